Background: an optimization exercise with open tools, aiming at small area. Do not read the settings as production practice.
At most, simulation tests tie the RTL to the original design; equivalence was not proved.
Order is by start time. A run may have started before the one above it ended, and the first run may already hold edits.
The series may have gaps, and a smaller design here may also do less where the tests do not look.
Function not checked in run 6: the RTL went through the layout flow alone.
Power is estimated from default activity; no workload was simulated.

<file path="constraint.sdc">
create_clock -name core_clock -period 10.0 [get_ports {clk}]
set_input_delay 2.0000 -clock core_clock [delete_from_list [all_inputs] [get_ports {clk}]]
set_output_delay 2.0000 -clock core_clock [all_outputs]
set_load 0.01 [all_outputs]
</file>
<file path="config.mk">
export PLATFORM = sky130hd
export DESIGN_NAME = updi_top
export DESIGN_NICKNAME = updi_top
export VERILOG_FILES = /design/flow/design.v
export SDC_FILE = /design/flow/constraint.sdc
export NUM_CORES = 4
export LEC_CHECK = 0
export CAP_MARGIN = 20
export CORE_MARGIN = 2
export CORE_UTILIZATION = 40
export SLEW_MARGIN = 20
</file>
<file path="design.v">
typedef enum {
	UPDI_LDS,
	UPDI_LD,
	UPDI_STS,
	UPDI_ST,
	UPDI_LDCS,
	UPDI_REPEAT,
	UPDI_STCS,
	UPDI_KEY
} updi_instruction;
typedef enum {
	UPDI_BRIDGE_MODE_IDLE,  
	UPDI_BRIDGE_MODE_TX,  
	UPDI_BRIDGE_MODE_RX,  
	UPDI_BRIDGE_MODE_BREAK  
} updi_bridge_mode;
typedef enum {
	UART_IDLE,
	UART_START,
	UART_DATA,
	UART_PARITY,
	UART_STOP
} uart_state;
module uart #(
	parameter DATA_BITS = 8,  
	parameter PARITY_BIT = "none",  
	parameter STOP_BITS = 1,  
	parameter UART_CLK_DIV = 10
) (
	input clk,
	input rst,
	input [DATA_BITS-1 : 0] tx_data,
	input transmit_start,
	output transmit_ready,
	output tx,
	output [DATA_BITS-1 : 0] rx_data,
	output rx_data_valid,
	output rx_error,
	input rx
);
	uart_tx #(DATA_BITS, PARITY_BIT, STOP_BITS, UART_CLK_DIV) tx_module (clk, rst, tx_data, transmit_start, transmit_ready, tx);
	uart_rx #(DATA_BITS, PARITY_BIT, UART_CLK_DIV) rx_module (clk, rst, rx_data, rx_data_valid, rx_error, rx);
endmodule
/*verilator lint_off WIDTHEXPAND*/
module uart_tx #(
	parameter DATA_BITS = 8,  
	parameter PARITY_BIT = "none",  
	parameter STOP_BITS = 1,  
	parameter UART_CLK_DIV = 10
) (
	input clk,  
	input rst,
	input [DATA_BITS-1 : 0] tx_data,
	input start,
	output logic ready,
	output logic tx
);
	uart_state state;
	logic [DATA_BITS-1 : 0] data;
	logic [$clog2(DATA_BITS)-1 : 0] counter;  
	logic parity;
	parity #(.BITS(DATA_BITS), .PARITY(PARITY_BIT)) parity_inst (data, parity);
	logic uart_clk, uart_clk_div_rst;
	clock_divider #(.DIV(UART_CLK_DIV)) clk_div_inst (
		.clk_in(clk),
		.rst(rst || uart_clk_div_rst),
		.clk_out(uart_clk)
	);
	always_ff @(posedge clk) begin
		if (rst) begin
			state <= UART_IDLE;
			ready <= 'b0;
		end
		else begin
			case (state)
				UART_IDLE: begin
					if (start) begin
						uart_clk_div_rst <= 'b1;
						state <= UART_START;
						ready <= 'b0;
						data <= tx_data;
						counter <= 'b0;
					end
					else begin
						ready <= 'b1;
					end
				end
				UART_START: begin
					uart_clk_div_rst <= 'b0;
					if (uart_clk == 'b1) begin
						state <= UART_DATA;
					end
				end
				UART_DATA: begin
					if (uart_clk == 'b1) begin
						if (counter == DATA_BITS-1) begin
							if (PARITY_BIT == "none") begin
								state <= UART_STOP;
							end
							else begin
								state <= UART_PARITY;
							end
						end
						else begin
							counter <= counter + 'b1;
							state <= UART_DATA;
						end
					end
				end
				UART_PARITY: begin
					if (uart_clk == 'b1) begin
						if (STOP_BITS > 1) begin
							counter <= STOP_BITS;
							state <= UART_STOP;
						end
						else begin
							state <= UART_IDLE;
						end
					end
				end
				UART_STOP: begin
					if (uart_clk == 'b1) begin
						if (counter != 'b1) begin
							counter <= counter - 'b1;
							state <= UART_STOP;
						end
						else begin
							state <= UART_IDLE;
							ready <= 'b1;
						end
					end
				end
			endcase
		end
	end
	always_comb begin
		tx = 'b1;
		case (state)
			UART_IDLE: tx = 'b1;
			UART_START: tx = 'b0;
			UART_DATA: tx = data[counter];
			UART_PARITY: tx = parity;
			UART_STOP: tx = 'b1;
		endcase
	end
endmodule
/*verilator lint_off WIDTHEXPAND*/
module uart_rx #(
	parameter DATA_BITS = 8,  
	parameter PARITY_BIT = "none",  
	parameter UART_CLK_DIV = 10
) (
	input clk,  
	input rst,
	output logic [DATA_BITS-1 : 0] rx_data,
	output logic rx_data_valid,  
	output logic rx_error,  
	input rx
);
	localparam FRAME_BITS = DATA_BITS + (PARITY_BIT == "none" ? 0 : 1);
	logic [FRAME_BITS-1 : 0] frame;  
	logic [$clog2(FRAME_BITS)-1 : 0] counter;  
	wire [DATA_BITS-1 : 0] data = frame[DATA_BITS-1 : 0];
	wire frame_parity = frame[$bits(frame)-1];
	logic expected_parity;
	parity #(.BITS(DATA_BITS), .PARITY(PARITY_BIT)) parity_inst (data, expected_parity);
	logic uart_clk, uart_clk_div_rst;
	clock_divider #(
		.DIV(UART_CLK_DIV),
		.SHIFT(UART_CLK_DIV >> 1)  
	) clk_div_inst (
		.clk_in(clk),
		.rst(rst || uart_clk_div_rst),
		.clk_out(uart_clk)
	);
	uart_state state;
	always_ff @(posedge clk) begin
		if (rst) begin
			state <= UART_IDLE;
			rx_data <= 'b0;
			rx_data_valid <= 'b0;
			rx_error <= 'b0;
			uart_clk_div_rst <= 'b0;
		end
		else begin
			case (state)
				UART_IDLE: begin
					frame <= 'b0;
					counter <= 'b0;
					rx_data_valid <= 'b0;
					rx_error <= 'b0;
					if (rx == 'b0) begin
						uart_clk_div_rst <= 'b1;
						state <= UART_START;
					end
				end
				UART_START: begin
					uart_clk_div_rst <= 'b0;
					if (uart_clk == 'b1) begin
						state <= UART_DATA;
					end
				end
				UART_DATA: begin
					if (uart_clk == 'b1) begin
						frame[counter] <= rx;
						if (counter == FRAME_BITS-1) begin
							state <= UART_PARITY;
						end
						else begin
							counter <= counter + 'b1;
							state <= UART_DATA;
						end
					end
				end
				UART_PARITY: begin
					if (uart_clk == 'b1) begin
						if (expected_parity == frame_parity) begin
							rx_data <= data;
							rx_data_valid <= 'b1;
						end
						else begin
							rx_error <= 'b1;
						end
						state <= UART_IDLE;
					end
				end
			endcase
		end
	end
endmodule
module parity #(
	parameter BITS = 8,
	parameter PARITY = "even"  
) (
	input [BITS-1 : 0] value,
	output logic out
);
	integer i;
	always_comb begin
		out = 'b0;
		if (PARITY != "none") begin
			for (i = 0; i < BITS; i = i + 1) begin
				out ^= value[i];
			end
			if (PARITY == "odd") begin
				out = ~out;
			end
		end
	end
endmodule
module clock_divider #(
	parameter DIV = 10,  
	parameter SHIFT = DIV-1  
) (
	input clk_in,
	input rst,
	output logic clk_out
);
	generate
		if (DIV == 1) begin
			assign clk_out = 'b1;
		end
		else begin
			localparam COUNTER_BITS = $clog2(DIV);
			logic [COUNTER_BITS-1 : 0] counter;
			always_ff @(posedge clk_in) begin
				if (rst) begin
					counter <= 'b0;
				end
				else begin
					if (counter == DIV - 1) begin
						counter <= 'b0;
					end
					else begin
						counter <= counter + 'b1;
					end
				end
			end
			always_comb begin
				if (rst) begin
					clk_out = 'b0;
				end
				else begin
					clk_out = (counter == SHIFT[COUNTER_BITS-1 : 0]);
				end
			end
		end
	endgenerate
endmodule
module fifo #(
	parameter DEPTH = 16,  
	parameter WIDTH = 8,  
	parameter ALMOST_EMPTY_THRESHOLD = 3,  
	parameter ALMOST_FULL_THRESHOLD = 3  
) (
	input clk,
	input rst,
	input [WIDTH-1 : 0] in,
	output logic [WIDTH-1 : 0] out,
	input rd_en,
	input wr_en,
	output logic empty,
	output logic almost_empty,
	output logic full,
	output logic almost_full
);
	localparam ADDR_BITS = $clog2(DEPTH);  
	logic [WIDTH-1 : 0] memory [DEPTH];
	logic [ADDR_BITS-1 : 0] rd_ptr;
	logic [ADDR_BITS-1 : 0] wr_ptr;
	integer n_elements;
	wire [ADDR_BITS-1 : 0] next_rd_ptr = rd_ptr + 'b1;
	wire [ADDR_BITS-1 : 0] next_wr_ptr = wr_ptr + 'b1;
	always_ff @(posedge clk) begin
		if (rst) begin
			out <= 'b0;
			rd_ptr <= 'b0;
			wr_ptr <= 'b0;
			n_elements <= 'b0;
		end
		else begin
			if (rd_en && !empty) begin
				out <= memory[rd_ptr];
				rd_ptr <= next_rd_ptr;
				n_elements <= n_elements - 'b1;
			end
			if (wr_en && !full) begin
				memory[wr_ptr] <= in;
				wr_ptr <= next_wr_ptr;
				n_elements <= n_elements + 'b1;
			end
		end
	end
	assign empty = (rd_ptr == wr_ptr);
	assign almost_empty = (n_elements <= ALMOST_EMPTY_THRESHOLD);
	assign full = (rd_ptr == next_wr_ptr);
	assign almost_full = (n_elements >= DEPTH - ALMOST_FULL_THRESHOLD);
endmodule
typedef enum {
	UART_FIFO_TX_IDLE,
	UART_FIFO_TX_READ_FIFO,
	UART_FIFO_TX_WAIT_UART_READY,
	UART_FIFO_TX_TRANSMISSION_START
} uart_fifo_tx_state;
module uart_fifo #(
	parameter DATA_BITS = 8,  
	parameter PARITY_BIT = "none",  
	parameter STOP_BITS = 1,  
	parameter FIFO_DEPTH = 16,  
	parameter UART_CLK_DIV = 10,
	parameter ALMOST_EMPTY_THRESHOLD = 3,
	parameter ALMOST_FULL_THRESHOLD = 3
) (
	input clk,
	input rst,
	input [DATA_BITS-1 : 0] tx_data,
	output [DATA_BITS-1 : 0] rx_data,
	input tx_fifo_wr_en,
	input rx_fifo_rd_en,
	output tx_fifo_full,
	output tx_fifo_almost_full,
	output tx_fifo_empty,
	output tx_fifo_almost_empty,
	output rx_fifo_full,
	output rx_fifo_almost_full,
	output rx_fifo_empty,
	output rx_fifo_almost_empty,
	output rx_error,
	output logic uart_busy,
	output tx,
	input rx
);
	logic [DATA_BITS-1 : 0] tx_data_current;
	logic [DATA_BITS-1 : 0] rx_data_current;
	logic tx_fifo_rd_en;
	logic rx_fifo_wr_en;
	logic transmit_start;
	wire transmit_ready;
	wire rx_data_valid;
	uart #(DATA_BITS, PARITY_BIT, STOP_BITS, UART_CLK_DIV) uart_inst (
		.clk(clk),
		.rst(rst),
		.tx_data(tx_data_current),
		.transmit_start(transmit_start),
		.transmit_ready(transmit_ready),
		.tx(tx),
		.rx_data(rx_data_current),
		.rx_data_valid(rx_data_valid),
		.rx_error(rx_error),
		.rx(rx)
	);
	fifo #(
		.DEPTH(FIFO_DEPTH),
		.WIDTH(DATA_BITS),
		.ALMOST_EMPTY_THRESHOLD(ALMOST_EMPTY_THRESHOLD),
		.ALMOST_FULL_THRESHOLD(ALMOST_FULL_THRESHOLD)
	) tx_fifo (
		.clk(clk),
		.rst(rst),
		.in(tx_data),
		.out(tx_data_current),
		.rd_en(tx_fifo_rd_en),
		.wr_en(tx_fifo_wr_en),
		.empty(tx_fifo_empty),
		.almost_empty(tx_fifo_almost_empty),
		.full(tx_fifo_full),
		.almost_full(tx_fifo_almost_full)
	);
	fifo #(
		.DEPTH(FIFO_DEPTH),
		.WIDTH(DATA_BITS),
		.ALMOST_EMPTY_THRESHOLD(ALMOST_EMPTY_THRESHOLD),
		.ALMOST_FULL_THRESHOLD(ALMOST_FULL_THRESHOLD)
	) rx_fifo (
		.clk(clk),
		.rst(rst),
		.in(rx_data_current),
		.out(rx_data),
		.rd_en(rx_fifo_rd_en),
		.wr_en(rx_fifo_wr_en),
		.empty(rx_fifo_empty),
		.almost_empty(rx_fifo_almost_empty),
		.full(rx_fifo_full),
		.almost_full(rx_fifo_almost_full)
	);
	logic prev_rx_data_valid;  
	always_ff @(posedge clk) begin
		if (rst) begin
			prev_rx_data_valid <= 'b0;
			rx_fifo_wr_en <= 'b0;
		end
		else begin
			if (prev_rx_data_valid == 'b0 && rx_data_valid == 'b1) begin
				rx_fifo_wr_en <= 'b1;
			end
			else begin
				rx_fifo_wr_en <= 'b0;
			end
			prev_rx_data_valid <= rx_data_valid;
		end
	end
	uart_fifo_tx_state tx_state;  
	logic queue_transmit_start;  
	always_ff @(posedge clk) begin
		if (rst) begin
			queue_transmit_start <= 'b0;
			tx_fifo_rd_en <= 'b0;
			tx_state <= UART_FIFO_TX_IDLE;
			transmit_start <= 'b0;
		end
		else begin
			case (tx_state)
				UART_FIFO_TX_IDLE: begin
					tx_fifo_rd_en <= 'b0;
					if (!tx_fifo_empty) begin
						tx_state <= UART_FIFO_TX_READ_FIFO;
					end
				end
				UART_FIFO_TX_READ_FIFO: begin
					if (transmit_ready) begin
						tx_fifo_rd_en <= 'b1;
						tx_state <= UART_FIFO_TX_TRANSMISSION_START;
					end
					else begin
						tx_fifo_rd_en <= 'b1;
						tx_state <= UART_FIFO_TX_WAIT_UART_READY;
					end
				end
				UART_FIFO_TX_WAIT_UART_READY: begin
					tx_fifo_rd_en <= 'b0;
					if (transmit_ready) begin
						tx_state <= UART_FIFO_TX_TRANSMISSION_START;
					end
				end
				UART_FIFO_TX_TRANSMISSION_START: begin
					transmit_start <= 'b1;
					tx_fifo_rd_en <= 'b0;
					if (!transmit_ready) begin
						transmit_start <= 'b0;
						if (!tx_fifo_empty) begin
							tx_state <= UART_FIFO_TX_READ_FIFO;
						end
						else begin
							tx_state <= UART_FIFO_TX_IDLE;
						end
					end
				end
			endcase
		end
	end
	always_comb begin
		uart_busy = 'b0;
		if (tx_state != UART_FIFO_TX_IDLE) begin
			uart_busy = 'b1;
		end
		if (!transmit_ready) begin
			uart_busy = 'b1;
		end
	end
endmodule
module updi_double_break #(
	parameter PULSE_CLK = 100000  
) (
	input clk,
	input rst,
	input start,
	output logic busy,
	output logic done,
	output logic pulse
);
	localparam COUNTER_BITS = $clog2(PULSE_CLK);
	logic [COUNTER_BITS-1 : 0] counter;  
	logic [1:0] pulse_n;  
	always_ff @(posedge clk) begin
		if (rst) begin
			counter <= 'b0;
			pulse_n <= 'b0;
			busy <= 'b0;
			done <= 'b0;
		end
		else begin
			done <= 'b0;
			if (busy) begin
				if (counter == 'b0) begin
					counter <= PULSE_CLK - 1;
					if (pulse_n == 'd3) begin
						pulse_n <= 'b0;
						busy <= 'b0;
						done <= 'b1;
					end
					else begin
						pulse_n <= pulse_n + 'b1;
					end
				end
				else begin
					counter <= counter - 'b1;
				end
			end
			else if (start) begin
				busy <= 'b1;
				counter <= PULSE_CLK-1;
				pulse_n <= 'b0;
			end
		end
	end
	always_comb begin
		pulse = busy
			? (pulse_n & 'b1) == 'b1
			: 'b1;
	end
endmodule
module uart_updi_bridge (
	input logic tx,
	output logic rx,
	input updi_bridge_mode mode,
	input updi_in,
	output logic updi_out,
	output logic updi_en
);
	always_comb begin
		updi_out = 'b1;
		updi_en = 'b1;
		rx = 'b1;
		case (mode)
			UPDI_BRIDGE_MODE_IDLE: begin
				updi_out = 'b1;
				updi_en = 'b1;
				rx = 'b1;
			end
			UPDI_BRIDGE_MODE_TX: begin
				updi_out = tx;
				updi_en = 'b1;
				rx = 'b1;
			end
			UPDI_BRIDGE_MODE_RX: begin
				updi_out = 'b0;
				updi_en = 'b0;
				rx = updi_in;
			end
			UPDI_BRIDGE_MODE_BREAK: begin
				updi_out = 'b0;
				updi_en = 'b1;
				rx = 'b1;
			end
		endcase
	end
endmodule
module updi_bridge_controller (
	input wr_en,  
	input override_en,  
	input override_value,  
	output updi_bridge_mode bridge_mode
);
	always_comb begin
		if (override_en) begin
			bridge_mode = override_value
				? UPDI_BRIDGE_MODE_IDLE
				: UPDI_BRIDGE_MODE_BREAK;
		end
		else begin
			bridge_mode = wr_en
				? UPDI_BRIDGE_MODE_TX
				: UPDI_BRIDGE_MODE_RX;
		end
	end
endmodule
module updi_phy #(
	parameter UART_FIFO_DEPTH = 16,
	parameter DOUBLE_BREAK_PULSE_CLK = 100000,
	parameter UART_CLK_DIV = 10
) (
	input clk,
	input rst,
	input [7:0] uart_tx_fifo_data,
	input uart_tx_fifo_wr_en,
	output uart_tx_fifo_full,
	output uart_tx_fifo_almost_full,
	output [7:0] uart_rx_fifo_data,
	input uart_rx_fifo_rd_en,
	output uart_rx_fifo_empty,
	output uart_rx_fifo_almost_empty,
	output rx_error,
	input double_break_start,
	output double_break_busy,
	output double_break_done,
	input updi_in,
	output updi_out,
	output updi_oe
);
	logic tx, rx;
	logic uart_tx_active;
	logic double_break_pulse;
	updi_bridge_mode bridge_mode;
	uart_fifo #(
		.DATA_BITS(8),
		.PARITY_BIT("even"),
		.STOP_BITS(2),
		.FIFO_DEPTH(UART_FIFO_DEPTH),
		.UART_CLK_DIV(UART_CLK_DIV)
	) uart_fifo_inst (
		.clk(clk),
		.rst(rst),
		.tx_data(uart_tx_fifo_data),
		.rx_data(uart_rx_fifo_data),
		.tx_fifo_wr_en(uart_tx_fifo_wr_en),
		.rx_fifo_rd_en(uart_rx_fifo_rd_en),
		.tx_fifo_full(uart_tx_fifo_full),
		.tx_fifo_almost_full(uart_tx_fifo_almost_full),
		.tx_fifo_empty(),
		.tx_fifo_almost_empty(),
		.rx_fifo_full(),
		.rx_fifo_almost_full(),
		.rx_fifo_empty(uart_rx_fifo_empty),
		.rx_fifo_almost_empty(uart_rx_fifo_almost_empty),
		.rx_error(rx_error),
		.uart_busy(uart_tx_active),
		.tx(tx),
		.rx(rx)
	);
	uart_updi_bridge bridge_inst (
		.tx(tx),
		.rx(rx),
		.mode(bridge_mode),
		.updi_in(updi_in),
		.updi_out(updi_out),
		.updi_en(updi_oe)
	);
	updi_bridge_controller bridge_ctrl_inst (
		.wr_en(uart_tx_active),
		.override_en(double_break_busy),
		.override_value(double_break_pulse),
		.bridge_mode(bridge_mode)
	);
	updi_double_break #(
		.PULSE_CLK(DOUBLE_BREAK_PULSE_CLK)
	) double_break_inst (
		.clk(clk),
		.rst(rst),
		.start(double_break_start),
		.busy(double_break_busy),
		.done(double_break_done),
		.pulse(double_break_pulse)
	);
endmodule
module delay #(
	parameter N_CLKS = 100
) (
	input clk,
	input rst,
	input start,
	output logic active,
	output logic done
);
	localparam COUNTER_BITS = $clog2(N_CLKS);
	logic [COUNTER_BITS-1 : 0] counter;
	always_ff @(posedge clk) begin
		if (rst) begin
			counter <= 'b0;
			active <= 'b0;
		end
		else begin
			if (start) begin
				active <= 'b1;
			end
			if (active) begin
				if (counter == N_CLKS-1) begin
					active <= 'b0;
					counter <= 'b0;
				end
				else begin
					counter <= counter + 'b1;
				end
			end
		end
	end
	always_comb begin
		done = 'b0;
		if (active) begin
			if (counter == N_CLKS-1) begin
				done = 'b1;
			end
		end
	end
endmodule
module one_shot #(
	parameter HOLD_CLOCKS = 100
) (
	input clk,
	input rst,
	input in,
	output logic out
);
	integer counter;
	always_ff @(posedge clk) begin
		if (rst) begin
			counter <= 'b0;
		end
		else begin
			if (in == 'b1) begin
				counter <= HOLD_CLOCKS;
			end
			else if (counter != 'b0) begin
				counter <= counter - 'b1;
			end
		end
	end
	always_comb begin
		out = (counter != 'b0);
	end
endmodule
module rom #(
	parameter FILE_NAME = "",
	parameter SIZE = 16,
	parameter DATA_BITS = 8,
	parameter ADDR_BITS = $clog2(SIZE)
) (
	input clk,
	input [ADDR_BITS-1 : 0] addr,
	output logic [DATA_BITS-1 : 0] out
);
	logic [DATA_BITS-1 : 0] data [SIZE];
	initial $readmemh("program.mem", data);
	always_comb begin
		out = data[addr];
	end
endmodule
typedef enum {
	PROG_DECODER_IDLE,
	PROG_DECODER_READ_LENGTH,
	PROG_DECODER_READ_ADDRESS,
	PROG_DECODER_READ_TYPE,
	PROG_DECODER_READ_DATA
} program_decoder_state;
/*verilator lint_off WIDTHEXPAND*/
module program_decoder #(
	parameter PROGRAM_SIZE = 16,  
	parameter PROG_ADDR_BITS = $clog2(PROGRAM_SIZE),  
	parameter DATA_BLOCK_MAX_SIZE = 64,  
	parameter DATA_BLOCK_ADDR_BITS = $clog2(DATA_BLOCK_MAX_SIZE)  
) (
	input clk,
	input rst,
	output logic [PROG_ADDR_BITS-1 : 0] prog_addr,
	input [7:0] prog_data,
	input start,
	output logic ready,
	output logic done,
	output logic [7:0] block_length,
	output logic [15:0] block_address,
	output logic [7:0] block_type,
	output logic [DATA_BLOCK_MAX_SIZE-1 : 0][7:0] block_data
);
	program_decoder_state state;
	logic [7:0] counter;
	always_ff @(posedge clk) begin
		if (rst) begin
			state <= PROG_DECODER_IDLE;
			counter <= 'b0;
			ready <= 'b0;
			done <= 'b0;
			prog_addr <= 'b0;
		end
		else begin
			case (state)
				PROG_DECODER_IDLE: begin
					ready <= 'b1;
					done <= 'b0;
					counter <= 'b0;
					if (start) begin
						ready <= 'b0;
						state <= PROG_DECODER_READ_LENGTH;
					end
				end
				PROG_DECODER_READ_LENGTH: begin
					block_length <= prog_data;
					prog_addr <= prog_addr + 'b1;
					state <= PROG_DECODER_READ_ADDRESS;
				end
				PROG_DECODER_READ_ADDRESS: begin
					if (counter == 'b0) begin
						block_address[15:8] <= prog_data;
						prog_addr <= prog_addr + 'b1;
						counter <= counter + 'b1;
					end
					else begin
						block_address[7:0] <= prog_data;
						prog_addr <= prog_addr + 'b1;
						counter <= 'b0;
						state <= PROG_DECODER_READ_TYPE;
					end
				end
				PROG_DECODER_READ_TYPE: begin
					block_type <= prog_data;
					prog_addr <= prog_addr + 'b1;
					state <= PROG_DECODER_READ_DATA;
				end
				PROG_DECODER_READ_DATA: begin
					if (counter < block_length) begin
						block_data[counter[DATA_BLOCK_ADDR_BITS-1 : 0]] <= prog_data;
						prog_addr <= prog_addr + 'b1;
						counter <= counter + 'b1;
					end
					else begin
						ready <= 'b1;
						done <= 'b1;
						state <= PROG_DECODER_IDLE;
					end
				end
			endcase
		end
	end
endmodule
module program_rom #(
	parameter FILE_NAME = "",
	parameter SIZE = 16,
	parameter DATA_BLOCK_MAX_SIZE = 64,
	parameter ROM_ADDR_BITS = $clog2(SIZE),
	localparam ROM_DATA_BITS = 8
) (
	input clk,
	input rst,
	input start,
	output ready,
	output done,
	output [7:0] block_length,
	output [15:0] block_address,
	output [7:0] block_type,
	output [DATA_BLOCK_MAX_SIZE-1 : 0][7:0] block_data
);
	logic [ROM_ADDR_BITS-1 : 0] rom_addr;
	logic [ROM_DATA_BITS-1 : 0] rom_data;
	rom #(
		.FILE_NAME(FILE_NAME),
		.SIZE(SIZE),
		.DATA_BITS(ROM_DATA_BITS),
		.ADDR_BITS(ROM_ADDR_BITS)
	) rom_inst (
		.clk(clk),
		.addr(rom_addr),
		.out(rom_data)
	);
	program_decoder #(
		.PROGRAM_SIZE(SIZE),
		.PROG_ADDR_BITS(ROM_ADDR_BITS),
		.DATA_BLOCK_MAX_SIZE(DATA_BLOCK_MAX_SIZE)
	) program_decoder_inst (
		.clk(clk),
		.rst(rst),
		.prog_addr(rom_addr),
		.prog_data(rom_data),
		.start(start),
		.ready(ready),
		.done(done),
		.block_length(block_length),
		.block_address(block_address),
		.block_type(block_type),
		.block_data(block_data)
	);
endmodule
module updi_instruction_converter ( 
	input updi_instruction instruction,
	input [1:0] size_a,
	input [1:0] size_b,
	input [1:0] ptr,
	input [3:0] cs_addr,
	input sib,
	input [1:0] size_c,
	output logic [7:0] opcode
);
	always_comb begin
		opcode = 'b0;
		case (instruction)
			UPDI_LDS: begin
				opcode = {
					3'b000,
					1'b0,
					size_a,
					size_b
				};
			end
			UPDI_LD: begin
				opcode = {
					3'b001,
					1'b0,
					ptr,
					size_a  
				};
			end
			UPDI_STS: begin
				opcode = {
					3'b010,
					1'b0,
					size_a,
					size_b
				};
			end
			UPDI_ST: begin
				opcode = {
					3'b011,
					1'b0,
					ptr,
					size_a  
				};
			end
			UPDI_LDCS: begin
				opcode = {
					3'b100,
					1'b0,
					cs_addr
				};
			end
			UPDI_REPEAT: begin
				opcode = {
					3'b101,
					3'b000,
					size_b
				};
			end
			UPDI_STCS: begin
				opcode = {
					3'b110,
					1'b0,
					cs_addr
				};
			end
			UPDI_KEY: begin
				opcode = {
					3'b111,
					2'b00,
					sib,
					size_c
				};
			end
		endcase
	end
endmodule
typedef enum {
	UPDI_INSTR_HDLR_IDLE,
	UPDI_INSTR_HDLR_WR_SYNCH,
	UPDI_INSTR_HDLR_WR_OPCODE,
	UPDI_INSTR_HDLR_WR_DATA,
	UPDI_INSTR_HDLR_DELAY_START,
	UPDI_INSTR_HDLR_DELAY,
	UPDI_INSTR_HDLR_WAIT_ACK
} updi_instruction_queue_handler_state;
module updi_instruction_queue_handler #(
	parameter MAX_DATA_SIZE = 16,
	parameter DATA_ADDR_BITS = $clog2(MAX_DATA_SIZE),
	parameter POST_WRITE_DELAY_CLKS = 1000
) (
	input clk,
	input rst,
	input start,
	output logic ready,
	output logic done,
	output logic waiting_for_ack,
	input ack_received,
	input [7:0] opcode,  
	input [MAX_DATA_SIZE-1 : 0][7:0] data,
	input [DATA_ADDR_BITS : 0] data_len,  
	input [MAX_DATA_SIZE-1 : 0] wait_ack_after,  
	output logic [7:0] fifo_data,
	output logic fifo_wr_en,
	input fifo_full
);
	logic post_write_delay_start, post_write_delay_done;
	delay #(.N_CLKS(POST_WRITE_DELAY_CLKS)) post_write_delay_inst (
		.clk(clk),
		.rst(rst),
		.start(post_write_delay_start),
		.active(),
		.done(post_write_delay_done)
	);
	updi_instruction_queue_handler_state state;
	logic [DATA_ADDR_BITS : 0] counter;
	always_ff @(posedge clk) begin
		waiting_for_ack <= 'b0;
		done <= 'b0;
		if (rst) begin
			state <= UPDI_INSTR_HDLR_IDLE;
			ready <= 'b0;
		end
		else begin
			case (state)
				UPDI_INSTR_HDLR_IDLE: begin
					if (start) begin
						ready <= 'b0;
						state <= UPDI_INSTR_HDLR_WR_SYNCH;
					end
					else begin
						ready <= 'b1;
					end
				end
				UPDI_INSTR_HDLR_WR_SYNCH: begin
					if (!fifo_full) begin
						state <= UPDI_INSTR_HDLR_WR_OPCODE;
					end
				end
				UPDI_INSTR_HDLR_WR_OPCODE: begin
					if (!fifo_full) begin
						if (data_len > 'b0) begin
							counter <= 'b0;
							state <= UPDI_INSTR_HDLR_WR_DATA;
						end
						else begin
							state <= UPDI_INSTR_HDLR_IDLE;
							done <= 'b1;
						end
					end
				end
				UPDI_INSTR_HDLR_WR_DATA: begin
					if (!fifo_full) begin
						if (wait_ack_after[counter[DATA_ADDR_BITS-1 : 0]] == 'b1 && !ack_received) begin
							state <= UPDI_INSTR_HDLR_WAIT_ACK;
						end
						else if (counter == data_len - 'b1) begin
							state <= UPDI_INSTR_HDLR_DELAY_START;
						end
						else begin
							counter <= counter + 'b1;
						end
					end
				end
				UPDI_INSTR_HDLR_DELAY_START: begin
					state <= UPDI_INSTR_HDLR_DELAY;
				end
				UPDI_INSTR_HDLR_DELAY: begin
					if (post_write_delay_done) begin
						done <= 'b1;
						state <= UPDI_INSTR_HDLR_IDLE;
					end
				end
				UPDI_INSTR_HDLR_WAIT_ACK: begin
					if (ack_received) begin
						waiting_for_ack <= 'b0;
						if (counter == data_len - 'b1) begin
							state <= UPDI_INSTR_HDLR_IDLE;
							done <= 'b1;
						end
						else begin
							counter <= counter + 'b1;
							state <= UPDI_INSTR_HDLR_WR_DATA;
						end
					end
					else begin
						waiting_for_ack <= 'b1;
					end
				end
			endcase
		end
	end
	wire [DATA_ADDR_BITS-1 : 0] index = counter[DATA_ADDR_BITS-1 : 0];
	always_comb begin
		fifo_data = 'b0;
		fifo_wr_en = 'b0;
		post_write_delay_start = 'b0;
		case (state)
			UPDI_INSTR_HDLR_WR_SYNCH: begin
				fifo_data = 'h55;
				fifo_wr_en = 'b1;
			end
			UPDI_INSTR_HDLR_WR_OPCODE: begin
				fifo_data = opcode;
				fifo_wr_en = 'b1;
			end
			UPDI_INSTR_HDLR_WR_DATA: begin
				fifo_data = data[index];
				fifo_wr_en = 'b1;
			end
			UPDI_INSTR_HDLR_DELAY_START: begin
				post_write_delay_start = 'b1;
			end
		endcase
	end
endmodule
typedef enum {
	UPDI_IN_HDLR_IDLE,
	UPDI_IN_HDLR_READ_ACK,
	UPDI_IN_HDLR_FIFO_READ,
	UPDI_IN_HDLR_FIFO_WRITE,
	UPDI_IN_HDLR_DELAY_START,
	UPDI_IN_HDLR_DELAY,
	UPDI_IN_HDLR_DONE
} updi_input_handler_state;
module updi_input_handler #(
	parameter BITS_N = 6,  
	parameter TIMEOUT_CLKS = 1000,  
	parameter POST_READ_DELAY_CLKS = 1000  
) (
	input clk,
	input rst,
	input wait_ack,
	output logic ack_received,
	output logic ack_error,
	input [BITS_N-1 : 0] n_bytes,
	input start,
	output logic ready,
	output logic done,  
	output logic timeout,
	input [7:0] in_fifo_data,
	input in_fifo_empty,
	output logic in_fifo_rd_en,
	output logic [7:0] out_fifo_data,
	input out_fifo_full,
	output logic out_fifo_wr_en
);
	logic timeout_rst, timeout_start, timeout_done;
	delay #(.N_CLKS(TIMEOUT_CLKS)) timeout_delay_inst (
		.clk(clk),
		.rst(rst | timeout_rst),
		.start(timeout_start),
		.active(),
		.done(timeout_done)
	);
	logic post_read_delay_start, post_read_delay_done;
	delay #(.N_CLKS(POST_READ_DELAY_CLKS)) post_read_delay_inst (
		.clk(clk),
		.rst(rst),
		.start(post_read_delay_start),
		.active(),
		.done(post_read_delay_done)
	);
	updi_input_handler_state state, delay_prev_state;
	logic [BITS_N-1 : 0] counter;
	assign out_fifo_data = in_fifo_data;
	always_ff @(posedge clk) begin
		if (rst) begin
			state <= UPDI_IN_HDLR_IDLE;
		end
		else begin
			case (state)
				UPDI_IN_HDLR_IDLE: begin
					if (start) begin
						counter <= n_bytes;
						state <= UPDI_IN_HDLR_FIFO_READ;
					end
					else if (wait_ack) begin
						state <= UPDI_IN_HDLR_READ_ACK;
					end
				end
				UPDI_IN_HDLR_READ_ACK: begin
					if (timeout_done) begin
						state <= UPDI_IN_HDLR_IDLE;
					end
					if (!in_fifo_empty) begin
						delay_prev_state <= UPDI_IN_HDLR_READ_ACK;
						state <= UPDI_IN_HDLR_DELAY_START;
					end
				end
				UPDI_IN_HDLR_FIFO_READ: begin
					if (timeout_done) begin
						state <= UPDI_IN_HDLR_IDLE;
					end
					if (!in_fifo_empty) begin
						state <= UPDI_IN_HDLR_FIFO_WRITE;
					end
				end
				UPDI_IN_HDLR_FIFO_WRITE: begin
					if (!out_fifo_full) begin
						if (counter == 'b1) begin
							delay_prev_state <= UPDI_IN_HDLR_FIFO_WRITE;
							state <= UPDI_IN_HDLR_DELAY_START;
						end
						else begin
							counter <= counter - 'b1;
							state <= UPDI_IN_HDLR_FIFO_READ;
						end
					end
				end
				UPDI_IN_HDLR_DELAY_START: begin
					state <= UPDI_IN_HDLR_DELAY;
				end
				UPDI_IN_HDLR_DELAY: begin
					if (post_read_delay_done) begin
						state <= UPDI_IN_HDLR_DONE;
					end
				end
				UPDI_IN_HDLR_DONE: begin
					state <= UPDI_IN_HDLR_IDLE;
				end
			endcase
		end
	end
	always_comb begin
		ready = 'b0;
		in_fifo_rd_en = 'b0;
		out_fifo_wr_en = 'b0;
		ack_received = 'b0;
		ack_error = 'b0;
		done = 'b0;
		timeout = 'b0;
		timeout_rst = 'b1;
		timeout_start = 'b0;
		post_read_delay_start = 'b0;
		case (state)
			UPDI_IN_HDLR_IDLE: begin
				ready = 'b1;
			end
			UPDI_IN_HDLR_READ_ACK: begin
				timeout_start = 'b1;
				timeout_rst = 'b0;
				if (timeout_done) begin
					timeout = 'b1;
				end
				if (!in_fifo_empty) begin
					in_fifo_rd_en = 'b1;
				end
			end
			UPDI_IN_HDLR_FIFO_READ: begin
				timeout_start = 'b1;
				timeout_rst = 'b0;
				if (timeout_done) begin
					timeout = 'b1;
				end
				if (!in_fifo_empty) begin
					in_fifo_rd_en = 'b1;
				end
			end
			UPDI_IN_HDLR_FIFO_WRITE: begin
				if (!out_fifo_full) begin
					out_fifo_wr_en = 'b1;
				end
			end
			UPDI_IN_HDLR_DELAY_START: begin
				post_read_delay_start = 'b1;
			end
			UPDI_IN_HDLR_DONE: begin
				if (delay_prev_state == UPDI_IN_HDLR_READ_ACK) begin
					if (in_fifo_data == 'h40) begin
						ack_received = 'b1;
					end
					else begin
						ack_error = 'b0;
					end
				end
				ready = 'b1;
				done = 'b1;
			end
		endcase
	end
endmodule
module updi_interface #(
	parameter MAX_DATA_SIZE = 16,
	parameter DATA_ADDR_BITS = $clog2(MAX_DATA_SIZE),
	parameter TIMEOUT_CLKS = 1000,
	parameter POST_READ_DELAY_CLKS = 1000,
	parameter POST_WRITE_DELAY_CLKS = 1000
) (
	input clk,
	input rst,
	input updi_instruction instruction,
	input [1:0] size_a,
	input [1:0] size_b,
	input [1:0] ptr,
	input [3:0] cs_addr,
	input sib,
	input [1:0] size_c,
	input [MAX_DATA_SIZE-1 : 0][7:0] data,
	input [DATA_ADDR_BITS:0] data_len,  
	input [MAX_DATA_SIZE-1 : 0] wait_ack_after,
	input tx_start,
	output tx_ready,
	output tx_done,
	input [DATA_ADDR_BITS-1 : 0] rx_n_bytes,
	input rx_start,
	output rx_ready,
	output rx_done,
	output rx_timeout,
	output ack_error,
	output [7:0] out_rx_fifo_data,
	output out_rx_fifo_wr_en,
	input out_rx_fifo_full,
	input [7:0] uart_rx_fifo_data,
	output uart_rx_fifo_rd_en,
	input uart_rx_fifo_empty,
	output [7:0] uart_tx_fifo_data,
	output uart_tx_fifo_wr_en,
	input uart_tx_fifo_full
);
	logic [7:0] opcode;
	logic waiting_for_ack, ack_received;
	updi_instruction_converter instr_conv (
		.instruction(instruction),
		.size_a(size_a),
		.size_b(size_b),
		.ptr(ptr),
		.cs_addr(cs_addr),
		.sib(sib),
		.size_c(size_c),
		.opcode(opcode)
	);
	updi_instruction_queue_handler #(
		.MAX_DATA_SIZE(MAX_DATA_SIZE),
		.DATA_ADDR_BITS(DATA_ADDR_BITS),
		.POST_WRITE_DELAY_CLKS(POST_WRITE_DELAY_CLKS)
	) instr_hdlr (
		.clk(clk),
		.rst(rst),
		.start(tx_start),
		.ready(tx_ready),
		.done(tx_done),
		.waiting_for_ack(waiting_for_ack),
		.ack_received(ack_received),
		.opcode(opcode),
		.data(data),
		.data_len(data_len),
		.wait_ack_after(wait_ack_after),
		.fifo_data(uart_tx_fifo_data),
		.fifo_wr_en(uart_tx_fifo_wr_en),
		.fifo_full(uart_tx_fifo_full)
	);
	updi_input_handler #(
		.BITS_N(DATA_ADDR_BITS),
		.TIMEOUT_CLKS(TIMEOUT_CLKS),
		.POST_READ_DELAY_CLKS(POST_READ_DELAY_CLKS)
	) input_hdlr (
		.clk(clk),
		.rst(rst),
		.wait_ack(waiting_for_ack),
		.ack_received(ack_received),
		.ack_error(ack_error),
		.n_bytes(rx_n_bytes),
		.start(rx_start),
		.ready(rx_ready),
		.done(rx_done),
		.timeout(rx_timeout),
		.in_fifo_data(uart_rx_fifo_data),
		.in_fifo_empty(uart_rx_fifo_empty),
		.in_fifo_rd_en(uart_rx_fifo_rd_en),
		.out_fifo_data(out_rx_fifo_data),
		.out_fifo_full(out_rx_fifo_full),
		.out_fifo_wr_en(out_rx_fifo_wr_en)
	);
endmodule
typedef enum {
	UPDI_PROG_IDLE,
	UPDI_PROG_RESET_UPDI_DB_START,
	UPDI_PROG_RESET_UPDI_DB_WAIT,
	UPDI_PROG_READ_UPDI_STATUS_READ,
	UPDI_PROG_READ_UPDI_STATUS_VERIFY,
	UPDI_PROG_UNLOCK_CHIPERASE_SEND_KEY,
	UPDI_PROG_UNLOCK_CHIPERASE_READ_STATUS,
	UPDI_PROG_UNLOCK_CHIPERASE_VERIFY_STATUS,
	UPDI_PROG_UNLOCK_CHIPERASE_RESET_DEVICE_START,
	UPDI_PROG_UNLOCK_CHIPERASE_RESET_DEVICE_WAIT_DELAY,
	UPDI_PROG_UNLOCK_CHIPERASE_RESET_DEVICE_CLEAR,
	UPDI_PROG_UNLOCK_CHIPERASE_WAIT_FINISH_READ,
	UPDI_PROG_UNLOCK_CHIPERASE_WAIT_FINISH_READ_VERIFY,
	UPDI_PROG_UNLOCK_CHIPERASE_WAIT_FINISH_WAIT_DELAY,
	UPDI_PROG_UNLOCK_NVMPROG_SEND_KEY,
	UPDI_PROG_UNLOCK_NVMPROG_READ_STATUS,
	UPDI_PROG_UNLOCK_NVMPROG_VERIFY_STATUS,
	UPDI_PROG_UNLOCK_NVMPROG_RESET_DEVICE_START,
	UPDI_PROG_UNLOCK_NVMPROG_RESET_DEVICE_WAIT_DELAY,
	UPDI_PROG_UNLOCK_NVMPROG_RESET_DEVICE_CLEAR,
	UPDI_PROG_UNLOCK_NVMPROG_WAIT_FINISH_READ,
	UPDI_PROG_UNLOCK_NVMPROG_WAIT_FINISH_READ_VERIFY,
	UPDI_PROG_UNLOCK_NVMPROG_WAIT_FINISH_WAIT_DELAY,
	UPDI_PROG_READ_DEVICE_ID_SET_RD_PTR,
	UPDI_PROG_READ_DEVICE_ID_SET_REPEAT,
	UPDI_PROG_READ_DEVICE_ID_READ,
	UPDI_PROG_READ_DEVICE_ID_GET_ID_BYTE0,
	UPDI_PROG_READ_DEVICE_ID_GET_ID_BYTE1,
	UPDI_PROG_READ_DEVICE_ID_GET_ID_BYTE2,
	UPDI_PROG_PROGRAM_ROM_DECODER_START_SEGMENT,
	UPDI_PROG_PROGRAM_ROM_DECODER_VERIFY_SEGMENT,
	UPDI_PROG_PROGRAM_ROM_NVM_CLEAR_WAIT_READY_READ,
	UPDI_PROG_PROGRAM_ROM_NVM_CLEAR_WAIT_READY_READ_VERIFY,
	UPDI_PROG_PROGRAM_ROM_NVM_CLEAR,
	UPDI_PROG_PROGRAM_ROM_NVM_WAIT_READY_READ,
	UPDI_PROG_PROGRAM_ROM_NVM_WAIT_READY_READ_VERIFY,
	UPDI_PROG_PROGRAM_ROM_SET_WR_PTR,
	UPDI_PROG_PROGRAM_ROM_SET_REPEAT,
	UPDI_PROG_PROGRAM_ROM_WRITE_DATA,
	UPDI_PROG_PROGRAM_ROM_WRITE_PAGE_BUFFER,
	UPDI_PROG_PROGRAM_ROM_RESET_DEVICE_START,
	UPDI_PROG_PROGRAM_ROM_RESET_DEVICE_WAIT_DELAY,
	UPDI_PROG_PROGRAM_ROM_RESET_DEVICE_CLEAR,
	UPDI_PROG_VERIFY_ROM
} updi_programmer_state;
module updi_programmer #(
	parameter ROM_FILE_NAME = "",
	parameter ROM_SIZE = 16,
	parameter ROM_ADDR_BITS = $clog2(ROM_SIZE),
	parameter ROM_DATA_BITS = 8,
	parameter MAX_INSTRUCTION_DATA_SIZE = 64,
	parameter DATA_ADDR_BITS = $clog2(MAX_INSTRUCTION_DATA_SIZE),
	parameter DATA_BLOCK_MAX_SIZE = MAX_INSTRUCTION_DATA_SIZE,
	parameter RX_OUT_FIFO_DEPTH = 16,
	parameter DELAY_N_CLKS = 1000,
	parameter TIMEOUT_CLKS = 1000,
	parameter POST_READ_DELAY_CLKS = 10,
	parameter POST_WRITE_DELAY_CLKS = 10,
	parameter AUTO_START = 0
) (
	input clk,
	input rst,
	input start,
	output logic busy,
	input phy_error,
	output error_out,
	output [7:0] uart_tx_fifo_data_in,
	output uart_tx_fifo_wr_en,
	input uart_tx_fifo_full,
	input [7:0] uart_rx_fifo_data_out,
	output uart_rx_fifo_rd_en,
	input uart_rx_fifo_empty,
	output logic double_break_start,
	input double_break_busy,
	input double_break_done
);
	logic program_start, program_ready, program_done;
	logic [7:0] program_block_length, program_block_type;
	logic [15:0] program_block_address;
	logic [DATA_BLOCK_MAX_SIZE-1 : 0][7:0] program_block_data;
	updi_instruction instruction;
	logic instr_sib;
	logic [1:0] instr_size_a, instr_size_b, instr_ptr, instr_size_c;
	logic [3:0] instr_cs_addr;
	logic [MAX_INSTRUCTION_DATA_SIZE-1 : 0][7:0] instr_data;
	logic [DATA_ADDR_BITS:0] instr_data_len;
	logic [MAX_INSTRUCTION_DATA_SIZE-1 : 0] instr_wait_ack_after;
	logic interface_tx_start, interface_tx_ready, interface_tx_done;
	logic interface_rx_start, interface_rx_ready, interface_rx_done, interface_ack_error, interface_rx_timeout;
	logic [DATA_ADDR_BITS-1 : 0] interface_rx_n_bytes;
	logic [7:0] out_rx_fifo_data_in;
	logic out_rx_fifo_wr_en, out_rx_fifo_full;
	logic [7:0] out_rx_fifo_data_out;
	logic out_rx_fifo_rd_en, out_rx_fifo_empty;
	logic delay_start, delay_done;
	assign error_out = interface_ack_error | interface_rx_timeout | phy_error;
	program_rom #(
		.FILE_NAME(ROM_FILE_NAME),
		.SIZE(ROM_SIZE),
		.DATA_BLOCK_MAX_SIZE(DATA_BLOCK_MAX_SIZE),
		.ROM_ADDR_BITS(ROM_ADDR_BITS)
	) rom_inst (
		.clk(clk),
		.rst(rst),
		.start(program_start),
		.ready(program_ready),
		.done(program_done),
		.block_length(program_block_length),
		.block_address(program_block_address),
		.block_type(program_block_type),
		.block_data(program_block_data)
	);
	updi_interface #(
		.MAX_DATA_SIZE(MAX_INSTRUCTION_DATA_SIZE),
		.DATA_ADDR_BITS(DATA_ADDR_BITS),
		.TIMEOUT_CLKS(TIMEOUT_CLKS),
		.POST_READ_DELAY_CLKS(POST_READ_DELAY_CLKS),
		.POST_WRITE_DELAY_CLKS(POST_WRITE_DELAY_CLKS)
	) interface_inst (
		.clk(clk),
		.rst(rst),
		.instruction(instruction),
		.size_a(instr_size_a),
		.size_b(instr_size_b),
		.ptr(instr_ptr),
		.cs_addr(instr_cs_addr),
		.sib(instr_sib),
		.size_c(instr_size_c),
		.data(instr_data),
		.data_len(instr_data_len),
		.wait_ack_after(instr_wait_ack_after),
		.tx_start(interface_tx_start),
		.tx_ready(interface_tx_ready),
		.tx_done(interface_tx_done),
		.rx_n_bytes(interface_rx_n_bytes),
		.rx_start(interface_rx_start),
		.rx_ready(interface_rx_ready),
		.rx_done(interface_rx_done),
		.rx_timeout(interface_rx_timeout),
		.ack_error(interface_ack_error),
		.out_rx_fifo_data(out_rx_fifo_data_in),
		.out_rx_fifo_wr_en(out_rx_fifo_wr_en),
		.out_rx_fifo_full(out_rx_fifo_full),
		.uart_rx_fifo_data(uart_rx_fifo_data_out),
		.uart_rx_fifo_rd_en(uart_rx_fifo_rd_en),
		.uart_rx_fifo_empty(uart_rx_fifo_empty),
		.uart_tx_fifo_data(uart_tx_fifo_data_in),
		.uart_tx_fifo_wr_en(uart_tx_fifo_wr_en),
		.uart_tx_fifo_full(uart_tx_fifo_full)
	);
	fifo #(
		.DEPTH(RX_OUT_FIFO_DEPTH)
	) rx_out_fifo_inst (
		.clk(clk),
		.rst(rst),
		.in(out_rx_fifo_data_in),
		.out(out_rx_fifo_data_out),
		.rd_en(out_rx_fifo_rd_en),
		.wr_en(out_rx_fifo_wr_en),
		.empty(out_rx_fifo_empty),
		.almost_empty(),
		.full(out_rx_fifo_full),
		.almost_full()
	);
	delay #(.N_CLKS(DELAY_N_CLKS)) delay_inst (
		.clk(clk),
		.rst(rst),
		.start(delay_start),
		.active(),
		.done(delay_done)
	);
	updi_programmer_state state, prev_state;
	logic valid, first_clock;
	always_ff @(posedge clk) begin
		prev_state <= state;
		if (rst) begin
			state <= AUTO_START
				? UPDI_PROG_RESET_UPDI_DB_START
				: UPDI_PROG_IDLE;
		end
		else begin
			case (state)
				UPDI_PROG_IDLE: begin
					if (start) begin
						state <= UPDI_PROG_RESET_UPDI_DB_START;
					end
				end
				UPDI_PROG_RESET_UPDI_DB_START: begin
					state <= UPDI_PROG_RESET_UPDI_DB_WAIT;
				end
				UPDI_PROG_RESET_UPDI_DB_WAIT: begin
					if (double_break_done && interface_tx_ready) begin
						state <= UPDI_PROG_READ_UPDI_STATUS_READ;
					end
				end
				UPDI_PROG_READ_UPDI_STATUS_READ: begin
					if (interface_rx_done) begin
						state <= UPDI_PROG_READ_UPDI_STATUS_VERIFY;
					end
				end
				UPDI_PROG_READ_UPDI_STATUS_VERIFY: begin
					state <= UPDI_PROG_UNLOCK_CHIPERASE_SEND_KEY;
				end
				UPDI_PROG_UNLOCK_CHIPERASE_SEND_KEY: begin
					if (interface_tx_done) begin
						state <= UPDI_PROG_UNLOCK_CHIPERASE_READ_STATUS;
					end
				end
				UPDI_PROG_UNLOCK_CHIPERASE_READ_STATUS: begin
					if (interface_rx_done) begin
						state <= UPDI_PROG_UNLOCK_CHIPERASE_VERIFY_STATUS;
					end
				end
				UPDI_PROG_UNLOCK_CHIPERASE_VERIFY_STATUS: begin
					state <= UPDI_PROG_UNLOCK_CHIPERASE_RESET_DEVICE_START;
				end
				UPDI_PROG_UNLOCK_CHIPERASE_RESET_DEVICE_START: begin
					if (interface_tx_done) begin
						state <= UPDI_PROG_UNLOCK_CHIPERASE_RESET_DEVICE_WAIT_DELAY;
					end
				end
				UPDI_PROG_UNLOCK_CHIPERASE_RESET_DEVICE_WAIT_DELAY: begin
					if (delay_done) begin
						state <= UPDI_PROG_UNLOCK_CHIPERASE_RESET_DEVICE_CLEAR;
					end
				end
				UPDI_PROG_UNLOCK_CHIPERASE_RESET_DEVICE_CLEAR: begin
					if (interface_tx_done) begin
						state <= UPDI_PROG_UNLOCK_CHIPERASE_WAIT_FINISH_READ;
					end
				end
				UPDI_PROG_UNLOCK_CHIPERASE_WAIT_FINISH_READ: begin
					if (interface_rx_done) begin
						state <= UPDI_PROG_UNLOCK_CHIPERASE_WAIT_FINISH_READ_VERIFY;
					end
				end
				UPDI_PROG_UNLOCK_CHIPERASE_WAIT_FINISH_READ_VERIFY: begin
					state <= valid
						? UPDI_PROG_UNLOCK_NVMPROG_SEND_KEY
						: UPDI_PROG_UNLOCK_CHIPERASE_WAIT_FINISH_WAIT_DELAY;
				end
				UPDI_PROG_UNLOCK_CHIPERASE_WAIT_FINISH_WAIT_DELAY: begin
					if (delay_done) begin
						state <= UPDI_PROG_UNLOCK_CHIPERASE_WAIT_FINISH_READ;
					end
				end
				UPDI_PROG_UNLOCK_NVMPROG_SEND_KEY: begin
					if (interface_tx_done) begin
						state <= UPDI_PROG_UNLOCK_NVMPROG_READ_STATUS;
					end
				end
				UPDI_PROG_UNLOCK_NVMPROG_READ_STATUS: begin
					if (interface_rx_done) begin
						state <= UPDI_PROG_UNLOCK_NVMPROG_VERIFY_STATUS;
					end
				end
				UPDI_PROG_UNLOCK_NVMPROG_VERIFY_STATUS: begin
					state <= UPDI_PROG_UNLOCK_NVMPROG_RESET_DEVICE_START;
				end
				UPDI_PROG_UNLOCK_NVMPROG_RESET_DEVICE_START: begin
					if (interface_tx_done) begin
						state <= UPDI_PROG_UNLOCK_NVMPROG_RESET_DEVICE_WAIT_DELAY;
					end
				end
				UPDI_PROG_UNLOCK_NVMPROG_RESET_DEVICE_WAIT_DELAY: begin
					if (delay_done) begin
						state <= UPDI_PROG_UNLOCK_NVMPROG_RESET_DEVICE_CLEAR;
					end
				end
				UPDI_PROG_UNLOCK_NVMPROG_RESET_DEVICE_CLEAR: begin
					if (interface_tx_done) begin
						state <= UPDI_PROG_UNLOCK_NVMPROG_WAIT_FINISH_READ;
					end
				end
				UPDI_PROG_UNLOCK_NVMPROG_WAIT_FINISH_READ: begin
					if (interface_rx_done) begin
						state <= UPDI_PROG_UNLOCK_NVMPROG_WAIT_FINISH_READ_VERIFY;
					end
				end
				UPDI_PROG_UNLOCK_NVMPROG_WAIT_FINISH_READ_VERIFY: begin
					state <= valid
						? UPDI_PROG_READ_DEVICE_ID_SET_RD_PTR
						: UPDI_PROG_UNLOCK_NVMPROG_WAIT_FINISH_WAIT_DELAY;
				end
				UPDI_PROG_UNLOCK_NVMPROG_WAIT_FINISH_WAIT_DELAY: begin
					if (delay_done) begin
						state <= UPDI_PROG_UNLOCK_NVMPROG_WAIT_FINISH_READ;
					end
				end
				UPDI_PROG_READ_DEVICE_ID_SET_RD_PTR: begin
					if (interface_tx_done) begin
						state <= UPDI_PROG_READ_DEVICE_ID_SET_REPEAT;
					end
				end
				UPDI_PROG_READ_DEVICE_ID_SET_REPEAT: begin
					if (interface_tx_done) begin
						state <= UPDI_PROG_READ_DEVICE_ID_READ;
					end
				end
				UPDI_PROG_READ_DEVICE_ID_READ: begin
					if (interface_rx_done) begin
						state <= UPDI_PROG_READ_DEVICE_ID_GET_ID_BYTE0;
					end
				end
				UPDI_PROG_READ_DEVICE_ID_GET_ID_BYTE0: begin
					state <= UPDI_PROG_READ_DEVICE_ID_GET_ID_BYTE1;
				end
				UPDI_PROG_READ_DEVICE_ID_GET_ID_BYTE1: begin
					state <= UPDI_PROG_READ_DEVICE_ID_GET_ID_BYTE2;
				end
				UPDI_PROG_READ_DEVICE_ID_GET_ID_BYTE2: begin
					state <= UPDI_PROG_PROGRAM_ROM_DECODER_START_SEGMENT;
				end
				UPDI_PROG_PROGRAM_ROM_DECODER_START_SEGMENT: begin
					if (program_done) begin
						state <= UPDI_PROG_PROGRAM_ROM_DECODER_VERIFY_SEGMENT;
					end
				end
				UPDI_PROG_PROGRAM_ROM_DECODER_VERIFY_SEGMENT: begin
					state <= valid
						? UPDI_PROG_PROGRAM_ROM_NVM_CLEAR_WAIT_READY_READ
						: UPDI_PROG_PROGRAM_ROM_RESET_DEVICE_START;
				end
				UPDI_PROG_PROGRAM_ROM_NVM_CLEAR_WAIT_READY_READ: begin
					if (interface_tx_done) begin
						state <= UPDI_PROG_PROGRAM_ROM_NVM_CLEAR_WAIT_READY_READ_VERIFY;
					end
				end
				UPDI_PROG_PROGRAM_ROM_NVM_CLEAR_WAIT_READY_READ_VERIFY: begin
					state <= valid
						? UPDI_PROG_PROGRAM_ROM_NVM_CLEAR
						: UPDI_PROG_PROGRAM_ROM_NVM_CLEAR_WAIT_READY_READ;
				end
				UPDI_PROG_PROGRAM_ROM_NVM_CLEAR: begin
					if (interface_tx_done) begin
						state <= UPDI_PROG_PROGRAM_ROM_NVM_WAIT_READY_READ;
					end
				end
				UPDI_PROG_PROGRAM_ROM_NVM_WAIT_READY_READ: begin
					if (interface_tx_done) begin
						state <= UPDI_PROG_PROGRAM_ROM_NVM_WAIT_READY_READ_VERIFY;
					end
				end
				UPDI_PROG_PROGRAM_ROM_NVM_WAIT_READY_READ_VERIFY: begin
					state <= valid
						? UPDI_PROG_PROGRAM_ROM_SET_WR_PTR
						: UPDI_PROG_PROGRAM_ROM_NVM_WAIT_READY_READ;
				end
				UPDI_PROG_PROGRAM_ROM_SET_WR_PTR: begin
					if (interface_tx_done) begin
						state <= UPDI_PROG_PROGRAM_ROM_SET_REPEAT;
					end
				end
				UPDI_PROG_PROGRAM_ROM_SET_REPEAT: begin
					if (interface_tx_done) begin
						state <= UPDI_PROG_PROGRAM_ROM_WRITE_DATA;
					end
				end
				UPDI_PROG_PROGRAM_ROM_WRITE_DATA: begin
					if (interface_tx_done) begin
						state <= UPDI_PROG_PROGRAM_ROM_WRITE_PAGE_BUFFER;
					end
				end
				UPDI_PROG_PROGRAM_ROM_WRITE_PAGE_BUFFER: begin
					if (interface_tx_done) begin
						state <= UPDI_PROG_PROGRAM_ROM_DECODER_START_SEGMENT;
					end
				end
				UPDI_PROG_PROGRAM_ROM_RESET_DEVICE_START: begin
					if (interface_tx_done) begin
						state <= UPDI_PROG_PROGRAM_ROM_RESET_DEVICE_WAIT_DELAY;
					end
				end
				UPDI_PROG_PROGRAM_ROM_RESET_DEVICE_WAIT_DELAY: begin
					if (delay_done) begin
						state <= UPDI_PROG_PROGRAM_ROM_RESET_DEVICE_CLEAR;
					end
				end
				UPDI_PROG_PROGRAM_ROM_RESET_DEVICE_CLEAR: begin
					if (interface_tx_done) begin
						state <= UPDI_PROG_VERIFY_ROM;
					end
				end
				UPDI_PROG_VERIFY_ROM: begin
					state <= UPDI_PROG_IDLE;
				end
			endcase
		end
	end
	always_comb begin
		first_clock = (state != prev_state);
		busy = 'b1;
		double_break_start = 'b0;
		instruction = UPDI_LDS;
		instr_sib = 'b0;
		instr_size_a = 'b0;
		instr_size_b = 'b0;
		instr_ptr = 'b0;
		instr_size_c = 'b0;
		instr_cs_addr = 'b0;
		instr_data = 'b0;
		instr_data_len = 'b0;
		instr_wait_ack_after = 'b0;
		interface_rx_n_bytes = 'b0;
		interface_rx_start = 'b0;
		interface_tx_start = 'b0;
		out_rx_fifo_rd_en = 'b0;
		delay_start = 'b0;
		program_start = 'b0;
		valid = 'b0;
		case (state)
			UPDI_PROG_IDLE: begin
				busy = 'b0;
			end
			UPDI_PROG_RESET_UPDI_DB_START: begin
				if (first_clock) begin
					double_break_start = 'b1;
				end
			end
			UPDI_PROG_READ_UPDI_STATUS_READ: begin
				instruction = UPDI_LDCS;
				instr_cs_addr = 'h0;
				interface_rx_n_bytes = 'd1;
				if (first_clock) begin
					interface_tx_start = 'b1;
					interface_rx_start = 'b1;
				end
				else if (!out_rx_fifo_empty) begin
					out_rx_fifo_rd_en = 'b1;
				end
			end
			UPDI_PROG_READ_UPDI_STATUS_VERIFY: begin
				if (out_rx_fifo_data_out != 'h00) begin
					valid = 'b1;
				end
			end
			UPDI_PROG_UNLOCK_CHIPERASE_SEND_KEY: begin
				instruction = UPDI_KEY;
				instr_data[7:0] = 'h4E564D4572617365;
				instr_data_len = 'd8;
				if (first_clock) begin
					interface_tx_start = 'b1;
				end
			end
			UPDI_PROG_UNLOCK_CHIPERASE_READ_STATUS: begin
				instruction = UPDI_LDCS;
				instr_cs_addr = 'h7;
				interface_rx_n_bytes = 'd1;
				if (first_clock) begin
					interface_tx_start = 'b1;
					interface_rx_start = 'b1;
				end
				else if (!out_rx_fifo_empty) begin
					out_rx_fifo_rd_en = 'b1;
				end
			end
			UPDI_PROG_UNLOCK_CHIPERASE_VERIFY_STATUS: begin
				if (out_rx_fifo_data_out[3] == 'b1) begin
					valid = 'b1;
				end
			end
			UPDI_PROG_UNLOCK_CHIPERASE_RESET_DEVICE_START: begin
				instruction = UPDI_STCS;
				instr_cs_addr = 'h8;
				instr_data[0] = 'h59;
				instr_data_len = 'd1;
				if (first_clock) begin
					interface_tx_start = 'b1;
					delay_start = 'b1;
				end
			end
			UPDI_PROG_UNLOCK_CHIPERASE_RESET_DEVICE_CLEAR: begin
				instruction = UPDI_STCS;
				instr_cs_addr = 'h8;
				instr_data[0] = 'h00;
				instr_data_len = 'd1;
				if (first_clock) begin
					interface_tx_start = 'b1;
				end
			end
			UPDI_PROG_UNLOCK_CHIPERASE_WAIT_FINISH_READ: begin
				instruction = UPDI_LDCS;
				instr_cs_addr = 'hB;
				interface_rx_n_bytes = 'd1;
				if (first_clock) begin
					interface_tx_start = 'b1;
					interface_rx_start = 'b1;
				end
				else if (!out_rx_fifo_empty) begin
					out_rx_fifo_rd_en = 'b1;
				end
			end
			UPDI_PROG_UNLOCK_CHIPERASE_WAIT_FINISH_READ_VERIFY: begin
				if (out_rx_fifo_data_in[0] == 'b0) begin
					valid = 'b1;
				end
				if (!valid) begin
					delay_start = 'b1;
				end
			end
			UPDI_PROG_UNLOCK_NVMPROG_SEND_KEY: begin
				instruction = UPDI_KEY;
				instr_data[7:0] = 'h4E564D50726F6720;
				instr_data_len = 'd8;
				if (first_clock) begin
					interface_tx_start = 'b1;
				end
			end
			UPDI_PROG_UNLOCK_NVMPROG_READ_STATUS: begin
				instruction = UPDI_LDCS;
				instr_cs_addr = 'h7;
				interface_rx_n_bytes = 'd1;
				if (first_clock) begin
					interface_tx_start = 'b1;
					interface_rx_start = 'b1;
				end
				else if (!out_rx_fifo_empty) begin
					out_rx_fifo_rd_en = 'b1;
				end
			end
			UPDI_PROG_UNLOCK_NVMPROG_VERIFY_STATUS: begin
				if (out_rx_fifo_data_out[4] == 'b1) begin
					valid = 'b1;
				end
			end
			UPDI_PROG_UNLOCK_NVMPROG_RESET_DEVICE_START: begin
				instruction = UPDI_STCS;
				instr_cs_addr = 'h8;
				instr_data[0] = 'h59;
				instr_data_len = 'd1;
				if (first_clock) begin
					interface_tx_start = 'b1;
					delay_start = 'b1;
				end
			end
			UPDI_PROG_UNLOCK_NVMPROG_RESET_DEVICE_CLEAR: begin
				instruction = UPDI_STCS;
				instr_cs_addr = 'h8;
				instr_data[0] = 'h00;
				instr_data_len = 'd1;
				if (first_clock) begin
					interface_tx_start = 'b1;
				end
			end
			UPDI_PROG_UNLOCK_NVMPROG_WAIT_FINISH_READ: begin
				instruction = UPDI_LDCS;
				instr_cs_addr = 'hB;
				interface_rx_n_bytes = 'd1;
				if (first_clock) begin
					interface_tx_start = 'b1;
					interface_rx_start = 'b1;
				end
				else if (!out_rx_fifo_empty) begin
					out_rx_fifo_rd_en = 'b1;
				end
			end
			UPDI_PROG_UNLOCK_NVMPROG_WAIT_FINISH_READ_VERIFY: begin
				if (out_rx_fifo_data_in[3] == 'b1) begin
					valid = 'b1;
				end
				if (!valid) begin
					delay_start = 'b1;
				end
			end
			UPDI_PROG_READ_DEVICE_ID_SET_RD_PTR: begin
				instruction = UPDI_ST;
				instr_ptr = 'b10;
				instr_size_a = 'b01;
				instr_data[0] = 'h00;
				instr_data[1] = 'h11;
				instr_data_len = 'd2;
				instr_wait_ack_after[1] = 'b1;
				if (first_clock) begin
					interface_tx_start = 'b1;
				end
			end
			UPDI_PROG_READ_DEVICE_ID_SET_REPEAT: begin
				instruction = UPDI_REPEAT;
				instr_data[0] = 'd2;
				instr_data_len = 'd1;
				if (first_clock) begin
					interface_tx_start = 'b1;
				end
			end
			UPDI_PROG_READ_DEVICE_ID_READ: begin
				instruction = UPDI_LD;
				instr_ptr = 'b01;
				instr_size_a = 'b00;
				interface_rx_n_bytes = 'd3;
				if (first_clock) begin
					interface_tx_start = 'b1;
					interface_rx_start = 'b1;
				end
				else if (interface_rx_ready) begin
					out_rx_fifo_rd_en = 'b1;
				end
			end
			UPDI_PROG_READ_DEVICE_ID_GET_ID_BYTE0: begin
				out_rx_fifo_rd_en = 'b1;
			end
			UPDI_PROG_READ_DEVICE_ID_GET_ID_BYTE1: begin
				out_rx_fifo_rd_en = 'b1;
			end
			UPDI_PROG_READ_DEVICE_ID_GET_ID_BYTE2: begin
			end
			UPDI_PROG_PROGRAM_ROM_DECODER_START_SEGMENT: begin
				if (first_clock) begin
					program_start = 'b1;
				end
			end
			UPDI_PROG_PROGRAM_ROM_DECODER_VERIFY_SEGMENT: begin
				if (program_block_type == 'b0) begin
					valid = 'b1;
				end
			end
			UPDI_PROG_PROGRAM_ROM_NVM_CLEAR_WAIT_READY_READ: begin
				instruction = UPDI_LDS;
				instr_size_a = 'b01;  
				instr_size_b = 'b00;  
				instr_data[0] = 'h02;
				instr_data[1] = 'h10;
				instr_data_len = 'd2;
				interface_rx_n_bytes = 'd1;
				if (first_clock) begin
					interface_tx_start = 'b1;
					interface_rx_start = 'b1;
				end
				else if (!out_rx_fifo_empty) begin
					out_rx_fifo_rd_en = 'b1;
				end
			end
			UPDI_PROG_PROGRAM_ROM_NVM_CLEAR_WAIT_READY_READ_VERIFY: begin
				if (out_rx_fifo_data_out[1] == 'b0) begin
					valid = 'b1;
				end
			end
			UPDI_PROG_PROGRAM_ROM_NVM_CLEAR: begin
				instruction = UPDI_STS;
				instr_size_a = 'b01;  
				instr_size_b = 'b00;  
				instr_data[0] = 'h00;
				instr_data[1] = 'h10;
				instr_data[2] = 'h04;
				instr_data_len = 'd3;
				instr_wait_ack_after[1] = 'b1;
				if (first_clock) begin
					interface_tx_start = 'b1;
				end
			end
			UPDI_PROG_PROGRAM_ROM_NVM_WAIT_READY_READ: begin
				instruction = UPDI_LDS;
				instr_size_a = 'b01;  
				instr_size_b = 'b00;  
				instr_data[0] = 'h02;
				instr_data[1] = 'h10;
				instr_data_len = 'd2;
				interface_rx_n_bytes = 'd1;
				if (first_clock) begin
					interface_tx_start = 'b1;
					interface_rx_start = 'b1;
				end
				if (!out_rx_fifo_empty) begin
					out_rx_fifo_rd_en = 'b1;
				end
			end
			UPDI_PROG_PROGRAM_ROM_NVM_WAIT_READY_READ_VERIFY: begin
				if (out_rx_fifo_data_out[1] == 'b0) begin
					valid = 'b1;
				end
			end
			UPDI_PROG_PROGRAM_ROM_SET_WR_PTR: begin
				instruction = UPDI_ST;
				instr_ptr = 'b10;  
				instr_size_a = 'b01;  
				instr_data[0] = program_block_address[7:0];
				instr_data[1] = program_block_address[15:8];
				instr_data_len = 'd2;
				if (first_clock) begin
					interface_tx_start = 'b1;
				end
			end
			UPDI_PROG_PROGRAM_ROM_SET_REPEAT: begin
				instruction = UPDI_REPEAT;
				instr_data[0] = (program_block_length >> 1) - 'b1;
				instr_data_len = 'd1;
				if (first_clock) begin
					interface_tx_start = 'b1;
				end
			end
			UPDI_PROG_PROGRAM_ROM_WRITE_DATA: begin
				instruction = UPDI_ST;
				instr_ptr = 'b01;  
				instr_size_a = 'b01;  
				instr_data = program_block_data;
				instr_data_len = program_block_length[DATA_ADDR_BITS:0];
				for (integer i = 1; i < MAX_INSTRUCTION_DATA_SIZE; i = i + 2) begin
					if (i < program_block_length) begin
						instr_wait_ack_after[i] = 'b1;
					end
				end
				if (first_clock) begin
					interface_tx_start = 'b1;
				end
			end
			UPDI_PROG_PROGRAM_ROM_WRITE_PAGE_BUFFER: begin
				instruction = UPDI_STS;
				instr_size_a = 'b01;  
				instr_size_b = 'b00;  
				instr_data[0] = 'h00;
				instr_data[1] = 'h10;
				instr_data[2] = 'h01;
				instr_data_len = 'd3;
				instr_wait_ack_after[1] = 'b1;
				if (first_clock) begin
					interface_tx_start = 'b1;
				end
			end
			UPDI_PROG_PROGRAM_ROM_RESET_DEVICE_START: begin
				instruction = UPDI_STCS;
				instr_cs_addr = 'h8;
				instr_data[0] = 'h59;
				instr_data_len = 'd1;
				if (first_clock) begin
					interface_tx_start = 'b1;
					delay_start = 'b1;
				end
			end
			UPDI_PROG_PROGRAM_ROM_RESET_DEVICE_CLEAR: begin
				instruction = UPDI_STCS;
				instr_cs_addr = 'h8;
				instr_data[0] = 'h00;
				instr_data_len = 'd1;
				if (first_clock) begin
					interface_tx_start = 'b1;
				end
			end
			UPDI_PROG_VERIFY_ROM: begin
			end
		endcase
	end
endmodule
module updi_top (
	input clk,
	input rst_btn,  
	input programmer_start,
	output programmer_busy,
	output error,
	input updi_i,
	output updi_o,
	output updi_oe
);
	localparam DOUBLE_BREAK_CLKS = 10000;
	localparam DELAY_CLKS = 10000;
	localparam TIMEOUT_CLKS = 50000;
	localparam POST_READ_DELAY_CLKS = 2000;
	localparam POST_WRITE_DELAY_CLKS = 2000;
	localparam ERROR_RST_CLKS = 20000;
	localparam UART_CLK_DIV = 8;
	wire rst = ~rst_btn;
	logic programmer_error;
	one_shot #(.HOLD_CLOCKS(ERROR_RST_CLKS)) error_rst_one_shot (
		.clk(clk),
		.rst(rst),
		.in(programmer_error),
		.out(error)
	);
	logic restart;
	one_shot #(.HOLD_CLOCKS(10)) error_restart_one_shot (
		.clk(clk),
		.rst(rst),
		.in(error),
		.out(restart)
	);
	logic [7:0] uart_tx_fifo_data_in, uart_rx_fifo_data_out;
	logic uart_tx_fifo_wr_en, uart_tx_fifo_full;
	logic uart_rx_fifo_rd_en, uart_rx_fifo_empty;
	logic phy_error;
	logic double_break_start, double_break_busy, double_break_done;
	updi_programmer #(
		.ROM_SIZE(512),
		.DELAY_N_CLKS(DELAY_CLKS),
		.TIMEOUT_CLKS(TIMEOUT_CLKS),
		.POST_READ_DELAY_CLKS(POST_READ_DELAY_CLKS),
		.POST_WRITE_DELAY_CLKS(POST_WRITE_DELAY_CLKS),
		.AUTO_START(0)
	) programmer_inst (
		.clk(clk),
		.rst(rst | error),
		.start(programmer_start | restart),
		.busy(programmer_busy),
		.phy_error(phy_error),
		.error_out(programmer_error),
		.uart_tx_fifo_data_in(uart_tx_fifo_data_in),
		.uart_tx_fifo_wr_en(uart_tx_fifo_wr_en),
		.uart_tx_fifo_full(uart_tx_fifo_full),
		.uart_rx_fifo_data_out(uart_rx_fifo_data_out),
		.uart_rx_fifo_rd_en(uart_rx_fifo_rd_en),
		.uart_rx_fifo_empty(uart_rx_fifo_empty),
		.double_break_start(double_break_start),
		.double_break_busy(double_break_busy),
		.double_break_done(double_break_done)
	);
	updi_phy #(
		.DOUBLE_BREAK_PULSE_CLK(DOUBLE_BREAK_CLKS),
		.UART_CLK_DIV(UART_CLK_DIV)
	) phy_inst (
		.clk(clk),
		.rst(rst | error),
		.uart_tx_fifo_data(uart_tx_fifo_data_in),
		.uart_tx_fifo_wr_en(uart_tx_fifo_wr_en),
		.uart_tx_fifo_full(uart_tx_fifo_full),
		.uart_tx_fifo_almost_full(),
		.uart_rx_fifo_data(uart_rx_fifo_data_out),
		.rx_error(phy_error),
		.uart_rx_fifo_rd_en(uart_rx_fifo_rd_en),
		.uart_rx_fifo_empty(uart_rx_fifo_empty),
		.uart_rx_fifo_almost_empty(),
		.double_break_start(double_break_start),
		.double_break_busy(double_break_busy),
		.double_break_done(double_break_done),
		.updi_in(updi_i),
		.updi_out(updi_o),
		.updi_oe(updi_oe)
	);
endmodule
</file>
<file path="run.sh">
#!/bin/bash
# synth_recipe.tcl (not shown) runs the flow's synth.tcl, then flattens the netlist and writes it again
# the make line also repeats each setting of config.mk as NAME=value (left out here)
make -C /OpenROAD-flow-scripts/flow DESIGN_CONFIG=/design/flow/config.mk WORK_HOME=/design/flow/orfs CLKGATE_MAP_FILE= SYNTH_SCRIPT=/design/flow/synth_recipe.tcl finish
</file>
<file path="program.mem">
40
80
00
00
19
C0
34
C0
33
C0
32
C0
31
C0
30
C0
2F
C0
2E
C0
2D
C0
2C
C0
2B
C0
2A
C0
29
C0
28
C0
28
C0
26
C0
25
C0
24
C0
23
C0
22
C0
21
C0
20
C0
1F
C0
1E
C0
1D
C0
1C
C0
11
24
1F
BE
CF
EF
CD
BF
DF
E3
DE
BF
40
80
40
00
80
91
40
00
80
93
40
00
81
11
05
C0
98
ED
21
E0
94
BF
20
93
41
00
8C
BB
2E
E3
A0
E0
BE
E3
01
C0
1D
92
AA
30
B2
07
E1
F7
31
D0
83
C0
C9
CF
8F
93
81
E0
80
93
8D
0A
8F
B7
8F
93
EF
93
FF
93
E0
E0
40
80
80
00
FE
E3
9F
93
68
94
8F
EF
0D
C0
E8
94
84
81
95
81
80
5D
9C
4F
84
83
95
83
88
5E
93
40
80
F0
84
83
95
83
8F
EF
90
81
98
1B
91
93
90
81
9F
4F
91
93
90
81
9F
4F
91
93
90
81
9F
4F
91
93
36
F3
9F
91
40
80
C0
00
FF
91
EF
91
8F
91
8F
BF
8F
91
18
95
88
ED
90
E0
84
BF
90
93
61
00
E0
E0
F6
E0
83
E5
82
83
8D
E0
85
83
80
E2
83
83
81
E0
80
83
10
92
02
02
80
93
03
0A
9E
EF
90
93
26
0A
90
93
27
0A
9B
E0
90
93
40
81
00
00
00
0A
E0
E8
FA
E0
2D
EF
31
E0
26
A7
37
A7
11
82
90
E8
92
83
84
87
81
E1
80
83
78
94
80
91
40
04
82
60
80
93
40
04
22
E0
80
91
44
04
82
27
80
93
44
04
8F
B7
F8
94
40
91
04
3E
50
91
05
3E
60
91
36
81
40
00
06
3E
70
91
07
3E
8F
BF
3F
B7
F8
94
80
91
04
3E
90
91
05
3E
A0
91
06
3E
B0
91
07
3E
3F
BF
84
1B
95
0B
A6
0B
B7
0B
8A
3F
91
05
A1
05
B1
05
60
F3
DB
CF
F8
94
FF
CF
00
00
00
01
00
00
00
00
00
00
00
00
00
00
00
00
00
00
00
00
00
00
00
00
00
00
00
00
00
00
00
00
00
00
00
00
00
00
00
00
00
00
00
00
00
00
00
00
00
00
00
00
00
00
00
00
00
00
00
00
00
00
00
00
00
00
00
00
00
00
00
00
00
00
00
00
00
00
00
00
00
00
00
00
00
00
00
00
00
00
00
00
00
00
00
00
00
00
00
00
00
00
00
00
00
00
00
00
00
00
00
00
00
00
</file>
==> impl_metrics.csv, run 1 <==
group,metric,value,unit
finish,n_fill_cell,14436,
power,switching_power,2.897,mW
timing,period_share,62.60,%
clock_tree,htreeDepth,4,
run,maxCapViolCount,0,
floorplanning,die-area,162400,um2
timing,finalHoldViolCount,0,
detailed_routing,drc_errors,0,
clock_tree,path_clk_slew,70,ps
clock_tree,cts_hold_buf,0,
detailed_routing,via_per_inst,6.079,
clock_tree,cts_sinks,1261,
setup_path,r2r_slack,3800,ps
hold_path,min_to,"phy_inst.uart_fifo_inst.rx_fifo_wr_en$_SDFF_PN0_",
detailed_routing,drt_iter0_drc,5152,
hold_path,worstHoldStart,"phy_inst.uart_fifo_inst.prev_rx_data_valid$_SDFF_PN0_",
timing,maxSlewHeadroom,18.13,%
timing,period_minus_slack,6260,ps
floorplanning,die_w,403.0,um
power,ir_drop,0.0001735,V
power,p_clk_share,44.1,%
setup_path,cp_max_fo,19,
floorplanning,core,158200,um2
setup_path,required,10710,ps
yosys,synth_enable_flop_cells,967,
setup_path,crit_type,"in -> reg",
power,combPwrFrac,8.0,%
power,p_leak,23.14,nW
timing,setup_viol,0,
power,p_sw_share,24.29,%
floorplanning,die_h,403.0,um
floorplanning,ios,8,
global_routing,grt_max_degree,112,
yosys,ys_ff_latch,1261,
global_routing,grt_pass1_wl,281100,um
yosys,synth_nets,5456,
setup_path,critPathLaunchType,"input pin",
setup_path,crit_path_end_kind,"register",
yosys,syn_avg_cell_area,11.84,um2
global_routing,grt_pass1_vias,44151,
detailed_routing,ant_nets,0,
global_routing,grt_use_total,22.42,%
timing,clock_skew,41.73,ps
placed_design,place_congestion,0.9456,
setup_path,reg2regPathDepth,18,
finish,n_antenna_cell,0,
yosys,yosysSeqAreaShare,54.85,%
timing,fin_ws,3740,ps
detailed_routing,num_vias,45512,
timing,slew_violations,0,
timing,worst-slew-pin-transition,1215,ps
clock_tree,clk_latency,790,ps
status,status,"timing/DRC/antenna clean",
power,seqPwrFrac,47.9,%
hold_path,hold_depth,1,
setup_path,arrival,6970,ps
timing,fmax,0.1598,GHz
placed_design,numPortBuffers,7,
power,p_total,11.93,mW
timing,rsz0062_at_grt,"no",
finish,layout-drive-gt1-share,15.88,%
hold_path,hp-class,"reg -> reg",
placed_design,hpwl,117500,um
detailed_routing,totalWireLength,185000,um
finish,syn_to_final_growth,11.16,%
setup_path,startpoint,"rst_btn",
power,p_int,9.029,mW
timing,setup_tns,0,ps
clock_tree,clock-root-buffer,"clkbuf_16",
detailed_routing,drt_first_pass_iters,6,
floorplanning,start_util,40.25,%
clock_tree,post_cts_buffers,0,
clock_tree,cts_resized,0,
yosys,ys_async_sr_fraction,0,%
power,powerDensity,168.5,nW/um2
placed_design,pre_cts_ws,3176,ps
yosys,netlist_area,63670,um2
detailed_routing,routedWlPerCell,24.71,um
clock_tree,clockBufferDepth,3,
yosys,ys.flop_type,"edfxtp_1",
finish,final_nets,5381,
yosys,yosys_warnings,22,
global_routing,grt_overflow,0,
clock_tree,numCtsBuffers,141,
clock_tree,cts_tree,"yes",
global_routing,antenna_found_initial,2,
floorplanning,row_count,146,
yosys,synth_cells,5377,
yosys,synthDistinctLibCells,102,
stage by stage:
stage	cells	hold slack, ps	instance area (um2)	util [%]
final	7487	384.3	70770	44.74
after global routing	7487	421.6	70770	44.74
after CTS	7487	383.4	70770	44.73
after detailed placement	7231	373.3	66060	41.76
after global placement	7231	372.4	66060	41.76
after floorplan	5377	325.8	63730	-
final cells by class:
class	count	area, um2	area share (%)
sequential	1261	34930	49.35
multi-input combinational	3688	27100	38.30
clock buffer	192	3908	5.521
tap	2072	2592	3.663
timing repair buffer	136	1151	1.626
clock inverter	64	798.3	1.128
inverter	74	290.3	0.4101
layer usage:
layer | vias to the layer above | share of wire, % | GRT usage (%)
li1 | 20399 | - | -
met1 | 22881 | 43 | 31.41
met2 | 1858 | 46 | 34.56
met3 | 374 | 8.2 | 4.822
met4 | 0 | 3.3 | 7.497
met5 | - | 0 | 0
synthesized netlist by cell type (24+ instances only):
master,number,area share (%)
a221oi_1,24,0.33
dfxtp_1,294,9.2
nand4_1,41,0.40
xnor2_1,102,1.4
mux2_2,195,3.4
ha_1,75,1.5
nand2_1,558,3.3
mux4_2,246,8.7
nand3_1,117,0.92
and3_1,38,0.37
nor2b_1,37,0.36
o21ai_0,378,3.0
nor3_1,125,0.98
nor4_1,53,0.52
edfxtp_1,967,46
a21oi_1,241,1.9
or3_1,34,0.33
a211oi_1,46,0.54
a22oi_1,36,0.42
buf_2,44,0.35
nor2_1,472,2.8
nand2b_1,46,0.45
mux2i_1,71,1.1
o22ai_1,29,0.28
o211ai_1,47,0.55
a22o_1,167,2.3
clkbuf_1,251,1.5
and2_1,69,0.68
buf_1,47,0.28
a31oi_1,44,0.43
xor2_1,98,1.3
inv_1,61,0.36
worst max-delay path by stage:
stage | cells past startpoint | endpoint
2_1_floorplan | 7 | register
3_3_place_gp | 16 | register
3_5_place_dp | 13 | register
4_1_cts | 13 | register
5_1_grt | 16 | register
6_report | 14 | register
power by group through the flow:
stage	registers [mW]	clock network (mW)	logic, mW
global route	5.73	5.58	1.05
CTS	5.72	5.36	0.953
floorplan	5.81	0	0.735
finish	5.72	5.26	0.951
detailed placement	5.83	0	0.946
global placement	5.82	0	0.936
worst max-delay path: stages:
cell and delay, ps:
clkdlybuf4s50_1 640, clkinv_1 370, nor4_4 350, buf_4 250, nand2_1 540, inv_1 470, ha_1 240, buf_4 340
a22oi_1 110, o21ai_0 970, a221oi_1 230, o21ai_0 140, o211ai_1 120, a32oi_1 190
kinds of logic after synthesis:
family          Yosys count  synth area share [%]
fa+ha+maj                79                 1.537
simple gates           1679                 12.32
buf+inv                 428                 2.714
flops                  1261                 54.85
mux                     512                 13.27
xor+xnor                201                 2.787
compound gates         1217                 12.53
placed cells by master (no fill, tap or decap), types with 75 or more instances in the layout:
cell type  count
edfxtp_1     967
nand2_1      556
nor2_1       469
o21ai_0      374
dfxtp_1      289
mux4_2       246
a21oi_1      240
mux2_2       195
a22o_1       167
clkbuf_16    146
nor3_1       122
buf_4        120
nand3_1      117
xnor2_1      102
xor2_1        98
ha_1          75
registers in the layout, summed over array words and instances (netlist names), 9 cells and up, named ones only:
register	cells
error_restart_one_shot.counter	32
error_rst_one_shot.counter	32
phy_inst.double_break_inst.counter	14
phy_inst.uart_fifo_inst.rx_fifo.memory	128
phy_inst.uart_fifo_inst.tx_fifo.memory	128
phy_inst.uart_fifo_inst.uart_inst.rx_module.frame	9
programmer_inst.delay_inst.counter	14
programmer_inst.interface_inst.input_hdlr.state	32
programmer_inst.rom_inst.program_decoder_inst.block_address	16
programmer_inst.rom_inst.program_decoder_inst.block_data	512
programmer_inst.rom_inst.program_decoder_inst.prog_addr	9
programmer_inst.rx_out_fifo_inst.memory	128
==> run 2: changes to the inputs <==
==> design.v (replaced) <==
module updi_top (
	input clk,
	input rst_btn,  
	input programmer_start,
	output programmer_busy,
	output error,
	input updi_i,
	output updi_o,
	output updi_oe
);
	wire rst = ~rst_btn;
	localparam [5:0]
		P_IDLE = 0, P_DB_START = 1, P_DB_WAIT = 2, P_ST_READ = 3, P_ST_VERIFY = 4,
		P_CE_KEY = 5, P_CE_RDST = 6, P_CE_VFST = 7, P_CE_RST_START = 8, P_CE_RST_WAIT = 9,
		P_CE_RST_CLR = 10, P_CE_WF_READ = 11, P_CE_WF_VERIFY = 12, P_CE_WF_DELAY = 13,
		P_NV_KEY = 14, P_NV_RDST = 15, P_NV_VFST = 16, P_NV_RST_START = 17, P_NV_RST_WAIT = 18,
		P_NV_RST_CLR = 19, P_NV_WF_READ = 20, P_NV_WF_VERIFY = 21, P_NV_WF_DELAY = 22,
		P_ID_PTR = 23, P_ID_REP = 24, P_ID_READ = 25, P_ID_B0 = 26, P_ID_B1 = 27, P_ID_B2 = 28,
		P_DEC_START = 29, P_DEC_VERIFY = 30, P_NC_WR_READ = 31, P_NC_WR_VERIFY = 32,
		P_NC_CLEAR = 33, P_NW_READ = 34, P_NW_VERIFY = 35, P_WR_PTR = 36, P_WR_REP = 37,
		P_WR_DATA = 38, P_WR_PAGE = 39, P_PR_RST_START = 40, P_PR_RST_WAIT = 41,
		P_PR_RST_CLR = 42, P_VERIFY_ROM = 43;
	logic errflag, err_d;
	logic perr;
	wire rstp = rst | errflag;
	logic [14:0] S;
	wire s_9999 = S[13] & S[10] & S[9] & S[8] & S[3] & S[2] & S[1] & S[0];
	wire s_19999 = S[14] & S[11] & S[10] & S[9] & S[4] & S[3] & S[2] & S[1] & S[0];
	always_ff @(posedge clk) begin
		if (rst) errflag <= 1'b0;
		else if (perr) errflag <= 1'b1;
		else if (errflag && s_19999) errflag <= 1'b0;
		err_d <= rst ? 1'b0 : errflag;
	end
	assign error = errflag;
	logic [5:0] ps;
	logic fc;
	logic q_ready, q_done, q_wait;
	logic [2:0] qs;
	logic [10:0] qc;
	logic ih_ready, ih_done, ack_rcv;
	logic [3:0] rxf_out;  
	logic of_out, of_empty;
	logic db_busy, db_done;
	logic [1:0] db_n;
	logic dl_act;
	logic [2:0] ds;
	logic d_done;
	logic [8:0] paddr;
	logic [7:0] blen;
	logic [15:0] baddr;
	logic btz;
	logic tx_start, rx_start, of_rd_en, dl_start, prog_start, db_start;
	logic [1:0] rx_n;
	logic valid;
	always_comb begin
		tx_start = 1'b0;
		rx_start = 1'b0;
		of_rd_en = 1'b0;
		dl_start = 1'b0;
		prog_start = 1'b0;
		db_start = 1'b0;
		rx_n = 2'd1;
		valid = 1'b0;
		case (ps)
			P_DB_START: db_start = fc;
			P_ST_READ, P_CE_RDST, P_CE_WF_READ, P_NV_RDST, P_NV_WF_READ, P_NC_WR_READ: begin
				tx_start = fc;
				rx_start = fc;
				of_rd_en = !fc && !of_empty;
			end
			P_NW_READ: begin
				tx_start = fc;
				rx_start = fc;
				of_rd_en = !of_empty;
			end
			P_ID_READ: begin
				tx_start = fc;
				rx_start = fc;
				rx_n = 2'd3;
				of_rd_en = !fc && ih_ready;
			end
			P_ID_B0, P_ID_B1: of_rd_en = 1'b1;
			P_CE_KEY, P_NV_KEY, P_CE_RST_CLR, P_NV_RST_CLR, P_PR_RST_CLR, P_ID_PTR, P_ID_REP,
			P_NC_CLEAR, P_WR_PTR, P_WR_REP, P_WR_DATA, P_WR_PAGE:
				tx_start = fc;
			P_CE_RST_START, P_NV_RST_START, P_PR_RST_START: begin
				tx_start = fc;
				dl_start = fc;
			end
			P_CE_WF_VERIFY: begin
				valid = !rxf_out[0];
				dl_start = !valid;
			end
			P_NV_WF_VERIFY: begin
				valid = rxf_out[2];
				dl_start = !valid;
			end
			P_DEC_START: prog_start = fc;
			P_DEC_VERIFY: valid = btz;
			P_NC_WR_VERIFY, P_NW_VERIFY: valid = !of_out;
			default: ;
		endcase
	end
	assign programmer_busy = (ps != P_IDLE);
	wire tx_done = q_done;
	wire rx_done = ih_done;
	wire dl_done = dl_act & s_9999;
	logic [5:0] ps_n;
	always_comb begin
		ps_n = ps;
		case (ps)
			P_IDLE: if (programmer_start | err_d) ps_n = P_DB_START;
			P_DB_START: ps_n = P_DB_WAIT;
			P_DB_WAIT: if (db_done && q_ready) ps_n = P_ST_READ;
			P_ST_READ: if (rx_done) ps_n = P_ST_VERIFY;
			P_ST_VERIFY: ps_n = P_CE_KEY;
			P_CE_KEY: if (tx_done) ps_n = P_CE_RDST;
			P_CE_RDST: if (rx_done) ps_n = P_CE_VFST;
			P_CE_VFST: ps_n = P_CE_RST_START;
			P_CE_RST_START: if (tx_done) ps_n = P_CE_RST_WAIT;
			P_CE_RST_WAIT: if (dl_done) ps_n = P_CE_RST_CLR;
			P_CE_RST_CLR: if (tx_done) ps_n = P_CE_WF_READ;
			P_CE_WF_READ: if (rx_done) ps_n = P_CE_WF_VERIFY;
			P_CE_WF_VERIFY: ps_n = valid ? P_NV_KEY : P_CE_WF_DELAY;
			P_CE_WF_DELAY: if (dl_done) ps_n = P_CE_WF_READ;
			P_NV_KEY: if (tx_done) ps_n = P_NV_RDST;
			P_NV_RDST: if (rx_done) ps_n = P_NV_VFST;
			P_NV_VFST: ps_n = P_NV_RST_START;
			P_NV_RST_START: if (tx_done) ps_n = P_NV_RST_WAIT;
			P_NV_RST_WAIT: if (dl_done) ps_n = P_NV_RST_CLR;
			P_NV_RST_CLR: if (tx_done) ps_n = P_NV_WF_READ;
			P_NV_WF_READ: if (rx_done) ps_n = P_NV_WF_VERIFY;
			P_NV_WF_VERIFY: ps_n = valid ? P_ID_PTR : P_NV_WF_DELAY;
			P_NV_WF_DELAY: if (dl_done) ps_n = P_NV_WF_READ;
			P_ID_PTR: if (tx_done) ps_n = P_ID_REP;
			P_ID_REP: if (tx_done) ps_n = P_ID_READ;
			P_ID_READ: if (rx_done) ps_n = P_ID_B0;
			P_ID_B0: ps_n = P_ID_B1;
			P_ID_B1: ps_n = P_ID_B2;
			P_ID_B2: ps_n = P_DEC_START;
			P_DEC_START: if (d_done) ps_n = P_DEC_VERIFY;
			P_DEC_VERIFY: ps_n = valid ? P_NC_WR_READ : P_PR_RST_START;
			P_NC_WR_READ: if (tx_done) ps_n = P_NC_WR_VERIFY;
			P_NC_WR_VERIFY: ps_n = valid ? P_NC_CLEAR : P_NC_WR_READ;
			P_NC_CLEAR: if (tx_done) ps_n = P_NW_READ;
			P_NW_READ: if (tx_done) ps_n = P_NW_VERIFY;
			P_NW_VERIFY: ps_n = valid ? P_WR_PTR : P_NW_READ;
			P_WR_PTR: if (tx_done) ps_n = P_WR_REP;
			P_WR_REP: if (tx_done) ps_n = P_WR_DATA;
			P_WR_DATA: if (tx_done) ps_n = P_WR_PAGE;
			P_WR_PAGE: if (tx_done) ps_n = P_DEC_START;
			P_PR_RST_START: if (tx_done) ps_n = P_PR_RST_WAIT;
			P_PR_RST_WAIT: if (dl_done) ps_n = P_PR_RST_CLR;
			P_PR_RST_CLR: if (tx_done) ps_n = P_VERIFY_ROM;
			P_VERIFY_ROM: ps_n = P_IDLE;
			default: ;
		endcase
	end
	always_ff @(posedge clk) begin
		if (rstp) ps <= P_IDLE;
		else ps <= ps_n;
		fc <= rstp ? (ps != P_IDLE) : (ps_n != ps);
	end
	wire [5:0] qj = qc[5:0];
	logic [7:0] opcode, dbyte;
	logic [6:0] dlen;
	logic wack;
	logic [7:0] rom_q;
	always_comb begin
		opcode = 8'h00;
		dbyte = 8'h00;
		dlen = 7'd0;
		wack = 1'b0;
		case (ps)
			P_ST_READ: opcode = 8'h80;
			P_CE_RDST, P_NV_RDST: opcode = 8'h87;
			P_CE_WF_READ, P_NV_WF_READ: opcode = 8'h8B;
			P_ID_READ: opcode = 8'h24;
			P_CE_KEY: begin
				opcode = 8'hE0;
				dlen = 7'd8;
				if (qj[5:3] == 3'd0)
					case (qj[2:0])
						3'd0: dbyte = 8'h65;
						3'd1: dbyte = 8'h73;
						3'd2: dbyte = 8'h61;
						3'd3: dbyte = 8'h72;
						3'd4: dbyte = 8'h45;
						3'd5: dbyte = 8'h4D;
						3'd6: dbyte = 8'h56;
						default: dbyte = 8'h4E;
					endcase
			end
			P_NV_KEY: begin
				opcode = 8'hE0;
				dlen = 7'd8;
				if (qj[5:3] == 3'd0)
					case (qj[2:0])
						3'd0: dbyte = 8'h20;
						3'd1: dbyte = 8'h67;
						3'd2: dbyte = 8'h6F;
						3'd3: dbyte = 8'h72;
						3'd4: dbyte = 8'h50;
						3'd5: dbyte = 8'h4D;
						3'd6: dbyte = 8'h56;
						default: dbyte = 8'h4E;
					endcase
			end
			P_CE_RST_START, P_NV_RST_START, P_PR_RST_START: begin
				opcode = 8'hC8;
				dlen = 7'd1;
				if (qj == 6'd0) dbyte = 8'h59;
			end
			P_CE_RST_CLR, P_NV_RST_CLR, P_PR_RST_CLR: begin
				opcode = 8'hC8;
				dlen = 7'd1;
			end
			P_ID_PTR: begin
				opcode = 8'h69;
				dlen = 7'd2;
				if (qj == 6'd1) dbyte = 8'h11;
				wack = (qj == 6'd1);
			end
			P_ID_REP: begin
				opcode = 8'hA0;
				dlen = 7'd1;
				if (qj == 6'd0) dbyte = 8'h02;
			end
			P_NC_WR_READ, P_NW_READ: begin
				opcode = 8'h04;
				dlen = 7'd2;
				if (qj == 6'd0) dbyte = 8'h02;
				if (qj == 6'd1) dbyte = 8'h10;
			end
			P_NC_CLEAR: begin
				opcode = 8'h44;
				dlen = 7'd3;
				if (qj == 6'd1) dbyte = 8'h10;
				if (qj == 6'd2) dbyte = 8'h04;
				wack = (qj == 6'd1);
			end
			P_WR_PAGE: begin
				opcode = 8'h44;
				dlen = 7'd3;
				if (qj == 6'd1) dbyte = 8'h10;
				if (qj == 6'd2) dbyte = 8'h01;
				wack = (qj == 6'd1);
			end
			P_WR_PTR: begin
				opcode = 8'h69;
				dlen = 7'd2;
				if (qj == 6'd0) dbyte = baddr[7:0];
				if (qj == 6'd1) dbyte = baddr[15:8];
			end
			P_WR_REP: begin
				opcode = 8'hA0;
				dlen = 7'd1;
				if (qj == 6'd0) dbyte = {1'b0, blen[7:1]} - 8'd1;
			end
			P_WR_DATA: begin
				opcode = 8'h65;
				dlen = blen[6:0];
				dbyte = rom_q;
				wack = qj[0] && ({2'b00, qj} < blen);
			end
			default: ;
		endcase
	end
	logic [7:0] rom [512];
	initial $readmemh("program.mem", rom);
	wire [5:0] rom_off = qj - blen[5:0];
	wire [8:0] rom_a = (ps == P_WR_DATA) ? (paddr + {3'b111, rom_off}) : paddr;
	assign rom_q = rom[rom_a];
	localparam [2:0] D_IDLE = 0, D_LEN = 1, D_ADDR = 2, D_TYPE = 3, D_DATA = 4;
	wire d_more = (S[7:0] < blen);
	always_ff @(posedge clk) begin
		if (rstp) begin
			ds <= D_IDLE;
			d_done <= 1'b0;
			paddr <= 9'd0;
		end
		else begin
			case (ds)
				D_IDLE: begin
					d_done <= 1'b0;
					if (prog_start) ds <= D_LEN;
				end
				D_LEN: begin
					blen <= rom_q;
					paddr <= paddr + 9'd1;
					ds <= D_ADDR;
				end
				D_ADDR: begin
					if (!S[0]) baddr[15:8] <= rom_q;
					else begin
						baddr[7:0] <= rom_q;
						ds <= D_TYPE;
					end
					paddr <= paddr + 9'd1;
				end
				D_TYPE: begin
					btz <= (rom_q == 8'd0);
					paddr <= paddr + 9'd1;
					ds <= D_DATA;
				end
				D_DATA: begin
					if (d_more) paddr <= paddr + 9'd1;
					else begin
						d_done <= 1'b1;
						ds <= D_IDLE;
					end
				end
				default: ;
			endcase
		end
	end
	always_ff @(posedge clk) begin
		if (rstp) begin
			db_busy <= 1'b0;
			db_done <= 1'b0;
			db_n <= 2'd0;
			dl_act <= 1'b0;
		end
		else begin
			db_done <= 1'b0;
			if (db_busy) begin
				if (s_9999) begin
					if (db_n == 2'd3) begin
						db_n <= 2'd0;
						db_busy <= 1'b0;
						db_done <= 1'b1;
					end
					else db_n <= db_n + 2'd1;
				end
			end
			else if (db_start) begin
				db_busy <= 1'b1;
				db_n <= 2'd0;
			end
			if (dl_start) dl_act <= 1'b1;
			if (dl_act && s_9999) dl_act <= 1'b0;
		end
	end
	always_ff @(posedge clk) begin
		if (perr) S <= 15'd0;
		else if (errflag) S <= S + 15'd1;
		else if (db_busy) S <= s_9999 ? 15'd0 : S + 15'd1;
		else if (dl_act) S <= S + 15'd1;
		else if (db_start || dl_start || ds == D_LEN) S <= 15'd0;
		else if (ds == D_ADDR) S <= {14'd0, !S[0]};
		else if (ds == D_DATA && d_more) S <= S + 15'd1;
	end
	localparam [2:0] Q_IDLE = 0, Q_SYNCH = 1, Q_OPC = 2, Q_DATA = 3, Q_DSTART = 4, Q_DELAY = 5, Q_WACK = 6;
	logic txf_full;
	wire q_last = (qc[6:0] == dlen - 7'd1);
	wire qc_1999 = qc[10] & qc[9] & qc[8] & qc[7] & qc[6] & qc[3] & qc[2] & qc[1] & qc[0];
	always_ff @(posedge clk) begin
		q_wait <= 1'b0;
		q_done <= 1'b0;
		if (rstp) begin
			qs <= Q_IDLE;
			q_ready <= 1'b0;
		end
		else begin
			case (qs)
				Q_IDLE: begin
					if (tx_start) begin
						q_ready <= 1'b0;
						qs <= Q_SYNCH;
					end
					else q_ready <= 1'b1;
				end
				Q_SYNCH: if (!txf_full) qs <= Q_OPC;
				Q_OPC: begin
					if (!txf_full) begin
						if (dlen != 7'd0) begin
							qc <= 11'd0;
							qs <= Q_DATA;
						end
						else begin
							qs <= Q_IDLE;
							q_done <= 1'b1;
						end
					end
				end
				Q_DATA: begin
					if (!txf_full) begin
						if (wack && !ack_rcv) qs <= Q_WACK;
						else if (q_last) qs <= Q_DSTART;
						else qc <= qc + 11'd1;
					end
				end
				Q_DSTART: begin
					qc <= 11'd0;
					qs <= Q_DELAY;
				end
				Q_DELAY: begin
					qc <= qc + 11'd1;
					if (qc_1999) begin
						q_done <= 1'b1;
						qs <= Q_IDLE;
					end
				end
				Q_WACK: begin
					if (ack_rcv) begin
						if (q_last) begin
							qs <= Q_IDLE;
							q_done <= 1'b1;
						end
						else begin
							qc <= qc + 11'd1;
							qs <= Q_DATA;
						end
					end
					else q_wait <= 1'b1;
				end
				default: ;
			endcase
		end
	end
	logic [7:0] q_byte;
	wire q_wr = (qs == Q_SYNCH) || (qs == Q_OPC) || (qs == Q_DATA);
	always_comb begin
		case (qs)
			Q_SYNCH: q_byte = 8'h55;
			Q_OPC: q_byte = opcode;
			default: q_byte = dbyte;
		endcase
	end
	logic [7:0] txm [16];
	logic [3:0] trd, twr;
	logic [7:0] tout;
	logic t_rd_en;
	wire t_empty = (trd == twr);
	assign txf_full = (trd == twr + 4'd1);
	always_ff @(posedge clk) begin
		if (rstp) begin
			tout <= 8'd0;
			trd <= 4'd0;
			twr <= 4'd0;
		end
		else begin
			if (t_rd_en && !t_empty) begin
				tout <= txm[trd];
				trd <= trd + 4'd1;
			end
			if (q_wr && !txf_full) twr <= twr + 4'd1;
		end
	end
	always_ff @(posedge clk) begin
		if (!rstp && q_wr && !txf_full) txm[twr] <= q_byte;
	end
	localparam [1:0] F_IDLE = 0, F_READ = 1, F_WAIT = 2, F_START = 3;
	logic [1:0] fs;
	logic t_start, t_ready;
	always_ff @(posedge clk) begin
		if (rstp) begin
			t_rd_en <= 1'b0;
			fs <= F_IDLE;
			t_start <= 1'b0;
		end
		else begin
			case (fs)
				F_IDLE: begin
					t_rd_en <= 1'b0;
					if (!t_empty) fs <= F_READ;
				end
				F_READ: begin
					t_rd_en <= 1'b1;
					fs <= t_ready ? F_START : F_WAIT;
				end
				F_WAIT: begin
					t_rd_en <= 1'b0;
					if (t_ready) fs <= F_START;
				end
				F_START: begin
					t_start <= 1'b1;
					t_rd_en <= 1'b0;
					if (!t_ready) begin
						t_start <= 1'b0;
						fs <= t_empty ? F_IDLE : F_READ;
					end
				end
			endcase
		end
	end
	wire uart_busy = (fs != F_IDLE) || !t_ready;
	localparam [2:0] U_IDLE = 0, U_START = 1, U_DATA = 2, U_PARITY = 3, U_STOP = 4;
	logic [2:0] us;
	logic [7:0] tdata;
	logic [2:0] tcnt;
	logic tdiv_rst;
	logic [2:0] tdiv;
	wire tclk = !(rstp || tdiv_rst) && (tdiv == 3'd7);
	always_ff @(posedge clk) begin
		if (rstp || tdiv_rst) tdiv <= 3'd0;
		else tdiv <= tdiv + 3'd1;
	end
	always_ff @(posedge clk) begin
		if (rstp) begin
			us <= U_IDLE;
			t_ready <= 1'b0;
		end
		else begin
			case (us)
				U_IDLE: begin
					if (t_start) begin
						tdiv_rst <= 1'b1;
						us <= U_START;
						t_ready <= 1'b0;
						tdata <= tout;
						tcnt <= 3'd0;
					end
					else t_ready <= 1'b1;
				end
				U_START: begin
					tdiv_rst <= 1'b0;
					if (tclk) us <= U_DATA;
				end
				U_DATA: begin
					if (tclk) begin
						if (tcnt == 3'd7) us <= U_PARITY;
						else tcnt <= tcnt + 3'd1;
					end
				end
				U_PARITY: begin
					if (tclk) begin
						tcnt <= 3'd2;
						us <= U_STOP;
					end
				end
				U_STOP: begin
					if (tclk) begin
						if (tcnt != 3'd1) tcnt <= tcnt - 3'd1;
						else begin
							us <= U_IDLE;
							t_ready <= 1'b1;
						end
					end
				end
				default: ;
			endcase
		end
	end
	logic tx;
	always_comb begin
		case (us)
			U_START: tx = 1'b0;
			U_DATA: tx = tdata[tcnt];
			U_PARITY: tx = ^tdata;
			default: tx = 1'b1;
		endcase
	end
	assign updi_oe = db_busy | uart_busy;
	assign updi_o = db_busy ? db_n[0] : tx;
	wire rx = updi_oe ? 1'b1 : updi_i;
	localparam [1:0] R_IDLE = 0, R_START = 1, R_DATA = 2, R_PARITY = 3;
	logic [1:0] rs;
	logic [3:0] rcnt;
	logic rdiv_rst;
	logic [2:0] rdiv;
	logic rp, rf0, rf1, rf3, rm;
	logic rx_valid, rx_error, rxf_wr;
	wire rclk = !(rstp || rdiv_rst) && (rdiv == 3'd4);
	always_ff @(posedge clk) begin
		if (rstp || rdiv_rst) rdiv <= 3'd0;
		else rdiv <= rdiv + 3'd1;
	end
	always_ff @(posedge clk) begin
		if (rstp) begin
			rs <= R_IDLE;
			rx_valid <= 1'b0;
			rx_error <= 1'b0;
			rdiv_rst <= 1'b0;
		end
		else begin
			case (rs)
				R_IDLE: begin
					rcnt <= 4'd0;
					rx_valid <= 1'b0;
					rx_error <= 1'b0;
					if (!rx) begin
						rdiv_rst <= 1'b1;
						rs <= R_START;
					end
				end
				R_START: begin
					rdiv_rst <= 1'b0;
					if (rclk) rs <= R_DATA;
				end
				R_DATA: begin
					if (rclk) begin
						rp <= (rcnt == 4'd0) ? rx : (rp ^ rx);
						case (rcnt)
							4'd0: rf0 <= rx;
							4'd1: rf1 <= rx;
							4'd2: rm <= !rx;
							4'd3: rf3 <= rx;
							4'd6: rm <= rm & rx;
							4'd4, 4'd5, 4'd7: rm <= rm & !rx;
							default: ;
						endcase
						if (rcnt == 4'd8) rs <= R_PARITY;
						else rcnt <= rcnt + 4'd1;
					end
				end
				R_PARITY: begin
					if (rclk) begin
						if (!rp) rx_valid <= 1'b1;
						else rx_error <= 1'b1;
						rs <= R_IDLE;
					end
				end
			endcase
		end
	end
	always_ff @(posedge clk) begin
		rxf_wr <= rstp ? 1'b0 : rx_valid;
	end
	wire [3:0] rx_feat = {rm & !rf0 & !rf1 & !rf3, rf3, rf1, rf0};
	logic [3:0] rxm [16];
	logic [3:0] rrd, rwr;
	logic rxf_rd;
	wire rxf_empty = (rrd == rwr);
	wire rxf_full = (rrd == rwr + 4'd1);
	always_ff @(posedge clk) begin
		if (rstp) begin
			rxf_out <= 4'd0;
			rrd <= 4'd0;
			rwr <= 4'd0;
		end
		else begin
			if (rxf_rd && !rxf_empty) begin
				rxf_out <= rxm[rrd];
				rrd <= rrd + 4'd1;
			end
			if (rxf_wr && !rxf_full) rwr <= rwr + 4'd1;
		end
	end
	always_ff @(posedge clk) begin
		if (!rstp && rxf_wr && !rxf_full) rxm[rwr] <= rx_feat;
	end
	localparam [2:0] I_IDLE = 0, I_READ_ACK = 1, I_FIFO_READ = 2, I_FIFO_WRITE = 3,
		I_DSTART = 4, I_DELAY = 5, I_DONE = 6;
	logic [2:0] ihs;
	logic [1:0] ihn;
	logic ih_prev_ack;
	logic [15:0] ihc;
	logic of_full;
	wire ih_reading = (ihs == I_READ_ACK) || (ihs == I_FIFO_READ);
	wire ih_to = ih_reading && ihc[15] & ihc[14] & ihc[9] & ihc[8] & ihc[6] & ihc[4];
	wire ih_pr_done = ihc[10] & ihc[9] & ihc[8] & ihc[7] & ihc[6] & ihc[3] & ihc[2] & ihc[1] & ihc[0];
	always_ff @(posedge clk) begin
		if (rstp || !(ih_reading || ihs == I_DELAY)) ihc <= 16'd0;
		else ihc <= ihc + 16'd1;
	end
	always_ff @(posedge clk) begin
		if (rstp) ihs <= I_IDLE;
		else begin
			case (ihs)
				I_IDLE: begin
					if (rx_start) begin
						ihn <= rx_n;
						ihs <= I_FIFO_READ;
					end
					else if (q_wait) ihs <= I_READ_ACK;
				end
				I_READ_ACK: begin
					if (ih_to) ihs <= I_IDLE;
					if (!rxf_empty) begin
						ih_prev_ack <= 1'b1;
						ihs <= I_DSTART;
					end
				end
				I_FIFO_READ: begin
					if (ih_to) ihs <= I_IDLE;
					if (!rxf_empty) ihs <= I_FIFO_WRITE;
				end
				I_FIFO_WRITE: begin
					if (!of_full) begin
						if (ihn == 2'd1) begin
							ih_prev_ack <= 1'b0;
							ihs <= I_DSTART;
						end
						else begin
							ihn <= ihn - 2'd1;
							ihs <= I_FIFO_READ;
						end
					end
				end
				I_DSTART: ihs <= I_DELAY;
				I_DELAY: if (ih_pr_done) ihs <= I_DONE;
				I_DONE: ihs <= I_IDLE;
				default: ;
			endcase
		end
	end
	assign ih_ready = (ihs == I_IDLE) || (ihs == I_DONE);
	assign ih_done = (ihs == I_DONE);
	assign ack_rcv = (ihs == I_DONE) && ih_prev_ack && rxf_out[3];
	assign rxf_rd = ih_reading && !rxf_empty;
	wire of_wr = (ihs == I_FIFO_WRITE) && !of_full;
	assign perr = ih_to | rx_error;
	logic [15:0] ofm;
	logic [3:0] ord, owr;
	assign of_empty = (ord == owr);
	assign of_full = (ord == owr + 4'd1);
	always_ff @(posedge clk) begin
		if (rstp) begin
			of_out <= 1'b0;
			ord <= 4'd0;
			owr <= 4'd0;
		end
		else begin
			if (of_rd_en && !of_empty) begin
				of_out <= ofm[ord];
				ord <= ord + 4'd1;
			end
			if (of_wr) owr <= owr + 4'd1;
		end
	end
	always_ff @(posedge clk) begin
		if (!rstp && of_wr) ofm[owr] <= rxf_out[1];
	end
endmodule
==> impl_metrics.csv, run 2 <==
group,metric,value,unit
hold_path,worstHoldStart,"tdiv[0]$_SDFF_PN0_",
yosys,synth_nets,2735,
setup_path,r2r-end,"txm[2][2]$_DFFE_PP_",
yosys,yosysMostFrequentCell,"nor2_1",
power,ir_drop,0.0001461,V
detailed_routing,drt_iter0_drc,2573,
yosys,synth_enable_flop_cells,268,
setup_path,critPathLaunchType,"register",
clock_tree,path_clk_slew,60,ps
detailed_routing,totalWireLength,85480,um
finish,n_fill_cell,5833,
clock_tree,cts_resized,0,
finish,final_cell_mix,"291 x nor2_1, 268 x edfxtp_1, 235 x nand2_1, 167 x a21oi_1, 150 x o21ai_0",
timing,fmax,0.1368,GHz
finish,final_common_cell,"nor2_1",
detailed_routing,ant_nets,0,
global_routing,grt_use_total,26.02,%
finish,final_nets,2622,
timing,clock_skew,32.96,ps
power,p_leak,9.218,nW
global_routing,grt_max_degree,69,
yosys,ys_ff_latch,392,
setup_path,required,10220,ps
placed_design,place_congestion,1.022,
floorplanning,die-area,64740,um2
global_routing,grt_pass1_wl,128700,um
timing,setup_viol,0,
clock_tree,numCtsBuffers,41,
floorplanning,core,61830,um2
floorplanning,die_h,254.5,um
run,maxCapViolCount,0,
status,status,"timing/DRC/antenna clean",
clock_tree,clockBufferDepth,3,
yosys,yosysSeqAreaShare,41.97,%
yosys,netlist_area,25090,um2
global_routing,grt_overflow,0,
finish,reg_top3,"txm x128, rxm x64",
hold_path,min_to,"tdiv[0]$_SDFF_PN0_",
finish,largest_reg_flops,128,
yosys,ys_async_sr_fraction,0,%
timing,finalHoldViolCount,0,
power,powerDensity,144.4,nW/um2
detailed_routing,drc_errors,0,
setup_path,crit_type,"reg -> reg",
clock_tree,post_cts_buffers,0,
floorplanning,row_count,91,
yosys,yosys.area.top_type_share,32.08,%
setup_path,r2r_slack,2690,ps
yosys,yosys_warnings,1,
clock_tree,cts_hold_buf,0,
timing,setup_tns,0,ps
clock_tree,clock-root-buffer,"clkbuf_16",
setup_path,cp_max_fo,16,
detailed_routing,drt_first_pass_iters,6,
power,p_total,3.905,mW
floorplanning,die_w,254.5,um
yosys,synthDistinctLibCells,95,
timing,period_share,73.11,%
clock_tree,cts_tree,"yes",
finish,layout-drive-gt1-share,9.126,%
finish,final-seq-area,10530,um2
finish,multiInputGateArea,13430,um2
hold_path,hp-class,"reg -> reg",
finish,syn_to_final_growth,7.760,%
yosys,syn_avg_cell_area,9.486,um2
timing,rsz0062_at_grt,"no",
yosys,synth_cells,2645,
finish,n_antenna_cell,0,
floorplanning,start_util,40.58,%
detailed_routing,num_vias,21794,
clock_tree,cts_sinks,392,
clock_tree,clk_latency,580,ps
setup_path,r2r_start,"qc[0]$_SDFFCE_PN0P_",
global_routing,antenna_found_initial,1,
timing,fin_hold_ws,429.6,ps
timing,maxSlewHeadroom,25.74,%
finish,final_area,27040,um2
global_routing,grt_pass1_vias,20708,
clock_tree,htreeDepth,2,
setup_path,crit_path_end_kind,"register",
detailed_routing,routedWlPerCell,25.13,um
placed_design,numPortBuffers,7,
setup_path,arrival,7530,ps
yosys,synth_top_area_cell,"edfxtp_1",
hold_path,hold_depth,1,
yosys,synthTopCellsByArea,"edfxtp_1 32%, dfxtp_1 9.9%, mux4_2 6.0%",
timing,period_minus_slack,7311,ps
timing,worst-slew-pin-transition,1110,ps
setup_path,reg2regPathDepth,15,
yosys,ys.flop_type,"edfxtp_1",
placed_design,hpwl,59310,um
detailed_routing,via_per_inst,6.408,
timing,slew_violations,0,
yosys,netlist_top_cells_count,"291 x nor2_1, 268 x edfxtp_1, 236 x nand2_1",
floorplanning,ios,8,
placed_design,post_dp_cell_area,25710,um2
[run 2: cell types whose count changed after synthesis, moves of 37 or more]
| cell | before | now |
|---|---|---|
| edfxtp_1 | 967 | 268 |
| a22o_1 | 167 | 6 |
| nor2_1 | 472 | 291 |
| clkbuf_1 | 251 | 112 |
| mux2_2 | 195 | 6 |
| mux2i_1 | 71 | 32 |
| xor2_1 | 98 | 39 |
| dfxtp_1 | 294 | 124 |
| and2_1 | 69 | 23 |
| a21oi_1 | 241 | 167 |
| nand3_1 | 117 | 80 |
| nand2_1 | 558 | 236 |
| mux4_2 | 246 | 67 |
| o21ai_0 | 378 | 152 |
[run 2: worst max-delay path, cell delays in order, from the launching register on]
cell and delay, ps:
edfxtp_1 560, inv_1 220, ha_1 270, fa_1 490, fa_1 590, o21ai_2 470, clkinv_1 600, ha_1 540
inv_1 260, nand2_1 70, a2111oi_0 630, o311a_1 390, a311oi_1 80, o32ai_1 740, a21oi_1 170, o21ai_1 860
[run 2: routing by layer]
| metal | wire [um] | global-route usage, % |
|---|---|---|
| met3 | 7887 | 5.338 |
| met4 | 4959 | 13.24 |
| met5 | 0 | 0 |
| met2 | 38030 | 40.19 |
| met1 | 34610 | 34.61 |
[run 2: metrics by stage]
| stage | std cells | utilization (%) | setup slack, ps |
|---|---|---|---|
| final | 3401 | 43.73 | 2689 |
| after global routing | 3401 | 43.73 | 2330 |
| after CTS | 3401 | 43.73 | 3020 |
| after detailed placement | 3326 | 41.59 | 3041 |
| after global placement | 3325 | 41.57 | 3057 |
| after floorplan | 2645 | - | 4260 |
[run 2: final cells by class]
cell class,instances,share of cell area [%]
Multi-Input combinational cell,1968,49.67
Timing Repair Buffer,55,1.583
Sequential cell,392,38.96
Clock inverter,20,0.6710
Clock buffer,55,4.216
Inverter,74,1.027
Tap cell,837,3.873
[run 2: worst max-delay path by stage]
stage,cells past startpoint,end,slack (ps),from
global placement,14,txm[0][2]$_DFFE_PP_,3060,qc[0]$_SDFFCE_PN0P_
detailed placement,16,txm[0][2]$_DFFE_PP_,3040,qc[0]$_SDFFCE_PN0P_
CTS,16,txm[2][2]$_DFFE_PP_,3020,qc[0]$_SDFFCE_PN0P_
floorplan,22,txm[0][2]$_DFFE_PP_,4260,qc[0]$_SDFFCE_PN0P_
global route,16,txm[2][2]$_DFFE_PP_,2330,qc[0]$_SDFFCE_PN0P_
finish,15,txm[2][2]$_DFFE_PP_,2690,qc[0]$_SDFFCE_PN0P_
[run 2: report_power, final]
part | internal (mW) | total, mW | switching, mW
Combinational | 0.202 | 0.528 | 0.326
Sequential | 1.81 | 1.90 | 0.0876
Clock | 0.838 | 1.48 | 0.641
[run 2: kinds of logic after synthesis]
family / count (synthesis) / synth area share [%]
AO/OA/AOI/OAI: 733 / 19.79
multiplexers: 105 / 7.560
AND/OR/NAND/NOR: 922 / 17.16
XOR/XNOR: 122 / 4.259
buffers and inverters: 285 / 4.827
adder cells (fa/ha/maj): 86 / 4.438
flip-flops: 392 / 41.97
==> run 3: changes to the inputs <==
--- a/design.v
+++ b/design.v
@@ -48,7 +48,6 @@
 	logic d_done;
 	logic [8:0] paddr;
 	logic [7:0] blen;
-	logic [15:0] baddr;
 	logic btz;
 	logic tx_start, rx_start, of_rd_en, dl_start, prog_start, db_start;
 	logic [1:0] rx_n;
@@ -163,25 +162,66 @@
 		fc <= rstp ? (ps != P_IDLE) : (ps_n != ps);
 	end
 	wire [5:0] qj = qc[5:0];
-	logic [7:0] opcode, dbyte;
+	logic [3:0] ocode;
 	logic [6:0] dlen;
 	logic wack;
-	logic [7:0] rom_q;
 	always_comb begin
-		opcode = 8'h00;
-		dbyte = 8'h00;
+		ocode = 4'd2;
 		dlen = 7'd0;
 		wack = 1'b0;
 		case (ps)
-			P_ST_READ: opcode = 8'h80;
-			P_CE_RDST, P_NV_RDST: opcode = 8'h87;
-			P_CE_WF_READ, P_NV_WF_READ: opcode = 8'h8B;
-			P_ID_READ: opcode = 8'h24;
-			P_CE_KEY: begin
-				opcode = 8'hE0;
+			P_ST_READ: ocode = 4'd3;
+			P_CE_RDST, P_NV_RDST: ocode = 4'd4;
+			P_CE_WF_READ, P_NV_WF_READ: ocode = 4'd5;
+			P_ID_READ: ocode = 4'd6;
+			P_CE_KEY, P_NV_KEY: begin
+				ocode = 4'd7;
 				dlen = 7'd8;
-				if (qj[5:3] == 3'd0)
-					case (qj[2:0])
+			end
+			P_CE_RST_START, P_NV_RST_START, P_PR_RST_START, P_CE_RST_CLR, P_NV_RST_CLR, P_PR_RST_CLR: begin
+				ocode = 4'd8;
+				dlen = 7'd1;
+			end
+			P_ID_PTR: begin
+				ocode = 4'd9;
+				dlen = 7'd2;
+				wack = (qj == 6'd1);
+			end
+			P_ID_REP, P_WR_REP: begin
+				ocode = 4'd10;
+				dlen = 7'd1;
+			end
+			P_NC_WR_READ, P_NW_READ: begin
+				ocode = 4'd11;
+				dlen = 7'd2;
+			end
+			P_NC_CLEAR, P_WR_PAGE: begin
+				ocode = 4'd12;
+				dlen = 7'd3;
+				wack = (qj == 6'd1);
+			end
+			P_WR_PTR: begin
+				ocode = 4'd9;
+				dlen = 7'd2;
+			end
+			P_WR_DATA: begin
+				ocode = 4'd13;
+				dlen = blen[6:0];
+				wack = qj[0] && ({2'b00, qj} < blen);
+			end
+			default: ;
+		endcase
+	end
+	logic [3:0] tcode;
+	logic [5:0] jtx;
+	logic [7:0] tbyte, dbyte;
+	logic [7:0] rom_q;
+	always_comb begin
+		dbyte = 8'h00;
+		case (ps)
+			P_CE_KEY:
+				if (jtx[5:3] == 3'd0)
+					case (jtx[2:0])
 						3'd0: dbyte = 8'h65;
 						3'd1: dbyte = 8'h73;
 						3'd2: dbyte = 8'h61;
@@ -191,12 +231,9 @@
 						3'd6: dbyte = 8'h56;
 						default: dbyte = 8'h4E;
 					endcase
-			end
-			P_NV_KEY: begin
-				opcode = 8'hE0;
-				dlen = 7'd8;
-				if (qj[5:3] == 3'd0)
-					case (qj[2:0])
+			P_NV_KEY:
+				if (jtx[5:3] == 3'd0)
+					case (jtx[2:0])
 						3'd0: dbyte = 8'h20;
 						3'd1: dbyte = 8'h67;
 						3'd2: dbyte = 8'h6F;
@@ -206,71 +243,60 @@
 						3'd6: dbyte = 8'h56;
 						default: dbyte = 8'h4E;
 					endcase
-			end
-			P_CE_RST_START, P_NV_RST_START, P_PR_RST_START: begin
-				opcode = 8'hC8;
-				dlen = 7'd1;
-				if (qj == 6'd0) dbyte = 8'h59;
-			end
-			P_CE_RST_CLR, P_NV_RST_CLR, P_PR_RST_CLR: begin
-				opcode = 8'hC8;
-				dlen = 7'd1;
-			end
-			P_ID_PTR: begin
-				opcode = 8'h69;
-				dlen = 7'd2;
-				if (qj == 6'd1) dbyte = 8'h11;
-				wack = (qj == 6'd1);
-			end
-			P_ID_REP: begin
-				opcode = 8'hA0;
-				dlen = 7'd1;
-				if (qj == 6'd0) dbyte = 8'h02;
-			end
+			P_CE_RST_START, P_NV_RST_START, P_PR_RST_START:
+				if (jtx == 6'd0) dbyte = 8'h59;
+			P_ID_PTR:
+				if (jtx == 6'd1) dbyte = 8'h11;
+			P_ID_REP:
+				if (jtx == 6'd0) dbyte = 8'h02;
 			P_NC_WR_READ, P_NW_READ: begin
-				opcode = 8'h04;
-				dlen = 7'd2;
-				if (qj == 6'd0) dbyte = 8'h02;
-				if (qj == 6'd1) dbyte = 8'h10;
+				if (jtx == 6'd0) dbyte = 8'h02;
+				if (jtx == 6'd1) dbyte = 8'h10;
 			end
 			P_NC_CLEAR: begin
-				opcode = 8'h44;
-				dlen = 7'd3;
-				if (qj == 6'd1) dbyte = 8'h10;
-				if (qj == 6'd2) dbyte = 8'h04;
-				wack = (qj == 6'd1);
+				if (jtx == 6'd1) dbyte = 8'h10;
+				if (jtx == 6'd2) dbyte = 8'h04;
 			end
 			P_WR_PAGE: begin
-				opcode = 8'h44;
-				dlen = 7'd3;
-				if (qj == 6'd1) dbyte = 8'h10;
-				if (qj == 6'd2) dbyte = 8'h01;
-				wack = (qj == 6'd1);
+				if (jtx == 6'd1) dbyte = 8'h10;
+				if (jtx == 6'd2) dbyte = 8'h01;
 			end
-			P_WR_PTR: begin
-				opcode = 8'h69;
-				dlen = 7'd2;
-				if (qj == 6'd0) dbyte = baddr[7:0];
-				if (qj == 6'd1) dbyte = baddr[15:8];
-			end
-			P_WR_REP: begin
-				opcode = 8'hA0;
-				dlen = 7'd1;
-				if (qj == 6'd0) dbyte = {1'b0, blen[7:1]} - 8'd1;
-			end
-			P_WR_DATA: begin
-				opcode = 8'h65;
-				dlen = blen[6:0];
+			P_WR_PTR:
+				if (jtx[5:1] == 5'd0) dbyte = rom_q;
+			P_WR_REP:
+				if (jtx == 6'd0) dbyte = {1'b0, blen[7:1]} - 8'd1;
+			P_WR_DATA:
 				dbyte = rom_q;
-				wack = qj[0] && ({2'b00, qj} < blen);
-			end
 			default: ;
 		endcase
+		case (tcode)
+			4'd0: tbyte = 8'h55;
+			4'd1: tbyte = dbyte;
+			4'd3: tbyte = 8'h80;
+			4'd4: tbyte = 8'h87;
+			4'd5: tbyte = 8'h8B;
+			4'd6: tbyte = 8'h24;
+			4'd7: tbyte = 8'hE0;
+			4'd8: tbyte = 8'hC8;
+			4'd9: tbyte = 8'h69;
+			4'd10: tbyte = 8'hA0;
+			4'd11: tbyte = 8'h04;
+			4'd12: tbyte = 8'h44;
+			4'd13: tbyte = 8'h65;
+			default: tbyte = 8'h00;
+		endcase
 	end
 	logic [7:0] rom [512];
 	initial $readmemh("program.mem", rom);
-	wire [5:0] rom_off = qj - blen[5:0];
-	wire [8:0] rom_a = (ps == P_WR_DATA) ? (paddr + {3'b111, rom_off}) : paddr;
+	logic [8:0] rom_off;
+	always_comb begin
+		case (ps)
+			P_WR_DATA: rom_off = {3'b111, jtx - blen[5:0]};
+			P_WR_PTR: rom_off = ~({1'b0, blen} + 9'd1 + {8'd0, jtx[0]});
+			default: rom_off = 9'd0;
+		endcase
+	end
+	wire [8:0] rom_a = paddr + rom_off;
 	assign rom_q = rom[rom_a];
 	localparam [2:0] D_IDLE = 0, D_LEN = 1, D_ADDR = 2, D_TYPE = 3, D_DATA = 4;
 	wire d_more = (S[7:0] < blen);
@@ -292,11 +318,7 @@
 					ds <= D_ADDR;
 				end
 				D_ADDR: begin
-					if (!S[0]) baddr[15:8] <= rom_q;
-					else begin
-						baddr[7:0] <= rom_q;
-						ds <= D_TYPE;
-					end
+					if (S[0]) ds <= D_TYPE;
 					paddr <= paddr + 9'd1;
 				end
 				D_TYPE: begin
@@ -419,37 +441,36 @@
 			endcase
 		end
 	end
-	logic [7:0] q_byte;
+	logic [3:0] q_code;
 	wire q_wr = (qs == Q_SYNCH) || (qs == Q_OPC) || (qs == Q_DATA);
 	always_comb begin
 		case (qs)
-			Q_SYNCH: q_byte = 8'h55;
-			Q_OPC: q_byte = opcode;
-			default: q_byte = dbyte;
+			Q_SYNCH: q_code = 4'd0;
+			Q_OPC: q_code = ocode;
+			default: q_code = 4'd1;
 		endcase
 	end
-	logic [7:0] txm [16];
+	logic [3:0] txm [16];
 	logic [3:0] trd, twr;
-	logic [7:0] tout;
 	logic t_rd_en;
 	wire t_empty = (trd == twr);
 	assign txf_full = (trd == twr + 4'd1);
 	always_ff @(posedge clk) begin
 		if (rstp) begin
-			tout <= 8'd0;
+			tcode <= 4'd0;
 			trd <= 4'd0;
 			twr <= 4'd0;
 		end
 		else begin
 			if (t_rd_en && !t_empty) begin
-				tout <= txm[trd];
+				tcode <= txm[trd];
 				trd <= trd + 4'd1;
 			end
 			if (q_wr && !txf_full) twr <= twr + 4'd1;
 		end
 	end
 	always_ff @(posedge clk) begin
-		if (!rstp && q_wr && !txf_full) txm[twr] <= q_byte;
+		if (!rstp && q_wr && !txf_full) txm[twr] <= q_code;
 	end
 	localparam [1:0] F_IDLE = 0, F_READ = 1, F_WAIT = 2, F_START = 3;
 	logic [1:0] fs;
@@ -509,7 +530,9 @@
 						tdiv_rst <= 1'b1;
 						us <= U_START;
 						t_ready <= 1'b0;
-						tdata <= tout;
+						tdata <= tbyte;
+						if (tcode == 4'd1) jtx <= jtx + 6'd1;
+						else if (tcode != 4'd0) jtx <= 6'd0;
 						tcnt <= 3'd0;
 					end
 					else t_ready <= 1'b1;
@@ -553,7 +576,7 @@
 		endcase
 	end
 	assign updi_oe = db_busy | uart_busy;
-	assign updi_o = db_busy ? db_n[0] : tx;
+	assign updi_o = db_busy ? db_n[0] : (uart_busy & tx);
 	wire rx = updi_oe ? 1'b1 : updi_i;
 	localparam [1:0] R_IDLE = 0, R_START = 1, R_DATA = 2, R_PARITY = 3;
 	logic [1:0] rs;
==> impl_metrics.csv, run 3 <==
group,metric,value,unit
setup_path,r2r_start,"ps[0]$_SDFF_PN0_",
setup_path,crit_path_end_kind,"register",
timing,rsz0062_at_grt,"no",
timing,maxSlewHeadroom,17.43,%
floorplanning,row_count,86,
yosys,synthTopCellsByArea,"edfxtp_1 26%, dfxtp_1 11%, ha_1 5.1%",
clock_tree,numCtsBuffers,36,
clock_tree,clock-root-buffer,"clkbuf_16",
yosys,synthDistinctLibCells,94,
hold_path,hp-class,"reg -> reg",
clock_tree,cts_hold_buf,0,
setup_path,r2r-end,"btz$_DFFE_PP_",
floorplanning,ios,8,
timing,period_share,70.44,%
clock_tree,cts_resized,0,
detailed_routing,routedWlPerCell,24.85,um
detailed_routing,via_per_inst,6.462,
yosys,yosys_warnings,1,
placed_design,place_congestion,1.074,
yosys,ys.flop_type,"edfxtp_1",
detailed_routing,num_vias,20912,
finish,syn_to_final_growth,8.964,%
yosys,synth_cells,2574,
setup_path,cpMaxStageDelayCell,"ha_1",
yosys,ys_async_sr_fraction,0,%
detailed_routing,drc_errors,0,
timing,finalHoldViolCount,0,
clock_tree,cts_sinks,314,
setup_path,cpPeakStageDelay,890,ps
setup_path,crit_type,"reg -> reg",
floorplanning,die_h,241.2,um
run,maxCapViolCount,0,
timing,clock_skew,30.07,ps
global_routing,grt_overflow,0,
floorplanning,die_w,241.2,um
global_routing,grt_use_total,27.33,%
finish,layout-drive-gt1-share,8.842,%
yosys,yosysSeqAreaShare,36.55,%
timing,slew_violations,0,
power,powerDensity,134.3,nW/um2
yosys,syn_avg_cell_area,8.747,um2
floorplanning,die-area,58200,um2
clock_tree,htreeDepth,2,
clock_tree,clk_latency,570,ps
timing,setup_viol,0,
finish,final_cell_mix,"267 x nor2_1, 201 x nand2_1, 194 x edfxtp_1, 177 x a21oi_1, 164 x o21ai_0",
hold_path,min_to,"tdiv[0]$_SDFF_PN0_",
status,status,"timing/DRC/antenna clean",
timing,fmax,0.1420,GHz
clock_tree,cts_tree,"yes",
setup_path,r2r_slack,2960,ps
yosys,yosysMostFrequentCell,"nor2_1",
setup_path,path_delay_family,"compound AO/OA/AOI/OAI gates",
floorplanning,start_util,40.63,%
clock_tree,clockBufferDepth,3,
setup_path,crit_buf_inv,4,
timing,worst-slew-pin-transition,1229,ps
global_routing,antenna_found_initial,0,
placed_design,hpwl,56220,um
finish,reg_top3,"rxm x64, txm x64",
detailed_routing,drt_first_pass_iters,6,
setup_path,cp_max_fo,40,
global_routing,grt_pass1_wl,122300,um
floorplanning,core,55420,um2
global_routing,grt_max_degree,57,
clock_tree,path_clk_slew,60,ps
finish,final_nets,2559,
setup_path,crit_chain,"buf_4 > nor2b_1 > nand2_1 > o22a_1 > fa_1 > buf_4 > inv_1 > ha_1 > inv_1 > a21oi_1 > a2111oi_0 > a2111oi_0 > o32ai_1 > a211oi_1 > nand2b_1 > nor4_1",
timing,setup_tns,0,ps
clock_tree,post_cts_buffers,0,
hold_path,worstHoldStart,"tdiv[0]$_SDFF_PN0_",
hold_path,hold_depth,1,
setup_path,reg2regPathDepth,16,
power,p_total,3.294,mW
setup_path,arrival,7400,ps
detailed_routing,totalWireLength,80430,um
yosys,synth_enable_flop_cells,194,
setup_path,critPathLaunchType,"register",
finish,final_common_cell,"nor2_1",
power,ir_drop,0.0001323,V
timing,period_minus_slack,7044,ps
global_routing,grt_pass1_vias,19781,
detailed_routing,ant_nets,0,
yosys,synth_top_area_cell,"edfxtp_1",
yosys,yosys.area.top_type_share,25.88,%
yosys,ys_ff_latch,314,
finish,n_antenna_cell,0,
yosys,synth_nets,2671,
yosys,netlist_area,22510,um2
power,p_leak,8.440,nW
setup_path,required,10360,ps
yosys,netlist_top_cells_count,"269 x nor2_1, 202 x nand2_1, 194 x edfxtp_1",
detailed_routing,drt_iter0_drc,2470,
placed_design,numPortBuffers,7,
## run 3: final cells by class
type / count / area, um2
Clock inverter: 24 / 329.1
Sequential cell: 314 / 8228
Multi-Input combinational cell: 1969 / 13330
Inverter: 80 / 300.3
Fill cell: 5386 / 30880
Clock buffer: 40 / 938.4
Tap cell: 748 / 935.9
Timing Repair Buffer: 61 / 475.5
## run 3: where the power goes
group	internal [mW]	leakage [nW]	switching (mW)
clock network	0.867	0.617	0.569
registers	1.42	2.82	0.0783
logic	0.145	5.01	0.211
## run 3: cells by family (layout without fill, tap and decap cells)
kind of cell             count (synthesis)  after routing  synth area share (%)
XOR/XNOR                               129            129                 5.085
flip-flops                             314            314                 36.55
multiplexers                            91             91                 6.813
buffers and inverters                  291            205                 4.957
AO/OA/AOI/OAI                          735            735                 21.72
adder cells (fa/ha/maj)                 93             93                 5.235
AND/OR/NAND/NOR                        921            921                 19.64
## run 3: through the flow
stage	worst slack, ps	util (%)	hold WS (ps)	std cells	cell area [um2]
2_1_floorplan	5022	-	404.3	2574	22510
3_3_place_gp	3420	41.95	416.4	3172	23250
3_5_place_dp	3232	41.96	417.5	3172	23250
4_1_cts	3152	44.24	434.1	3236	24520
5_1_grt	2800	44.27	472.8	3236	24530
6_report	2956	44.27	433.7	3236	24530
## run 3: worst max-delay path by stage
stage / cells past startpoint / startpoint / end
floorplan: 24 / ps[0]$_SDFF_PN0_ / btz$_DFFE_PP_
global placement: 16 / ps[0]$_SDFF_PN0_ / btz$_DFFE_PP_
detailed placement: 16 / ps[0]$_SDFF_PN0_ / btz$_DFFE_PP_
CTS: 16 / ps[0]$_SDFF_PN0_ / btz$_DFFE_PP_
global route: 16 / ps[0]$_SDFF_PN0_ / btz$_DFFE_PP_
finish: 16 / ps[0]$_SDFF_PN0_ / btz$_DFFE_PP_
## run 3: routing by layer
| metal | GRT usage [%] | wire length, um |
|---|---|---|
| met3 | 5.401 | 7027 |
| met1 | 36.06 | 32740 |
| met4 | 12.31 | 4263 |
| met2 | 43.44 | 36400 |
| met5 | 0 | 0 |
==> run 4: changes to the inputs <==
==> flow/run.sh (new file) <==
#!/bin/bash
# Own flow: the standard layout, with the standard synthesis netlist's
# combinational logic re-mapped by ABC for area (registers untouched: same
# instances, names and cell types). The re-mapped logic is only used if ABC's
# combinational equivalence check (registers cut) proves it equal to the
# standard netlist's.
set -uo pipefail
WORK=$(pwd)
F=$WORK/flow
R=$WORK/orfs/results/$FLOW_PLATFORM/updi_top/base
LIB=$FLOW_HOME/platforms/sky130hd/lib/sky130_fd_sc_hd__tt_025C_1v80.lib
YOSYS=$(command -v yosys || echo $FLOW_HOME/../tools/install/yosys/bin/yosys)
YABC=$(command -v yosys-abc || echo $(dirname $YOSYS)/yosys-abc)

bash standard.sh synth > $WORK/std_synth.log 2>&1 || exit 1

cp $R/1_2_yosys.v $WORK/synth_std.v
printf 'strash\n&get -n\n&deepsyn -T 60\n&put\ndch\namap\n' > $WORK/area.abc
cat > $WORK/reopt.ys <<EOS
read_liberty -ignore_miss_func $LIB
read_verilog $WORK/synth_std.v
blackbox sky130_fd_sc_hd__dfxtp_1 sky130_fd_sc_hd__edfxtp_1
hierarchy -top $FLOW_TOP
flatten
delete t:\$scopeinfo
opt -full
abc -script $WORK/area.abc -liberty $LIB $(cat $F/dontuse.txt)
opt_clean -purge
tee -o $WORK/reopt_stat.txt stat -liberty $LIB
write_verilog -noattr -noexpr $WORK/synth_reopt.v
EOS
ok=0
if $YOSYS -s $WORK/reopt.ys > $WORK/reopt.log 2>&1; then
  # equivalence check, registers cut into inputs/outputs
  python3 $F/cut.py $WORK/synth_std.v $WORK/cec_a.v > $WORK/cec.log 2>&1 &&
  python3 $F/cut.py $WORK/synth_reopt.v $WORK/cec_b.v >> $WORK/cec.log 2>&1 &&
  for x in a b; do
    $YOSYS -q -p "read_liberty -ignore_miss_func $LIB; read_verilog $WORK/cec_$x.v; hierarchy -top $FLOW_TOP; flatten; delete t:\$scopeinfo; opt_clean; write_blif $WORK/cec_$x.blif" >> $WORK/cec.log 2>&1 || echo FAIL >> $WORK/cec.log
  done &&
  ! grep -q FAIL $WORK/cec.log &&
  $YABC -c "cec $WORK/cec_a.blif $WORK/cec_b.blif" >> $WORK/cec.log 2>&1 &&
  grep -q "Networks are equivalent" $WORK/cec.log && ok=1
fi
echo "reopt ok=$ok" | tee -a $WORK/cec.log
if [ $ok = 1 ]; then
  cp $WORK/synth_reopt.v $R/1_2_yosys.v
  touch $R/1_2_yosys.v
  rm -f $R/1_synth.odb $R/1_synth.sdc
fi

bash standard.sh > $WORK/layout.log 2>&1
==> flow/cut.py (new file) <==
import re,sys
src=open(sys.argv[1]).read()
pat=re.compile(r'(sky130_fd_sc_hd__e?dfxtp_\d+)\s+(\\\S+|\S+)\s*\((.*?)\);',re.S)
ins=[];outs=[];assigns=[]
def repl(m):
    name=m.group(2)
    pins=dict(re.findall(r'\.(\w+)\(\s*(.*?)\s*\)\s*(?:,|$)',m.group(3).strip(),re.S))
    key=re.sub(r'[^A-Za-z0-9_]','_',name)
    q='fq_'+key; ins.append(q); assigns.append(f'assign {pins["Q"]} = {q} ;')
    for p in ('D','DE'):
        if p in pins:
            o=f'f{p.lower()}_'+key; outs.append(o); assigns.append(f'assign {o} = {pins[p]} ;')
    return ''
body=pat.sub(repl,src)
# add ports
m=re.search(r'module\s+updi_top\s*\((.*?)\);',body,re.S)
ports=m.group(1)+','+','.join(ins+outs)
decl='\n'.join([f'input {x};' for x in ins]+[f'output {x};' for x in outs])
body=body[:m.start()]+'module updi_top('+ports+');\n'+decl+'\n'+body[m.end():]
i=body.rindex('endmodule'); body=body[:i]+'\n'.join(assigns)+'\n'+body[i:]
open(sys.argv[2],'w').write(body)
print(len(ins),'flops')
==> flow/dontuse.txt (new file) <==
-dont_use sky130_fd_sc_hd__probe_p_8 -dont_use sky130_fd_sc_hd__probec_p_8 -dont_use sky130_fd_sc_hd__lpflow_bleeder_1 -dont_use sky130_fd_sc_hd__lpflow_clkbufkapwr_1 -dont_use sky130_fd_sc_hd__lpflow_clkbufkapwr_16 -dont_use sky130_fd_sc_hd__lpflow_clkbufkapwr_2 -dont_use sky130_fd_sc_hd__lpflow_clkbufkapwr_4 -dont_use sky130_fd_sc_hd__lpflow_clkbufkapwr_8 -dont_use sky130_fd_sc_hd__lpflow_clkinvkapwr_1 -dont_use sky130_fd_sc_hd__lpflow_clkinvkapwr_16 -dont_use sky130_fd_sc_hd__lpflow_clkinvkapwr_2 -dont_use sky130_fd_sc_hd__lpflow_clkinvkapwr_4 -dont_use sky130_fd_sc_hd__lpflow_clkinvkapwr_8 -dont_use sky130_fd_sc_hd__lpflow_decapkapwr_12 -dont_use sky130_fd_sc_hd__lpflow_decapkapwr_3 -dont_use sky130_fd_sc_hd__lpflow_decapkapwr_4 -dont_use sky130_fd_sc_hd__lpflow_decapkapwr_6 -dont_use sky130_fd_sc_hd__lpflow_decapkapwr_8 -dont_use sky130_fd_sc_hd__lpflow_inputiso0n_1 -dont_use sky130_fd_sc_hd__lpflow_inputiso0p_1 -dont_use sky130_fd_sc_hd__lpflow_inputiso1n_1 -dont_use sky130_fd_sc_hd__lpflow_inputiso1p_1 -dont_use sky130_fd_sc_hd__lpflow_inputisolatch_1 -dont_use sky130_fd_sc_hd__lpflow_isobufsrc_1 -dont_use sky130_fd_sc_hd__lpflow_isobufsrc_16 -dont_use sky130_fd_sc_hd__lpflow_isobufsrc_2 -dont_use sky130_fd_sc_hd__lpflow_isobufsrc_4 -dont_use sky130_fd_sc_hd__lpflow_isobufsrc_8 -dont_use sky130_fd_sc_hd__lpflow_isobufsrckapwr_16 -dont_use sky130_fd_sc_hd__lpflow_lsbuf_lh_hl_isowell_tap_1 -dont_use sky130_fd_sc_hd__lpflow_lsbuf_lh_hl_isowell_tap_2 -dont_use sky130_fd_sc_hd__lpflow_lsbuf_lh_hl_isowell_tap_4 -dont_use sky130_fd_sc_hd__lpflow_lsbuf_lh_isowell_4 -dont_use sky130_fd_sc_hd__lpflow_lsbuf_lh_isowell_tap_1 -dont_use sky130_fd_sc_hd__lpflow_lsbuf_lh_isowell_tap_2 -dont_use sky130_fd_sc_hd__lpflow_lsbuf_lh_isowell_tap_4 
==> standard.sh (new file) <==
#!/bin/bash
# synth_recipe.tcl (not shown) runs the flow's synth.tcl, then flattens the netlist and writes it again
# the make line also repeats each setting of config.mk as NAME=value (left out here)
make -C /OpenROAD-flow-scripts/flow DESIGN_CONFIG=/design/flow/config.mk WORK_HOME=/design/flow/orfs CLKGATE_MAP_FILE= SYNTH_SCRIPT=/design/flow/synth_recipe.tcl "${@:-finish}"
removed: run.sh
==> impl_metrics.csv, run 4 <==
group,metric,value,unit
setup_path,reg2regPathDepth,28,
timing,slew_violations,0,
clock_tree,cts_hold_buf,0,
power,ir_drop,0.0001568,V
setup_path,startpoint,"ps[2]$_SDFF_PN0_",
yosys,netlist_area,17450,um2
global_routing,grt_use_total,31.07,%
finish,final_area,19990,um2
detailed_routing,drt_first_pass_iters,8,
floorplanning,die_h,212.9,um
placed_design,hpwl,53540,um
clock_tree,clockBufferDepth,3,
finish,final_nets,2250,
placed_design,pre_cts_ws,1729,ps
clock_tree,post_cts_buffers,0,
setup_path,cp_max_fo,13,
run,maxCapViolCount,0,
detailed_routing,num_vias,17974,
clock_tree,cts_sinks,314,
detailed_routing,ant_nets,0,
hold_path,hp-class,"reg -> reg",
detailed_routing,drc_errors,0,
clock_tree,cts_tree,"yes",
placed_design,numPortBuffers,7,
global_routing,grt_use_met1,44.89,%
power,switching_power,0.9236,mW
timing,period_share,86.96,%
setup_path,critPathLaunchType,"register",
power,combPwrFrac,14.2,%
setup_path,r2r-end,"btz$_DFFE_PP_",
power,p_total,3.359,mW
floorplanning,ios,8,
status,status,"timing/DRC/antenna clean",
timing,fin_ws,1304,ps
power,p_leak,6.590,nW
finish,fin_cells,2860,
placed_design,dp_cells,2793,
detailed_routing,routedWlPerCell,24.67,um
detailed_routing,drt_iter0_drc,2736,
finish,final_common_cell,"nor2_1",
setup_path,cpPeakStageDelay,1020,ps
yosys,synth_nets,2146,
timing,fmax,0.1150,GHz
setup_path,arrival,9040,ps
yosys,synth_cells,2142,
power,p_clk_share,41.3,%
timing,period_minus_slack,8696,ps
timing,rsz0062_at_grt,"no",
hold_path,worstHoldStart,"tdiv[0]$_SDFF_PN0_",
finish,syn_to_final_growth,14.50,%
finish,final_util,46.40,%
setup_path,crit_top_cell,"clkinv_1",
timing,fin_hold_ws,443.2,ps
floorplanning,row_count,76,
finish,reg_top3,"rxm x64, txm x64",
timing,finalHoldViolCount,0,
global_routing,grt_overflow,0,
power,p_sw_share,27.50,%
global_routing,antenna_found_initial,3,
setup_path,r2r_slack,1300,ps
power,powerDensity,168.1,nW/um2
setup_path,crit_type,"reg -> reg",
floorplanning,start_util,40.52,%
placed_design,post_dp_cell_area,18730,um2
hold_path,hold_depth,1,
setup_path,crit_path_end_kind,"register",
power,seqPwrFrac,44.5,%
global_routing,use_met3,7.104,%
clock_tree,cts_resized,0,
detailed_routing,via_per_inst,6.285,
floorplanning,die-area,45320,um2
hold_path,min_to,"tdiv[0]$_SDFF_PN0_",
power,p_int,2.435,mW
global_routing,busiest_layer,"met1",
global_routing,grt_pass1_wl,104900,um
detailed_routing,totalWireLength,70570,um
yosys,syn_avg_cell_area,8.149,um2
clock_tree,clk_latency,550,ps
floorplanning,die_w,212.9,um
timing,worst-slew-pin-transition,1103,ps
floorplanning,core,43080,um2
setup_path,cpMaxStageDelayCell,"o41ai_1",
clock_tree,path_clk_slew,60,ps
timing,clock_skew,22.76,ps
clock_tree,numCtsBuffers,36,
setup_path,r2r_start,"ps[2]$_SDFF_PN0_",
finish,final_cell_mix,"499 x nor2_1, 246 x clkinv_1, 201 x nand2_1, 194 x edfxtp_1, 127 x o21ai_0",
global_routing,use_met2,44.40,%
placed_design,place_congestion,1.112,
yosys,yosys_warnings,1,
clock_tree,htreeDepth,2,
global_routing,grt_max_degree,37,
clock_tree,clock-root-buffer,"clkbuf_16",
global_routing,grt_pass1_vias,16757,
timing,setup_tns,0,ps
finish,layout-drive-gt1-share,5.321,%
timing,setup_viol,0,
timing,maxSlewHeadroom,25.52,%
setup_path,required,10340,ps
-- run 4: cell types whose count changed in the layout (fill, tap and decap cells not counted), moves of 57 or more --
cell,change
nand3_1,-57
inv_1,-77
clkinv_1,+239
ha_1,-91
a21oi_1,-75
xnor2_1,-79
nor2_1,+232
-- run 4: worst max-delay path: cells and delay by family (launching register included) --
kind                   cells  cell delay [ps]
flip-flops                 1              590
AND/OR/NAND/NOR           10             2300
buffers and inverters      8             2540
AO/OA/AOI/OAI             10             3010
-- run 4: worst max path at each step --
| stage | to | slack (ps) | cells after the start |
|---|---|---|---|
| 6_report | btz$_DFFE_PP_ | 1300 | 28 |
| 2_1_floorplan | btz$_DFFE_PP_ | 2090 | 29 |
| 3_3_place_gp | btz$_DFFE_PP_ | 1690 | 30 |
| 3_5_place_dp | btz$_DFFE_PP_ | 1730 | 30 |
| 4_1_cts | btz$_DFFE_PP_ | 1690 | 30 |
| 5_1_grt | btz$_DFFE_PP_ | 670 | 28 |
-- run 4: metal layers --
layer,vias to the layer above,wire length [um]
li1,8166,-
met1,8527,30970
met2,1049,28670
met3,230,7691
met4,2,3230
met5,-,10
-- run 4: final cells by class --
cell class	instances	area, um2
Tap cell	585	732.0
Inverter	243	912.1
Clock inverter	17	201.4
Clock buffer	49	1055
Sequential cell	314	8228
Fill cell	4272	23090
Antenna cell	1	2.502
Multi-Input combinational cell	1585	8342
Timing Repair Buffer	66	513.0
-- run 4: power by group through the flow --
stage          sequential (mW)  combinational (mW)  clock [mW]
2_1_floorplan             1.51               0.291           0
3_3_place_gp              1.52               0.466           0
3_5_place_dp              1.52               0.467           0
4_1_cts                   1.49               0.468        1.41
5_1_grt                   1.50               0.519        1.46
6_report                  1.49               0.478        1.39
==> run 5: changes to the inputs <==
--- a/design.v
+++ b/design.v
@@ -441,36 +441,53 @@
 			endcase
 		end
 	end
-	logic [3:0] q_code;
 	wire q_wr = (qs == Q_SYNCH) || (qs == Q_OPC) || (qs == Q_DATA);
-	always_comb begin
-		case (qs)
-			Q_SYNCH: q_code = 4'd0;
-			Q_OPC: q_code = ocode;
-			default: q_code = 4'd1;
-		endcase
-	end
-	logic [3:0] txm [16];
 	logic [3:0] trd, twr;
 	logic t_rd_en;
+	logic [3:0] sA, sB, oA, oB;
+	logic vA, vB;
 	wire t_empty = (trd == twr);
 	assign txf_full = (trd == twr + 4'd1);
+	wire t_pop = t_rd_en && !t_empty;
+	wire t_push = q_wr && !txf_full;
+	wire hitB0 = vB && (trd == sB);
+	wire hitB1 = vB && (trd == sB + 4'd1);
+	wire hitA0 = vA && (trd == sA);
+	wire hitA1 = vA && (trd == sA + 4'd1);
+	wire popB = t_pop && hitB1;
+	wire popA = t_pop && hitA1;
+	wire push_synch = t_push && (qs == Q_SYNCH);
 	always_ff @(posedge clk) begin
 		if (rstp) begin
 			tcode <= 4'd0;
 			trd <= 4'd0;
 			twr <= 4'd0;
+			vA <= 1'b0;
+			vB <= 1'b0;
 		end
 		else begin
-			if (t_rd_en && !t_empty) begin
-				tcode <= txm[trd];
+			if (t_pop) begin
+				tcode <= (hitB0 || hitA0) ? 4'd0 : hitB1 ? oB : hitA1 ? oA : 4'd1;
 				trd <= trd + 4'd1;
 			end
-			if (q_wr && !txf_full) twr <= twr + 4'd1;
+			if (t_push) twr <= twr + 4'd1;
+			if (push_synch) begin
+				vA <= vB && !popB;
+				vB <= 1'b1;
+			end
+			else begin
+				vA <= vA && !popA;
+				vB <= vB && !popB;
+			end
 		end
 	end
 	always_ff @(posedge clk) begin
-		if (!rstp && q_wr && !txf_full) txm[twr] <= q_code;
+		if (push_synch) begin
+			sA <= sB;
+			oA <= oB;
+			sB <= twr;
+		end
+		if (t_push && qs == Q_OPC) oB <= ocode;
 	end
 	localparam [1:0] F_IDLE = 0, F_READ = 1, F_WAIT = 2, F_START = 3;
 	logic [1:0] fs;
==> impl_metrics.csv, run 5 <==
group,metric,value,unit
yosys,netlist_area,15760,um2
clock_tree,numCtsBuffers,30,
clock_tree,path_clk_slew,60,ps
finish,n_fill_cell,3902,
setup_path,crit_type,"reg -> reg",
hold_path,hold_depth,2,
setup_path,required,10400,ps
global_routing,antenna_found_initial,0,
clock_tree,htreeDepth,1,
timing,fin_ws,1701,ps
clock_tree,cts_resized,0,
timing,period_share,82.99,%
detailed_routing,via_per_inst,6.228,
setup_path,crit_buf_inv,9,
status,status,"timing/DRC/antenna clean",
finish,final-seq-area,6827,um2
timing,period_minus_slack,8299,ps
global_routing,grt_pass1_wl,97120,um
placed_design,pre_cts_ws,2161,ps
finish,final_common_cell,"nor2_1",
power,powerDensity,172.9,nW/um2
timing,setup_tns,0,ps
floorplanning,row_count,72,
placed_design,post_dp_cell_area,16830,um2
finish,syn_to_final_growth,13.55,%
finish,n_antenna_cell,0,
detailed_routing,num_vias,16717,
clock_tree,clock-root-buffer,"clkbuf_16",
timing,clock_skew,11.48,ps
clock_tree,post_cts_buffers,0,
timing,fmax,0.1205,GHz
detailed_routing,drc_errors,0,
run,maxCapViolCount,0,
floorplanning,die_w,202.5,um
timing,maxSlewHeadroom,27.16,%
setup_path,cp_num_cells,29,
placed_design,hpwl,49390,um
timing,worst-slew-pin-transition,1084,ps
global_routing,grt_overflow,0,
power,ir_drop,0.0001647,V
floorplanning,core,38740,um2
floorplanning,start_util,40.68,%
detailed_routing,totalWireLength,64360,um
global_routing,grt_pass1_vias,15866,
global_routing,grt_use_total,30.93,%
yosys,syn_avg_cell_area,7.657,um2
timing,finalHoldViolCount,0,
setup_path,path_delay_family,"buffers and inverters",
setup_path,cp_max_fo,20,
setup_path,critPathLaunchType,"register",
setup_path,crit_path_end_kind,"register",
clock_tree,clk_latency,560,ps
finish,final_nets,2146,
global_routing,grt_max_degree,39,
timing,slew_violations,0,
yosys,yosys_warnings,1,
setup_path,arrival,8700,ps
detailed_routing,drt_iter0_drc,2040,
clock_tree,clockBufferDepth,3,
clock_tree,cts_sinks,268,
finish,final_cell_mix,"488 x nor2_1, 262 x clkinv_1, 173 x o21ai_0, 146 x edfxtp_1, 140 x nand2_1",
yosys,synth_nets,2062,
clock_tree,cts_hold_buf,0,
setup_path,crit_top_cell,"clkinv_1",
placed_design,place_congestion,1.100,
yosys,synth_cells,2058,
setup_path,cpMaxStageDelayCell,"dfxtp_1",
detailed_routing,routedWlPerCell,23.98,um
floorplanning,die-area,41000,um2
clock_tree,cts_tree,"yes",
detailed_routing,drt_first_pass_iters,6,
finish,multiInputGateArea,7984,um2
setup_path,cpPeakStageDelay,660,ps
finish,layout-drive-gt1-share,4.478,%
finish,final_area,17890,um2
floorplanning,die_h,202.5,um
hold_path,hp-class,"reg -> reg",
timing,rsz0062_at_grt,"no",
finish,largest_reg_flops,64,
detailed_routing,ant_nets,0,
finish,reg_top3,"rxm x64, ihc x16, ofm x16",
placed_design,numPortBuffers,7,
setup_path,reg2regPathDepth,29,
power,p_total,3.093,mW
timing,setup_viol,0,
power,p_leak,5.705,nW
floorplanning,ios,8,
-- run 5: worst reg2reg max path, delay by kind of cell (launching register included) --
kind                   cells  cell delay [ps]
DFF                        1              660
AOI/OAI and AO/OA         12             2560
buffers and inverters      9             3010
and+or+nand+nor            8             1900
-- run 5: through the flow --
step                hold WS [ps]  std cells  util, %
floorplan                  403.7       2058        -
global placement           414.8       2628    43.45
detailed placement         422.3       2628    43.45
CTS                        436.0       2684    46.18
global route               461.0       2684    46.19
finish                     429.2       2684    46.19
-- run 5: worst paths after layout --
path | startpoint | to | slack, ps
hold / removal | rx_valid$_SDFFE_PN0P_ | rxf_wr$_SDFF_PN0_ | 430
setup reg to reg | ps[5]$_SDFF_PN0_ | btz$_DFFE_PP_ | 1700
setup / recovery | ps[5]$_SDFF_PN0_ | btz$_DFFE_PP_ | 1700
hold reg to reg | rx_valid$_SDFFE_PN0P_ | rxf_wr$_SDFF_PN0_ | 430
-- run 5: cell type report --
type | instances | area share, %
Multi-Input combinational cell | 1532 | 44.62
Sequential cell | 268 | 38.15
Inverter | 258 | 5.412
Clock buffer | 36 | 4.440
Tap cell | 518 | 3.622
Timing Repair Buffer | 52 | 2.280
Clock inverter | 20 | 1.475
-- run 5: routing by layer --
layer  vias up  GRT usage (%)  part of all wire (%)
met5         -              0                     0
met3       235          5.714                   9.0
met1      7804          41.32                    41
met2       913          48.10                    44
met4         0          15.51                   5.9
li1       7765              -                     -
-- run 5: power by group --
group | switching, mW | internal (mW) | total, mW
combinational | 0.375 | 0.180 | 0.555
sequential | 0.0981 | 1.26 | 1.35
clock | 0.463 | 0.722 | 1.19
total | 0.936 | 2.16 | 3.09
==> run 6: changes to the inputs <==
--- a/design.v
+++ b/design.v
@@ -212,7 +212,7 @@
 			default: ;
 		endcase
 	end
-	logic [3:0] tcode;
+	logic [3:0] ccode;
 	logic [5:0] jtx;
 	logic [7:0] tbyte, dbyte;
 	logic [7:0] rom_q;
@@ -269,7 +269,7 @@
 				dbyte = rom_q;
 			default: ;
 		endcase
-		case (tcode)
+		case (ccode)
 			4'd0: tbyte = 8'h55;
 			4'd1: tbyte = dbyte;
 			4'd3: tbyte = 8'h80;
@@ -450,26 +450,25 @@
 	assign txf_full = (trd == twr + 4'd1);
 	wire t_pop = t_rd_en && !t_empty;
 	wire t_push = q_wr && !txf_full;
-	wire hitB0 = vB && (trd == sB);
-	wire hitB1 = vB && (trd == sB + 4'd1);
-	wire hitA0 = vA && (trd == sA);
-	wire hitA1 = vA && (trd == sA + 4'd1);
-	wire popB = t_pop && hitB1;
-	wire popA = t_pop && hitA1;
+	logic t_latch;
+	wire [3:0] tlast = trd - 4'd1;
+	wire hitB0 = vB && (tlast == sB);
+	wire hitB1 = vB && (tlast == sB + 4'd1);
+	wire hitA0 = vA && (tlast == sA);
+	wire hitA1 = vA && (tlast == sA + 4'd1);
+	wire popB = t_latch && hitB1;
+	wire popA = t_latch && hitA1;
+	wire [3:0] lcode = (hitB0 || hitA0) ? 4'd0 : hitB1 ? oB : hitA1 ? oA : 4'd1;
 	wire push_synch = t_push && (qs == Q_SYNCH);
 	always_ff @(posedge clk) begin
 		if (rstp) begin
-			tcode <= 4'd0;
 			trd <= 4'd0;
 			twr <= 4'd0;
 			vA <= 1'b0;
 			vB <= 1'b0;
 		end
 		else begin
-			if (t_pop) begin
-				tcode <= (hitB0 || hitA0) ? 4'd0 : hitB1 ? oB : hitA1 ? oA : 4'd1;
-				trd <= trd + 4'd1;
-			end
+			if (t_pop) trd <= trd + 4'd1;
 			if (t_push) twr <= twr + 4'd1;
 			if (push_synch) begin
 				vA <= vB && !popB;
@@ -526,11 +525,11 @@
 	wire uart_busy = (fs != F_IDLE) || !t_ready;
 	localparam [2:0] U_IDLE = 0, U_START = 1, U_DATA = 2, U_PARITY = 3, U_STOP = 4;
 	logic [2:0] us;
-	logic [7:0] tdata;
 	logic [2:0] tcnt;
 	logic tdiv_rst;
 	logic [2:0] tdiv;
 	wire tclk = !(rstp || tdiv_rst) && (tdiv == 3'd7);
+	assign t_latch = !rstp && (us == U_IDLE) && t_start;
 	always_ff @(posedge clk) begin
 		if (rstp || tdiv_rst) tdiv <= 3'd0;
 		else tdiv <= tdiv + 3'd1;
@@ -547,9 +546,9 @@
 						tdiv_rst <= 1'b1;
 						us <= U_START;
 						t_ready <= 1'b0;
-						tdata <= tbyte;
-						if (tcode == 4'd1) jtx <= jtx + 6'd1;
-						else if (tcode != 4'd0) jtx <= 6'd0;
+						ccode <= lcode;
+						if (lcode == 4'd1) jtx <= jtx + 6'd1;
+						else if (lcode != 4'd0) jtx <= 6'h3F;
 						tcnt <= 3'd0;
 					end
 					else t_ready <= 1'b1;
@@ -587,8 +586,8 @@
 	always_comb begin
 		case (us)
 			U_START: tx = 1'b0;
-			U_DATA: tx = tdata[tcnt];
-			U_PARITY: tx = ^tdata;
+			U_DATA: tx = tbyte[tcnt];
+			U_PARITY: tx = ^tbyte;
 			default: tx = 1'b1;
 		endcase
 	end
@@ -664,15 +663,17 @@
 	logic rxf_rd;
 	wire rxf_empty = (rrd == rwr);
 	wire rxf_full = (rrd == rwr + 4'd1);
+	logic rxf_any;
+	assign rxf_out = rxf_any ? rxm[rrd - 4'd1] : 4'd0;
 	always_ff @(posedge clk) begin
 		if (rstp) begin
-			rxf_out <= 4'd0;
+			rxf_any <= 1'b0;
 			rrd <= 4'd0;
 			rwr <= 4'd0;
 		end
 		else begin
 			if (rxf_rd && !rxf_empty) begin
-				rxf_out <= rxm[rrd];
+				rxf_any <= 1'b1;
 				rrd <= rrd + 4'd1;
 			end
 			if (rxf_wr && !rxf_full) rwr <= rwr + 4'd1;
@@ -746,15 +747,17 @@
 	logic [3:0] ord, owr;
 	assign of_empty = (ord == owr);
 	assign of_full = (ord == owr + 4'd1);
+	logic of_any;
+	assign of_out = of_any & ofm[ord - 4'd1];
 	always_ff @(posedge clk) begin
 		if (rstp) begin
-			of_out <= 1'b0;
+			of_any <= 1'b0;
 			ord <= 4'd0;
 			owr <= 4'd0;
 		end
 		else begin
 			if (of_rd_en && !of_empty) begin
-				of_out <= ofm[ord];
+				of_any <= 1'b1;
 				ord <= ord + 4'd1;
 			end
 			if (of_wr) owr <= owr + 4'd1;
--- a/flow/run.sh
+++ b/flow/run.sh
@@ -15,7 +15,7 @@
 bash standard.sh synth > $WORK/std_synth.log 2>&1 || exit 1
 
 cp $R/1_2_yosys.v $WORK/synth_std.v
-printf 'strash\n&get -n\n&deepsyn -T 60\n&put\ndch\namap\n' > $WORK/area.abc
+printf 'strash\n&get -n\n&deepsyn -T 300\n&put\ndch\namap\n' > $WORK/area.abc
 cat > $WORK/reopt.ys <<EOS
 read_liberty -ignore_miss_func $LIB
 read_verilog $WORK/synth_std.v
--- a/config.mk
+++ b/config.mk
@@ -8,4 +8,5 @@
 export CAP_MARGIN = 20
 export CORE_MARGIN = 2
 export CORE_UTILIZATION = 40
+export CTS_BUF_LIST = sky130_fd_sc_hd__clkbuf_2 sky130_fd_sc_hd__clkbuf_4 sky130_fd_sc_hd__clkbuf_8
 export SLEW_MARGIN = 20
==> impl_metrics.csv, run 6 <==
group,metric,value,unit
status,status,"timing/DRC/antenna clean",
finish,final_cell_mix,"521 x nor2_1, 256 x clkinv_1, 167 x nand2_1, 142 x edfxtp_1, 133 x o21ai_0",
setup_path,path_delay_family,"compound AO/OA/AOI/OAI gates",
detailed_routing,drt_iter0_drc,2005,
setup_path,crit_path_end_kind,"output port",
clock_tree,cts_hold_buf,0,
placed_design,place_congestion,1.107,
clock_tree,clk_latency,630,ps
setup_path,cp_max_fo,11,
detailed_routing,totalWireLength,65250,um
clock_tree,clock-root-buffer,"clkbuf_8",
global_routing,antenna_found_initial,3,
floorplanning,row_count,71,
placed_design,dp_cells,2689,
timing,finalHoldViolCount,0,
power,p_leak,6.210,nW
timing,period_minus_slack,9648,ps
finish,reg_top3,"rxm x64, ihc x16, ofm x16",
floorplanning,die_h,200.5,um
detailed_routing,via_per_inst,6.182,
detailed_routing,routedWlPerCell,23.41,um
floorplanning,die-area,40210,um2
setup_path,arrival,7650,ps
global_routing,grt_pass1_wl,98310,um
finish,layout-drive-gt1-share,11.91,%
setup_path,crit_top_cell,"nor2_1",
placed_design,post_dp_cell_area,17070,um2
floorplanning,ios,8,
floorplanning,start_util,40.83,%
detailed_routing,drc_errors,0,
hold_path,hp-class,"reg -> reg",
setup_path,crit_buf_inv,12,
clock_tree,cts_tree,"yes",
finish,n_fill_cell,3840,
setup_path,crit_type,"reg -> out",
timing,setup_viol,0,
global_routing,grt_overflow,0,
finish,final_common_cell,"nor2_1",
finish,fin_cells,2787,
power,p_sw_share,28.71,%
finish,largest_reg_flops,64,
detailed_routing,num_vias,17228,
timing,maxSlewHeadroom,26.67,%
timing,clock_skew,47.77,ps
placed_design,hpwl,49970,um
run,maxCapViolCount,0,
power,switching_power,0.7606,mW
setup_path,cpMaxStageDelayCell,"or3_1",
clock_tree,clockBufferDepth,3,
finish,final_util,48.70,%
global_routing,grt_pass1_vias,16302,
setup_path,required,8000,ps
finish,final-seq-area,6566,um2
clock_tree,numCtsBuffers,44,
clock_tree,path_clk_slew,70,ps
floorplanning,core,37840,um2
power,p_int,1.889,mW
timing,fmax,0.1036,GHz
floorplanning,die_w,200.5,um
finish,final_nets,2243,
finish,multiInputGateArea,8218,um2
power,seqPwrFrac,47.1,%
timing,slew_violations,0,
setup_path,cpPeakStageDelay,380,ps
yosys,syn_avg_cell_area,7.507,um2
yosys,netlist_area,15450,um2
finish,final_area,18430,um2
detailed_routing,ant_nets,0,
clock_tree,cts_sinks,257,
power,powerDensity,143.8,nW/um2
yosys,synth_nets,2062,
timing,period_share,96.48,%
yosys,yosys_warnings,1,
global_routing,grt_use_total,31.71,%
placed_design,numPortBuffers,7,
timing,worst-slew-pin-transition,1092,ps
global_routing,grt_max_degree,36,
yosys,synth_cells,2058,
detailed_routing,drt_first_pass_iters,9,
clock_tree,htreeDepth,2,
finish,syn_to_final_growth,19.28,%
setup_path,critPathLaunchType,"register",
power,combPwrFrac,14.0,%
power,p_clk_share,38.9,%
power,ir_drop,0.0001296,V
[run 6: power by group through the flow]
stage               logic, mW  registers [mW]  clock network, mW
global route            0.414            1.26               1.10
CTS                     0.367            1.25               1.05
detailed placement      0.364            1.27                  0
floorplan               0.240            1.25                  0
global placement        0.364            1.27                  0
finish                  0.372            1.25               1.03
[run 6: layout make-up]
cell class                 instances  share of cell area (%)
clock inverter                    16                  0.8011
inverter                         263                   5.431
antenna                            1                 0.01358
multi-input combinational       1538                   44.59
clock buffer                      66                   4.352
timing repair buffer             135                   5.710
tap                              511                   3.469
sequential                       257                   35.63
[run 6: what timing repair did]
action                                  CTS  global route
pin swaps                                 4             8
setup buffers                            13             1
endpoints found under the setup margin    1             1
gates resized for setup                  40            46
[run 6: routing by layer]
metal	vias up	track usage (%)	share of wire (%)
li1	7880	-	-
met1	8102	42.23	42
met2	975	48.59	43
met3	267	7.581	10
met4	4	14.92	5.2
met5	-	0	0.034
[run 6: per-stage QoR]
step / setup WS, ps / hold WS (ps) / setup TNS [ps] / total power, mW
after floorplan: 14.30 / 403.5 / 0 / 1.495
after global placement: -330.8 / 419.7 / -330.8 / 1.631
after detailed placement: -81.48 / 428.3 / -81.48 / 1.634
after CTS: 214.7 / 442.1 / 0 / 2.665
after global routing: -93.02 / 454.6 / -93.02 / 2.773
final: 351.6 / 440.7 / 0 / 2.650
[run 6: path summary, 6_finish.rpt]
kind | start | end | slack (ps) | depth (start not counted)
setup reg to reg | ps[3]$_SDFF_PN0_ | btz$_DFFE_PP_ | 3300 | 36
hold / removal | oB[0]$_DFFE_PP_ | oA[0]$_DFFE_PP_ | 440 | 0
hold reg to reg | oB[0]$_DFFE_PP_ | oA[0]$_DFFE_PP_ | 440 | 0
setup / recovery | ps[3]$_SDFF_PN0_ | updi_o | 350 | 46
==> run 7: changes to the inputs <==
--- a/design.v
+++ b/design.v
@@ -212,7 +212,7 @@
 			default: ;
 		endcase
 	end
-	logic [3:0] ccode;
+	logic [3:0] lcode;
 	logic [5:0] jtx;
 	logic [7:0] tbyte, dbyte;
 	logic [7:0] rom_q;
@@ -269,7 +269,7 @@
 				dbyte = rom_q;
 			default: ;
 		endcase
-		case (ccode)
+		case (lcode)
 			4'd0: tbyte = 8'h55;
 			4'd1: tbyte = dbyte;
 			4'd3: tbyte = 8'h80;
@@ -458,7 +458,7 @@
 	wire hitA1 = vA && (tlast == sA + 4'd1);
 	wire popB = t_latch && hitB1;
 	wire popA = t_latch && hitA1;
-	wire [3:0] lcode = (hitB0 || hitA0) ? 4'd0 : hitB1 ? oB : hitA1 ? oA : 4'd1;
+	assign lcode = (hitB0 || hitA0) ? 4'd0 : hitB1 ? oB : hitA1 ? oA : 4'd1;
 	wire push_synch = t_push && (qs == Q_SYNCH);
 	always_ff @(posedge clk) begin
 		if (rstp) begin
@@ -525,6 +525,7 @@
 	wire uart_busy = (fs != F_IDLE) || !t_ready;
 	localparam [2:0] U_IDLE = 0, U_START = 1, U_DATA = 2, U_PARITY = 3, U_STOP = 4;
 	logic [2:0] us;
+	logic [7:0] tdata;
 	logic [2:0] tcnt;
 	logic tdiv_rst;
 	logic [2:0] tdiv;
@@ -546,9 +547,9 @@
 						tdiv_rst <= 1'b1;
 						us <= U_START;
 						t_ready <= 1'b0;
-						ccode <= lcode;
+						tdata <= tbyte;
 						if (lcode == 4'd1) jtx <= jtx + 6'd1;
-						else if (lcode != 4'd0) jtx <= 6'h3F;
+						else if (lcode != 4'd0) jtx <= 6'd0;
 						tcnt <= 3'd0;
 					end
 					else t_ready <= 1'b1;
@@ -586,8 +587,8 @@
 	always_comb begin
 		case (us)
 			U_START: tx = 1'b0;
-			U_DATA: tx = tbyte[tcnt];
-			U_PARITY: tx = ^tbyte;
+			U_DATA: tx = tdata[tcnt];
+			U_PARITY: tx = ^tdata;
 			default: tx = 1'b1;
 		endcase
 	end
--- a/flow/run.sh
+++ b/flow/run.sh
@@ -15,7 +15,7 @@
 bash standard.sh synth > $WORK/std_synth.log 2>&1 || exit 1
 
 cp $R/1_2_yosys.v $WORK/synth_std.v
-printf 'strash\n&get -n\n&deepsyn -T 300\n&put\ndch\namap\n' > $WORK/area.abc
+printf 'strash\n&get -n\n&deepsyn -T 120\n&put\ndch\namap\n' > $WORK/area.abc
 cat > $WORK/reopt.ys <<EOS
 read_liberty -ignore_miss_func $LIB
 read_verilog $WORK/synth_std.v
@@ -48,4 +48,5 @@
   rm -f $R/1_synth.odb $R/1_synth.sdc
 fi
 
+export CTS_ARGS="-sink_clustering_enable -repair_clock_nets -buf_list {sky130_fd_sc_hd__clkbuf_2 sky130_fd_sc_hd__clkbuf_4 sky130_fd_sc_hd__clkbuf_8} -dont_use_dummy_load"
 bash standard.sh > $WORK/layout.log 2>&1
--- a/config.mk
+++ b/config.mk
@@ -7,6 +7,5 @@
 export LEC_CHECK = 0
 export CAP_MARGIN = 20
 export CORE_MARGIN = 2
-export CORE_UTILIZATION = 40
-export CTS_BUF_LIST = sky130_fd_sc_hd__clkbuf_2 sky130_fd_sc_hd__clkbuf_4 sky130_fd_sc_hd__clkbuf_8
+export CORE_UTILIZATION = 45
 export SLEW_MARGIN = 20
==> impl_metrics.csv, run 7 <==
group,metric,value,unit
status,status,"timing/DRC/antenna clean",
clock_tree,clk_latency,600,ps
detailed_routing,ant_nets,0,
timing,setup_tns,0,ps
clock_tree,cts_resized,0,
global_routing,grt_overflow,0,
hold_path,hp-class,"reg -> reg",
timing,fin_hold_ws,432.2,ps
timing,period_share,87.70,%
global_routing,antenna_found_initial,1,
clock_tree,numCtsBuffers,46,
placed_design,pre_cts_ws,1574,ps
finish,fin_cells,2623,
setup_path,cpMaxStageDelayCell,"a221oi_1",
clock_tree,path_clk_slew,50,ps
detailed_routing,drt_iter0_drc,2009,
setup_path,crit_top_cell,"nor2_1",
power,p_total,2.461,mW
timing,slew_violations,0,
detailed_routing,drt_first_pass_iters,8,
finish,final_common_cell,"nor2_1",
yosys,yosys_warnings,1,
global_routing,grt_max_degree,59,
floorplanning,die_w,190.4,um
setup_path,cpPeakStageDelay,630,ps
clock_tree,cts_hold_buf,0,
global_routing,grt_pass1_wl,90990,um
finish,final_util,50.32,%
yosys,netlist_area,15640,um2
timing,period_minus_slack,8770,ps
finish,final_area,17300,um2
setup_path,cp_max_fo,18,
detailed_routing,drc_errors,0,
floorplanning,start_util,45.50,%
clock_tree,clock-root-buffer,"clkbuf_8",
placed_design,post_dp_cell_area,16660,um2
yosys,synth_nets,2073,
setup_path,required,10290,ps
detailed_routing,num_vias,16635,
finish,largest_reg_flops,64,
timing,worst-slew-pin-transition,1120,ps
clock_tree,clockBufferDepth,3,
finish,reg_top3,"rxm x64, ihc x16, ofm x16",
floorplanning,row_count,68,
detailed_routing,routedWlPerCell,23.09,um
placed_design,hpwl,45960,um
run,maxCapViolCount,0,
detailed_routing,totalWireLength,60550,um
timing,setup_viol,0,
timing,fin_ws,1230,ps
finish,syn_to_final_growth,10.61,%
floorplanning,die_h,190.4,um
setup_path,crit_type,"reg -> reg",
setup_path,crit_path_end_kind,"register",
clock_tree,cts_sinks,261,
detailed_routing,via_per_inst,6.342,
yosys,synth_cells,2069,
power,p_leak,5.581,nW
global_routing,grt_use_total,32.99,%
clock_tree,cts_tree,"yes",
power,ir_drop,0.0001106,V
power,powerDensity,142.2,nW/um2
finish,final_nets,2174,
finish,layout-drive-gt1-share,4.613,%
placed_design,dp_cells,2577,
setup_path,arrival,9060,ps
clock_tree,htreeDepth,2,
placed_design,place_congestion,1.122,
floorplanning,ios,8,
timing,rsz0062_at_grt,"no",
timing,finalHoldViolCount,0,
placed_design,numPortBuffers,7,
yosys,syn_avg_cell_area,7.559,um2
floorplanning,die-area,36260,um2
finish,final_cell_mix,"541 x nor2_1, 253 x clkinv_1, 197 x nand2_1, 146 x edfxtp_1, 126 x o21ai_0",
clock_tree,post_cts_buffers,0,
global_routing,grt_pass1_vias,15674,
timing,clock_skew,66.26,ps
setup_path,critPathLaunchType,"register",
timing,maxSlewHeadroom,24.52,%
floorplanning,core,34370,um2
timing,fmax,0.1140,GHz
finish,n_antenna_cell,0,
run 7: path summary, 6_finish.rpt:
path / startpoint / depth (start not counted) / slack, ps / endpoint
worst max register to register: ps[2]$_SDFF_PN0_ / 34 / 1230 / tdata[0]$_DFFE_PP_
worst min register to register: tdiv[0]$_SDFF_PN0_ / 1 / 430 / tdiv[0]$_SDFF_PN0_
worst max-delay path: ps[2]$_SDFF_PN0_ / 34 / 1230 / tdata[0]$_DFFE_PP_
worst min-delay path: tdiv[0]$_SDFF_PN0_ / 1 / 430 / tdiv[0]$_SDFF_PN0_
run 7: per-layer routing:
metal	GRT usage, %	up-vias	part of all wire, %
met5	0	-	0
met4	19.62	0	6.8
met3	7.232	279	9.7
met2	52.06	1009	44
met1	41.45	7637	39
li1	-	7710	-
run 7: power by group:
group | internal [mW] | leakage (nW) | switching [mW] | total [mW]
clock | 0.404 | 0.331 | 0.399 | 0.803
combinational | 0.125 | 2.99 | 0.276 | 0.402
sequential | 1.20 | 2.26 | 0.0574 | 1.26
run 7: layout make-up:
| class | count | area [um2] |
|---|---|---|
| Clock buffer | 46 | 633.1 |
| Inverter | 254 | 953.4 |
| Multi-Input combinational cell | 1554 | 8040 |
| Fill cell | 3436 | 17080 |
| Timing Repair Buffer | 53 | 415.4 |
| Tap cell | 455 | 569.3 |
| Sequential cell | 261 | 6686 |
run 7: critical path, delay by kind of cell, from the launching register on:
family / cells / cell delay [ps]
DFF: 1 / 520
buffers and inverters: 6 / 1870
and+or+nand+nor: 18 / 3170
AOI/OAI and AO/OA: 10 / 2960
==> run 8: changes to the inputs <==
--- a/config.mk
+++ b/config.mk
@@ -5,7 +5,7 @@
 export SDC_FILE = /design/flow/constraint.sdc
 export NUM_CORES = 4
 export LEC_CHECK = 0
-export CAP_MARGIN = 20
+export CAP_MARGIN = 10
 export CORE_MARGIN = 2
-export CORE_UTILIZATION = 45
-export SLEW_MARGIN = 20
+export CORE_UTILIZATION = 55
+export SLEW_MARGIN = 10
==> impl_metrics.csv, run 8 <==
group,metric,value,unit
timing,finalHoldViolCount,0,
detailed_routing,ant_nets,0,
finish,final_nets,2164,
setup_path,crit_top_cell,"nor2_1",
timing,maxSlewHeadroom,15.13,%
setup_path,cp_max_fo,18,
global_routing,grt_pass1_vias,16846,
clock_tree,cts_resized,0,
hold_path,hp-class,"reg -> reg",
clock_tree,numCtsBuffers,42,
clock_tree,clock-root-buffer,"clkbuf_8",
finish,final_cell_mix,"541 x nor2_1, 253 x clkinv_1, 197 x nand2_1, 146 x edfxtp_1, 126 x o21ai_0",
clock_tree,path_clk_slew,60,ps
setup_path,cpPeakStageDelay,870,ps
finish,final_common_cell,"nor2_1",
yosys,synth_cells,2069,
power,switching_power,0.7331,mW
finish,layout-drive-gt1-share,4.078,%
timing,rsz0062_at_grt,"no",
timing,worst-slew-pin-transition,1270,ps
floorplanning,core,27860,um2
finish,final_util,61.32,%
finish,n_fill_cell,2320,
placed_design,place_congestion,1.137,
detailed_routing,drt_iter0_drc,3064,
setup_path,arrival,9290,ps
power,p_leak,5.517,nW
timing,fin_hold_ws,439.9,ps
detailed_routing,routedWlPerCell,24.55,um
global_routing,grt_use_total,40.64,%
finish,largest_reg_flops,64,
global_routing,grt_overflow,0,
global_routing,antenna_found_initial,0,
detailed_routing,drt_first_pass_iters,9,
clock_tree,htreeDepth,2,
yosys,netlist_area,15640,um2
setup_path,crit_type,"reg -> reg",
power,ir_drop,0.0001258,V
finish,n_antenna_cell,0,
clock_tree,clk_latency,580,ps
detailed_routing,totalWireLength,62270,um
floorplanning,start_util,56.14,%
power,combPwrFrac,16.8,%
finish,syn_to_final_growth,9.241,%
run,maxCapViolCount,0,
clock_tree,cts_hold_buf,0,
finish,reg_top3,"rxm x64, ihc x16, ofm x16",
timing,setup_viol,0,
placed_design,numPortBuffers,7,
setup_path,crit_path_end_kind,"register",
floorplanning,row_count,61,
floorplanning,ios,8,
yosys,yosys_warnings,1,
timing,period_share,89.36,%
global_routing,grt_max_degree,65,
global_routing,grt_pass1_wl,94770,um
power,powerDensity,142.0,nW/um2
yosys,syn_avg_cell_area,7.559,um2
timing,clock_skew,76.72,ps
timing,fmax,0.1119,GHz
power,p_clk_share,31.4,%
power,p_sw_share,30.21,%
detailed_routing,via_per_inst,6.892,
detailed_routing,drc_errors,0,
setup_path,cpMaxStageDelayCell,"a21oi_1",
floorplanning,die-area,29800,um2
status,status,"timing/DRC/antenna clean",
power,seqPwrFrac,51.9,%
detailed_routing,num_vias,17478,
placed_design,hpwl,45900,um
timing,setup_tns,0,ps
clock_tree,cts_sinks,261,
floorplanning,die_h,172.6,um
placed_design,pre_cts_ws,1486,ps
clock_tree,cts_tree,"yes",
timing,fin_ws,1064,ps
setup_path,critPathLaunchType,"register",
power,p_int,1.693,mW
timing,slew_violations,0,
timing,period_minus_slack,8936,ps
clock_tree,post_cts_buffers,0,
clock_tree,clockBufferDepth,3,
yosys,synth_nets,2073,
setup_path,required,10360,ps
floorplanning,die_w,172.6,um
-- run 8: path summary, 6_finish.rpt --
| path | from | cells past startpoint | slack, ps | to |
|---|---|---|---|---|
| worst max-delay path | ps[2]$_SDFF_PN0_ | 30 | 1060 | tdata[2]$_DFFE_PP_ |
| worst min register to register | tdiv[0]$_SDFF_PN0_ | 1 | 440 | tdiv[0]$_SDFF_PN0_ |
| worst min-delay path | tdiv[0]$_SDFF_PN0_ | 1 | 440 | tdiv[0]$_SDFF_PN0_ |
| worst max register to register | ps[2]$_SDFF_PN0_ | 30 | 1060 | tdata[2]$_DFFE_PP_ |
-- run 8: stage by stage --
step / power, mW / instances / cell area [um2]
finish: 2.427 / 2536 / 17080
global route: 2.508 / 2536 / 17080
CTS: 2.410 / 2536 / 17080
detailed placement: 1.672 / 2494 / 16510
global placement: 1.655 / 2494 / 16510
floorplan: 1.525 / 2069 / 15640
-- run 8: cell type report --
cell class / count / area, um2 / share of cell area (%)
flip-flops and latches: 261 / 6686 / 39.14
multi-input cells: 1554 / 8023 / 46.96
well taps: 378 / 473.0 / 2.768
inverters: 254 / 953.4 / 5.581
repair buffers: 47 / 370.4 / 2.168
clock buffers: 42 / 578.1 / 3.384
-- run 8: worst max-delay path: cells and delay by family (launching register included) --
family | cells | cell delay, ps
flip-flops | 1 | 520
AO/OA/AOI/OAI | 9 | 3010
AND/OR/NAND/NOR | 15 | 3390
buffers and inverters | 6 | 1830
-- run 8: metal layers --
layer  vias to the layer above  wire length, um  GRT usage (%)
li1                       7669                -              -
met1                      7921            22300          49.62
met2                      1486            27320          64.51
met3                       400             7920          10.47
met4                         2             4683          25.04
met5                         -               39         0.9615
-- run 8: power by group through the flow --
stage | registers, mW | clock network (mW) | logic [mW]
2_1_floorplan | 1.26 | 0 | 0.267
5_1_grt | 1.27 | 0.797 | 0.445
3_5_place_dp | 1.28 | 0 | 0.394
3_3_place_gp | 1.28 | 0 | 0.380
6_report | 1.26 | 0.762 | 0.406
4_1_cts | 1.26 | 0.756 | 0.397
==> run 9: changes to the inputs <==
--- a/config.mk
+++ b/config.mk
@@ -5,7 +5,7 @@
 export SDC_FILE = /design/flow/constraint.sdc
 export NUM_CORES = 4
 export LEC_CHECK = 0
-export CAP_MARGIN = 10
+export CAP_MARGIN = 20
 export CORE_MARGIN = 2
-export CORE_UTILIZATION = 55
-export SLEW_MARGIN = 10
+export CORE_UTILIZATION = 50
+export SLEW_MARGIN = 20
==> impl_metrics.csv, run 9 <==
group,metric,value,unit
floorplanning,die_h,180.9,um
clock_tree,cts_resized,0,
detailed_routing,drt_first_pass_iters,6,
placed_design,hpwl,44470,um
clock_tree,path_clk_slew,60,ps
setup_path,required,10250,ps
timing,rsz0062_at_grt,"no",
setup_path,r2r_slack,1240,ps
floorplanning,start_util,50.99,%
power,p_leak,5.537,nW
global_routing,antenna_found_initial,0,
hold_path,worstHoldStart,"oB[3]$_DFFE_PP_",
setup_path,cp_max_fo,18,
clock_tree,clock-root-buffer,"clkbuf_8",
finish,syn_to_final_growth,9.633,%
setup_path,r2r-end,"tdata[0]$_DFFE_PP_",
power,p_total,2.423,mW
power,p_sw_share,29.75,%
finish,n_fill_cell,2852,
finish,final_util,55.90,%
clock_tree,clockBufferDepth,3,
global_routing,grt_pass1_wl,90760,um
global_routing,grt_use_total,35.49,%
setup_path,critPathLaunchType,"register",
floorplanning,core,30670,um2
detailed_routing,drt_iter0_drc,2417,
finish,n_antenna_cell,0,
yosys,yosys_warnings,1,
global_routing,grt_overflow,0,
setup_path,cpPeakStageDelay,610,ps
setup_path,cpMaxStageDelayCell,"a221oi_1",
timing,worst-slew-pin-transition,1039,ps
global_routing,grt_max_degree,65,
finish,reg_top3,"rxm x64, ihc x16, ofm x16",
setup_path,reg2regPathDepth,34,
clock_tree,numCtsBuffers,43,
power,p_clk_share,31.5,%
yosys,syn_avg_cell_area,7.559,um2
clock_tree,cts_hold_buf,0,
detailed_routing,routedWlPerCell,23.15,um
power,powerDensity,141.3,nW/um2
setup_path,crit_type,"reg -> reg",
status,status,"timing/DRC/antenna clean",
finish,final_nets,2166,
yosys,synth_cells,2069,
floorplanning,die-area,32710,um2
placed_design,dp_cells,2513,
placed_design,place_congestion,1.138,
timing,slew_violations,0,
clock_tree,post_cts_buffers,0,
yosys,netlist_area,15640,um2
clock_tree,clk_latency,590,ps
timing,period_share,87.57,%
finish,fin_cells,2556,
detailed_routing,totalWireLength,59180,um
timing,maxSlewHeadroom,30.32,%
power,switching_power,0.7208,mW
timing,setup_tns,0,ps
finish,final_area,17150,um2
timing,period_minus_slack,8757,ps
detailed_routing,drc_errors,0,
global_routing,grt_pass1_vias,15906,
setup_path,crit_path_end_kind,"register",
clock_tree,cts_sinks,261,
timing,clock_skew,80.44,ps
yosys,synth_nets,2073,
power,ir_drop,0.0001520,V
placed_design,numPortBuffers,7,
power,seqPwrFrac,51.9,%
power,p_int,1.702,mW
detailed_routing,via_per_inst,6.621,
finish,layout-drive-gt1-share,4.259,%
detailed_routing,ant_nets,0,
finish,largest_reg_flops,64,
timing,fmax,0.1142,GHz
clock_tree,htreeDepth,2,
hold_path,hp-class,"reg -> reg",
timing,setup_viol,0,
finish,final_cell_mix,"541 x nor2_1, 253 x clkinv_1, 197 x nand2_1, 146 x edfxtp_1, 126 x o21ai_0",
clock_tree,cts_tree,"yes",
detailed_routing,num_vias,16922,
setup_path,r2r_start,"ps[2]$_SDFF_PN0_",
floorplanning,ios,8,
finish,final_common_cell,"nor2_1",
setup_path,crit_top_cell,"nor2_1",
setup_path,arrival,9000,ps
timing,finalHoldViolCount,0,
run,maxCapViolCount,0,
floorplanning,die_w,180.9,um
power,combPwrFrac,16.6,%
hold_path,min_to,"oA[3]$_DFFE_PP_",
hold_path,hold_depth,0,
floorplanning,row_count,64,
placed_design,post_dp_cell_area,16540,um2
==> run 9: worst max-delay path: cells and delay by family, from the launching register on <==
family | cells | cell delay [ps]
simple gates | 18 | 3290
flops | 1 | 540
compound gates | 10 | 2800
buf+inv | 6 | 1850
==> run 9: layout make-up <==
type,instances,area [um2],share of cell area [%]
clock buffer,43,591.8,3.452
inverter,254,953.4,5.561
multi-input combinational,1554,8040,46.89
sequential,261,6686,39.00
tap,396,495.5,2.890
timing repair buffer,48,377.9,2.204
==> run 9: worst max path at each step <==
stage	start	to	slack (ps)	cells after the start
after floorplan	ps[2]$_SDFF_PN0_	tdata[2]$_DFFE_PP_	2170	30
after global placement	ps[2]$_SDFF_PN0_	tdata[3]$_DFFE_PP_	1650	31
after detailed placement	ps[2]$_SDFF_PN0_	tdata[0]$_DFFE_PP_	1670	34
after CTS	ps[2]$_SDFF_PN0_	tdata[0]$_DFFE_PP_	1670	34
after global routing	ps[2]$_SDFF_PN0_	tdata[2]$_DFFE_PP_	670	33
final	ps[2]$_SDFF_PN0_	tdata[0]$_DFFE_PP_	1240	34
==> run 9: routing by layer <==
layer,share of wire [%],vias to the layer above,GRT usage (%)
li1,-,7691,-
met1,38,7762,45.68
met2,43,1162,54.72
met3,12,307,9.151
met4,6.7,0,19.13
met5,0,-,0
==> run 9: stage by stage <==
stage	setup WS, ps	hold slack, ps
2_1_floorplan	2170	403.9
3_3_place_gp	1653	415.3
3_5_place_dp	1675	423.3
4_1_cts	1669	413.2
5_1_grt	665.8	406.3
6_report	1243	427.0
==> run 9: power by group through the flow <==
stage / clock network [mW] / logic [mW] / registers, mW
after floorplan: 0 / 0.267 / 1.26
after global placement: 0 / 0.381 / 1.28
after detailed placement: 0 / 0.389 / 1.28
after CTS: 0.771 / 0.392 / 1.26
after global routing: 0.812 / 0.443 / 1.27
final: 0.764 / 0.401 / 1.26

-- afterwards: timing with drivers on the ports --
The results above use ideal ports. As a check the final layouts listed here were re-extracted and re-timed, cells and wires unchanged. Step 1, drivers: a clkbuf_16 drives clk and a buf_2 each remaining input, both assumed. Step 2, shift: input delay + t, output delay - t, t = (earliest + latest rising clock arrival at the registers) / 2. This alone moves slack from input paths to output paths. Slacks: no drivers / after step 1 / after step 2; pairs: no drivers / after step 1.
| run | t (ns) | setup WS [ns] | hold slack, ns |
|---|---|---|---|
| run 1 | 0.837 | 3.740 / 3.749 / 2.913 | 0.384 / 0.384 / 0.384 |
| run 2 | 0.615 | 2.689 / 2.689 / 2.689 | 0.430 / 0.430 / 0.430 |
| run 3 | 0.613 | 2.956 / 2.956 / 2.956 | 0.434 / 0.434 / 0.434 |
| run 4 | 0.595 | 1.304 / 1.304 / 1.304 | 0.443 / 0.443 / 0.443 |
| run 5 | 0.609 | 1.701 / 1.701 / 1.701 | 0.429 / 0.429 / 0.429 |
| run 6 | 0.661 | 0.352 / 0.299 / 0.960 | 0.441 / 0.441 / 0.441 |
| run 7 | 0.621 | 1.230 / 1.230 / 1.230 | 0.432 / 0.432 / 0.432 |
| run 8 | 0.598 | 1.064 / 1.064 / 1.064 | 0.440 / 0.440 / 0.440 |
| run 9 | 0.607 | 1.243 / 1.243 / 1.243 | 0.427 / 0.427 / 0.427 |
After both steps setup and hold are still met in every run listed. The setup slack of run 1, which loses most, moves by +0.009 ns with the drivers and by -0.827 ns with both steps.
